This design comes from an exercise in tuning for small area and few clock cycles on the open sky130 flow, not from production work. RTL that was checked went through simulation tests only; none was proved equivalent to the original. The runs stand in the order in which they began. Some may have run side by side, so a run need not build on the results above it, and the first need not be the original design. Not every run is shown, and edits may drop behaviour that the tests do not exercise. Only the layout flow was run in runs 2 to 8; the RTL was not checked for function there. Power and IR drop assume default switching activity.

**design/flow/run.sh**
```bash
#!/bin/bash
# synth_recipe.tcl (not shown) runs the flow's synth.tcl, then flattens the netlist and writes it again
# the make line also repeats each setting of config.mk as NAME=value (left out here)
make -C /OpenROAD-flow-scripts/flow DESIGN_CONFIG=/design/flow/config.mk WORK_HOME=/design/flow/orfs CLKGATE_MAP_FILE= SYNTH_SCRIPT=/design/flow/synth_recipe.tcl finish
```
**design/flow/config.mk**
```make
export PLATFORM = sky130hd
export DESIGN_NAME = krnl_vadd_rtl
export DESIGN_NICKNAME = krnl_vadd_rtl
export VERILOG_FILES = /design/flow/design.v
export SDC_FILE = /design/flow/constraint.sdc
export NUM_CORES = 4
export LEC_CHECK = 0
export CAP_MARGIN = 20
export CORE_MARGIN = 2
export CORE_UTILIZATION = 40
export PLACE_DENSITY = 0.6
export SLEW_MARGIN = 20
```
**design/flow/constraint.sdc**
```tcl
create_clock -name core_clock -period 8.0 [get_ports {ap_clk}]
set_input_delay 1.6000 -clock core_clock [delete_from_list [all_inputs] [get_ports {ap_clk}]]
set_output_delay 1.6000 -clock core_clock [all_outputs]
set_load 0.01 [all_outputs]
```
**design/flow/design.v**
```verilog
`default_nettype none
`timescale 1ns/1ps
module krnl_vadd_rtl_control_s_axi
#(parameter
    C_S_AXI_ADDR_WIDTH = 6,
    C_S_AXI_DATA_WIDTH = 32
)(
    input  wire                          ACLK,
    input  wire                          ARESET,
    input  wire [C_S_AXI_ADDR_WIDTH-1:0] AWADDR,
    input  wire                          AWVALID,
    output wire                          AWREADY,
    input  wire [C_S_AXI_DATA_WIDTH-1:0] WDATA,
    input  wire [C_S_AXI_DATA_WIDTH/8-1:0] WSTRB,
    input  wire                          WVALID,
    output wire                          WREADY,
    output wire [1:0]                    BRESP,
    output wire                          BVALID,
    input  wire                          BREADY,
    input  wire [C_S_AXI_ADDR_WIDTH-1:0] ARADDR,
    input  wire                          ARVALID,
    output wire                          ARREADY,
    output reg  [C_S_AXI_DATA_WIDTH-1:0] RDATA,
    output wire [1:0]                    RRESP,
    output wire                          RVALID,
    input  wire                          RREADY,
    output wire                          ap_start_pulse,
    input  wire                          ap_done,
    input  wire                          ap_idle,
    output wire [63:0]                   a,
    output wire [63:0]                   b,
    output wire [63:0]                   c,
    output wire [31:0]                   length_r
);
localparam
    ADDR_AP_CTRL         = 6'h00,
    ADDR_GIE             = 6'h04,
    ADDR_IER             = 6'h08,
    ADDR_ISR             = 6'h0c,
    ADDR_A_DATA_0        = 6'h10,
    ADDR_A_DATA_1        = 6'h14,
    ADDR_B_DATA_0        = 6'h1c,
    ADDR_B_DATA_1        = 6'h20,
    ADDR_C_DATA_0        = 6'h28,
    ADDR_C_DATA_1        = 6'h2c,
    ADDR_LENGTH_R_DATA_0 = 6'h34;
reg         bvalid;
reg         rvalid;
reg  [5:0]  raddr;
reg  [3:0]  st;             
reg         int_ap_start;
reg         int_ap_done;
reg         int_auto_restart;
reg         int_gie;
reg  [1:0]  int_ier;
reg  [1:0]  int_isr;
reg  [63:0] int_a;
reg  [63:0] int_b;
reg  [63:0] int_c;
reg  [31:0] int_length_r;
wire        wr    = AWVALID & WVALID & ~bvalid & ~ARESET;
wire        ar_hs = ARVALID & ~rvalid & ~ARESET;
wire [31:0] wdat  = WDATA & {32{~ARESET}};
wire        wr0   = wr & WSTRB[0];
assign AWREADY = wr;
assign WREADY  = wr;
assign BRESP   = 2'b00;
assign BVALID  = bvalid;
assign ARREADY = ~rvalid & ~ARESET;
assign RRESP   = 2'b00;
assign RVALID  = rvalid;
assign a        = int_a;
assign b        = int_b;
assign c        = int_c;
assign length_r = int_length_r;
assign ap_start_pulse = wr0 & (AWADDR == ADDR_AP_CTRL) & WDATA[0] & ~int_ap_start;
always @(posedge ACLK) begin
    if (ARESET)
        bvalid <= 1'b0;
    else if (wr)
        bvalid <= 1'b1;
    else if (BREADY)
        bvalid <= 1'b0;
end
always @(posedge ACLK) begin
    if (ARESET)
        rvalid <= 1'b0;
    else if (ar_hs)
        rvalid <= 1'b1;
    else if (RREADY)
        rvalid <= 1'b0;
end
always @(posedge ACLK) begin
    if (ar_hs) begin
        raddr <= ARADDR;
        st    <= {ap_done, ap_idle, int_ap_done, int_ap_start};
    end
end
always @(*) begin
    case (raddr)
        ADDR_AP_CTRL:         RDATA = {24'd0, int_auto_restart, 3'd0, st};
        ADDR_GIE:             RDATA = {31'd0, int_gie};
        ADDR_IER:             RDATA = {30'd0, int_ier};
        ADDR_ISR:             RDATA = {30'd0, int_isr};
        ADDR_A_DATA_0:        RDATA = int_a[31:0];
        ADDR_A_DATA_1:        RDATA = int_a[63:32];
        ADDR_B_DATA_0:        RDATA = int_b[31:0];
        ADDR_B_DATA_1:        RDATA = int_b[63:32];
        ADDR_C_DATA_0:        RDATA = int_c[31:0];
        ADDR_C_DATA_1:        RDATA = int_c[63:32];
        ADDR_LENGTH_R_DATA_0: RDATA = int_length_r;
        default:              RDATA = 32'd0;
    endcase
end
always @(posedge ACLK) begin
    if (ARESET)
        int_ap_start <= 1'b0;
    else if (ap_start_pulse)
        int_ap_start <= 1'b1;
    else if (ap_done)
        int_ap_start <= int_auto_restart;
end
always @(posedge ACLK) begin
    if (ARESET)
        int_ap_done <= 1'b0;
    else if (ap_done)
        int_ap_done <= 1'b1;
    else if (ar_hs && ARADDR == ADDR_AP_CTRL)
        int_ap_done <= 1'b0;
end
always @(posedge ACLK) begin
    if (ARESET)
        int_auto_restart <= 1'b0;
    else if (wr0 && AWADDR == ADDR_AP_CTRL)
        int_auto_restart <= WDATA[7];
end
always @(posedge ACLK) begin
    if (ARESET)
        int_gie <= 1'b0;
    else if (wr0 && AWADDR == ADDR_GIE)
        int_gie <= WDATA[0];
end
always @(posedge ACLK) begin
    if (ARESET)
        int_ier <= 2'b0;
    else if (wr0 && AWADDR == ADDR_IER)
        int_ier <= WDATA[1:0];
end
always @(posedge ACLK) begin
    if (ARESET)
        int_isr <= 2'b0;
    else if (ap_done)
        int_isr <= int_isr | int_ier;
    else if (wr0 && AWADDR == ADDR_ISR)
        int_isr <= int_isr ^ WDATA[1:0];
end
function automatic [3:0] be(input [5:0] addr);
    be = {4{ARESET}} | ({4{wr && AWADDR == addr}} & WSTRB);
endfunction
wire [3:0] be_a0 = be(ADDR_A_DATA_0);
wire [3:0] be_a1 = be(ADDR_A_DATA_1);
wire [3:0] be_b0 = be(ADDR_B_DATA_0);
wire [3:0] be_b1 = be(ADDR_B_DATA_1);
wire [3:0] be_c0 = be(ADDR_C_DATA_0);
wire [3:0] be_c1 = be(ADDR_C_DATA_1);
wire [3:0] be_l  = be(ADDR_LENGTH_R_DATA_0);
genvar k;
generate
for (k = 0; k < 4; k = k + 1) begin : g_byte
    always @(posedge ACLK) begin
        if (be_a0[k]) int_a[8*k +: 8]        <= wdat[8*k +: 8];
        if (be_a1[k]) int_a[32 + 8*k +: 8]   <= wdat[8*k +: 8];
        if (be_b0[k]) int_b[8*k +: 8]        <= wdat[8*k +: 8];
        if (be_b1[k]) int_b[32 + 8*k +: 8]   <= wdat[8*k +: 8];
        if (be_c0[k]) int_c[8*k +: 8]        <= wdat[8*k +: 8];
        if (be_c1[k]) int_c[32 + 8*k +: 8]   <= wdat[8*k +: 8];
        if (be_l[k])  int_length_r[8*k +: 8] <= wdat[8*k +: 8];
    end
end
endgenerate
endmodule
`default_nettype wire
`default_nettype none
`timescale 1 ns / 1 ps 
module krnl_vadd_rtl_int #( 
  parameter integer  C_S_AXI_CONTROL_DATA_WIDTH = 32,
  parameter integer  C_S_AXI_CONTROL_ADDR_WIDTH = 6,
  parameter integer  C_M_AXI_GMEM_ID_WIDTH = 1,
  parameter integer  C_M_AXI_GMEM_ADDR_WIDTH = 64,
  parameter integer  C_M_AXI_GMEM_DATA_WIDTH = 32
)
(
  input  wire  ap_clk,
  input  wire  ap_rst_n,
  output wire                                 m_axi_gmem_AWVALID,
  input  wire                                 m_axi_gmem_AWREADY,
  output wire [C_M_AXI_GMEM_ADDR_WIDTH-1:0]   m_axi_gmem_AWADDR,
  output wire [C_M_AXI_GMEM_ID_WIDTH - 1:0]   m_axi_gmem_AWID,
  output wire [7:0]                           m_axi_gmem_AWLEN,
  output wire [2:0]                           m_axi_gmem_AWSIZE,
  output wire [1:0]                           m_axi_gmem_AWBURST,
  output wire [1:0]                           m_axi_gmem_AWLOCK,
  output wire [3:0]                           m_axi_gmem_AWCACHE,
  output wire [2:0]                           m_axi_gmem_AWPROT,
  output wire [3:0]                           m_axi_gmem_AWQOS,
  output wire [3:0]                           m_axi_gmem_AWREGION,
  output wire                                 m_axi_gmem_WVALID,
  input  wire                                 m_axi_gmem_WREADY,
  output wire [C_M_AXI_GMEM_DATA_WIDTH-1:0]   m_axi_gmem_WDATA,
  output wire [C_M_AXI_GMEM_DATA_WIDTH/8-1:0] m_axi_gmem_WSTRB,
  output wire                                 m_axi_gmem_WLAST,
  output wire                                 m_axi_gmem_ARVALID,
  input  wire                                 m_axi_gmem_ARREADY,
  output wire [C_M_AXI_GMEM_ADDR_WIDTH-1:0]   m_axi_gmem_ARADDR,
  output wire [C_M_AXI_GMEM_ID_WIDTH-1:0]     m_axi_gmem_ARID,
  output wire [7:0]                           m_axi_gmem_ARLEN,
  output wire [2:0]                           m_axi_gmem_ARSIZE,
  output wire [1:0]                           m_axi_gmem_ARBURST,
  output wire [1:0]                           m_axi_gmem_ARLOCK,
  output wire [3:0]                           m_axi_gmem_ARCACHE,
  output wire [2:0]                           m_axi_gmem_ARPROT,
  output wire [3:0]                           m_axi_gmem_ARQOS,
  output wire [3:0]                           m_axi_gmem_ARREGION,
  input  wire                                 m_axi_gmem_RVALID,
  output wire                                 m_axi_gmem_RREADY,
  input  wire [C_M_AXI_GMEM_DATA_WIDTH - 1:0] m_axi_gmem_RDATA,
  input  wire                                 m_axi_gmem_RLAST,
  input  wire [C_M_AXI_GMEM_ID_WIDTH - 1:0]   m_axi_gmem_RID,
  input  wire [1:0]                           m_axi_gmem_RRESP,
  input  wire                                 m_axi_gmem_BVALID,
  output wire                                 m_axi_gmem_BREADY,
  input  wire [1:0]                           m_axi_gmem_BRESP,
  input  wire [C_M_AXI_GMEM_ID_WIDTH - 1:0]   m_axi_gmem_BID,
  input  wire                                    s_axi_control_AWVALID,
  output wire                                    s_axi_control_AWREADY,
  input  wire [C_S_AXI_CONTROL_ADDR_WIDTH-1:0]   s_axi_control_AWADDR,
  input  wire                                    s_axi_control_WVALID,
  output wire                                    s_axi_control_WREADY,
  input  wire [C_S_AXI_CONTROL_DATA_WIDTH-1:0]   s_axi_control_WDATA,
  input  wire [C_S_AXI_CONTROL_DATA_WIDTH/8-1:0] s_axi_control_WSTRB,
  input  wire                                    s_axi_control_ARVALID,
  output wire                                    s_axi_control_ARREADY,
  input  wire [C_S_AXI_CONTROL_ADDR_WIDTH-1:0]   s_axi_control_ARADDR,
  output wire                                    s_axi_control_RVALID,
  input  wire                                    s_axi_control_RREADY,
  output wire [C_S_AXI_CONTROL_DATA_WIDTH-1:0]   s_axi_control_RDATA,
  output wire [1:0]                              s_axi_control_RRESP,
  output wire                                    s_axi_control_BVALID,
  input  wire                                    s_axi_control_BREADY,
  output wire [1:0]                              s_axi_control_BRESP 
);
localparam integer LP_LOG_BURST = 1;
localparam integer LP_BURST     = 1 << LP_LOG_BURST;
localparam integer LP_BI_W      = (LP_LOG_BURST > 0) ? LP_LOG_BURST : 1;
logic        areset;
logic        ap_start_pulse;
logic        ap_done;
logic        running;
logic [63:0] a;
logic [63:0] b;
logic [63:0] c;
logic [31:0] length_r;
logic [15:0] lm1;
assign m_axi_gmem_AWID     = {C_M_AXI_GMEM_ID_WIDTH{1'b0}};
assign m_axi_gmem_AWSIZE   = 3'd2;
assign m_axi_gmem_AWBURST  = 2'b01;
assign m_axi_gmem_AWLOCK   = 2'b00;
assign m_axi_gmem_AWCACHE  = 4'b0011;
assign m_axi_gmem_AWPROT   = 3'b000;
assign m_axi_gmem_AWQOS    = 4'b0000;
assign m_axi_gmem_AWREGION = 4'b0000;
assign m_axi_gmem_ARID     = {C_M_AXI_GMEM_ID_WIDTH{1'b0}};
assign m_axi_gmem_ARSIZE   = 3'd2;
assign m_axi_gmem_ARBURST  = 2'b01;
assign m_axi_gmem_ARLOCK   = 2'b00;
assign m_axi_gmem_ARCACHE  = 4'b0011;
assign m_axi_gmem_ARPROT   = 3'b000;
assign m_axi_gmem_ARQOS    = 4'b0000;
assign m_axi_gmem_ARREGION = 4'b0000;
assign m_axi_gmem_WSTRB    = {C_M_AXI_GMEM_DATA_WIDTH/8{1'b1}};
assign m_axi_gmem_BREADY   = 1'b1;
always @(posedge ap_clk) begin
  areset <= ~ap_rst_n;
end
krnl_vadd_rtl_control_s_axi #(
  .C_S_AXI_ADDR_WIDTH( C_S_AXI_CONTROL_ADDR_WIDTH ),
  .C_S_AXI_DATA_WIDTH( C_S_AXI_CONTROL_DATA_WIDTH )
)
inst_krnl_vadd_control_s_axi (
  .ACLK           ( ap_clk                ),
  .ARESET         ( areset                ),
  .AWADDR         ( s_axi_control_AWADDR  ),
  .AWVALID        ( s_axi_control_AWVALID ),
  .AWREADY        ( s_axi_control_AWREADY ),
  .WDATA          ( s_axi_control_WDATA   ),
  .WSTRB          ( s_axi_control_WSTRB   ),
  .WVALID         ( s_axi_control_WVALID  ),
  .WREADY         ( s_axi_control_WREADY  ),
  .BRESP          ( s_axi_control_BRESP   ),
  .BVALID         ( s_axi_control_BVALID  ),
  .BREADY         ( s_axi_control_BREADY  ),
  .ARADDR         ( s_axi_control_ARADDR  ),
  .ARVALID        ( s_axi_control_ARVALID ),
  .ARREADY        ( s_axi_control_ARREADY ),
  .RDATA          ( s_axi_control_RDATA   ),
  .RRESP          ( s_axi_control_RRESP   ),
  .RVALID         ( s_axi_control_RVALID  ),
  .RREADY         ( s_axi_control_RREADY  ),
  .ap_start_pulse ( ap_start_pulse        ),
  .ap_done        ( ap_done               ),
  .ap_idle        ( ~running              ),
  .a              ( a                     ),
  .b              ( b                     ),
  .c              ( c                     ),
  .length_r       ( length_r              )
);
assign lm1 = length_r[15:0] - 1'b1;
always @(posedge ap_clk) begin
  if (areset)
    running <= 1'b0;
  else if (ap_start_pulse)
    running <= 1'b1;
  else if (ap_done)
    running <= 1'b0;
end
logic [15:0] ar_off;      
logic        ar_sel;      
logic        ar_done;
logic        ar_last;
logic        arxfer;
assign ar_last = (ar_off >> LP_LOG_BURST) == (lm1 >> LP_LOG_BURST);
assign m_axi_gmem_ARVALID = running & ~ar_done;
assign m_axi_gmem_ARADDR  = (ar_sel ? b : a) + {ar_off, 2'b00};
assign m_axi_gmem_ARLEN   = ar_last ? 8'(lm1 & (LP_BURST - 1)) : 8'(LP_BURST - 1);
assign arxfer = m_axi_gmem_ARVALID & m_axi_gmem_ARREADY;
always @(posedge ap_clk) begin
  if (ap_start_pulse) begin
    ar_off  <= 16'd0;
    ar_sel  <= 1'b0;
    ar_done <= 1'b0;
  end
  else if (arxfer) begin
    ar_sel <= ~ar_sel;
    if (ar_sel) begin
      ar_off  <= ar_off + LP_BURST;
      ar_done <= ar_last;
    end
  end
end
logic                               r_phase;    
logic [LP_BI_W-1:0]                 r_beat;
logic [C_M_AXI_GMEM_DATA_WIDTH-1:0] abuf [LP_BURST];
logic                               rxfer;
assign m_axi_gmem_RREADY = ~r_phase | m_axi_gmem_WREADY;
assign rxfer = m_axi_gmem_RVALID & m_axi_gmem_RREADY;
always @(posedge ap_clk) begin
  if (ap_start_pulse) begin
    r_phase <= 1'b0;
    r_beat  <= '0;
  end
  else if (rxfer) begin
    if (m_axi_gmem_RLAST) begin
      r_phase <= ~r_phase;
      r_beat  <= '0;
    end
    else begin
      r_beat  <= r_beat + 1'b1;
    end
  end
end
always @(posedge ap_clk) begin
  if (rxfer & ~r_phase) abuf[r_beat] <= m_axi_gmem_RDATA;
end
assign m_axi_gmem_WVALID = m_axi_gmem_RVALID & r_phase;
assign m_axi_gmem_WDATA  = abuf[r_beat] + m_axi_gmem_RDATA;
logic [15:0] w_cnt;
assign m_axi_gmem_WLAST = (&w_cnt[7:0]) | (w_cnt == lm1);
always @(posedge ap_clk) begin
  if (ap_start_pulse)
    w_cnt <= 16'd0;
  else if (m_axi_gmem_WVALID & m_axi_gmem_WREADY)
    w_cnt <= w_cnt + 1'b1;
end
logic [7:0] aw_idx;
logic       aw_done;
logic       aw_last;
assign aw_last = (aw_idx == lm1[15:8]);
assign m_axi_gmem_AWVALID = running & ~aw_done;
assign m_axi_gmem_AWADDR  = c + {aw_idx, 10'd0};
assign m_axi_gmem_AWLEN   = aw_last ? lm1[7:0] : 8'hff;
always @(posedge ap_clk) begin
  if (ap_start_pulse) begin
    aw_idx  <= 8'd0;
    aw_done <= 1'b0;
  end
  else if (m_axi_gmem_AWVALID & m_axi_gmem_AWREADY) begin
    aw_idx  <= aw_idx + 1'b1;
    aw_done <= aw_last;
  end
end
logic [7:0] b_cnt;
assign ap_done = running & m_axi_gmem_BVALID & (b_cnt == lm1[15:8]);
always @(posedge ap_clk) begin
  if (ap_start_pulse)
    b_cnt <= 8'd0;
  else if (m_axi_gmem_BVALID)
    b_cnt <= b_cnt + 1'b1;
end
endmodule
`default_nettype wire
`default_nettype none
`timescale 1 ns / 1 ps 
module krnl_vadd_rtl #( 
  parameter integer  C_S_AXI_CONTROL_DATA_WIDTH = 32,
  parameter integer  C_S_AXI_CONTROL_ADDR_WIDTH = 6,
  parameter integer  C_M_AXI_GMEM_ID_WIDTH = 1,
  parameter integer  C_M_AXI_GMEM_ADDR_WIDTH = 64,
  parameter integer  C_M_AXI_GMEM_DATA_WIDTH = 32
)
(
  input  wire  ap_clk,
  input  wire  ap_rst_n,
  output wire                                 m_axi_gmem_AWVALID,
  input  wire                                 m_axi_gmem_AWREADY,
  output wire [C_M_AXI_GMEM_ADDR_WIDTH-1:0]   m_axi_gmem_AWADDR,
  output wire [C_M_AXI_GMEM_ID_WIDTH - 1:0]   m_axi_gmem_AWID,
  output wire [7:0]                           m_axi_gmem_AWLEN,
  output wire [2:0]                           m_axi_gmem_AWSIZE,
  output wire [1:0]                           m_axi_gmem_AWBURST,
  output wire [1:0]                           m_axi_gmem_AWLOCK,
  output wire [3:0]                           m_axi_gmem_AWCACHE,
  output wire [2:0]                           m_axi_gmem_AWPROT,
  output wire [3:0]                           m_axi_gmem_AWQOS,
  output wire [3:0]                           m_axi_gmem_AWREGION,
  output wire                                 m_axi_gmem_WVALID,
  input  wire                                 m_axi_gmem_WREADY,
  output wire [C_M_AXI_GMEM_DATA_WIDTH-1:0]   m_axi_gmem_WDATA,
  output wire [C_M_AXI_GMEM_DATA_WIDTH/8-1:0] m_axi_gmem_WSTRB,
  output wire                                 m_axi_gmem_WLAST,
  output wire                                 m_axi_gmem_ARVALID,
  input  wire                                 m_axi_gmem_ARREADY,
  output wire [C_M_AXI_GMEM_ADDR_WIDTH-1:0]   m_axi_gmem_ARADDR,
  output wire [C_M_AXI_GMEM_ID_WIDTH-1:0]     m_axi_gmem_ARID,
  output wire [7:0]                           m_axi_gmem_ARLEN,
  output wire [2:0]                           m_axi_gmem_ARSIZE,
  output wire [1:0]                           m_axi_gmem_ARBURST,
  output wire [1:0]                           m_axi_gmem_ARLOCK,
  output wire [3:0]                           m_axi_gmem_ARCACHE,
  output wire [2:0]                           m_axi_gmem_ARPROT,
  output wire [3:0]                           m_axi_gmem_ARQOS,
  output wire [3:0]                           m_axi_gmem_ARREGION,
  input  wire                                 m_axi_gmem_RVALID,
  output wire                                 m_axi_gmem_RREADY,
  input  wire [C_M_AXI_GMEM_DATA_WIDTH - 1:0] m_axi_gmem_RDATA,
  input  wire                                 m_axi_gmem_RLAST,
  input  wire [C_M_AXI_GMEM_ID_WIDTH - 1:0]   m_axi_gmem_RID,
  input  wire [1:0]                           m_axi_gmem_RRESP,
  input  wire                                 m_axi_gmem_BVALID,
  output wire                                 m_axi_gmem_BREADY,
  input  wire [1:0]                           m_axi_gmem_BRESP,
  input  wire [C_M_AXI_GMEM_ID_WIDTH - 1:0]   m_axi_gmem_BID,
  input  wire                                    s_axi_control_AWVALID,
  output wire                                    s_axi_control_AWREADY,
  input  wire [C_S_AXI_CONTROL_ADDR_WIDTH-1:0]   s_axi_control_AWADDR,
  input  wire                                    s_axi_control_WVALID,
  output wire                                    s_axi_control_WREADY,
  input  wire [C_S_AXI_CONTROL_DATA_WIDTH-1:0]   s_axi_control_WDATA,
  input  wire [C_S_AXI_CONTROL_DATA_WIDTH/8-1:0] s_axi_control_WSTRB,
  input  wire                                    s_axi_control_ARVALID,
  output wire                                    s_axi_control_ARREADY,
  input  wire [C_S_AXI_CONTROL_ADDR_WIDTH-1:0]   s_axi_control_ARADDR,
  output wire                                    s_axi_control_RVALID,
  input  wire                                    s_axi_control_RREADY,
  output wire [C_S_AXI_CONTROL_DATA_WIDTH-1:0]   s_axi_control_RDATA,
  output wire [1:0]                              s_axi_control_RRESP,
  output wire                                    s_axi_control_BVALID,
  input  wire                                    s_axi_control_BREADY,
  output wire [1:0]                              s_axi_control_BRESP 
);
krnl_vadd_rtl_int #(
  .C_S_AXI_CONTROL_DATA_WIDTH  ( C_S_AXI_CONTROL_DATA_WIDTH ),
  .C_S_AXI_CONTROL_ADDR_WIDTH  ( C_S_AXI_CONTROL_ADDR_WIDTH ),
  .C_M_AXI_GMEM_ID_WIDTH       ( C_M_AXI_GMEM_ID_WIDTH ),
  .C_M_AXI_GMEM_ADDR_WIDTH     ( C_M_AXI_GMEM_ADDR_WIDTH ),
  .C_M_AXI_GMEM_DATA_WIDTH     ( C_M_AXI_GMEM_DATA_WIDTH )
)
inst_krnl_vadd_rtl_int (
  .ap_clk                 ( ap_clk ),
  .ap_rst_n               ( ap_rst_n ),
  .m_axi_gmem_AWVALID     ( m_axi_gmem_AWVALID ),
  .m_axi_gmem_AWREADY     ( m_axi_gmem_AWREADY ),
  .m_axi_gmem_AWADDR      ( m_axi_gmem_AWADDR ),
  .m_axi_gmem_AWID        ( m_axi_gmem_AWID ),
  .m_axi_gmem_AWLEN       ( m_axi_gmem_AWLEN ),
  .m_axi_gmem_AWSIZE      ( m_axi_gmem_AWSIZE ),
  .m_axi_gmem_AWBURST     ( m_axi_gmem_AWBURST ),
  .m_axi_gmem_AWLOCK      ( m_axi_gmem_AWLOCK ),
  .m_axi_gmem_AWCACHE     ( m_axi_gmem_AWCACHE ),
  .m_axi_gmem_AWPROT      ( m_axi_gmem_AWPROT ),
  .m_axi_gmem_AWQOS       ( m_axi_gmem_AWQOS ),
  .m_axi_gmem_AWREGION    ( m_axi_gmem_AWREGION ),
  .m_axi_gmem_WVALID      ( m_axi_gmem_WVALID ),
  .m_axi_gmem_WREADY      ( m_axi_gmem_WREADY ),
  .m_axi_gmem_WDATA       ( m_axi_gmem_WDATA ),
  .m_axi_gmem_WSTRB       ( m_axi_gmem_WSTRB ),
  .m_axi_gmem_WLAST       ( m_axi_gmem_WLAST ),
  .m_axi_gmem_ARVALID     ( m_axi_gmem_ARVALID ),
  .m_axi_gmem_ARREADY     ( m_axi_gmem_ARREADY ),
  .m_axi_gmem_ARADDR      ( m_axi_gmem_ARADDR ),
  .m_axi_gmem_ARID        ( m_axi_gmem_ARID ),
  .m_axi_gmem_ARLEN       ( m_axi_gmem_ARLEN ),
  .m_axi_gmem_ARSIZE      ( m_axi_gmem_ARSIZE ),
  .m_axi_gmem_ARBURST     ( m_axi_gmem_ARBURST ),
  .m_axi_gmem_ARLOCK      ( m_axi_gmem_ARLOCK ),
  .m_axi_gmem_ARCACHE     ( m_axi_gmem_ARCACHE ),
  .m_axi_gmem_ARPROT      ( m_axi_gmem_ARPROT ),
  .m_axi_gmem_ARQOS       ( m_axi_gmem_ARQOS ),
  .m_axi_gmem_ARREGION    ( m_axi_gmem_ARREGION ),
  .m_axi_gmem_RVALID      ( m_axi_gmem_RVALID ),
  .m_axi_gmem_RREADY      ( m_axi_gmem_RREADY ),
  .m_axi_gmem_RDATA       ( m_axi_gmem_RDATA ),
  .m_axi_gmem_RLAST       ( m_axi_gmem_RLAST ),
  .m_axi_gmem_RID         ( m_axi_gmem_RID ),
  .m_axi_gmem_RRESP       ( m_axi_gmem_RRESP ),
  .m_axi_gmem_BVALID      ( m_axi_gmem_BVALID ),
  .m_axi_gmem_BREADY      ( m_axi_gmem_BREADY ),
  .m_axi_gmem_BRESP       ( m_axi_gmem_BRESP ),
  .m_axi_gmem_BID         ( m_axi_gmem_BID ),
  .s_axi_control_AWVALID  ( s_axi_control_AWVALID ),
  .s_axi_control_AWREADY  ( s_axi_control_AWREADY ),
  .s_axi_control_AWADDR   ( s_axi_control_AWADDR ),
  .s_axi_control_WVALID   ( s_axi_control_WVALID ),
  .s_axi_control_WREADY   ( s_axi_control_WREADY ),
  .s_axi_control_WDATA    ( s_axi_control_WDATA ),
  .s_axi_control_WSTRB    ( s_axi_control_WSTRB ),
  .s_axi_control_ARVALID  ( s_axi_control_ARVALID ),
  .s_axi_control_ARREADY  ( s_axi_control_ARREADY ),
  .s_axi_control_ARADDR   ( s_axi_control_ARADDR ),
  .s_axi_control_RVALID   ( s_axi_control_RVALID ),
  .s_axi_control_RREADY   ( s_axi_control_RREADY ),
  .s_axi_control_RDATA    ( s_axi_control_RDATA ),
  .s_axi_control_RRESP    ( s_axi_control_RRESP ),
  .s_axi_control_BVALID   ( s_axi_control_BVALID ),
  .s_axi_control_BREADY   ( s_axi_control_BREADY ),
  .s_axi_control_BRESP    ( s_axi_control_BRESP )
);
endmodule
`default_nettype wire
```
==> metrics.yaml, run 1 <==
sta:
  finClkSkew_ns: 0.01316
  setup_viol: 0
  maxSlewHeadroom_pct: 24.87
  setup_tns_ns: 0
  drv_slew: 0
  rsz0062_at_grt: "false"
  finalCritPeriodShare_pct: 93.68
  clock.fmax_mhz: 133.4
  tightest_slew_ns: 1.118
  final_hold_viol_count: 0
  final.min_clock_period_ns: 7.494
global_routing:
  overflow: 0
  grt_start_max_net_pins: 75
  grt_pass1_vias: 15800
  grt_use_total_pct: 23.88
  antenna_found_initial: 3
  grt_pass1_wl_um: 97020
yosys:
  async_reset_ff_share_pct: 0
  avgSynthCellArea_um2: 10.89
  ys_warn_count: 2
  yosysTopAreaCell: "edfxtp_1"
  synth_edf_count: 298
  synth_cells: 1937
  synth.area.top_cells: "edfxtp_1, dfxtp_1, xnor2_1"
  synthFlopType: "edfxtp_1"
  synth_top_area_share_pct: 42.41
  synth_seq_cells: 363
  synth-seq-area-share_pct: 48.58
  synth_cell_type_count: 78
  syn_area_um2: 21100
die:
  start_util_pct: 40.31
  coreArea_um2: 52340
  die_y_um: 233.7
  fp.dieW_um: 233.7
  fp.dieArea_um2: 54600
  placementRows: 84
  num_io_pins: 372
place:
  place_hpwl_um: 50580
  gp_congestion: 0.9901
  port_buffers: 303
setup_path:
  cp-end-kind: "output port"
  slowest_stage: "or4b_2"
  cp.required_ns: 6.40
  crit_start: "inst_krnl_vadd_rtl_int.ar_sel"
  cp_cell_sequence: "buf_4 > mux2_2 > ha_1 > inv_1 > o21ai_0 > a21oi_1 > o31ai_2 > nand2_1 > or4b_2 > nand3_1 > clkdlybuf4s50_1"
  reg2regPathDepth: 9
  arrival_ns: 5.89
  cp_max_fo: 41
  crit_type: "register to output port"
  r2r_setup_slack_ns: 4.01
  slowest_delay_ns: 0.77
  cp-start-kind: "register"
finish:
  areaGrowthSynthToFinish_pct: 23.24
  drive_above_1_share_pct: 7.439
  antenna_cells: 0
  layout.cells.most_common: "clkdlybuf4s50_1"
  nets: 2372
  final_cell_mix: "clkdlybuf4s50_1, edfxtp_1, nor2_1, nand2_1, xnor2_1"
detailed_routing:
  num_vias: 16360
  dr.pass1.iters: 5
  drt-initial-drc-count: 1180
  totalWireLength_um: 67250
  ant_nets: 0
  via_per_inst: 5.577
  drc: 0
  wl_per_cell_um: 22.93
outcome:
  status: "no timing/DRC/antenna violations"
pwr:
  cellLeakagePower_nw: 9.725
  cellPowerDensity_nw_per_um2: 206.7
  p_switching_mw: 1.442
  ir_drop_uv: 165.2
  internal_power_mw: 3.931
  total_power_mw: 5.373
  p_clk_share_pct: 38.3
  switching_share_pct: 26.84
  combPwrFrac_pct: 19.0
  power_frac_seq_pct: 42.7
clock_tree:
  cts_tree: "yes"
  clkTransAtPathRegs_ns: 0.06
  cts_sinks: 363
  cts_setup_buffers: 0
  htreeDepth: 2
  clk_path_buf_depth: 3
  cts-root-buf: "clkbuf_16"
  clk-insertion-delay-late_ns: 0.57
  cts.repair.resized: 0
  hold_buffers: 0
  numCtsBuffers: 42
run:
  maxCapViolCount: 0
worst_hold_path:
  hold_class: "register to register"
  whs_path_depth: 0
power groups by stage:
stage               Sequential, mW  Combinational (mW)  Clock (mW)
finish                        2.29                1.02        2.06
global route                  2.31                1.10        2.17
CTS                           2.29                1.03        2.10
detailed placement            2.33                1.02           0
global placement              2.33                1.01           0
floorplan                     2.28               0.631           0
state kept, by name, summed over array words and instances, names as in the netlist, named ones only:
register and count:
inst_krnl_vadd_rtl_int.w_cnt 16, inst_krnl_vadd_rtl_int.ar_off 15, inst_krnl_vadd_rtl_int.aw_idx 8, inst_krnl_vadd_rtl_int.aw_done 1
inst_krnl_vadd_rtl_int.inst_krnl_vadd_control_s_axi.st 4, inst_krnl_vadd_rtl_int.inst_krnl_vadd_control_s_axi.rvalid 1, inst_krnl_vadd_rtl_int.running 1, inst_krnl_vadd_rtl_int.inst_krnl_vadd_control_s_axi.int_isr 2
inst_krnl_vadd_rtl_int.abuf 64, inst_krnl_vadd_rtl_int.ar_sel 1, inst_krnl_vadd_rtl_int.areset 1, inst_krnl_vadd_rtl_int.inst_krnl_vadd_control_s_axi.int_b 64
inst_krnl_vadd_rtl_int.inst_krnl_vadd_control_s_axi.bvalid 1, inst_krnl_vadd_rtl_int.inst_krnl_vadd_control_s_axi.int_ier 2, inst_krnl_vadd_rtl_int.r_phase 1, inst_krnl_vadd_rtl_int.ar_done 1
inst_krnl_vadd_rtl_int.b_cnt 8, inst_krnl_vadd_rtl_int.r_beat 1, inst_krnl_vadd_rtl_int.inst_krnl_vadd_control_s_axi.int_a 64, inst_krnl_vadd_rtl_int.inst_krnl_vadd_control_s_axi.int_gie 1
inst_krnl_vadd_rtl_int.inst_krnl_vadd_control_s_axi.raddr 6, inst_krnl_vadd_rtl_int.inst_krnl_vadd_control_s_axi.int_c 64
cells in the mapped netlist (all sizes together) (7+ instances only):
| cell type | instances |
|---|---|
| xnor3 | 7 |
| nor2 | 167 |
| nor4b | 15 |
| o21bai | 10 |
| and3 | 32 |
| a22oi | 27 |
| nor2b | 56 |
| a21oi | 72 |
| nor4 | 17 |
| nand3 | 73 |
| a31oi | 12 |
| edfxtp | 298 |
| nand2b | 11 |
| or3 | 17 |
| a21o | 58 |
| o21a | 8 |
| mux2i | 77 |
| dfxtp | 65 |
| nor3 | 59 |
| ha | 59 |
| xor2 | 105 |
| xnor2 | 118 |
| inv | 45 |
| a221oi | 35 |
| nand2 | 122 |
| mux2 | 51 |
| o21ai | 27 |
| clkbuf | 60 |
| buf | 92 |
| nand3b | 8 |
| a32oi | 11 |
| and4 | 9 |
| nand4 | 37 |
final cells by class:
class	instances	area, µm²
Clock inverter	22	277.8
Tap cell	688	860.8
Multi-Input combinational cell	1437	10060
Inverter	45	168.9
Sequential cell	363	10250
Fill cell	4715	26340
Timing Repair Buffer	322	3176
Clock buffer	56	1205
worst max-delay path: cells and delay by family, from the launching register on:
kind	cells	cell delay (ns)
AO/OA/AOI/OAI	3	1.20
AND/OR/NAND/NOR	3	1.53
buffers and inverters	3	1.07
adder cells (fa/ha/maj)	1	0.35
flip-flops	1	0.67
multiplexers	1	0.43
worst max-delay path by stage:
stage	depth (start not counted)	endpoint
detailed placement	13	m_axi_gmem_WDATA[22]
global placement	13	m_axi_gmem_WDATA[22]
floorplan	21	m_axi_gmem_ARADDR[61]
finish	11	m_axi_gmem_ARADDR[36]
global route	11	m_axi_gmem_ARADDR[36]
CTS	11	m_axi_gmem_ARADDR[46]
routing by layer:
layer  vias up  share of wire [%]  GRT usage [%]
li1       7557                  -              -
met1      8028                 41          30.96
met2       646                 48          40.12
met3       121                6.9          3.650
met4         4                3.6          9.078
met5         -              0.037              0
metrics by stage:
stage | area (µm²) | utilization (%) | hold WS, ns | cells | setup WS, ns
4_1_cts | 26000 | 49.68 | 0.4447 | 2933 | 0.5958
5_1_grt | 26000 | 49.68 | 0.4578 | 2933 | 0.3590
6_report | 26000 | 49.68 | 0.4451 | 2933 | 0.5055
3_3_place_gp | 24520 | 46.84 | 0.4224 | 2855 | 0.9503
3_5_place_dp | 24520 | 46.84 | 0.4340 | 2855 | 0.9067
2_1_floorplan | 21320 | - | 0.4079 | 1997 | 1.334
kinds of logic after synthesis:
| family | Yosys count | synth area share, % |
|---|---|---|
| xor gates and xnor gates | 231 | 10.15 |
| buffers and inverters | 197 | 4.982 |
| other | 2 | 0.03560 |
| adders and majority gates | 63 | 3.831 |
| AOI/OAI and AO/OA | 298 | 9.999 |
| DFF | 363 | 48.58 |
| and+or+nand+nor | 654 | 15.94 |
| muxes | 129 | 6.482 |
Testbench counts, summed over its fixed seeds: cycles 60,838.
==> run 2: changes to the inputs <==
--- a/design/flow/design.v
+++ b/design/flow/design.v
@@ -330,7 +330,11 @@
 logic        arxfer;
 assign ar_last = (ar_off >> LP_LOG_BURST) == (lm1 >> LP_LOG_BURST);
 assign m_axi_gmem_ARVALID = running & ~ar_done;
-assign m_axi_gmem_ARADDR  = (ar_sel ? b : a) + {ar_off, 2'b00};
+logic [63:0] ar_base;
+logic [18:0] ar_lo;
+assign ar_base = ar_sel ? b : a;
+assign ar_lo = {1'b0, ar_base[17:0]} + {1'b0, ar_off, 2'b00};
+assign m_axi_gmem_ARADDR  = {ar_base[63:18] + ar_lo[18], ar_lo[17:0]};
 assign m_axi_gmem_ARLEN   = ar_last ? 8'(lm1 & (LP_BURST - 1)) : 8'(LP_BURST - 1);
 assign arxfer = m_axi_gmem_ARVALID & m_axi_gmem_ARREADY;
 always @(posedge ap_clk) begin
@@ -351,7 +355,9 @@
 logic [LP_BI_W-1:0]                 r_beat;
 logic [C_M_AXI_GMEM_DATA_WIDTH-1:0] abuf [LP_BURST];
 logic                               rxfer;
-assign m_axi_gmem_RREADY = ~r_phase | m_axi_gmem_WREADY;
+logic                               w_valid;
+logic [C_M_AXI_GMEM_DATA_WIDTH-1:0] w_data;
+assign m_axi_gmem_RREADY = ~r_phase | ~w_valid | m_axi_gmem_WREADY;
 assign rxfer = m_axi_gmem_RVALID & m_axi_gmem_RREADY;
 always @(posedge ap_clk) begin
   if (ap_start_pulse) begin
@@ -371,8 +377,19 @@
 always @(posedge ap_clk) begin
   if (rxfer & ~r_phase) abuf[r_beat] <= m_axi_gmem_RDATA;
 end
-assign m_axi_gmem_WVALID = m_axi_gmem_RVALID & r_phase;
-assign m_axi_gmem_WDATA  = abuf[r_beat] + m_axi_gmem_RDATA;
+always @(posedge ap_clk) begin
+  if (areset)
+    w_valid <= 1'b0;
+  else if (rxfer & r_phase)
+    w_valid <= 1'b1;
+  else if (m_axi_gmem_WREADY)
+    w_valid <= 1'b0;
+end
+always @(posedge ap_clk) begin
+  if (rxfer & r_phase) w_data <= abuf[r_beat] + m_axi_gmem_RDATA;
+end
+assign m_axi_gmem_WVALID = w_valid;
+assign m_axi_gmem_WDATA  = w_data;
 logic [15:0] w_cnt;
 assign m_axi_gmem_WLAST = (&w_cnt[7:0]) | (w_cnt == lm1);
 always @(posedge ap_clk) begin
@@ -386,7 +403,9 @@
 logic       aw_last;
 assign aw_last = (aw_idx == lm1[15:8]);
 assign m_axi_gmem_AWVALID = running & ~aw_done;
-assign m_axi_gmem_AWADDR  = c + {aw_idx, 10'd0};
+logic [8:0] aw_mid;
+assign aw_mid = {1'b0, c[17:10]} + {1'b0, aw_idx};
+assign m_axi_gmem_AWADDR  = {c[63:18] + aw_mid[8], aw_mid[7:0], c[9:0]};
 assign m_axi_gmem_AWLEN   = aw_last ? lm1[7:0] : 8'hff;
 always @(posedge ap_clk) begin
   if (ap_start_pulse) begin
==> design/flow/flow/run.sh (new file) <==
#!/bin/bash
# Standard layout, with the smallest buffer on every input and output port
# instead of the default port buffer cell.
set -euo pipefail
export BUFFER_PORTS_ARGS="-buffer_cell sky130_fd_sc_hd__buf_1"
bash standard.sh BUFFER_PORTS_ARGS="$BUFFER_PORTS_ARGS" finish > standard_flow.log 2>&1
==> design/flow/standard.sh (new file) <==
#!/bin/bash
# synth_recipe.tcl (not shown) runs the flow's synth.tcl, then flattens the netlist and writes it again
# the make line also repeats each setting of config.mk as NAME=value (left out here)
make -C /OpenROAD-flow-scripts/flow DESIGN_CONFIG=/design/flow/config.mk WORK_HOME=/design/flow/orfs CLKGATE_MAP_FILE= SYNTH_SCRIPT=/design/flow/synth_recipe.tcl "${@:-finish}"
removed: design/flow/run.sh
==> metrics.yaml, run 2 <==
global_routing:
  overflow: 0  # unchanged
  antenna_found_initial: 8  # +5
  grt_pass1_vias: 15800  # -0.019%
  grt_start_max_net_pins: 76  # +1.3%
  grt_use_total_pct: 22.66  # -1.2 points
  grt_pass1_wl_um: 96120  # -0.92%
die:
  num_io_pins: 372  # unchanged
  fp.dieArea_um2: 55410  # +1.5%
  die_y_um: 235.4  # +0.74%
  placementRows: 84  # unchanged
  start_util_pct: 40.59  # +0.28 points
  fp.dieW_um: 235.4  # +0.74%
  coreArea_um2: 52760  # +0.80%
detailed_routing:
  num_vias: 16130  # -1.4%
  dr.pass1.iters: 6  # +1
  drc: 0  # unchanged
  via_per_inst: 5.638  # +1.1%
  totalWireLength_um: 64770  # -3.7%
  drt-initial-drc-count: 1419  # +20%
  ant_nets: 0  # unchanged
  wl_per_cell_um: 22.64  # -1.3%
setup_path:
  r2r_setup_slack_ns: 3.37  # -0.64 ns
  cp-end-kind: "output port"
  cp_max_fo: 16  # -61%
  arrival_ns: 6.10  # +0.21 ns
  r2r_end: "inst_krnl_vadd_rtl_int.w_data[30]"
  reg2regPathDepth: 13  # +4
  cp.required_ns: 6.40  # about the same
  cp-start-kind: "register"
  crit_type: "register to output port"
yosys:
  synth-seq-area-share_pct: 52.44  # +3.9 points
  synth_cells: 1847  # -4.6%
  synth_edf_count: 330  # +11%
  syn_area_um2: 21420  # +1.5%
  synth_cell_type_count: 73  # -6.4%
  synth_seq_cells: 396  # +9.1%
  avgSynthCellArea_um2: 11.60  # +6.5%
  synth_top_area_share_pct: 46.27  # +3.9 points
  synthFlopType: "edfxtp_1"
  yosysTopAreaCell: "edfxtp_1"
  synth.most_common_cell: "edfxtp_1"
  async_reset_ff_share_pct: 0  # unchanged
  ys_warn_count: 2  # unchanged
  synth.area.top_cells: "edfxtp_1, dfxtp_1, xnor2_1"
  synthTopCellsByCount: "edfxtp_1, nor2_1, xnor2_1"
clock_tree:
  numCtsBuffers: 45  # +7.1%
  clk_path_buf_depth: 3  # unchanged
  clk-insertion-delay-late_ns: 0.60  # +0.03 ns
  hold_buffers: 0  # unchanged
  cts_setup_buffers: 0  # unchanged
  htreeDepth: 2  # unchanged
  cts_tree: "yes"
  cts-root-buf: "clkbuf_16"
  clkTransAtPathRegs_ns: 0.06  # about the same
  cts_sinks: 396  # +9.1%
finish:
  drive_above_1_share_pct: 7.877  # +0.44 points
  multi_input_area_um2: 9545  # -5.1%
  n_fill_cell: 4911  # +4.2%
  areaGrowthSynthToFinish_pct: 14.04
  nets: 2301  # -3.0%
  regArea_um2: 11240  # +9.6%
  final_util_pct: 46.29  # -3.4 points
  layoutNonFillerInstCount: 2861  # -2.5%
  final_cell_mix: "edfxtp_1, buf_1, nor2_1, xnor2_1, nand2_1"
  layout.cells.most_common: "edfxtp_1"
sta:
  finClkSkew_ns: 0.03199  # +0.01883 ns
  setup_tns_ns: 0  # unchanged
  finalCritPeriodShare_pct: 96.19  # +2.5 points
  clock.fmax_mhz: 129.9  # -2.6%
  final.min_clock_period_ns: 7.695  # +0.2009 ns
  maxSlewHeadroom_pct: 27.99  # +3.1 points
  rsz0062_at_grt: "false"
  final_hold_viol_count: 0  # unchanged
  setup_viol: 0  # unchanged
  drv_slew: 0  # unchanged
  tightest_slew_ns: 1.075  # -0.04285 ns
worst_hold_path:
  hold_class: "register to register"
  whs_path_depth: 0  # unchanged
place:
  port_buffers: 303  # unchanged
  place_hpwl_um: 47850  # -5.4%
  gp_congestion: 0.9034  # -8.8%
  placed_cells: 2777  # -2.7%
pwr:
  cellPowerDensity_nw_per_um2: 215.0  # +4.0%
  ir_drop_uv: 160.2  # -3.0%
  total_power_mw: 5.250  # -2.3%
  cellLeakagePower_nw: 8.749  # -10%
run:
  maxCapViolCount: 0  # unchanged
outcome:
  status: "no timing/DRC/antenna violations"
[run 2: critical path, stage by stage, from the launching register on]
cell      delay (ns)
dfxtp_4         0.51
mux2_2          0.41
ha_1            0.28
a21o_1          0.10
a21o_1          0.14
a21oi_1         0.10
o21ai_1         0.31
a211oi_1        0.16
o41ai_1         0.57
a21oi_1         0.13
o21bai_1        0.33
ha_1            0.28
ha_1            0.20
inv_1           0.08
a211oi_2        0.31
and2_1          0.24
nand3_1         0.16
nor4_2          0.39
nand2_1         0.12
xor2_1          0.15
mux2i_1         0.33
buf_1           0.20
[run 2: cell type report]
cell class,count,area share (%)
sequential,396,46.00
timing repair buffer,322,5.241
antenna,2,0.02049
multi-input combinational,1342,39.08
inverter,29,0.4457
clock buffer,62,4.954
clock inverter,20,0.7275
tap,688,3.525
[run 2: kinds of logic (layout without fill, tap and decap cells)]
| kind of cell | count (synthesis) | count (layout) | share of synthesized area [%] |
|---|---|---|---|
| xor gates and xnor gates | 239 | 239 | 10.07 |
| DFF | 396 | 396 | 52.44 |
| buffers and inverters | 169 | 433 | 4.341 |
| muxes | 103 | 103 | 5.129 |
| AOI/OAI and AO/OA | 305 | 305 | 10.26 |
| adders and majority gates | 66 | 66 | 3.961 |
| and+or+nand+nor | 567 | 567 | 13.76 |
| other | 2 | 64 | 0.03507 |
[run 2: where the power goes]
group          switching (mW)  internal, mW  leakage [nW]  total, mW
clock network           0.871          1.10         0.676       1.97
logic                   0.442         0.288          4.25      0.730
registers               0.126          2.42          3.83       2.55
[run 2: per-stage QoR]
stage               hold WS (ns)  cell area (µm²)  setup WS (ns)
floorplan                 0.4086            21640         0.9068
global placement          0.4156            23000         0.6670
detailed placement        0.4256            23000         0.5656
CTS                       0.4353            24390        0.08784
global route              0.4522            24420        0.02484
finish                    0.4323            24420         0.3046
[run 2: how the worst max path moves through the flow]
stage | from | endpoint | slack [ns] | cells after the start
final | inst_krnl_vadd_rtl_int.ar_sel | m_axi_gmem_ARADDR[40] | 0.30 | 21
after global routing | inst_krnl_vadd_rtl_int.ar_sel | m_axi_gmem_ARADDR[40] | 0.02 | 21
after CTS | inst_krnl_vadd_rtl_int.ar_sel | m_axi_gmem_ARADDR[40] | 0.09 | 21
after detailed placement | inst_krnl_vadd_rtl_int.ar_sel | m_axi_gmem_ARADDR[40] | 0.57 | 21
after global placement | inst_krnl_vadd_rtl_int.ar_sel | m_axi_gmem_ARADDR[40] | 0.67 | 21
after floorplan | inst_krnl_vadd_rtl_int.ar_sel | m_axi_gmem_ARADDR[40] | 0.91 | 26
[run 2: what timing repair did]
action                     CTS  global route
setup endpoints to repair    6             7
gates cloned                 0             0
gates resized for setup      1             4
[run 2: routing by layer]
| layer | track usage [%] | up-vias | share of wire [%] |
|---|---|---|---|
| met2 | 36.52 | 675 | 46 |
| met5 | 0 | - | 0.11 |
| met4 | 7.180 | 10 | 2.8 |
| met1 | 30.48 | 8002 | 42 |
| li1 | - | 7332 | - |
| met3 | 4.937 | 111 | 8.7 |
==> run 3: changes to the inputs <==
--- a/design/flow/config.mk
+++ b/design/flow/config.mk
@@ -8,5 +8,7 @@
 export CAP_MARGIN = 20
 export CORE_MARGIN = 2
 export CORE_UTILIZATION = 40
+export CTS_BUF_LIST = sky130_fd_sc_hd__clkbuf_4 sky130_fd_sc_hd__clkbuf_8
+export CTS_CLUSTER_SIZE = 20
 export PLACE_DENSITY = 0.6
 export SLEW_MARGIN = 20
==> metrics.yaml, run 3 <==
outcome:
  status: "no timing/DRC/antenna violations"
setup_path:
  cp_max_fo: 16  # unchanged
  arrival_ns: 6.02  # -0.08 ns
  cp.required_ns: 6.40  # about the same
  cp-start-kind: "register"
  crit_type: "register to output port"
  cp-end-kind: "output port"
sta:
  clock.fmax_mhz: 131.2  # +0.94%
  tightest_slew_ns: 1.060  # -0.01542 ns
  final_hold_viol_count: 0  # unchanged
  final.min_clock_period_ns: 7.624  # -0.07163 ns
  finClkSkew_ns: 0.02577  # -0.006227 ns
  fin_ws_ns: 0.3762  # +0.07163 ns
  maxSlewHeadroom_pct: 29.02  # +1.0 points
  drv_slew: 0  # unchanged
  setup_tns_ns: 0  # unchanged
  finalCritPeriodShare_pct: 95.30  # -0.90 points
  rsz0062_at_grt: "false"
  setup_viol: 0  # unchanged
pwr:
  ir_drop_uv: 126.3  # -21%
  cellLeakagePower_nw: 8.804  # +0.62%
  cellPowerDensity_nw_per_um2: 210.8  # -1.9%
detailed_routing:
  dr.pass1.iters: 7  # +1
  via_per_inst: 5.554  # -1.5%
  ant_nets: 0  # unchanged
  wl_per_cell_um: 22.45  # -0.83%
  num_vias: 16120  # -0.074%
  totalWireLength_um: 65150  # +0.60%
  drt-initial-drc-count: 1438  # +1.3%
  drc: 0  # unchanged
place:
  placed_cell_area_um2: 23000  # unchanged
  gp_congestion: 0.9034  # unchanged
  place_hpwl_um: 47850  # unchanged
  port_buffers: 303  # unchanged
  pre_cts_ws_ns: 0.5656  # unchanged
finish:
  final_util_pct: 46.24  # -0.054 points
  nets: 2327  # +1.1%
  areaGrowthSynthToFinish_pct: 13.90
  finish.instance_area_um2: 24390  # -0.12%
  drive_above_1_share_pct: 10.04  # +2.2 points
  final_cell_mix: "edfxtp_1, buf_1, nor2_1, xnor2_1, nand2_1"
  layout.cells.most_common: "edfxtp_1"
yosys:
  synth_cells: 1847  # unchanged
  synth.area.top_cells: "edfxtp_1, dfxtp_1, xnor2_1"
  synth_edf_count: 330  # unchanged
  synthFlopType: "edfxtp_1"
  async_reset_ff_share_pct: 0  # unchanged
  yosysTopAreaCell: "edfxtp_1"
  synth_top_area_share_pct: 46.27  # unchanged
  synth-seq-area-share_pct: 52.44  # unchanged
  ys_warn_count: 2  # unchanged
  synth_cell_type_count: 73  # unchanged
  synth_seq_cells: 396  # unchanged
  syn_area_um2: 21420  # unchanged
  synthTopCellsByCount: "edfxtp_1, nor2_1, xnor2_1"
  avgSynthCellArea_um2: 11.60  # unchanged
  synth.most_common_cell: "edfxtp_1"
clock_tree:
  clk-insertion-delay-late_ns: 0.66  # +0.06 ns
  hold_buffers: 0  # unchanged
  clkTransAtPathRegs_ns: 0.06  # about the same
  cts-root-buf: "clkbuf_8"
  numCtsBuffers: 71  # +58%
  clk_path_buf_depth: 3  # unchanged
  htreeDepth: 3  # +1
  cts_tree: "yes"
  cts_sinks: 396  # unchanged
run:
  maxCapViolCount: 0  # unchanged
global_routing:
  grt_pass1_vias: 16080  # +1.8%
  antenna_found_initial: 9  # +1
  grt_pass1_wl_um: 96720  # +0.63%
  grt_start_max_net_pins: 76  # unchanged
  overflow: 0  # unchanged
  grt_use_total_pct: 22.87  # +0.20 points
die:
  die_y_um: 235.4  # unchanged
  fp.dieW_um: 235.4  # unchanged
  start_util_pct: 40.59  # unchanged
  coreArea_um2: 52760  # unchanged
  num_io_pins: 372  # unchanged
  placementRows: 84  # unchanged
  fp.dieArea_um2: 55410  # unchanged
worst_hold_path:
  hold_class: "register to register"
## run 3: cell count changes in the layout (fill, tap and decap cells not counted), sizes merged
cell	change
clkinv	+2
clkbuf	+33
inv	+5
diode	+1
## run 3: logic make-up after synthesis
kind of cell | after synthesis | share of synthesized area (%)
mux | 103 | 5.129
xor+xnor | 239 | 10.07
flops | 396 | 52.44
simple gates | 567 | 13.76
compound gates | 305 | 10.26
buf+inv | 169 | 4.341
other cells | 2 | 0.03507
fa+ha+maj | 66 | 3.961
## run 3: worst paths after layout
path	start	to	slack, ns	cells past startpoint
max	inst_krnl_vadd_rtl_int.ar_sel	m_axi_gmem_ARADDR[40]	0.38	21
min	register	register	0.44	0
min reg2reg	register	register	0.44	0
max reg2reg	register	inst_krnl_vadd_rtl_int.w_data[30]	3.43	13
## run 3: layout make-up
cell class	count	area, µm²
diodes	3	7.507
clock buffers	95	1176
clock inverters	27	172.7
fillers	4935	28370
inverters	29	108.9
multi-input cells	1342	9553
flip-flops and latches	396	11240
well taps	688	860.8
repair buffers	322	1280
## run 3: timing repair
item	in CTS	in global routing
cloned	0	0
buffers inserted	0	0
resized for setup	4	2
endpoints found under the setup margin	6	7
## run 3: metal layers
metal	routed length [µm]	track usage, %	up-vias
li1	-	-	7391
met4	1962	8.608	10
met3	5305	5.793	128
met1	27840	30.15	7914
met5	72	0	-
met2	29970	36.29	675
## run 3: through the flow
stage | power [mW] | cells | hold WS, ns
3_5_place_dp | 3.317 | 2777 | 0.4256
5_1_grt | 5.351 | 2902 | 0.4663
6_report | 5.142 | 2902 | 0.4393
3_3_place_gp | 3.297 | 2777 | 0.4156
2_1_floorplan | 3.085 | 1907 | 0.4086
4_1_cts | 5.185 | 2899 | 0.4418
## run 3: power by group
part	switching, mW	leakage (nW)	total (mW)	internal [mW]
logic	0.443	4.25	0.731	0.288
registers	0.126	3.83	2.55	2.42
clock network	0.868	0.724	1.86	0.993
## run 3: critical path, stage by stage (launching register included)
cell and delay (ns):
dfxtp_4 0.51, mux2_2 0.41, ha_1 0.28, a21o_1 0.10, a21o_1 0.14, a21oi_1 0.09
o21ai_1 0.32, a211oi_1 0.19, o41ai_2 0.44, a21oi_1 0.11, o21bai_1 0.32, ha_1 0.27
ha_1 0.20, inv_1 0.08, a211oi_2 0.31, and2_1 0.23, nand3_1 0.16, nor4_2 0.39
nand2_1 0.12, xor2_1 0.15, mux2i_1 0.32, buf_1 0.20
==> run 4: changes to the inputs <==
==> design/flow/config.mk (replaced) <==
export PLATFORM = sky130hd
export DESIGN_NAME = krnl_vadd_rtl
export DESIGN_NICKNAME = krnl_vadd_rtl
export VERILOG_FILES = /design/flow/design.v
export SDC_FILE = /design/flow/constraint.sdc
export NUM_CORES = 4
export LEC_CHECK = 0
export CAP_MARGIN = 20
export CORE_MARGIN = 2
export CORE_UTILIZATION = 60
export CTS_BUF_LIST = sky130_fd_sc_hd__clkbuf_2 sky130_fd_sc_hd__clkbuf_4
export CTS_CLUSTER_SIZE = 30
export PLACE_DENSITY = 0.75
export SLEW_MARGIN = 20
==> metrics.yaml, run 4 <==
detailed_routing:
  num_vias: 16550  # +2.7%
  ant_nets: 0  # unchanged
  dr.pass1.iters: 9  # +2
  drc: 0  # unchanged
  drt-initial-drc-count: 1755  # +22%
  wl_per_cell_um: 22.02  # -1.9%
  via_per_inst: 6.057  # +9.0%
  totalWireLength_um: 60150  # -7.7%
finish:
  layout.cells.most_common: "edfxtp_1"
  final_cell_mix: "edfxtp_1, buf_1, clkbuf_4, nor2_1, xnor2_1"
  n_fill_cell: 2690  # -45%
  nets: 2355  # +1.2%
  drive_above_1_share_pct: 11.78  # +1.7 points
  areaGrowthSynthToFinish_pct: 12.33
run:
  maxCapViolCount: 0  # unchanged
sta:
  drv_slew: 0  # unchanged
  final_hold_viol_count: 0  # unchanged
  maxSlewHeadroom_pct: 26.85  # -2.2 points
  finalCritPeriodShare_pct: 95.18  # -0.12 points
  tightest_slew_ns: 1.092  # +0.03235 ns
  setup_tns_ns: 0  # unchanged
  setup_viol: 0  # unchanged
  rsz0062_at_grt: "false"
  final.min_clock_period_ns: 7.614  # -0.009629 ns
  clock.fmax_mhz: 131.3  # +0.13%
  finClkSkew_ns: 0.06932  # +0.04355 ns
clock_tree:
  clk_path_buf_depth: 3  # unchanged
  clkTransAtPathRegs_ns: 0.07  # about the same
  numCtsBuffers: 100  # +41%
  clk-insertion-delay-late_ns: 0.81  # +0.15 ns
  cts_tree: "yes"
  cts_setup_buffers: 0  # unchanged
  cts-root-buf: "clkbuf_4"
  cts_sinks: 396  # unchanged
  hold_buffers: 0  # unchanged
  htreeDepth: 3  # unchanged
pwr:
  p_switching_mw: 1.405  # -2.2%
  cellLeakagePower_nw: 8.842  # +0.44%
  internal_power_mw: 3.613  # -2.5%
  combPwrFrac_pct: 14.5  # +0.3 points
  total_power_mw: 5.018  # -2.4%
  ir_drop_uv: 123.0  # -2.6%
  switching_share_pct: 28.01  # +0.066 points
  cellPowerDensity_nw_per_um2: 208.6  # -1.0%
  p_clk_share_pct: 34.9  # -1.3 points
  power_frac_seq_pct: 50.6  # +1.0 points
setup_path:
  cp_max_fo: 16  # unchanged
  cp.required_ns: 6.40  # about the same
  cp-end-kind: "output port"
  arrival_ns: 6.01  # about the same
  crit_type: "register to output port"
  cp-start-kind: "register"
worst_hold_path:
  hold_class: "register to register"
global_routing:
  overflow: 0  # unchanged
  grt_use_total_pct: 31.91  # +9.0 points
  grt_start_max_net_pins: 76  # unchanged
  grt_pass1_vias: 15630  # -2.8%
  antenna_found_initial: 5  # -4
  grt_pass1_wl_um: 88610  # -8.4%
yosys:
  synthFlopType: "edfxtp_1"
  synth_compound_area_share_pct: 10.26  # unchanged
  synth_top_family_by_area: "simple AND/OR/NAND/NOR gates"
  synth_top_area_share_pct: 46.27  # unchanged
  synth.area.top_cells: "edfxtp_1, dfxtp_1, xnor2_1"
  avgSynthCellArea_um2: 11.60  # unchanged
  synth_seq_cells: 396  # unchanged
  synth_cells: 1847  # unchanged
  async_reset_ff_share_pct: 0  # unchanged
  muxShareOfSynthArea_pct: 5.129  # unchanged
  synth-seq-area-share_pct: 52.44  # unchanged
  synth-simple-area-share_pct: 13.76  # unchanged
  synth.most_common_cell: "edfxtp_1"
  synth_edf_count: 330  # unchanged
  synth_xor_area_share_pct: 10.07  # unchanged
  syn_area_um2: 21420  # unchanged
  yosysTopAreaCell: "edfxtp_1"
  synth_cell_type_count: 73  # unchanged
  synthTopCellsByCount: "edfxtp_1, nor2_1, xnor2_1"
  synthAdderAreaFrac_pct: 3.961  # unchanged
  ys_warn_count: 2  # unchanged
die:
  fp.dieArea_um2: 37220  # -33%
  fp.dieW_um: 192.9  # -18%
  placementRows: 69  # -18%
  die_y_um: 192.9  # -18%
  start_util_pct: 60.51  # +20 points
  coreArea_um2: 35400  # -33%
  num_io_pins: 372  # unchanged
place:
  place_hpwl_um: 43480  # -9.1%
  port_buffers: 303  # unchanged
  gp_congestion: 0.9336  # +3.3%
outcome:
  status: "no timing/DRC/antenna violations"
## run 4: logic make-up (layout without fill, tap and decap cells)
group / count (synthesis) / count (layout)
AOI/OAI and AO/OA: 305 / 305
xor gates and xnor gates: 239 / 239
adders and majority gates: 66 / 66
buffers and inverters: 169 / 529
DFF: 396 / 396
muxes: 103 / 103
other: 2 / 66
and+or+nand+nor: 567 / 567
## run 4: path summary, 6_finish.rpt
| kind | from | to | slack [ns] | cells after the start |
|---|---|---|---|---|
| max | inst_krnl_vadd_rtl_int.ar_sel | m_axi_gmem_ARADDR[40] | 0.39 | 21 |
| min | inst_krnl_vadd_rtl_int.ar_done | inst_krnl_vadd_rtl_int.ar_done | 0.45 | 2 |
| max reg2reg | register | inst_krnl_vadd_rtl_int.w_data[30] | 3.82 | 13 |
| min reg2reg | inst_krnl_vadd_rtl_int.ar_done | inst_krnl_vadd_rtl_int.ar_done | 0.45 | 2 |
## run 4: layout make-up
cell class | instances | area (µm²) | share of cell area (%)
clock buffers | 139 | 1044 | 4.338
multi-input cells | 1342 | 9565 | 39.76
flip-flops and latches | 396 | 11240 | 46.71
repair buffers | 321 | 1272 | 5.289
well taps | 461 | 576.8 | 2.398
inverters | 29 | 108.9 | 0.4525
diodes | 4 | 10.01 | 0.04161
clock inverters | 40 | 244.0 | 1.014
## run 4: worst max-delay path: stages (launching register included)
cell      delay, ns
dfxtp_4        0.49
mux2_2         0.41
ha_1           0.28
a21o_1         0.10
a21o_1         0.14
a21oi_1        0.10
o21ai_1        0.27
a211oi_1       0.19
o41ai_2        0.46
a21oi_1        0.14
o21bai_2       0.24
ha_1           0.25
ha_1           0.20
inv_1          0.08
a211oi_2       0.30
and2_1         0.27
nand3_1        0.18
nor4_2         0.40
nand2_1        0.11
xor2_1         0.15
mux2i_1        0.28
buf_1          0.19
## run 4: routing by layer
metal  track usage, %  up-vias  share of wire [%]
li1                 -     7531                  -
met1            42.41     7919                 39
met2            50.22      955                 46
met3            7.041      142                 11
met4            15.03        0                4.1
met5                0        -                  0
## run 4: what timing repair did
action,4_1_cts,5_1_grt
gates cloned,0,0
endpoints found under the setup margin,3,17
gates resized for setup,4,5
## run 4: power groups by stage
stage	registers (mW)	logic (mW)	clock network [mW]
2_1_floorplan	2.56	0.524	0
3_3_place_gp	2.58	0.696	0
3_5_place_dp	2.58	0.716	0
4_1_cts	2.54	0.722	1.78
5_1_grt	2.56	0.800	1.88
6_report	2.54	0.726	1.75
## run 4: metrics by stage
| stage | setup WS, ns | utilization [%] | instances | hold slack [ns] | instance area, µm² |
|---|---|---|---|---|---|
| floorplan | 0.9068 | - | 1907 | 0.4086 | 21640 |
| global placement | 0.9061 | 64.17 | 2549 | 0.4200 | 22710 |
| detailed placement | 0.7407 | 64.19 | 2549 | 0.4332 | 22720 |
| CTS | 0.05116 | 67.89 | 2728 | 0.4423 | 24030 |
| global route | 0.05088 | 67.94 | 2729 | 0.4640 | 24050 |
| finish | 0.3858 | 67.96 | 2732 | 0.4461 | 24060 |
==> run 5: changes to the inputs <==
--- a/design/flow/config.mk
+++ b/design/flow/config.mk
@@ -8,7 +8,8 @@
 export CAP_MARGIN = 20
 export CORE_MARGIN = 2
 export CORE_UTILIZATION = 60
-export CTS_BUF_LIST = sky130_fd_sc_hd__clkbuf_2 sky130_fd_sc_hd__clkbuf_4
+export CTS_BUF_LIST = sky130_fd_sc_hd__clkbuf_16
+export CTS_CLUSTER_DIAMETER = 60
 export CTS_CLUSTER_SIZE = 30
 export PLACE_DENSITY = 0.75
 export SLEW_MARGIN = 20
==> metrics.yaml, run 5 <==
yosys:
  synth_top_family_by_area: "simple AND/OR/NAND/NOR gates"
  muxShareOfSynthArea_pct: 5.129  # unchanged
  synth_compound_area_share_pct: 10.26  # unchanged
  ys_warn_count: 2  # unchanged
  synth_seq_cells: 396  # unchanged
  yosysTopAreaCell: "edfxtp_1"
  synthAdderAreaFrac_pct: 3.961  # unchanged
  synth_cells: 1847  # unchanged
  syn_area_um2: 21420  # unchanged
  synth-simple-area-share_pct: 13.76  # unchanged
  synth.most_common_cell: "edfxtp_1"
  synth_top_area_share_pct: 46.27  # unchanged
  synthTopCellsByCount: "edfxtp_1, nor2_1, xnor2_1"
  avgSynthCellArea_um2: 11.60  # unchanged
  synth_cell_type_count: 73  # unchanged
  synthFlopType: "edfxtp_1"
  synth_xor_area_share_pct: 10.07  # unchanged
  synth_edf_count: 330  # unchanged
  async_reset_ff_share_pct: 0  # unchanged
  synth-seq-area-share_pct: 52.44  # unchanged
  synth.area.top_cells: "edfxtp_1, dfxtp_1, xnor2_1"
setup_path:
  crit_buf_inv: 2  # unchanged
  reg2regPathDepth: 13  # unchanged
  crit_type: "register to output port"
  slowest_delay_ns: 0.54  # +0.05 ns
  r2r_end: "inst_krnl_vadd_rtl_int.w_data[30]"
  cpLargestDelayFamily: "compound AO/OA/AOI/OAI gates"
  crit_start: "inst_krnl_vadd_rtl_int.ar_sel"
  arrival_ns: 5.89  # -0.12 ns
  slowest_stage: "or4_1"
  cp_common_cell: "ha_1"
  r2r_setup_slack_ns: 3.83  # about the same
  cp-start-kind: "register"
  cp-end-kind: "output port"
  cp.required_ns: 6.40  # about the same
  cp_max_fo: 16  # unchanged
  cp_cell_sequence: "mux2_2 > ha_1 > a21o_1 > a21o_1 > a21oi_1 > o21ai_1 > a211oi_1 > o41ai_2 > a21oi_1 > o21bai_1 > ha_1 > ha_1 > inv_1 > a211oi_1 > nand2_1 > or4_1 > nor2_1 > nand2_1 > xor2_1 > buf_1"
detailed_routing:
  num_vias: 16030  # -3.1%
  drc: 0  # unchanged
  wl_per_cell_um: 22.60  # +2.7%
  dr.pass1.iters: 6  # -3
  drt-initial-drc-count: 1802  # +2.7%
  ant_nets: 0  # unchanged
  totalWireLength_um: 59100  # -1.7%
  via_per_inst: 6.131  # +1.2%
finish:
  layout.cells.most_common: "edfxtp_1"
  areaGrowthSynthToFinish_pct: 11.43
  drive_above_1_share_pct: 7.725  # -4.1 points
  final_cell_mix: "edfxtp_1, buf_1, nor2_1, xnor2_1, nand2_1"
  nets: 2289  # -2.8%
die:
  placementRows: 69  # unchanged
  start_util_pct: 60.51  # unchanged
  num_io_pins: 372  # unchanged
  die_y_um: 192.9  # unchanged
  fp.dieArea_um2: 37220  # unchanged
  fp.dieW_um: 192.9  # unchanged
  coreArea_um2: 35400  # unchanged
sta:
  clock.fmax_mhz: 133.4  # +1.6%
  drv_slew: 0  # unchanged
  setup_tns_ns: 0  # unchanged
  finalCritPeriodShare_pct: 93.68  # -1.5 points
  tightest_slew_ns: 1.044  # -0.04835 ns
  maxSlewHeadroom_pct: 30.09  # +3.2 points
  final.min_clock_period_ns: 7.494  # -0.1199 ns
  finClkSkew_ns: 0.02102  # -0.04830 ns
  rsz0062_at_grt: "false"
  final_hold_viol_count: 0  # unchanged
  setup_viol: 0  # unchanged
place:
  place_hpwl_um: 43480  # unchanged
  port_buffers: 303  # unchanged
  gp_congestion: 0.9336  # unchanged
outcome:
  status: "no timing/DRC/antenna violations"
global_routing:
  antenna_found_initial: 4  # -1
  grt_use_total_pct: 31.14  # -0.77 points
  overflow: 0  # unchanged
  grt_start_max_net_pins: 76  # unchanged
  grt_pass1_wl_um: 87080  # -1.7%
  grt_pass1_vias: 15000  # -4.0%
clock_tree:
  clk_path_buf_depth: 3  # unchanged
  numCtsBuffers: 34  # -66%
  cts_sinks: 396  # unchanged
  cts.repair.resized: 0  # -4
  clk-insertion-delay-late_ns: 0.54  # -0.27 ns
  cts_setup_buffers: 0  # unchanged
  cts_tree: "yes"
  hold_buffers: 0  # unchanged
  clkTransAtPathRegs_ns: 0.07  # about the same
  htreeDepth: 2  # -1
  cts-root-buf: "clkbuf_16"
pwr:
  ir_drop_uv: 196.5  # +60%
  cellPowerDensity_nw_per_um2: 206.8  # -0.88%
  cellLeakagePower_nw: 8.597  # -2.8%
  total_power_mw: 4.934  # -1.7%
worst_hold_path:
  hold_class: "register to register"
  whs_path_depth: 0  # -2
run:
  maxCapViolCount: 0  # unchanged
-- run 5: final cells by class --
type	instances	area [µm²]
flip-flops and latches	396	11240
multi-input cells	1342	9552
diodes	5	12.51
clock buffers	35	875.8
well taps	461	576.8
repair buffers	321	1272
clock inverters	26	230.2
inverters	29	108.9
fillers	2655	11530
-- run 5: worst max path at each step --
stage | end | cells after the start
6_report | m_axi_gmem_ARADDR[52] | 20
5_1_grt | m_axi_gmem_ARADDR[52] | 20
4_1_cts | m_axi_gmem_ARADDR[32] | 21
3_5_place_dp | m_axi_gmem_ARADDR[40] | 21
3_3_place_gp | m_axi_gmem_ARADDR[40] | 21
2_1_floorplan | m_axi_gmem_ARADDR[40] | 26
-- run 5: power breakdown --
group | switching, mW | internal (mW)
Sequential | 0.119 | 2.42
Clock | 0.806 | 0.862
Combinational | 0.439 | 0.288
Total | 1.36 | 3.57
-- run 5: per-layer routing --
| layer | routed length, µm | track usage, % | up-vias | part of all wire (%) |
|---|---|---|---|---|
| li1 | - | - | 7334 | - |
| met1 | 24310 | 42.65 | 7739 | 41 |
| met2 | 27170 | 49.94 | 840 | 46 |
| met3 | 5352 | 5.593 | 118 | 9.1 |
| met4 | 2246 | 11.68 | 2 | 3.8 |
| met5 | 16 | 0 | - | 0.027 |
-- run 5: kinds of logic after synthesis --
logic type,Yosys count
multiplexers,103
adder cells (fa/ha/maj),66
AND/OR/NAND/NOR,567
buffers and inverters,169
flip-flops,396
AO/OA/AOI/OAI,305
other,2
XOR/XNOR,239
-- run 5: per-stage QoR --
stage	utilization [%]	area, µm²	hold WS [ns]	instances	setup slack, ns
2_1_floorplan	-	21640	0.4086	1907	0.9068
3_3_place_gp	64.17	22710	0.4200	2549	0.9061
3_5_place_dp	64.19	22720	0.4332	2549	0.7407
4_1_cts	67.31	23830	0.4427	2610	0.1803
5_1_grt	67.38	23850	0.4583	2610	0.1483
6_report	67.42	23860	0.4472	2615	0.5058
==> run 6: changes to the inputs <==
--- a/design/flow/config.mk
+++ b/design/flow/config.mk
@@ -9,7 +9,7 @@
 export CORE_MARGIN = 2
 export CORE_UTILIZATION = 60
 export CTS_BUF_LIST = sky130_fd_sc_hd__clkbuf_16
-export CTS_CLUSTER_DIAMETER = 60
+export CTS_CLUSTER_DIAMETER = 100
 export CTS_CLUSTER_SIZE = 30
 export PLACE_DENSITY = 0.75
 export SLEW_MARGIN = 20
==> metrics.yaml, run 6 <==
detailed_routing:
  top_layer: "met5"
  drt-initial-drc-count: 1565  # -13%
  totalWireLength_um: 58540  # -0.95%
  drc: 0  # unchanged
  wl_met1_um: 23770  # -2.2%
  dr.pass1.iters: 8  # +2
  wl_per_cell_um: 22.68  # +0.36%
  via_per_inst: 6.164  # +0.54%
  num_vias: 15910  # -0.77%
  route.met2.wl_um: 27170  # about the same
  met3_length_um: 5556  # +3.8%
  ant_nets: 0  # unchanged
clock_tree:
  clkTransAtPathRegs_ns: 0.11  # +0.04 ns
  cts_sinks: 396  # unchanged
  clk-insertion-delay-late_ns: 0.53  # about the same
  numCtsBuffers: 17  # -50%
  htreeDepth: 1  # -1
  cts_tree: "yes"
  clk_path_buf_depth: 3  # unchanged
  cts-root-buf: "clkbuf_16"
finish:
  layoutNonFillerInstCount: 2581  # -1.3%
  n_fill_cell: 2731  # +2.9%
  drive_above_1_share_pct: 6.094  # -1.6 points
  nets: 2272  # -0.74%
  layout.cells.most_common: "edfxtp_1"
  final_cell_mix: "edfxtp_1, buf_1, nor2_1, xnor2_1, nand2_1"
  areaGrowthSynthToFinish_pct: 8.512
setup_path:
  cp_max_fo: 16  # unchanged
  crit_type: "register to output port"
  cp-start-kind: "register"
  slowest_stage: "or4_1"
  slowest_delay_ns: 0.54  # about the same
  cpLargestDelayFamily: "compound AO/OA/AOI/OAI gates"
  cp_cell_sequence: "mux2_2 > ha_1 > a21o_1 > a21o_1 > a21oi_1 > o21ai_1 > a211oi_1 > o41ai_2 > a21oi_1 > o21bai_1 > ha_1 > ha_1 > inv_1 > a211oi_1 > nand2_1 > or4_1 > nor2_1 > nand2_1 > xor2_1 > buf_1"
  cp.required_ns: 6.40  # about the same
  arrival_ns: 5.94  # +0.05 ns
  crit_buf_inv: 2  # unchanged
  cp_common_cell: "ha_1"
  cp-end-kind: "output port"
die:
  num_io_pins: 372  # unchanged
  fp.dieArea_um2: 37220  # unchanged
  fp.dieW_um: 192.9  # unchanged
  coreArea_um2: 35400  # unchanged
  placementRows: 69  # unchanged
  start_util_pct: 60.51  # unchanged
  die_y_um: 192.9  # unchanged
yosys:
  ys_warn_count: 2  # unchanged
  synth_edf_count: 330  # unchanged
  synth-seq-area-share_pct: 52.44  # unchanged
  avgSynthCellArea_um2: 11.60  # unchanged
  synth_seq_cells: 396  # unchanged
  synthFlopType: "edfxtp_1"
  synthTopCellsByCount: "edfxtp_1, nor2_1, xnor2_1"
  synth_top_area_share_pct: 46.27  # unchanged
  yosysTopAreaCell: "edfxtp_1"
  async_reset_ff_share_pct: 0  # unchanged
  synth.most_common_cell: "edfxtp_1"
  synth_cells: 1847  # unchanged
  synth_cell_type_count: 73  # unchanged
  synth.area.top_cells: "edfxtp_1, dfxtp_1, xnor2_1"
  syn_area_um2: 21420  # unchanged
global_routing:
  antenna_found_initial: 4  # unchanged
  grt_start_max_net_pins: 76  # unchanged
  grt_use_total_pct: 30.61  # -0.53 points
  overflow: 0  # unchanged
  grt_pass1_vias: 14830  # -1.2%
  grt_pass1_wl_um: 85970  # -1.3%
sta:
  finClkSkew_ns: 0.01441  # -0.006610 ns
  setup_tns_ns: 0  # unchanged
  maxSlewHeadroom_pct: 27.48  # -2.6 points
  tightest_slew_ns: 1.083  # +0.03893 ns
  final.min_clock_period_ns: 7.536  # +0.04163 ns
  clock.fmax_mhz: 132.7  # -0.55%
  setup_viol: 0  # unchanged
  holdWs_ns: 0.4548  # +0.007599 ns
  finalCritPeriodShare_pct: 94.20  # +0.52 points
  final_hold_viol_count: 0  # unchanged
  rsz0062_at_grt: "false"
  drv_slew: 0  # unchanged
run:
  maxCapViolCount: 0  # unchanged
worst_hold_path:
  hold_class: "register to register"
pwr:
  ir_drop_uv: 150.2  # -24%
  cellPowerDensity_nw_per_um2: 184.7  # -11%
  cellLeakagePower_nw: 8.329  # -3.1%
place:
  place_hpwl_um: 43480  # unchanged
  placed_cells: 2549  # unchanged
  port_buffers: 303  # unchanged
  gp_congestion: 0.9336  # unchanged
outcome:
  status: "no timing/DRC/antenna violations"
[run 6: cell counts after synthesis]
No cell type changed its count.
[run 6: worst paths after layout]
path / cells after the start / start / to / slack [ns]
worst max register to register: 13 / register / inst_krnl_vadd_rtl_int.w_data[30] / 3.81
worst min-delay path: 2 / inst_krnl_vadd_rtl_int.ar_done / inst_krnl_vadd_rtl_int.ar_done / 0.45
worst min register to register: 2 / inst_krnl_vadd_rtl_int.ar_done / inst_krnl_vadd_rtl_int.ar_done / 0.45
worst max-delay path: 20 / inst_krnl_vadd_rtl_int.ar_sel / m_axi_gmem_ARADDR[52] / 0.46
[run 6: cell families after synthesis]
kind of cell / Yosys count / share of synthesized area [%]
flip-flops: 396 / 52.44
AND/OR/NAND/NOR: 567 / 13.76
adder cells (fa/ha/maj): 66 / 3.961
multiplexers: 103 / 5.129
AO/OA/AOI/OAI: 305 / 10.26
buffers and inverters: 169 / 4.341
XOR/XNOR: 239 / 10.07
other: 2 / 0.03507
[run 6: timing repair]
action,4_1_cts,5_1_grt
setup endpoints to repair,0,14
setup buffers,0,0
hold buffers,0,0
resized for setup,0,5
[run 6: area by class of cell]
type	count	area [µm²]	area share, %
repair buffers	321	1272	5.475
inverters	29	108.9	0.4684
multi-input cells	1342	9552	41.10
well taps	461	576.8	2.482
clock buffers	17	425.4	1.831
clock inverters	12	61.31	0.2638
diodes	3	7.507	0.03230
flip-flops and latches	396	11240	48.35
[run 6: stage by stage]
step           instance area, µm²  setup WS (ns)  utilization, %  power (mW)
2_1_floorplan               21640         0.9068               -       3.085
3_3_place_gp                22710         0.9061           64.17       3.271
3_5_place_dp                22720         0.7407           64.19       3.299
4_1_cts                     23210         0.1448           65.56       4.297
5_1_grt                     23230         0.1025           65.63       4.454
6_report                    23240         0.4641           65.66       4.293
[run 6: routing by layer]
layer  vias up  GRT usage (%)
met2       791          49.66
li1       7284              -
met5         -              0
met4         2          10.55
met1      7732          42.06
met3       101          5.140
[run 6: power by group]
group / internal (mW) / total (mW) / switching [mW] / leakage, nW
clock network: 0.400 / 1.03 / 0.630 / 0.265
registers: 2.42 / 2.54 / 0.119 / 3.83
logic: 0.288 / 0.725 / 0.437 / 4.24
[run 6: worst reg2reg max path, delay by kind of cell (launching register included)]
kind	cells	cell delay, ns
fa+ha+maj	2	0.56
flops	1	0.33
compound gates	7	2.13
buf+inv	2	0.47
simple gates	1	0.17
mux	1	0.29
==> run 7: changes to the inputs <==
--- a/design/flow/design.v
+++ b/design/flow/design.v
@@ -1,4 +1,47 @@
 `default_nettype none
+module krnl_vadd_rtl_adder #(
+  parameter integer W = 32
+)
+(
+  input  wire [W-1:0] a,
+  input  wire [W-1:0] b,
+  input  wire         cin,
+  output wire [W-1:0] s,
+  output wire         cout
+);
+logic [W-1:0] p;     
+logic [W-1:0] gp;    
+logic [W-1:0] pp;    
+always_comb begin
+  p  = a ^ b;
+  gp = a & b;
+  pp = p;
+  gp[0] = gp[0] | (p[0] & cin);
+  for (int d = 1; d < W; d = d * 2) begin
+    for (int i = 2 * d - 1; i < W; i = i + 2 * d) begin
+      gp[i] = gp[i] | (pp[i] & gp[i - d]);
+      pp[i] = pp[i] & pp[i - d];
+    end
+  end
+  for (int d = 1 << $clog2(W); d >= 1; d = d / 2) begin
+    for (int i = 3 * d - 1; i < W; i = i + 2 * d) begin
+      gp[i] = gp[i] | (pp[i] & gp[i - d]);
+      pp[i] = pp[i] & pp[i - d];
+    end
+  end
+end
+generate
+  if (W > 1) begin : g_wide
+    assign s = p ^ {gp[W-2:0], cin};
+  end
+  else begin : g_bit
+    assign s = p ^ cin;
+  end
+endgenerate
+assign cout = gp[W-1];
+endmodule
+`default_nettype wire
+`default_nettype none
 `timescale 1ns/1ps
 module krnl_vadd_rtl_control_s_axi
 #(parameter
@@ -25,8 +68,8 @@
     output wire                          RVALID,
     input  wire                          RREADY,
     output wire                          ap_start_pulse,
+    output wire                          ap_start,
     input  wire                          ap_done,
-    input  wire                          ap_idle,
     output wire [63:0]                   a,
     output wire [63:0]                   b,
     output wire [63:0]                   c,
@@ -46,8 +89,8 @@
     ADDR_LENGTH_R_DATA_0 = 6'h34;
 reg         bvalid;
 reg         rvalid;
-reg  [5:0]  raddr;
-reg  [3:0]  st;             
+reg  [3:0]  raddr;          
+reg  [1:0]  st;             
 reg         int_ap_start;
 reg         int_ap_done;
 reg         int_auto_restart;
@@ -69,6 +112,7 @@
 assign ARREADY = ~rvalid & ~ARESET;
 assign RRESP   = 2'b00;
 assign RVALID  = rvalid;
+assign ap_start = int_ap_start;
 assign a        = int_a;
 assign b        = int_b;
 assign c        = int_c;
@@ -92,24 +136,24 @@
 end
 always @(posedge ACLK) begin
     if (ar_hs) begin
-        raddr <= ARADDR;
-        st    <= {ap_done, ap_idle, int_ap_done, int_ap_start};
+        raddr <= (ARADDR[1:0] == 2'b00) ? ARADDR[5:2] : 4'h6;
+        st    <= {int_ap_done | ap_done, ap_done ? int_auto_restart : int_ap_start};
     end
 end
 always @(*) begin
     case (raddr)
-        ADDR_AP_CTRL:         RDATA = {24'd0, int_auto_restart, 3'd0, st};
-        ADDR_GIE:             RDATA = {31'd0, int_gie};
-        ADDR_IER:             RDATA = {30'd0, int_ier};
-        ADDR_ISR:             RDATA = {30'd0, int_isr};
-        ADDR_A_DATA_0:        RDATA = int_a[31:0];
-        ADDR_A_DATA_1:        RDATA = int_a[63:32];
-        ADDR_B_DATA_0:        RDATA = int_b[31:0];
-        ADDR_B_DATA_1:        RDATA = int_b[63:32];
-        ADDR_C_DATA_0:        RDATA = int_c[31:0];
-        ADDR_C_DATA_1:        RDATA = int_c[63:32];
-        ADDR_LENGTH_R_DATA_0: RDATA = int_length_r;
-        default:              RDATA = 32'd0;
+        ADDR_AP_CTRL[5:2]:         RDATA = {24'd0, int_auto_restart, 4'd0, ~st[0], st};
+        ADDR_GIE[5:2]:             RDATA = {31'd0, int_gie};
+        ADDR_IER[5:2]:             RDATA = {30'd0, int_ier};
+        ADDR_ISR[5:2]:             RDATA = {30'd0, int_isr};
+        ADDR_A_DATA_0[5:2]:        RDATA = int_a[31:0];
+        ADDR_A_DATA_1[5:2]:        RDATA = int_a[63:32];
+        ADDR_B_DATA_0[5:2]:        RDATA = int_b[31:0];
+        ADDR_B_DATA_1[5:2]:        RDATA = int_b[63:32];
+        ADDR_C_DATA_0[5:2]:        RDATA = int_c[31:0];
+        ADDR_C_DATA_1[5:2]:        RDATA = int_c[63:32];
+        ADDR_LENGTH_R_DATA_0[5:2]: RDATA = int_length_r;
+        default:                   RDATA = 32'd0;
     endcase
 end
 always @(posedge ACLK) begin
@@ -123,10 +167,10 @@
 always @(posedge ACLK) begin
     if (ARESET)
         int_ap_done <= 1'b0;
-    else if (ap_done)
-        int_ap_done <= 1'b1;
     else if (ar_hs && ARADDR == ADDR_AP_CTRL)
         int_ap_done <= 1'b0;
+    else if (ap_done)
+        int_ap_done <= 1'b1;
 end
 always @(posedge ACLK) begin
     if (ARESET)
@@ -254,6 +298,7 @@
 localparam integer LP_BI_W      = (LP_LOG_BURST > 0) ? LP_LOG_BURST : 1;
 logic        areset;
 logic        ap_start_pulse;
+logic        ap_start;
 logic        ap_done;
 logic        running;
 logic [63:0] a;
@@ -279,9 +324,7 @@
 assign m_axi_gmem_ARREGION = 4'b0000;
 assign m_axi_gmem_WSTRB    = {C_M_AXI_GMEM_DATA_WIDTH/8{1'b1}};
 assign m_axi_gmem_BREADY   = 1'b1;
-always @(posedge ap_clk) begin
-  areset <= ~ap_rst_n;
-end
+assign areset = ~ap_rst_n;
 krnl_vadd_rtl_control_s_axi #(
   .C_S_AXI_ADDR_WIDTH( C_S_AXI_CONTROL_ADDR_WIDTH ),
   .C_S_AXI_DATA_WIDTH( C_S_AXI_CONTROL_DATA_WIDTH )
@@ -307,46 +350,46 @@
   .RVALID         ( s_axi_control_RVALID  ),
   .RREADY         ( s_axi_control_RREADY  ),
   .ap_start_pulse ( ap_start_pulse        ),
+  .ap_start       ( ap_start              ),
   .ap_done        ( ap_done               ),
-  .ap_idle        ( ~running              ),
   .a              ( a                     ),
   .b              ( b                     ),
   .c              ( c                     ),
   .length_r       ( length_r              )
 );
 assign lm1 = length_r[15:0] - 1'b1;
-always @(posedge ap_clk) begin
-  if (areset)
-    running <= 1'b0;
-  else if (ap_start_pulse)
-    running <= 1'b1;
-  else if (ap_done)
-    running <= 1'b0;
-end
-logic [15:0] ar_off;      
+assign running = ap_start;
+logic [15:1] ar_off;      
 logic        ar_sel;      
 logic        ar_done;
 logic        ar_last;
 logic        arxfer;
-assign ar_last = (ar_off >> LP_LOG_BURST) == (lm1 >> LP_LOG_BURST);
+assign ar_last = (ar_off[15:1] == lm1[15:1]);
 assign m_axi_gmem_ARVALID = running & ~ar_done;
 logic [63:0] ar_base;
-logic [18:0] ar_lo;
+logic [17:3] ar_lo;
+logic        ar_lo_c;
+logic [63:18] ar_hi;
 assign ar_base = ar_sel ? b : a;
-assign ar_lo = {1'b0, ar_base[17:0]} + {1'b0, ar_off, 2'b00};
-assign m_axi_gmem_ARADDR  = {ar_base[63:18] + ar_lo[18], ar_lo[17:0]};
-assign m_axi_gmem_ARLEN   = ar_last ? 8'(lm1 & (LP_BURST - 1)) : 8'(LP_BURST - 1);
+krnl_vadd_rtl_adder #(.W(15)) inst_ar_lo_add (
+  .a(ar_base[17:3]), .b(ar_off), .cin(1'b0), .s(ar_lo), .cout(ar_lo_c)
+);
+krnl_vadd_rtl_adder #(.W(46)) inst_ar_hi_inc (
+  .a(ar_base[63:18]), .b(46'd0), .cin(ar_lo_c), .s(ar_hi), .cout()
+);
+assign m_axi_gmem_ARADDR  = {ar_hi, ar_lo, ar_base[2:0]};
+assign m_axi_gmem_ARLEN   = {7'd0, ~ar_last | lm1[0]};
 assign arxfer = m_axi_gmem_ARVALID & m_axi_gmem_ARREADY;
 always @(posedge ap_clk) begin
   if (ap_start_pulse) begin
-    ar_off  <= 16'd0;
+    ar_off  <= 15'd0;
     ar_sel  <= 1'b0;
     ar_done <= 1'b0;
   end
   else if (arxfer) begin
     ar_sel <= ~ar_sel;
     if (ar_sel) begin
-      ar_off  <= ar_off + LP_BURST;
+      ar_off  <= ar_off + 1'b1;
       ar_done <= ar_last;
     end
   end
@@ -385,8 +428,12 @@
   else if (m_axi_gmem_WREADY)
     w_valid <= 1'b0;
 end
+logic [C_M_AXI_GMEM_DATA_WIDTH-1:0] sum;
+krnl_vadd_rtl_adder #(.W(C_M_AXI_GMEM_DATA_WIDTH)) inst_adder (
+  .a(abuf[r_beat]), .b(m_axi_gmem_RDATA), .cin(1'b0), .s(sum), .cout()
+);
 always @(posedge ap_clk) begin
-  if (rxfer & r_phase) w_data <= abuf[r_beat] + m_axi_gmem_RDATA;
+  if (rxfer & r_phase) w_data <= sum;
 end
 assign m_axi_gmem_WVALID = w_valid;
 assign m_axi_gmem_WDATA  = w_data;
@@ -403,9 +450,16 @@
 logic       aw_last;
 assign aw_last = (aw_idx == lm1[15:8]);
 assign m_axi_gmem_AWVALID = running & ~aw_done;
-logic [8:0] aw_mid;
-assign aw_mid = {1'b0, c[17:10]} + {1'b0, aw_idx};
-assign m_axi_gmem_AWADDR  = {c[63:18] + aw_mid[8], aw_mid[7:0], c[9:0]};
+logic [17:10] aw_mid;
+logic         aw_mid_c;
+logic [63:18] aw_hi;
+krnl_vadd_rtl_adder #(.W(8)) inst_aw_mid_add (
+  .a(c[17:10]), .b(aw_idx), .cin(1'b0), .s(aw_mid), .cout(aw_mid_c)
+);
+krnl_vadd_rtl_adder #(.W(46)) inst_aw_hi_inc (
+  .a(c[63:18]), .b(46'd0), .cin(aw_mid_c), .s(aw_hi), .cout()
+);
+assign m_axi_gmem_AWADDR  = {aw_hi, aw_mid, c[9:0]};
 assign m_axi_gmem_AWLEN   = aw_last ? lm1[7:0] : 8'hff;
 always @(posedge ap_clk) begin
   if (ap_start_pulse) begin
==> design/flow/flow/run.sh (replaced) <==
#!/bin/bash
# Standard layout, with the smallest buffer on every input and output port
# instead of the default port buffer cell, and one tie cell per constant
# value instead of one per constant output.
set -euo pipefail
export BUFFER_PORTS_ARGS="-buffer_cell sky130_fd_sc_hd__buf_1"
export SKIP_REPAIR_TIE_FANOUT=1
bash standard.sh BUFFER_PORTS_ARGS="$BUFFER_PORTS_ARGS" SKIP_REPAIR_TIE_FANOUT=1 finish > standard_flow.log 2>&1
--- a/design/flow/config.mk
+++ b/design/flow/config.mk
@@ -10,6 +10,6 @@
 export CORE_UTILIZATION = 60
 export CTS_BUF_LIST = sky130_fd_sc_hd__clkbuf_16
 export CTS_CLUSTER_DIAMETER = 100
-export CTS_CLUSTER_SIZE = 30
+export CTS_CLUSTER_SIZE = 28
 export PLACE_DENSITY = 0.75
 export SLEW_MARGIN = 20
==> metrics.yaml, run 7 <==
sta:
  rsz0062_at_grt: "true"
  setup_tns_ns: 0  # unchanged
  finalCritPeriodShare_pct: 97.98  # +3.8 points
  tightest_slew_ns: 1.114  # +0.03071 ns
  finClkSkew_ns: 0.01983  # +0.005413 ns
  clock.fmax_mhz: 127.6  # -3.9%
  setup_viol: 0  # unchanged
  maxSlewHeadroom_pct: 25.07  # -2.4 points
  final.min_clock_period_ns: 7.838  # +0.3024 ns
  drv_slew: 0  # unchanged
  final_hold_viol_count: 0  # unchanged
yosys:
  synth.area.top_cells: "edfxtp_1, dfxtp_1, ha_1"
  syn_area_um2: 20780  # -3.0%
  synth_compound_area_share_pct: 7.918  # -2.3 points
  synth-simple-area-share_pct: 12.09  # -1.7 points
  synth_edf_count: 326  # -1.2%
  synth_seq_cells: 390  # -1.5%
  ys_warn_count: 6  # +4
  synth-seq-area-share_pct: 53.28  # +0.84 points
  synth_cells: 1680  # -9.0%
  synth_top_family_by_area: "simple AND/OR/NAND/NOR gates"
  synthAdderAreaFrac_pct: 8.840  # +4.9 points
  synth_xor_area_share_pct: 7.599  # -2.5 points
  synth_cell_type_count: 77  # +5.5%
  async_reset_ff_share_pct: 0  # unchanged
  synth_top_area_share_pct: 47.11  # +0.84 points
  yosysTopAreaCell: "edfxtp_1"
  synthFlopType: "edfxtp_1"
  avgSynthCellArea_um2: 12.37  # +6.7%
  synthTopCellsByCount: "edfxtp_1, nand2_1, ha_1"
  muxShareOfSynthArea_pct: 5.287  # +0.16 points
  synth.most_common_cell: "edfxtp_1"
setup_path:
  cp.required_ns: 6.40  # about the same
  r2r_end: "inst_krnl_vadd_rtl_int.w_data[30]"
  reg2regPathDepth: 13  # unchanged
  r2r_setup_slack_ns: 2.82  # -0.99 ns
  cp-start-kind: "register"
  arrival_ns: 6.24  # +0.30 ns
  cp-end-kind: "output port"
  crit_type: "register to output port"
  cp_max_fo: 26  # +10
die:
  placementRows: 68  # -1.4%
  coreArea_um2: 34290  # -3.1%
  die_y_um: 190.1  # -1.5%
  fp.dieArea_um2: 36140  # -2.9%
  start_util_pct: 60.60  # +0.095 points
  fp.dieW_um: 190.1  # -1.5%
  num_io_pins: 372  # unchanged
outcome:
  status: "no timing/DRC/antenna violations"
global_routing:
  grt_pass1_wl_um: 78670  # -8.5%
  antenna_found_initial: 3  # -1
  grt_pass1_vias: 14240  # -4.0%
  overflow: 0  # unchanged
  grt_use_total_pct: 28.52  # -2.1 points
  grt_start_max_net_pins: 64  # -16%
pwr:
  cellLeakagePower_nw: 8.355  # +0.32%
  total_power_mw: 4.403  # +2.6%
  cellPowerDensity_nw_per_um2: 195.3  # +5.7%
  ir_drop_uv: 247.8  # +65%
place:
  gp_congestion: 0.9037  # -3.2%
  port_buffers: 303  # unchanged
  placed_cell_area_um2: 21900  # -3.6%
  place_hpwl_um: 38690  # -11%
clock_tree:
  cts-root-buf: "clkbuf_16"
  numCtsBuffers: 18  # +1
  clk-insertion-delay-late_ns: 0.54  # about the same
  htreeDepth: 1  # unchanged
  cts_sinks: 390  # -1.5%
  clkTransAtPathRegs_ns: 0.11  # about the same
  clk_path_buf_depth: 3  # unchanged
  cts_tree: "yes"
finish:
  final_cell_mix: "edfxtp_1, buf_1, nand2_1, ha_1, nor2_1"
  nets: 2121  # -6.6%
  layout.cells.most_common: "edfxtp_1"
  drive_above_1_share_pct: 8.298  # +2.2 points
  areaGrowthSynthToFinish_pct: 8.484  # about the same
  n_fill_cell: 2650  # -3.0%
  final_util_pct: 65.74  # +0.087 points
  finish.instance_area_um2: 22540  # -3.0%
detailed_routing:
  totalWireLength_um: 52760  # -9.9%
  drt-initial-drc-count: 1393  # -11%
  ant_nets: 0  # unchanged
  dr.pass1.iters: 6  # -2
  via_per_inst: 6.143  # -0.34%
  drc: 0  # unchanged
  num_vias: 14500  # -8.9%
  wl_per_cell_um: 22.35  # -1.4%
run:
  maxCapViolCount: 0  # unchanged
worst_hold_path:
  whs_path_depth: 2  # unchanged
  hold_class: "register to register"
## run 7: cell count changes in the layout (fill, tap and decap cells not counted), sizes merged, moves of 25 or more
cell   before  now
a21oi      60   30
and2       10   50
conb       62    2
fa          3   28
ha         63  102
inv        39   70
nand3      89   48
nor2b      51   16
xnor2     123   66
xor2      113   86
## run 7: cells by family (layout without fill, tap and decap cells)
family          count (synthesis)  in the layout
other cells                     2              3
flops                         390            390
mux                           101            101
simple gates                  480            480
compound gates                220            220
buf+inv                       194            418
fa+ha+maj                     130            130
xor+xnor                      163            163
## run 7: worst max path at each step
stage / start / cells after the start / to
after floorplan: inst_krnl_vadd_rtl_int.ar_sel / 29 / m_axi_gmem_ARADDR[63]
after detailed placement: inst_krnl_vadd_rtl_int.ar_sel / 24 / m_axi_gmem_ARADDR[63]
after global routing: inst_krnl_vadd_rtl_int.ar_sel / 25 / m_axi_gmem_ARADDR[63]
after global placement: inst_krnl_vadd_rtl_int.ar_sel / 24 / m_axi_gmem_ARADDR[63]
final: inst_krnl_vadd_rtl_int.ar_sel / 24 / m_axi_gmem_ARADDR[43]
after CTS: inst_krnl_vadd_rtl_int.ar_sel / 24 / m_axi_gmem_ARADDR[63]
## run 7: repair_timing
action	4_1_cts	5_1_grt
hold buffers	0	0
cloned	0	1
pin swaps	1	1
gates resized for setup	5	5
buffers inserted	0	1
endpoints found under the setup margin	2	12
## run 7: layout make-up
| type | count | area (µm²) | area share [%] |
|---|---|---|---|
| Antenna cell | 1 | 2.502 | 0.01110 |
| Clock buffer | 19 | 475.5 | 2.109 |
| Clock inverter | 13 | 73.82 | 0.3275 |
| Inverter | 57 | 214.0 | 0.9492 |
| Multi-Input combinational cell | 1096 | 8760 | 38.86 |
| Sequential cell | 390 | 11080 | 49.13 |
| Tap cell | 455 | 569.3 | 2.526 |
| Timing Repair Buffer | 329 | 1371 | 6.084 |
## run 7: metal layers
layer | vias up | global-route usage, % | share of wire [%]
met5 | - | 0 | 0.044
met4 | 4 | 9.511 | 3.1
met3 | 98 | 4.483 | 9.7
met2 | 765 | 44.95 | 46
met1 | 7074 | 40.72 | 41
li1 | 6557 | - | -
## run 7: report_power, final
part	internal (mW)	switching, mW
registers	2.42	0.145
logic	0.306	0.453
clock network	0.447	0.636
total	3.17	1.23
## run 7: per-stage QoR
step	std cells	hold WS, ns	setup slack, ns
4_1_cts	2357	0.4783	0.05928
5_1_grt	2359	0.4976	-0.06454
3_3_place_gp	2325	0.4548	0.6426
2_1_floorplan	1680	0.4409	0.3114
3_5_place_dp	2325	0.4631	0.5894
6_report	2360	0.4827	0.1617
## run 7: worst max-delay path, stage by stage, from the launching register on
cell      delay [ns]
dfxtp_4         0.51
buf_16          0.24
mux2_2          0.39
fa_1            0.45
a21o_1          0.18
a21oi_2         0.21
o21bai_1        0.11
a31oi_1         0.31
o21ai_2         0.14
nor4_2          0.25
o41ai_1         0.15
buf_4           0.16
fa_1            0.39
ha_1            0.20
ha_1            0.22
inv_1           0.14
a221oi_4        0.06
and4b_2         0.27
nand4_1         0.19
or2_2           0.26
nor2b_1         0.08
and2_1          0.16
ha_1            0.19
xor2_1          0.25
buf_1           0.18
==> run 8: changes to the inputs <==
==> design/flow/flow/run.sh (replaced) <==
#!/bin/bash
# Standard layout, with the smallest buffer on every input and output port
# instead of the default port buffer cell.
set -euo pipefail
export BUFFER_PORTS_ARGS="-buffer_cell sky130_fd_sc_hd__buf_1"
bash standard.sh BUFFER_PORTS_ARGS="$BUFFER_PORTS_ARGS" finish > standard_flow.log 2>&1
==> metrics.yaml, run 8 <==
sta:
  holdWs_ns: 0.4947  # +0.01198 ns
  tightest_slew_ns: 1.233  # +0.1188 ns
  final_hold_viol_count: 0  # unchanged
  setup_viol: 0  # unchanged
  maxSlewHeadroom_pct: 17.07  # -8.0 points
  clock.fmax_mhz: 129.3  # +1.4%
  finalCritPeriodShare_pct: 96.67  # -1.3 points
  finClkSkew_ns: 0.01967  # -0.0001539 ns
  drv_slew: 0  # unchanged
  rsz0062_at_grt: "true"
  final.min_clock_period_ns: 7.734  # -0.1048 ns
finish:
  multi_input_area_um2: 8985  # +2.6%
  drive_above_1_share_pct: 7.998  # -0.30 points
  n_fill_cell: 2654  # +0.15%
  layoutNonFillerInstCount: 2418  # +2.5%
  nets: 2180  # +2.8%
  layout.cells.most_common: "edfxtp_1"
  antenna_cells: 0  # -1
  final_cell_mix: "edfxtp_1, buf_1, nand2_1, ha_1, nor2_1"
  final_util_pct: 66.25  # +0.51 points
  regArea_um2: 11070  # about the same
  finish.instance_area_um2: 22720  # +0.78%
  areaGrowthSynthToFinish_pct: 9.327
detailed_routing:
  via_per_inst: 6.018  # -2.0%
  drc: 0  # unchanged
  dr.pass1.iters: 6  # unchanged
  num_vias: 14550  # +0.37%
  ant_nets: 0  # unchanged
  totalWireLength_um: 52210  # -1.0%
  drt-initial-drc-count: 1418  # +1.8%
  wl_per_cell_um: 21.59  # -3.4%
place:
  place_hpwl_um: 38210  # -1.2%
  gp_congestion: 0.8920  # -1.3%
  port_buffers: 303  # unchanged
  placed_cell_area_um2: 22120  # +0.97%
  placed_cells: 2385  # +2.6%
yosys:
  synth_top_family_by_area: "simple AND/OR/NAND/NOR gates"
  synth_top_area_share_pct: 47.11  # unchanged
  synth.most_common_cell: "edfxtp_1"
  syn_area_um2: 20780  # unchanged
  synth.area.top_cells: "edfxtp_1, dfxtp_1, ha_1"
  yosysTopAreaCell: "edfxtp_1"
  synth_xor_area_share_pct: 7.599  # unchanged
  synth_cell_type_count: 77  # unchanged
  synth_cells: 1680  # unchanged
  synth_compound_area_share_pct: 7.918  # unchanged
  muxShareOfSynthArea_pct: 5.287  # unchanged
  synthFlopType: "edfxtp_1"
  synth_edf_count: 326  # unchanged
  synthAdderAreaFrac_pct: 8.840  # unchanged
  async_reset_ff_share_pct: 0  # unchanged
  synth_seq_cells: 390  # unchanged
  ys_warn_count: 6  # unchanged
  synth-seq-area-share_pct: 53.28  # unchanged
  avgSynthCellArea_um2: 12.37  # unchanged
  synthTopCellsByCount: "edfxtp_1, nand2_1, ha_1"
  synth-simple-area-share_pct: 12.09  # unchanged
die:
  num_io_pins: 372  # unchanged
  die_y_um: 190.1  # unchanged
  start_util_pct: 60.60  # unchanged
  placementRows: 68  # unchanged
  fp.dieArea_um2: 36140  # unchanged
  fp.dieW_um: 190.1  # unchanged
  coreArea_um2: 34290  # unchanged
pwr:
  total_power_mw: 4.403  # about the same
  ir_drop_uv: 156.4  # -37%
  cellPowerDensity_nw_per_um2: 193.8  # -0.77%
  cellLeakagePower_nw: 8.533  # +2.1%
worst_hold_path:
  hold_class: "register to register"
  whs_path_depth: 2  # unchanged
clock_tree:
  hold_buffers: 0  # unchanged
  clkTransAtPathRegs_ns: 0.12  # about the same
  htreeDepth: 1  # unchanged
  numCtsBuffers: 18  # unchanged
  cts-root-buf: "clkbuf_16"
  cts_sinks: 390  # unchanged
  clk-insertion-delay-late_ns: 0.54  # about the same
  cts_tree: "yes"
  clk_path_buf_depth: 3  # unchanged
setup_path:
  cp-start-kind: "register"
  arrival_ns: 6.13  # -0.11 ns
  cp_max_fo: 12  # -54%
  cp.required_ns: 6.40  # about the same
  reg2regPathDepth: 13  # unchanged
  crit_type: "register to output port"
  cp-end-kind: "output port"
global_routing:
  overflow: 0  # unchanged
  antenna_found_initial: 1  # -2
  grt_use_total_pct: 28.44  # -0.079 points
  grt_pass1_wl_um: 78680  # about the same
  grt_pass1_vias: 14140  # -0.70%
  grt_start_max_net_pins: 65  # +1.6%
run:
  maxCapViolCount: 0  # unchanged
outcome:
  status: "no timing/DRC/antenna violations"
run 8: cell types whose count changed in the layout (fill, tap and decap cells not counted), sizes merged:
cell    delta
conb      +60
diode      -1
clkbuf     -1
run 8: where the power goes:
group          internal (mW)  total [mW]  switching, mW
clock network          0.446        1.09          0.639
logic                  0.305       0.761          0.456
registers               2.42        2.56          0.141
total                   3.17        4.40           1.24
run 8: logic make-up (layout without fill, tap and decap cells):
group | after synthesis | count (layout)
buf+inv | 194 | 417
fa+ha+maj | 130 | 130
simple gates | 480 | 480
mux | 101 | 101
compound gates | 220 | 220
xor+xnor | 163 | 163
flops | 390 | 390
other cells | 2 | 62
run 8: area by class of cell:
type | instances | share of cell area (%)
clock buffers | 19 | 2.093
multi-input cells | 1156 | 39.55
inverters | 57 | 0.9418
repair buffers | 328 | 5.838
well taps | 455 | 2.506
flip-flops and latches | 390 | 48.75
clock inverters | 13 | 0.3195
run 8: worst max-delay path, cell delays in order (launching register included):
cell and delay (ns):
dfxtp_4 0.48, mux2_2 0.38, ha_1 0.22, fa_1 0.42
a21o_1 0.17, a21oi_1 0.28, o21bai_1 0.14, a31oi_2 0.27
o21ai_2 0.10, nor4_1 0.27, o41ai_1 0.15, buf_4 0.16
fa_1 0.40, ha_1 0.21, ha_1 0.22, inv_1 0.15
a221oi_4 0.07, and4b_2 0.28, nand4_1 0.18, or2_2 0.24
nor2b_1 0.08, and2_1 0.16, ha_1 0.18, xor2_1 0.21
buf_1 0.19
run 8: repair_timing:
| item | 4_1_cts | 5_1_grt |
|---|---|---|
| setup endpoints to repair | 2 | 6 |
| gates resized for setup | 2 | 7 |
| pin swaps | 0 | 5 |
| buffers inserted | 0 | 1 |
run 8: routing by layer:
| metal | GRT usage (%) | vias to the layer above | routed length, µm |
|---|---|---|---|
| li1 | - | 6605 | - |
| met2 | 44.40 | 775 | 23880 |
| met1 | 40.66 | 7069 | 21360 |
| met4 | 10.47 | 2 | 1879 |
| met3 | 4.280 | 100 | 5075 |
| met5 | 0 | - | 13 |
run 8: per-stage QoR:
step	setup slack, ns	TNS [ns]
finish	0.2665	0
CTS	0.04883	0
global placement	0.6406	0
floorplan	0.3114	0
global route	-0.09735	-0.1320
detailed placement	0.5061	0
run 8: final timing paths:
check	start	endpoint	slack [ns]
min	register	register	0.49
max reg2reg	register	inst_krnl_vadd_rtl_int.w_data[31]	2.61
min reg2reg	register	register	0.49
max	inst_krnl_vadd_rtl_int.ar_sel	m_axi_gmem_ARADDR[43]	0.27
==> run 9: changes to the inputs <==
--- a/design/flow/design.v
+++ b/design/flow/design.v
@@ -1,4 +1,52 @@
 `default_nettype none
+module krnl_vadd_rtl_incr #(
+  parameter integer W   = 16,
+  parameter bit     DEC = 1'b0
+)
+(
+  input  wire [W-1:0] a,
+  output wire [W-1:0] y
+);
+logic [W-1:0] c;     
+always_comb begin
+  c[0] = 1'b1;
+  for (int i = 1; i < W; i++) c[i] = c[i-1] & (a[i-1] ^ DEC);
+end
+assign y = a ^ c;
+endmodule
+`default_nettype wire
+`default_nettype none
+module krnl_vadd_rtl_incr_blk #(
+  parameter integer W = 46,
+  parameter integer B = 8
+)
+(
+  input  wire [W-1:0] a,
+  input  wire         cin,
+  output logic [W-1:0] y
+);
+localparam integer NB = (W + B - 1) / B;
+logic [NB:0]   bc;       
+logic [NB-1:0] ones;     
+logic          c;
+always_comb begin
+  for (int k = 0; k < NB; k++) begin
+    ones[k] = 1'b1;
+    for (int i = k * B; i < (k + 1) * B && i < W; i++) ones[k] = ones[k] & a[i];
+  end
+  bc[0] = cin;
+  for (int k = 0; k < NB; k++) bc[k+1] = bc[k] & ones[k];
+  for (int k = 0; k < NB; k++) begin
+    c = bc[k];
+    for (int i = k * B; i < (k + 1) * B && i < W; i++) begin
+      y[i] = a[i] ^ c;
+      c    = c & a[i];
+    end
+  end
+end
+endmodule
+`default_nettype wire
+`default_nettype none
 module krnl_vadd_rtl_adder #(
   parameter integer W = 32
 )
@@ -357,39 +405,44 @@
   .c              ( c                     ),
   .length_r       ( length_r              )
 );
-assign lm1 = length_r[15:0] - 1'b1;
+krnl_vadd_rtl_incr #(.W(16), .DEC(1'b1)) inst_lm1 (.a(length_r[15:0]), .y(lm1));
 assign running = ap_start;
 logic [15:1] ar_off;      
+logic [15:1] ar_off_inc;
 logic        ar_sel;      
 logic        ar_done;
 logic        ar_last;
 logic        arxfer;
 assign ar_last = (ar_off[15:1] == lm1[15:1]);
 assign m_axi_gmem_ARVALID = running & ~ar_done;
+logic        ar_sel_n;
 logic [63:0] ar_base;
 logic [17:3] ar_lo;
 logic        ar_lo_c;
 logic [63:18] ar_hi;
-assign ar_base = ar_sel ? b : a;
+assign ar_base = {ar_sel_n ? a[63:18] : b[63:18], ar_sel ? b[17:0] : a[17:0]};
 krnl_vadd_rtl_adder #(.W(15)) inst_ar_lo_add (
   .a(ar_base[17:3]), .b(ar_off), .cin(1'b0), .s(ar_lo), .cout(ar_lo_c)
 );
-krnl_vadd_rtl_adder #(.W(46)) inst_ar_hi_inc (
-  .a(ar_base[63:18]), .b(46'd0), .cin(ar_lo_c), .s(ar_hi), .cout()
+krnl_vadd_rtl_incr_blk #(.W(46), .B(8)) inst_ar_hi_inc (
+  .a(ar_base[63:18]), .cin(ar_lo_c), .y(ar_hi)
 );
 assign m_axi_gmem_ARADDR  = {ar_hi, ar_lo, ar_base[2:0]};
 assign m_axi_gmem_ARLEN   = {7'd0, ~ar_last | lm1[0]};
 assign arxfer = m_axi_gmem_ARVALID & m_axi_gmem_ARREADY;
+krnl_vadd_rtl_incr #(.W(15)) inst_ar_off_inc (.a(ar_off), .y(ar_off_inc));
 always @(posedge ap_clk) begin
   if (ap_start_pulse) begin
     ar_off  <= 15'd0;
-    ar_sel  <= 1'b0;
-    ar_done <= 1'b0;
+    ar_sel   <= 1'b0;
+    ar_sel_n <= 1'b1;
+    ar_done  <= 1'b0;
   end
   else if (arxfer) begin
-    ar_sel <= ~ar_sel;
+    ar_sel   <= ~ar_sel;
+    ar_sel_n <= ar_sel;
     if (ar_sel) begin
-      ar_off  <= ar_off + 1'b1;
+      ar_off  <= ar_off_inc;
       ar_done <= ar_last;
     end
   end
@@ -438,14 +491,18 @@
 assign m_axi_gmem_WVALID = w_valid;
 assign m_axi_gmem_WDATA  = w_data;
 logic [15:0] w_cnt;
+logic [15:0] w_cnt_inc;
+krnl_vadd_rtl_incr #(.W(16)) inst_w_cnt_inc (.a(w_cnt), .y(w_cnt_inc));
 assign m_axi_gmem_WLAST = (&w_cnt[7:0]) | (w_cnt == lm1);
 always @(posedge ap_clk) begin
   if (ap_start_pulse)
     w_cnt <= 16'd0;
   else if (m_axi_gmem_WVALID & m_axi_gmem_WREADY)
-    w_cnt <= w_cnt + 1'b1;
+    w_cnt <= w_cnt_inc;
 end
 logic [7:0] aw_idx;
+logic [7:0] aw_idx_inc;
+krnl_vadd_rtl_incr #(.W(8)) inst_aw_idx_inc (.a(aw_idx), .y(aw_idx_inc));
 logic       aw_done;
 logic       aw_last;
 assign aw_last = (aw_idx == lm1[15:8]);
@@ -456,8 +513,8 @@
 krnl_vadd_rtl_adder #(.W(8)) inst_aw_mid_add (
   .a(c[17:10]), .b(aw_idx), .cin(1'b0), .s(aw_mid), .cout(aw_mid_c)
 );
-krnl_vadd_rtl_adder #(.W(46)) inst_aw_hi_inc (
-  .a(c[63:18]), .b(46'd0), .cin(aw_mid_c), .s(aw_hi), .cout()
+krnl_vadd_rtl_incr_blk #(.W(46), .B(8)) inst_aw_hi_inc (
+  .a(c[63:18]), .cin(aw_mid_c), .y(aw_hi)
 );
 assign m_axi_gmem_AWADDR  = {aw_hi, aw_mid, c[9:0]};
 assign m_axi_gmem_AWLEN   = aw_last ? lm1[7:0] : 8'hff;
@@ -467,17 +524,19 @@
     aw_done <= 1'b0;
   end
   else if (m_axi_gmem_AWVALID & m_axi_gmem_AWREADY) begin
-    aw_idx  <= aw_idx + 1'b1;
+    aw_idx  <= aw_idx_inc;
     aw_done <= aw_last;
   end
 end
 logic [7:0] b_cnt;
+logic [7:0] b_cnt_inc;
+krnl_vadd_rtl_incr #(.W(8)) inst_b_cnt_inc (.a(b_cnt), .y(b_cnt_inc));
 assign ap_done = running & m_axi_gmem_BVALID & (b_cnt == lm1[15:8]);
 always @(posedge ap_clk) begin
   if (ap_start_pulse)
     b_cnt <= 8'd0;
   else if (m_axi_gmem_BVALID)
-    b_cnt <= b_cnt + 1'b1;
+    b_cnt <= b_cnt_inc;
 end
 endmodule
 `default_nettype wire
==> design/flow/flow/run.sh (replaced) <==
#!/bin/bash
# Standard layout, with the smallest buffer on every input and output port
# instead of the default port buffer cell, and one tie cell per constant
# value instead of one per constant output.
set -euo pipefail
export BUFFER_PORTS_ARGS="-buffer_cell sky130_fd_sc_hd__buf_1"
export SKIP_REPAIR_TIE_FANOUT=1
bash standard.sh BUFFER_PORTS_ARGS="$BUFFER_PORTS_ARGS" SKIP_REPAIR_TIE_FANOUT=1 finish > standard_flow.log 2>&1
==> metrics.yaml, run 9 <==
clock_tree:
  clkTransAtPathRegs_ns: 0.11  # about the same
  numCtsBuffers: 18  # unchanged
  clk-insertion-delay-late_ns: 0.53  # about the same
  clk_path_buf_depth: 3  # unchanged
  cts_setup_buffers: 0  # unchanged
  cts_tree: "yes"
  cts-root-buf: "clkbuf_16"
  htreeDepth: 1  # unchanged
  cts_sinks: 391  # +0.26%
finish:
  final_cell_mix: "edfxtp_1, buf_1, ha_1, nand2_1, mux2_2"
  finish.instance_area_um2: 22170  # -2.4%
  layout.cells.most_common: "edfxtp_1"
  final_util_pct: 65.95  # -0.31 points
  regArea_um2: 11090  # +0.16%
  drive_above_1_share_pct: 9.459  # +1.5 points
  nets: 2128  # -2.4%
  layoutNonFillerInstCount: 2281  # -5.7%
  areaGrowthSynthToFinish_pct: 7.820
  multi_input_area_um2: 8482  # -5.6%
  n_fill_cell: 2552  # -3.8%
run:
  maxCapViolCount: 0  # unchanged
outcome:
  status: "no timing/DRC/antenna violations"
yosys:
  ys_warn_count: 10  # +4
  synth_edf_count: 326  # unchanged
  avgSynthCellArea_um2: 12.77  # +3.3%
  synth_cell_type_count: 61  # -21%
  synth_top_area_share_pct: 47.61  # +0.50 points
  syn_area_um2: 20560  # -1.0%
  yosysTopAreaCell: "edfxtp_1"
  synth_seq_cells: 391  # +0.26%
  synth_cells: 1610  # -4.2%
  async_reset_ff_share_pct: 0  # unchanged
  synthTopCellsByCount: "edfxtp_1, ha_1, nand2_1"
  synth.most_common_cell: "edfxtp_1"
  synth-seq-area-share_pct: 53.94  # +0.66 points
  synth.area.top_cells: "edfxtp_1, ha_1, dfxtp_1"
  synthFlopType: "edfxtp_1"
setup_path:
  cp.required_ns: 6.40  # about the same
  crit_type: "register to output port"
  cpLargestDelayFamily: "adder cells"
  cp_cell_sequence: "buf_4 > mux2_2 > ha_1 > fa_1 > a21oi_1 > a2bb2oi_1 > a21oi_1 > and3_1 > a31oi_1 > a21oi_1 > fa_1 > nand3_1 > a211oi_2 > nand4_1 > a211oi_1 > ha_1 > ha_1 > ha_1 > ha_1 > ha_1 > ha_1 > ha_1 > xnor2_1 > buf_1"
  cp-end-kind: "output port"
  cp-start-kind: "register"
  crit_buf_inv: 2  # -1
  slowest_delay_ns: 0.50  # +0.02 ns
  slowest_stage: "fa_1"
  arrival_ns: 6.06  # -0.07 ns
  crit_start: "inst_krnl_vadd_rtl_int.ar_sel"
  cp_common_cell: "ha_1"
  cp_max_fo: 8  # -4
die:
  fp.dieW_um: 189.1  # -0.52%
  placementRows: 67  # -1.5%
  coreArea_um2: 33620  # -2.0%
  fp.dieArea_um2: 35760  # -1.0%
  start_util_pct: 61.16  # +0.56 points
  die_y_um: 189.1  # -0.52%
  num_io_pins: 372  # unchanged
detailed_routing:
  via_per_inst: 6.137  # +2.0%
  wl_per_cell_um: 23.19  # +7.4%
  drc: 0  # unchanged
  ant_nets: 0  # unchanged
  totalWireLength_um: 52910  # +1.3%
  drt-initial-drc-count: 1502  # +5.9%
  num_vias: 14000  # -3.8%
  dr.pass1.iters: 6  # unchanged
sta:
  final.min_clock_period_ns: 7.662  # -0.07119 ns
  finClkSkew_ns: 0.01092  # -0.008754 ns
  setup_viol: 0  # unchanged
  setup_tns_ns: 0  # unchanged
  clock.fmax_mhz: 130.5  # +0.93%
  maxSlewHeadroom_pct: 30.28  # +13 points
  tightest_slew_ns: 1.043  # -0.1891 ns
  finalCritPeriodShare_pct: 95.78  # -0.89 points
  drv_slew: 0  # unchanged
  final_hold_viol_count: 0  # unchanged
  rsz0062_at_grt: "false"
pwr:
  cellPowerDensity_nw_per_um2: 195.4  # +0.83%
  p_switching_mw: 1.193  # -3.5%
  combPwrFrac_pct: 16.7  # -0.6 points
  ir_drop_uv: 194.6  # +24%
  internal_power_mw: 3.139  # -0.88%
  p_clk_share_pct: 24.7  # about the same
  cellLeakagePower_nw: 8.452  # -0.95%
  switching_share_pct: 27.54  # -0.53 points
  power_frac_seq_pct: 58.6  # +0.5 points
worst_hold_path:
  hold_class: "register to register"
global_routing:
  antenna_found_initial: 2  # +1
  grt_pass1_vias: 13740  # -2.9%
  overflow: 0  # unchanged
  grt_start_max_net_pins: 65  # unchanged
  grt_pass1_wl_um: 79380  # +0.89%
  grt_use_total_pct: 29.19  # +0.74 points
place:
  placed_cell_area_um2: 21620  # -2.3%
  gp_congestion: 0.9162  # +2.7%
  placed_cells: 2247  # -5.8%
  port_buffers: 303  # unchanged
  place_hpwl_um: 38760  # +1.4%
[run 9: cell types whose count changed after synthesis, moves of 15 or more]
cell and delta:
a21oi_2 +30, a21o_1 -15, mux2i_1 -15, ha_1 +80
nor2_1 -53, nand2_1 +49, xnor2_1 -27, mux2_2 +15
xor2_1 -31
[run 9: layout make-up]
| cell class | count | area share (%) |
|---|---|---|
| timing repair buffer | 322 | 5.779 |
| sequential | 391 | 50.03 |
| clock buffer | 19 | 2.145 |
| multi-input combinational | 1031 | 38.26 |
| antenna | 4 | 0.04515 |
| inverter | 55 | 0.9313 |
| clock inverter | 11 | 0.2766 |
| tap | 448 | 2.528 |
[run 9: through the flow]
stage          total power, mW  hold slack [ns]  setup slack (ns)
3_3_place_gp             3.273           0.4455            0.9532
5_1_grt                  4.498           0.4885            0.1017
6_report                 4.332           0.4792            0.3377
3_5_place_dp             3.302           0.4629            0.8344
2_1_floorplan            3.054           0.4326             1.215
4_1_cts                  4.339           0.4782            0.2118
[run 9: logic make-up after synthesis]
group	synth area share, %
simple gates	9.670
flops	53.94
compound gates	8.160
fa+ha+maj	13.80
buf+inv	5.026
mux	5.361
xor+xnor	4.004
other cells	0.03653
[run 9: metal layers]
layer,wire length [µm],track usage (%),up-vias
li1,-,-,6320
met1,21120,40.57,6831
met2,24820,46.73,744
met3,5016,4.838,103
met4,1948,10.28,0
met5,0,0,-
[run 9: path summary, 6_finish.rpt]
check                          end  slack [ns]  depth (start not counted)
min                       register        0.48                          1
min reg2reg               register        0.48                          1
max reg2reg               register        2.56                         21
max          m_axi_gmem_ARADDR[57]        0.34                         24
[run 9: power by group through the flow]
stage               combinational [mW]  sequential (mW)  clock [mW]
finish                           0.723             2.54        1.07
detailed placement               0.720             2.58           0
global placement                 0.700             2.57           0
global route                     0.798             2.56        1.14
floorplan                        0.499             2.56           0
CTS                              0.726             2.54        1.08
[run 9: what timing repair did]
| action | CTS | global route |
|---|---|---|
| hold buffers | 0 | 0 |
| resized for setup | 0 | 1 |
| setup endpoints to repair | 0 | 3 |
Testbench counts for the RTL of run 9, summed over its fixed seeds: cycles 57,720.
==> run 10: changes to the inputs <==
==> design/flow/config.mk (replaced) <==
export PLATFORM = sky130hd
export DESIGN_NAME = krnl_vadd_rtl
export DESIGN_NICKNAME = krnl_vadd_rtl
export VERILOG_FILES = /design/flow/design.v
export SDC_FILE = /design/flow/constraint.sdc
export NUM_CORES = 4
export LEC_CHECK = 0
export CAP_MARGIN = 0
export CORE_MARGIN = 2
export CORE_UTILIZATION = 70
export CTS_BUF_LIST = sky130_fd_sc_hd__clkbuf_16
export CTS_CLUSTER_DIAMETER = 100
export CTS_CLUSTER_SIZE = 28
export PLACE_DENSITY = 0.85
export SLEW_MARGIN = 0
==> metrics.yaml, run 10 <==
detailed_routing:
  wl_per_cell_um: 23.81  # +2.6%
  totalWireLength_um: 52730  # -0.33%
  drt-initial-drc-count: 1960  # +30%
  drc: 0  # unchanged
  dr.pass1.iters: 9  # +3
  via_per_inst: 6.495  # +5.8%
  num_vias: 14390  # +2.8%
  ant_nets: 0  # unchanged
place:
  place_hpwl_um: 38330  # -1.1%
  port_buffers: 303  # unchanged
  gp_congestion: 0.9303  # +1.5%
setup_path:
  cp.required_ns: 6.40  # about the same
  cp_cell_sequence: "mux2_2 > ha_1 > fa_1 > a21oi_1 > a2bb2oi_1 > a21oi_1 > and3_1 > a31oi_1 > a21oi_1 > fa_1 > nand3_1 > a211oi_2 > nand4_1 > a211oi_1 > buf_4 > ha_1 > ha_1 > ha_1 > ha_1 > ha_1 > ha_1 > ha_1 > xnor2_1 > buf_1"
  crit_type: "register to output port"
  slowest_delay_ns: 0.51  # about the same
  cp-end-kind: "output port"
  cpLargestDelayFamily: "adder cells"
  crit_buf_inv: 2  # unchanged
  r2r_setup_slack_ns: 2.53  # -0.03 ns
  cp-start-kind: "register"
  arrival_ns: 6.05  # about the same
  cp_max_fo: 10  # +2
  cp_common_cell: "ha_1"
  slowest_stage: "fa_1"
clock_tree:
  cts_tree: "yes"
  clkTransAtPathRegs_ns: 0.11  # about the same
  clk-insertion-delay-late_ns: 0.53  # about the same
  hold_buffers: 0  # unchanged
  cts-root-buf: "clkbuf_16"
  clk_path_buf_depth: 3  # unchanged
  numCtsBuffers: 17  # -1
  cts.repair.resized: 1  # +1
  htreeDepth: 1  # unchanged
  cts_sinks: 391  # unchanged
  cts_setup_buffers: 0  # unchanged
pwr:
  cellPowerDensity_nw_per_um2: 194.4  # -0.54%
  cellLeakagePower_nw: 8.450  # about the same
  total_power_mw: 4.285  # -1.1%
  ir_drop_uv: 187.5  # -3.6%
finish:
  areaGrowthSynthToFinish_pct: 7.223
  final_util_pct: 76.60  # +11 points
  layout.cells.most_common: "edfxtp_1"
  nets: 2129  # +0.047%
  final_cell_mix: "edfxtp_1, buf_1, ha_1, nand2_1, mux2_2"
  drive_above_1_share_pct: 9.349  # -0.11 points
global_routing:
  grt_pass1_wl_um: 79670  # +0.37%
  grt_start_max_net_pins: 65  # unchanged
  overflow: 0  # unchanged
  antenna_found_initial: 2  # unchanged
  grt_use_total_pct: 34.01  # +4.8 points
  grt_pass1_vias: 14010  # +2.0%
sta:
  final_hold_viol_count: 0  # unchanged
  clock.fmax_mhz: 130.7  # +0.13%
  maxSlewHeadroom_pct: 28.26  # -2.0 points
  drv_slew: 0  # unchanged
  finClkSkew_ns: 0.01196  # +0.001038 ns
  finalCritPeriodShare_pct: 95.66  # -0.12 points
  setup_viol: 0  # unchanged
  rsz0062_at_grt: "false"
  setup_tns_ns: 0  # unchanged
  final.min_clock_period_ns: 7.653  # -0.009619 ns
  tightest_slew_ns: 1.074  # +0.03011 ns
yosys:
  synth_edf_count: 326  # unchanged
  ys_warn_count: 10  # unchanged
  synth_seq_cells: 391  # unchanged
  synth_top_area_share_pct: 47.61  # unchanged
  synthFlopType: "edfxtp_1"
  synth-seq-area-share_pct: 53.94  # unchanged
  syn_area_um2: 20560  # unchanged
  yosysTopAreaCell: "edfxtp_1"
  synthTopCellsByCount: "edfxtp_1, ha_1, nand2_1"
  synth.most_common_cell: "edfxtp_1"
  synth.area.top_cells: "edfxtp_1, ha_1, dfxtp_1"
  avgSynthCellArea_um2: 12.77  # unchanged
  synth_cells: 1610  # unchanged
  synth_cell_type_count: 61  # unchanged
  async_reset_ff_share_pct: 0  # unchanged
die:
  coreArea_um2: 28780  # -14%
  num_io_pins: 372  # unchanged
  start_util_pct: 71.44  # +10 points
  die_y_um: 175.4  # -7.3%
  placementRows: 62  # -7.5%
  fp.dieW_um: 175.4  # -7.3%
  fp.dieArea_um2: 30760  # -14%
run:
  maxCapViolCount: 0  # unchanged
worst_hold_path:
  hold_class: "register to register"
outcome:
  status: "no timing/DRC/antenna violations"
## run 10: cell count changes in the layout (fill, tap and decap cells not counted), sizes merged
| cell | delta |
|---|---|
| buf | +2 |
| bufinv | +1 |
| clkbuf | -2 |
| clkinv | -1 |
| diode | -2 |
## run 10: where the power goes
group          internal, mW  switching, mW  leakage [nW]
clock                 0.410          0.603         0.276
combinational         0.279          0.451          4.54
sequential             2.42          0.123          3.63
total                  3.11           1.18          8.45
## run 10: per-stage QoR
step	hold slack, ns	instance area (µm²)	std cells	worst slack, ns
after global routing	0.5087	22040	2214	0.04416
after global placement	0.4466	21550	2185	0.7708
after floorplan	0.4326	20560	1610	1.215
final	0.4774	22050	2215	0.3473
after CTS	0.4748	22040	2213	0.1667
after detailed placement	0.4569	21550	2185	0.5970
## run 10: logic make-up (layout without fill, tap and decap cells)
family	count (synthesis)	in the layout	synth area share, %
and+or+nand+nor	401	401	9.670
DFF	391	391	53.94
AOI/OAI and AO/OA	224	224	8.160
adders and majority gates	210	210	13.80
buffers and inverters	188	407	5.026
muxes	100	100	5.361
xor gates and xnor gates	94	94	4.004
other	2	4	0.03653
## run 10: final cells by class
type                       count  area (µm²)
inverter                      55       206.4
clock buffer                  17       425.4
multi-input combinational   1031        8482
timing repair buffer         324        1296
sequential                   391       11100
clock inverter                11       55.05
antenna                        2       5.005
fill                        1823        6734
tap                          384       480.5
## run 10: final timing paths
kind	startpoint	to	cells after the start
setup / recovery	inst_krnl_vadd_rtl_int.ar_sel	m_axi_gmem_ARADDR[57]	24
hold / removal	register	register	1
setup reg to reg	register	register	21
hold reg to reg	register	register	1
## run 10: per-layer routing
| metal | part of all wire (%) | GRT usage (%) | wire length [µm] | vias to the layer above |
|---|---|---|---|---|
| met5 | 0.025 | 0 | 13 | - |
| met1 | 37 | 45.91 | 19740 | 6988 |
| li1 | - | - | - | 6321 |
| met2 | 48 | 55.64 | 25210 | 930 |
| met3 | 11 | 6.169 | 5716 | 146 |
| met4 | 3.9 | 12.57 | 2055 | 2 |
==> run 11: changes to the inputs <==
--- a/design/flow/design.v
+++ b/design/flow/design.v
@@ -500,44 +500,39 @@
   else if (m_axi_gmem_WVALID & m_axi_gmem_WREADY)
     w_cnt <= w_cnt_inc;
 end
-logic [7:0] aw_idx;
-logic [7:0] aw_idx_inc;
-krnl_vadd_rtl_incr #(.W(8)) inst_aw_idx_inc (.a(aw_idx), .y(aw_idx_inc));
-logic       aw_done;
-logic       aw_last;
-assign aw_last = (aw_idx == lm1[15:8]);
-assign m_axi_gmem_AWVALID = running & ~aw_done;
+logic [7:0] b_cnt;
+logic [7:0] b_cnt_inc;
+logic       aw_sent;
+logic       b_last;
 logic [17:10] aw_mid;
 logic         aw_mid_c;
 logic [63:18] aw_hi;
+krnl_vadd_rtl_incr #(.W(8)) inst_b_cnt_inc (.a(b_cnt), .y(b_cnt_inc));
 krnl_vadd_rtl_adder #(.W(8)) inst_aw_mid_add (
-  .a(c[17:10]), .b(aw_idx), .cin(1'b0), .s(aw_mid), .cout(aw_mid_c)
+  .a(c[17:10]), .b(b_cnt), .cin(1'b0), .s(aw_mid), .cout(aw_mid_c)
 );
-krnl_vadd_rtl_incr_blk #(.W(46), .B(8)) inst_aw_hi_inc (
+krnl_vadd_rtl_incr_blk #(.W(46), .B(16)) inst_aw_hi_inc (
   .a(c[63:18]), .cin(aw_mid_c), .y(aw_hi)
 );
+assign b_last = (b_cnt == lm1[15:8]);
+assign m_axi_gmem_AWVALID = running & ~aw_sent;
 assign m_axi_gmem_AWADDR  = {aw_hi, aw_mid, c[9:0]};
-assign m_axi_gmem_AWLEN   = aw_last ? lm1[7:0] : 8'hff;
+assign m_axi_gmem_AWLEN   = b_last ? lm1[7:0] : 8'hff;
+assign ap_done = running & m_axi_gmem_BVALID & b_last;
 always @(posedge ap_clk) begin
   if (ap_start_pulse) begin
-    aw_idx  <= 8'd0;
-    aw_done <= 1'b0;
+    b_cnt   <= 8'd0;
+    aw_sent <= 1'b0;
   end
-  else if (m_axi_gmem_AWVALID & m_axi_gmem_AWREADY) begin
-    aw_idx  <= aw_idx_inc;
-    aw_done <= aw_last;
+  else begin
+    if (m_axi_gmem_AWVALID & m_axi_gmem_AWREADY)
+      aw_sent <= 1'b1;
+    else if (m_axi_gmem_BVALID & ~b_last)
+      aw_sent <= 1'b0;
+    if (m_axi_gmem_BVALID)
+      b_cnt <= b_cnt_inc;
   end
 end
-logic [7:0] b_cnt;
-logic [7:0] b_cnt_inc;
-krnl_vadd_rtl_incr #(.W(8)) inst_b_cnt_inc (.a(b_cnt), .y(b_cnt_inc));
-assign ap_done = running & m_axi_gmem_BVALID & (b_cnt == lm1[15:8]);
-always @(posedge ap_clk) begin
-  if (ap_start_pulse)
-    b_cnt <= 8'd0;
-  else if (m_axi_gmem_BVALID)
-    b_cnt <= b_cnt_inc;
-end
 endmodule
 `default_nettype wire
 `default_nettype none
==> design/flow/config.mk (replaced) <==
export PLATFORM = sky130hd
export DESIGN_NAME = krnl_vadd_rtl
export DESIGN_NICKNAME = krnl_vadd_rtl
export VERILOG_FILES = /design/flow/design.v
export SDC_FILE = /design/flow/constraint.sdc
export NUM_CORES = 4
export LEC_CHECK = 0
export CAP_MARGIN = 20
export CORE_MARGIN = 2
export CORE_UTILIZATION = 60
export CTS_BUF_LIST = sky130_fd_sc_hd__clkbuf_16
export CTS_CLUSTER_DIAMETER = 100
export CTS_CLUSTER_SIZE = 28
export PLACE_DENSITY = 0.75
export SLEW_MARGIN = 20
==> metrics.yaml, run 11 <==
setup_path:
  cp-start-kind: "register"
  reg2regPathDepth: 21  # unchanged
  crit_type: "register to output port"
  cp.required_ns: 6.40  # about the same
  cp_max_fo: 17  # +7
  cp-end-kind: "output port"
  r2r_setup_slack_ns: 2.41  # -0.12 ns
  arrival_ns: 6.04  # about the same
sta:
  clock.fmax_mhz: 131.0  # +0.22%
  finalCritPeriodShare_pct: 95.45  # -0.21 points
  setup_tns_ns: 0  # unchanged
  drv_slew: 0  # unchanged
  setup_viol: 0  # unchanged
  final_hold_viol_count: 0  # unchanged
  rsz0062_at_grt: "false"
  maxSlewHeadroom_pct: 39.97  # +12 points
  holdWs_ns: 0.4865  # +0.009140 ns
  finClkSkew_ns: 0.02001  # +0.008054 ns
  final.min_clock_period_ns: 7.636  # -0.01707 ns
  tightest_slew_ns: 0.8956  # -0.1779 ns
finish:
  layout.cells.most_common: "edfxtp_1"
  layoutNonFillerInstCount: 2210  # -0.23%
  nets: 2059  # -3.3%
  final_cell_mix: "edfxtp_1, buf_1, ha_1, nand2_1, mux2_2"
  areaGrowthSynthToFinish_pct: 7.830
  drive_above_1_share_pct: 7.993  # -1.4 points
detailed_routing:
  num_vias: 13320  # -7.4%
  wl_per_cell_um: 22.72  # -4.6%
  drc: 0  # unchanged
  dr.pass1.iters: 7  # -2
  ant_nets: 0  # unchanged
  drt-initial-drc-count: 1311  # -33%
  totalWireLength_um: 50210  # -4.8%
  via_per_inst: 6.029  # -7.2%
place:
  placed_cells: 2176  # -0.41%
  port_buffers: 303  # unchanged
  place_hpwl_um: 37390  # -2.5%
  gp_congestion: 0.9155  # -1.6%
global_routing:
  antenna_found_initial: 5  # +3
  grt_pass1_wl_um: 76250  # -4.3%
  grt_start_max_net_pins: 74  # +14%
  overflow: 0  # unchanged
  grt_pass1_vias: 13210  # -5.7%
  grt_use_total_pct: 28.30  # -5.7 points
pwr:
  cellPowerDensity_nw_per_um2: 200.8  # +3.3%
  p_switching_mw: 1.231  # +4.6%
  switching_share_pct: 28.45  # +0.98 points
  power_frac_seq_pct: 58.0  # -1.3 points
  cellLeakagePower_nw: 8.272  # -2.1%
  p_clk_share_pct: 22.9  # -0.7 points
  internal_power_mw: 3.097  # -0.35%
  ir_drop_uv: 227.7  # +21%
  combPwrFrac_pct: 19.1  # +2.0 points
yosys:
  synth_compound_area_share_pct: 7.354  # -0.81 points
  async_reset_ff_share_pct: 0  # unchanged
  synth_top_area_share_pct: 48.97  # +1.4 points
  synth.most_common_cell: "edfxtp_1"
  yosysTopAreaCell: "edfxtp_1"
  avgSynthCellArea_um2: 12.95  # +1.4%
  synth_xor_area_share_pct: 3.586  # -0.42 points
  synth_seq_cells: 383  # -2.0%
  synthAdderAreaFrac_pct: 14.01  # +0.21 points
  synth_cells: 1544  # -4.1%
  synth_top_family_by_area: "adder cells"
  synth-simple-area-share_pct: 9.414  # -0.26 points
  ys_warn_count: 11  # +1
  synthFlopType: "edfxtp_1"
  muxShareOfSynthArea_pct: 6.103  # +0.74 points
  synthTopCellsByCount: "edfxtp_1, ha_1, nand2_1"
  syn_area_um2: 19990  # -2.8%
  synth.area.top_cells: "edfxtp_1, ha_1, dfxtp_1"
  synth_cell_type_count: 58  # -4.9%
  synth_edf_count: 326  # unchanged
  synth-seq-area-share_pct: 54.68  # +0.74 points
die:
  start_util_pct: 61.13  # -10 points
  placementRows: 66  # +6.5%
  num_io_pins: 372  # unchanged
  coreArea_um2: 32700  # +14%
  die_y_um: 186.5  # +6.4%
  fp.dieW_um: 186.5  # +6.4%
  fp.dieArea_um2: 34790  # +13%
clock_tree:
  clk-insertion-delay-late_ns: 0.53  # about the same
  cts_sinks: 383  # -2.0%
  hold_buffers: 0  # unchanged
  cts_setup_buffers: 0  # unchanged
  clkTransAtPathRegs_ns: 0.12  # about the same
  cts_tree: "yes"
  cts.repair.resized: 0  # -1
  numCtsBuffers: 17  # unchanged
  htreeDepth: 1  # unchanged
  clk_path_buf_depth: 3  # unchanged
  cts-root-buf: "clkbuf_16"
worst_hold_path:
  whs_path_depth: 2  # +1
  hold_class: "register to register"
outcome:
  status: "no timing/DRC/antenna violations"
run:
  maxCapViolCount: 0  # unchanged
[run 11: metrics by stage]
| step | util (%) | worst slack (ns) | power [mW] | cell area (µm²) |
|---|---|---|---|---|
| after CTS | 65.89 | 0.3729 | 4.355 | 21550 |
| after global placement | 64.41 | 1.113 | 3.346 | 21060 |
| after global routing | 65.91 | 0.1169 | 4.533 | 21550 |
| after floorplan | - | 1.476 | 3.101 | 19990 |
| final | 65.92 | 0.3644 | 4.329 | 21560 |
| after detailed placement | 64.41 | 0.9523 | 3.374 | 21060 |
[run 11: power by group through the flow]
stage | combinational [mW] | clock (mW) | sequential (mW)
final | 0.827 | 0.993 | 2.51
after global placement | 0.803 | 0 | 2.54
after global routing | 0.925 | 1.08 | 2.53
after floorplan | 0.577 | 0 | 2.52
after CTS | 0.832 | 1.02 | 2.51
after detailed placement | 0.823 | 0 | 2.55
[run 11: cell families after synthesis]
family,Yosys count
xor gates and xnor gates,81
adders and majority gates,207
other,2
and+or+nand+nor,379
DFF,383
muxes,111
AOI/OAI and AO/OA,206
buffers and inverters,175
[run 11: area by class of cell]
| type | count | area, µm² |
|---|---|---|
| Sequential cell | 383 | 10930 |
| Fill cell | 2506 | 11150 |
| Clock buffer | 17 | 425.4 |
| Multi-Input combinational cell | 986 | 8134 |
| Clock inverter | 13 | 58.81 |
| Antenna cell | 4 | 10.01 |
| Inverter | 43 | 161.4 |
| Tap cell | 442 | 553.0 |
| Timing Repair Buffer | 322 | 1281 |
[run 11: layer usage]
metal	vias to the layer above	part of all wire, %	global-route usage (%)
met5	-	0.018	0
met3	92	10	6.413
met2	663	47	46.67
li1	6122	-	-
met4	2	3.7	10.20
met1	6445	39	37.03
[run 11: worst max-delay path by stage]
| stage | from | endpoint | slack, ns | cells after the start |
|---|---|---|---|---|
| 2_1_floorplan | inst_krnl_vadd_rtl_int.ar_sel | m_axi_gmem_ARADDR[57] | 1.48 | 25 |
| 3_3_place_gp | register | m_axi_gmem_AWADDR[49] | 1.11 | 26 |
| 3_5_place_dp | register | m_axi_gmem_AWADDR[49] | 0.95 | 26 |
| 4_1_cts | register | m_axi_gmem_AWADDR[49] | 0.37 | 26 |
| 5_1_grt | inst_krnl_vadd_rtl_int.ar_sel | m_axi_gmem_ARADDR[57] | 0.12 | 23 |
| 6_report | inst_krnl_vadd_rtl_int.ar_sel | m_axi_gmem_ARADDR[63] | 0.36 | 22 |
[run 11: worst max-delay path, cell delays in order, from the launching register on]
cell	delay, ns
dfxtp_1	0.44
buf_4	0.35
mux2_2	0.42
ha_1	0.28
nor2b_1	0.16
o31a_1	0.19
o21ai_0	0.16
a31oi_1	0.30
nand3_1	0.12
nand2_1	0.09
fa_1	0.30
nand3_1	0.13
a221oi_2	0.31
o21a_1	0.37
nor4b_2	0.49
and2_1	0.28
ha_1	0.19
ha_1	0.19
ha_1	0.15
ha_1	0.14
ha_1	0.15
xnor2_1	0.13
buf_1	0.17
Testbench counts for the RTL of run 11, summed over its fixed seeds: cycles 57,712.
==> run 12: changes to the inputs <==
--- a/design/flow/design.v
+++ b/design/flow/design.v
@@ -427,7 +427,7 @@
 krnl_vadd_rtl_incr_blk #(.W(46), .B(8)) inst_ar_hi_inc (
   .a(ar_base[63:18]), .cin(ar_lo_c), .y(ar_hi)
 );
-assign m_axi_gmem_ARADDR  = {ar_hi, ar_lo, ar_base[2:0]};
+assign m_axi_gmem_ARADDR  = {ar_hi, ar_lo, ar_base[2], 2'b00};
 assign m_axi_gmem_ARLEN   = {7'd0, ~ar_last | lm1[0]};
 assign arxfer = m_axi_gmem_ARVALID & m_axi_gmem_ARREADY;
 krnl_vadd_rtl_incr #(.W(15)) inst_ar_off_inc (.a(ar_off), .y(ar_off_inc));
@@ -516,7 +516,7 @@
 );
 assign b_last = (b_cnt == lm1[15:8]);
 assign m_axi_gmem_AWVALID = running & ~aw_sent;
-assign m_axi_gmem_AWADDR  = {aw_hi, aw_mid, c[9:0]};
+assign m_axi_gmem_AWADDR  = {aw_hi, aw_mid, c[9:2], 2'b00};
 assign m_axi_gmem_AWLEN   = b_last ? lm1[7:0] : 8'hff;
 assign ap_done = running & m_axi_gmem_BVALID & b_last;
 always @(posedge ap_clk) begin
==> metrics.yaml, run 12 <==
setup_path:
  cp-start-kind: "register"
  cpLargestDelayFamily: "adder cells"
  cp.required_ns: 6.40  # about the same
  slowest_delay_ns: 0.46  # -0.03 ns
  cp_cell_sequence: "buf_4 > mux2_2 > ha_1 > nor2b_1 > o31a_1 > o21ai_0 > a31oi_1 > nand3_1 > nand2_1 > fa_1 > nand3_1 > a221oi_1 > o21a_1 > nor4b_4 > ha_1 > ha_1 > ha_1 > ha_1 > ha_1 > ha_1 > ha_1 > xnor2_1 > buf_1"
  cp_common_cell: "ha_1"
  arrival_ns: 6.03  # about the same
  cp-end-kind: "output port"
  slowest_stage: "a221oi_1"
  reg2regPathDepth: 22  # +4.8%
  r2r_setup_slack_ns: 2.82  # +0.41 ns
  cp_max_fo: 15  # -2
  crit_type: "register to output port"
  crit_buf_inv: 2  # unchanged
global_routing:
  overflow: 0  # unchanged
  grt_pass1_vias: 13400  # +1.4%
  grt_pass1_wl_um: 77460  # +1.6%
  met2_usage_pct: 45.90  # -0.77 points
  antenna_found_initial: 3  # -2
  grt.busiest_layer: "met2"
  use_met3_pct: 7.166  # +0.75 points
  grt_start_max_net_pins: 74  # unchanged
  grt_use_total_pct: 28.72  # +0.41 points
  grt_util_met1_pct: 38.76  # +1.7 points
die:
  num_io_pins: 372  # unchanged
  coreArea_um2: 32700  # unchanged
  start_util_pct: 61.28  # +0.15 points
  die_y_um: 186.8  # +0.12%
  fp.dieArea_um2: 34880  # +0.25%
  fp.dieW_um: 186.8  # +0.12%
  placementRows: 66  # unchanged
finish:
  nets: 2063  # +0.19%
  layout.cells.most_common: "edfxtp_1"
  final_cell_mix: "edfxtp_1, buf_1, ha_1, nand2_1, mux2_2"
  areaGrowthSynthToFinish_pct: 7.873  # about the same
  drive_above_1_share_pct: 8.489  # +0.50 points
  n_fill_cell: 2513  # +0.28%
sta:
  finClkSkew_ns: 0.01306  # -0.006954 ns
  final.min_clock_period_ns: 7.625  # -0.01031 ns
  final_hold_viol_count: 0  # unchanged
  clock.fmax_mhz: 131.1  # +0.14%
  tightest_slew_ns: 1.041  # +0.1457 ns
  drv_slew: 0  # unchanged
  setup_tns_ns: 0  # unchanged
  rsz0062_at_grt: "false"
  maxSlewHeadroom_pct: 30.20  # -9.8 points
  holdWs_ns: 0.4906  # +0.004090 ns
  finalCritPeriodShare_pct: 95.32  # -0.13 points
  setup_viol: 0  # unchanged
run:
  maxCapViolCount: 0  # unchanged
yosys:
  synth_cells: 1552  # +0.52%
  yosysTopAreaCell: "edfxtp_1"
  synth_seq_cells: 383  # unchanged
  ys_warn_count: 11  # unchanged
  synth.most_common_cell: "edfxtp_1"
  syn_area_um2: 20040  # +0.25%
  synth_cell_type_count: 56  # -3.4%
  avgSynthCellArea_um2: 12.91  # -0.27%
  synthTopCellsByCount: "edfxtp_1, ha_1, nand2_1"
  synthFlopType: "edfxtp_1"
  synth-seq-area-share_pct: 54.54  # -0.14 points
  async_reset_ff_share_pct: 0  # unchanged
  synth_top_area_share_pct: 48.85  # -0.12 points
  synth.area.top_cells: "edfxtp_1, ha_1, dfxtp_1"
  synth_edf_count: 326  # unchanged
pwr:
  p_switching_mw: 1.241  # +0.82%
  switching_share_pct: 28.50  # +0.055 points
  cellLeakagePower_nw: 8.267  # about the same
  ir_drop_uv: 181.3  # -20%
  internal_power_mw: 3.114  # +0.55%
  cellPowerDensity_nw_per_um2: 201.5  # +0.34%
  power_frac_seq_pct: 57.6  # -0.4 points
  combPwrFrac_pct: 19.2  # about the same
  p_clk_share_pct: 23.2  # +0.3 points
detailed_routing:
  via_per_inst: 6.115  # +1.4%
  totalWireLength_um: 51010  # +1.6%
  drt-initial-drc-count: 1413  # +7.8%
  dr.pass1.iters: 8  # +1
  num_vias: 13540  # +1.6%
  wl_per_cell_um: 23.04  # +1.4%
  drc: 0  # unchanged
  ant_nets: 0  # unchanged
place:
  gp_congestion: 0.9311  # +1.7%
  place_hpwl_um: 37700  # +0.83%
  port_buffers: 299  # -1.3%
clock_tree:
  cts_tree: "yes"
  clk_path_buf_depth: 3  # unchanged
  htreeDepth: 1  # unchanged
  cts-root-buf: "clkbuf_16"
  hold_buffers: 0  # unchanged
  cts_setup_buffers: 0  # unchanged
  cts_sinks: 383  # unchanged
  clkTransAtPathRegs_ns: 0.11  # about the same
  numCtsBuffers: 17  # unchanged
  clk-insertion-delay-late_ns: 0.52  # about the same
  cts.repair.resized: 0  # unchanged
outcome:
  status: "no timing/DRC/antenna violations"
worst_hold_path:
  whs_path_depth: 2  # unchanged
  hold_end: "inst_krnl_vadd_rtl_int.ar_done"
  hold_class: "register to register"
  hp-start: "inst_krnl_vadd_rtl_int.ar_done"
[run 12: cell families (layout without fill, tap and decap cells)]
| family | count (synthesis) | after routing | synth area share (%) |
|---|---|---|---|
| other cells | 2 | 7 | 0.03747 |
| simple gates | 380 | 380 | 9.421 |
| xor+xnor | 81 | 81 | 3.540 |
| fa+ha+maj | 207 | 207 | 13.97 |
| compound gates | 221 | 221 | 7.929 |
| mux | 102 | 102 | 5.625 |
| flops | 383 | 383 | 54.54 |
| buf+inv | 176 | 391 | 4.932 |
[run 12: how the worst max path moves through the flow]
stage	to	cells after the start	slack (ns)	from
after detailed placement	m_axi_gmem_ARADDR[57]	23	0.88	inst_krnl_vadd_rtl_int.ar_sel
after global placement	m_axi_gmem_ARADDR[57]	23	1.02	inst_krnl_vadd_rtl_int.ar_sel
after global routing	m_axi_gmem_ARADDR[57]	23	0.08	inst_krnl_vadd_rtl_int.ar_sel
final	m_axi_gmem_ARADDR[57]	23	0.37	inst_krnl_vadd_rtl_int.ar_sel
after floorplan	m_axi_gmem_ARADDR[57]	25	1.53	inst_krnl_vadd_rtl_int.ar_sel
after CTS	m_axi_gmem_ARADDR[57]	23	0.24	inst_krnl_vadd_rtl_int.ar_sel
[run 12: layer usage]
layer / up-vias / part of all wire [%] / wire length, µm
li1: 6133 / - / -
met1: 6604 / 40 / 20420
met2: 714 / 46 / 23620
met3: 88 / 11 / 5401
met4: 0 / 3.1 / 1568
met5: - / 0 / 0
[run 12: stage by stage]
step	setup WS [ns]	cells	total power [mW]	utilization, %	instance area (µm²)
2_1_floorplan	1.531	1552	3.101	-	20040
3_3_place_gp	1.019	2180	3.347	64.49	21090
3_5_place_dp	0.8753	2180	3.383	64.49	21090
4_1_cts	0.2417	2209	4.370	66.00	21580
5_1_grt	0.08152	2211	4.550	66.09	21610
6_report	0.3747	2214	4.356	66.11	21620
[run 12: final cells by class]
type | count | area, µm² | share of cell area, %
inverters | 41 | 153.9 | 0.7119
clock inverters | 11 | 45.04 | 0.2084
clock buffers | 18 | 450.4 | 2.084
multi-input cells | 993 | 8183 | 37.85
diodes | 5 | 12.51 | 0.05788
repair buffers | 321 | 1289 | 5.961
well taps | 442 | 553.0 | 2.558
flip-flops and latches | 383 | 10930 | 50.57
[run 12: power by group through the flow]
| stage | clock [mW] | combinational [mW] | sequential (mW) |
|---|---|---|---|
| after global routing | 1.09 | 0.931 | 2.53 |
| after global placement | 0 | 0.803 | 2.54 |
| final | 1.01 | 0.836 | 2.51 |
| after floorplan | 0 | 0.578 | 2.52 |
| after CTS | 1.02 | 0.838 | 2.51 |
| after detailed placement | 0 | 0.830 | 2.55 |
[run 12: worst reg2reg max path: cells and delay by family (launching register included)]
| kind | cells | cell delay (ns) |
|---|---|---|
| fa+ha+maj | 14 | 2.77 |
| flops | 1 | 0.56 |
| xor+xnor | 2 | 0.53 |
| compound gates | 2 | 0.49 |
| simple gates | 2 | 0.37 |
| buf+inv | 2 | 0.34 |
Testbench counts for the RTL of run 12, summed over its fixed seeds: cycles 57,712.
==> run 13: changes to the inputs <==
--- a/design/flow/design.v
+++ b/design/flow/design.v
@@ -427,7 +427,7 @@
 krnl_vadd_rtl_incr_blk #(.W(46), .B(8)) inst_ar_hi_inc (
   .a(ar_base[63:18]), .cin(ar_lo_c), .y(ar_hi)
 );
-assign m_axi_gmem_ARADDR  = {ar_hi, ar_lo, ar_base[2], 2'b00};
+assign m_axi_gmem_ARADDR  = {ar_hi, ar_lo, ar_base[2:0]};
 assign m_axi_gmem_ARLEN   = {7'd0, ~ar_last | lm1[0]};
 assign arxfer = m_axi_gmem_ARVALID & m_axi_gmem_ARREADY;
 krnl_vadd_rtl_incr #(.W(15)) inst_ar_off_inc (.a(ar_off), .y(ar_off_inc));
@@ -516,7 +516,7 @@
 );
 assign b_last = (b_cnt == lm1[15:8]);
 assign m_axi_gmem_AWVALID = running & ~aw_sent;
-assign m_axi_gmem_AWADDR  = {aw_hi, aw_mid, c[9:2], 2'b00};
+assign m_axi_gmem_AWADDR  = {aw_hi, aw_mid, c[9:0]};
 assign m_axi_gmem_AWLEN   = b_last ? lm1[7:0] : 8'hff;
 assign ap_done = running & m_axi_gmem_BVALID & b_last;
 always @(posedge ap_clk) begin
--- a/design/flow/config.mk
+++ b/design/flow/config.mk
@@ -5,11 +5,11 @@
 export SDC_FILE = /design/flow/constraint.sdc
 export NUM_CORES = 4
 export LEC_CHECK = 0
-export CAP_MARGIN = 20
+export CAP_MARGIN = 0
 export CORE_MARGIN = 2
 export CORE_UTILIZATION = 60
 export CTS_BUF_LIST = sky130_fd_sc_hd__clkbuf_16
 export CTS_CLUSTER_DIAMETER = 100
 export CTS_CLUSTER_SIZE = 28
 export PLACE_DENSITY = 0.75
-export SLEW_MARGIN = 20
+export SLEW_MARGIN = 0
==> metrics.yaml, run 13 <==
outcome:
  status: "no timing/DRC/antenna violations"
setup_path:
  slowest_delay_ns: 0.49  # +0.03 ns
  cp-end-kind: "output port"
  crit_start: "inst_krnl_vadd_rtl_int.ar_sel"
  cp.required_ns: 6.40  # about the same
  cp-start-kind: "register"
  cp_cell_sequence: "buf_4 > mux2_2 > ha_1 > nor2b_1 > o31a_1 > o21ai_0 > a31oi_1 > nand3_1 > nand2_1 > fa_1 > nand3_1 > a221oi_2 > o21a_1 > nor4b_2 > and2_1 > ha_1 > ha_1 > ha_1 > ha_1 > ha_1 > xnor2_1 > buf_1"
  slowest_stage: "nor4b_2"
  cp_max_fo: 17  # +2
  cp_common_cell: "ha_1"
  crit_type: "register to output port"
  arrival_ns: 6.04  # about the same
finish:
  layout.cells.most_common: "edfxtp_1"
  final_cell_mix: "edfxtp_1, buf_1, ha_1, nand2_1, mux2_2"
  drive_above_1_share_pct: 7.993  # -0.50 points
  areaGrowthSynthToFinish_pct: 7.830  # about the same
  n_fill_cell: 2506  # -0.28%
  nets: 2059  # -0.19%
  final_util_pct: 65.92  # -0.19 points
yosys:
  synthFlopType: "edfxtp_1"
  async_reset_ff_share_pct: 0  # unchanged
  ys_warn_count: 11  # unchanged
  synth.most_common_cell: "edfxtp_1"
  syn_area_um2: 19990  # -0.25%
  synth_cells: 1544  # -0.52%
  avgSynthCellArea_um2: 12.95  # +0.27%
  synth_edf_count: 326  # unchanged
  synth.area.top_cells: "edfxtp_1, ha_1, dfxtp_1"
  yosysTopAreaCell: "edfxtp_1"
  synthTopCellsByCount: "edfxtp_1, ha_1, nand2_1"
  synth_cell_type_count: 58  # +3.6%
  synth_seq_cells: 383  # unchanged
  synth_top_area_share_pct: 48.97  # +0.12 points
  synth-seq-area-share_pct: 54.68  # +0.14 points
global_routing:
  grt_pass1_vias: 13210  # -1.4%
  antenna_found_initial: 5  # +2
  grt_use_total_pct: 28.30  # -0.41 points
  grt_start_max_net_pins: 74  # unchanged
  grt_pass1_wl_um: 76250  # -1.6%
  overflow: 0  # unchanged
die:
  num_io_pins: 372  # unchanged
  placementRows: 66  # unchanged
  coreArea_um2: 32700  # unchanged
  fp.dieW_um: 186.5  # -0.12%
  start_util_pct: 61.13  # -0.15 points
  die_y_um: 186.5  # -0.12%
  fp.dieArea_um2: 34790  # -0.25%
pwr:
  cellLeakagePower_nw: 8.272  # about the same
  ir_drop_uv: 227.7  # +26%
  cellPowerDensity_nw_per_um2: 200.8  # -0.34%
detailed_routing:
  ant_nets: 0  # unchanged
  via_per_inst: 6.029  # -1.4%
  wl_per_cell_um: 22.72  # -1.4%
  drt-initial-drc-count: 1311  # -7.2%
  totalWireLength_um: 50210  # -1.6%
  drc: 0  # unchanged
  dr.pass1.iters: 7  # -1
  num_vias: 13320  # -1.6%
place:
  port_buffers: 303  # +1.3%
  gp_congestion: 0.9155  # -1.7%
  place_hpwl_um: 37390  # -0.82%
  pre_cts_ws_ns: 0.9523  # +0.07704 ns
worst_hold_path:
  hold_class: "register to register"
clock_tree:
  htreeDepth: 1  # unchanged
  cts_tree: "yes"
  numCtsBuffers: 17  # unchanged
  cts_setup_buffers: 0  # unchanged
  cts-root-buf: "clkbuf_16"
  clk-insertion-delay-late_ns: 0.53  # about the same
  cts_sinks: 383  # unchanged
  clk_path_buf_depth: 3  # unchanged
  hold_buffers: 0  # unchanged
  clkTransAtPathRegs_ns: 0.12  # about the same
  cts.repair.resized: 0  # unchanged
sta:
  setup_tns_ns: 0  # unchanged
  final.min_clock_period_ns: 7.636  # +0.01031 ns
  tightest_slew_ns: 0.8956  # -0.1457 ns
  drv_slew: 0  # unchanged
  fin_ws_ns: 0.3644  # -0.01031 ns
  finalCritPeriodShare_pct: 95.45  # +0.13 points
  setup_viol: 0  # unchanged
  rsz0062_at_grt: "false"
  final_hold_viol_count: 0  # unchanged
  clock.fmax_mhz: 131.0  # -0.13%
  finClkSkew_ns: 0.02001  # +0.006954 ns
  maxSlewHeadroom_pct: 39.97  # +9.8 points
run:
  maxCapViolCount: 0  # unchanged
==> run 13: changes by cell type in the layout (fill, tap and decap cells not counted), moves of 5 or more <==
cell / previous run / this run
a21oi_1: 40 / 48
a21oi_2: 10 / 0
mux2i_1: 17 / 24
nand2_1: 150 / 145
o21ai_0: 31 / 24
==> run 13: logic make-up (layout without fill, tap and decap cells) <==
kind of cell	count (synthesis)	count (layout)	synth area share (%)
mux	111	111	6.103
fa+ha+maj	207	207	14.01
buf+inv	175	395	4.819
other cells	2	6	0.03757
compound gates	206	206	7.354
simple gates	379	379	9.414
flops	383	383	54.68
xor+xnor	81	81	3.586
==> run 13: per-stage QoR <==
stage / power [mW] / cell area (µm²) / instances / hold WS [ns]
floorplan: 3.101 / 19990 / 1544 / 0.4374
finish: 4.329 / 21560 / 2210 / 0.4865
global route: 4.533 / 21550 / 2209 / 0.5240
global placement: 3.346 / 21060 / 2176 / 0.4528
detailed placement: 3.374 / 21060 / 2176 / 0.4704
CTS: 4.355 / 21550 / 2206 / 0.4849
==> run 13: final cells by class <==
type                       instances  area [µm²]  area share, %
sequential                       383       10930          50.71
multi-input combinational        986        8134          37.74
timing repair buffer             322        1281          5.944
tap                              442       553.0          2.566
clock buffer                      17       425.4          1.974
inverter                          43       161.4         0.7488
clock inverter                    13       58.81         0.2728
antenna                            4       10.01        0.04644
==> run 13: worst paths after layout <==
path                                              end  slack (ns)  depth (start not counted)
worst max register to register               register        2.41                         21
worst min register to register               register        0.49                          2
worst min-delay path                         register        0.49                          2
worst max-delay path            m_axi_gmem_ARADDR[63]        0.36                         22
==> run 13: worst max-delay path: cells and delay by family, from the launching register on <==
family	cells	cell delay, ns
compound gates	5	1.33
xor+xnor	1	0.13
fa+ha+maj	7	1.40
buf+inv	2	0.52
flops	1	0.44
mux	1	0.42
simple gates	6	1.27
==> run 13: power by group <==
group	total (mW)	switching, mW	leakage [nW]	internal [mW]
combinational	0.827	0.509	4.43	0.318
sequential	2.51	0.128	3.57	2.38
clock	0.993	0.595	0.276	0.398
total	4.33	1.23	8.27	3.10
==> run 13: per-layer routing <==
| metal | wire [µm] | GRT usage (%) | vias up |
|---|---|---|---|
| met5 | 9 | 0 | - |
| met4 | 1855 | 10.20 | 2 |
| met3 | 5074 | 6.413 | 92 |
| met2 | 23700 | 46.67 | 663 |
| met1 | 19580 | 37.03 | 6445 |
| li1 | - | - | 6122 |
Testbench counts for the RTL of run 13, summed over its fixed seeds: cycles 57,712.
==> run 14: changes to the inputs <==
==> design/flow/config.mk (replaced) <==
export PLATFORM = sky130hd
export DESIGN_NAME = krnl_vadd_rtl
export DESIGN_NICKNAME = krnl_vadd_rtl
export VERILOG_FILES = /design/flow/design.v
export SDC_FILE = /design/flow/constraint.sdc
export NUM_CORES = 4
export LEC_CHECK = 0
export CAP_MARGIN = 20
export CORE_MARGIN = 2
export CORE_UTILIZATION = 60
export CTS_BUF_LIST = sky130_fd_sc_hd__clkbuf_16
export CTS_CLUSTER_DIAMETER = 100
export CTS_CLUSTER_SIZE = 30
export PLACE_DENSITY = 0.75
export SLEW_MARGIN = 20
==> metrics.yaml, run 14 <==
finish:
  layout.cells.most_common: "edfxtp_1"
  nets: 2058  # -0.049%
  drive_above_1_share_pct: 7.889  # -0.10 points
  n_fill_cell: 2528  # +0.88%
  areaGrowthSynthToFinish_pct: 7.711
  final_cell_mix: "edfxtp_1, buf_1, ha_1, nand2_1, mux2_2"
die:
  fp.dieArea_um2: 34790  # unchanged
  num_io_pins: 372  # unchanged
  placementRows: 66  # unchanged
  coreArea_um2: 32700  # unchanged
  die_y_um: 186.5  # unchanged
  start_util_pct: 61.13  # unchanged
  fp.dieW_um: 186.5  # unchanged
setup_path:
  cp-end-kind: "output port"
  cp-start-kind: "register"
  cp_cell_sequence: "buf_4 > mux2_2 > ha_1 > nor2b_1 > o31a_1 > o21ai_0 > a31oi_1 > nand3_1 > nand2_1 > fa_1 > nand3_1 > a221oi_2 > o21a_1 > nor4b_2 > and2_1 > ha_1 > ha_1 > ha_1 > ha_1 > ha_1 > xnor2_1 > buf_1"
  slowest_stage: "nor4b_2"
  crit_type: "register to output port"
  cp.required_ns: 6.40  # about the same
  cp_common_cell: "ha_1"
  r2r_setup_slack_ns: 2.40  # about the same
  slowest_delay_ns: 0.47  # -0.02 ns
  arrival_ns: 6.01  # -0.03 ns
  cp_max_fo: 17  # unchanged
detailed_routing:
  totalWireLength_um: 49980  # -0.47%
  dr.pass1.iters: 7  # unchanged
  ant_nets: 0  # unchanged
  drt-initial-drc-count: 1483  # +13%
  num_vias: 13390  # +0.47%
  drc: 0  # unchanged
  via_per_inst: 6.066  # +0.61%
  wl_per_cell_um: 22.64  # -0.33%
global_routing:
  grt_pass1_vias: 13160  # -0.43%
  grt_pass1_wl_um: 76000  # -0.32%
  grt_start_max_net_pins: 74  # unchanged
  grt_use_total_pct: 28.21  # -0.091 points
  antenna_found_initial: 5  # unchanged
  overflow: 0  # unchanged
yosys:
  syn_area_um2: 19990  # unchanged
  synth_cell_type_count: 58  # unchanged
  synth.most_common_cell: "edfxtp_1"
  synth_edf_count: 326  # unchanged
  async_reset_ff_share_pct: 0  # unchanged
  synthTopCellsByCount: "edfxtp_1, ha_1, nand2_1"
  avgSynthCellArea_um2: 12.95  # unchanged
  synth.area.top_cells: "edfxtp_1, ha_1, dfxtp_1"
  yosysTopAreaCell: "edfxtp_1"
  synth_top_area_share_pct: 48.97  # unchanged
  synth_seq_cells: 383  # unchanged
  ys_warn_count: 11  # unchanged
  synth-seq-area-share_pct: 54.68  # unchanged
  synth_cells: 1544  # unchanged
  synthFlopType: "edfxtp_1"
sta:
  setup_tns_ns: 0  # unchanged
  rsz0062_at_grt: "false"
  clock.fmax_mhz: 131.5  # +0.39%
  finClkSkew_ns: 0.01816  # -0.001850 ns
  drv_slew: 0  # unchanged
  tightest_slew_ns: 0.9010  # +0.005385 ns
  fin_ws_ns: 0.3944  # +0.03003 ns
  setup_viol: 0  # unchanged
  finalCritPeriodShare_pct: 95.07  # -0.38 points
  final_hold_viol_count: 0  # unchanged
  maxSlewHeadroom_pct: 39.94  # about the same
  final.min_clock_period_ns: 7.606  # -0.03003 ns
worst_hold_path:
  hold_class: "register to register"
clock_tree:
  htreeDepth: 1  # unchanged
  numCtsBuffers: 16  # -1
  cts.repair.resized: 0  # unchanged
  cts_setup_buffers: 0  # unchanged
  clk-insertion-delay-late_ns: 0.54  # about the same
  hold_buffers: 0  # unchanged
  cts_tree: "yes"
  clkTransAtPathRegs_ns: 0.12  # about the same
  clk_path_buf_depth: 3  # unchanged
  cts-root-buf: "clkbuf_16"
  cts_sinks: 383  # unchanged
pwr:
  combPwrFrac_pct: 19.1  # about the same
  power_frac_seq_pct: 58.2  # +0.2 points
  p_switching_mw: 1.236  # +0.37%
  switching_share_pct: 28.66  # +0.22 points
  p_clk_share_pct: 22.7  # -0.2 points
  cellPowerDensity_nw_per_um2: 200.3  # -0.28%
  cellLeakagePower_nw: 8.258  # -0.17%
  ir_drop_uv: 191.4  # -16%
  internal_power_mw: 3.076  # -0.69%
place:
  pre_cts_ws_ns: 0.9523  # unchanged
  place_hpwl_um: 37390  # unchanged
  gp_congestion: 0.9155  # unchanged
  port_buffers: 303  # unchanged
outcome:
  status: "no timing/DRC/antenna violations"
run:
  maxCapViolCount: 0  # unchanged
## run 14: changes by cell type in the layout (fill, tap and decap cells not counted), sizes merged
cell,delta
diode,-1
clkinv,+1
inv,-2
clkbuf,-1
## run 14: layer usage
layer / part of all wire [%] / up-vias / global-route usage [%]
li1: - / 6125 / -
met1: 39 / 6468 / 37.27
met2: 47 / 697 / 46.18
met3: 10 / 93 / 6.112
met4: 3.8 / 4 / 10.47
met5: 0.054 / - / 0
## run 14: critical path, delay by kind of cell (launching register included)
kind,cells,cell delay [ns]
buffers and inverters,2,0.53
and+or+nand+nor,6,1.25
AOI/OAI and AO/OA,5,1.31
adders and majority gates,7,1.40
DFF,1,0.44
muxes,1,0.42
xor gates and xnor gates,1,0.12
## run 14: logic make-up (layout without fill, tap and decap cells)
logic type / count (synthesis) / count (layout) / synth area share (%)
xor gates and xnor gates: 81 / 81 / 3.586
and+or+nand+nor: 379 / 379 / 9.414
DFF: 383 / 383 / 54.68
buffers and inverters: 175 / 393 / 4.819
AOI/OAI and AO/OA: 206 / 206 / 7.354
adders and majority gates: 207 / 207 / 14.01
other: 2 / 5 / 0.03757
muxes: 111 / 111 / 6.103
## run 14: area by class of cell
| class | count | area (µm²) | area share, % |
|---|---|---|---|
| Antenna cell | 3 | 7.507 | 0.03487 |
| Clock buffer | 16 | 400.4 | 1.859 |
| Clock inverter | 12 | 62.56 | 0.2905 |
| Inverter | 43 | 161.4 | 0.7496 |
| Multi-Input combinational cell | 986 | 8134 | 37.78 |
| Sequential cell | 383 | 10930 | 50.77 |
| Tap cell | 442 | 553.0 | 2.568 |
| Timing Repair Buffer | 322 | 1281 | 5.950 |
## run 14: path summary, 6_finish.rpt
kind	from	end	cells past startpoint
setup / recovery	inst_krnl_vadd_rtl_int.ar_sel	m_axi_gmem_ARADDR[63]	22
hold / removal	inst_krnl_vadd_rtl_int.aw_sent	inst_krnl_vadd_rtl_int.aw_sent	2
setup reg to reg	register	register	21
hold reg to reg	inst_krnl_vadd_rtl_int.aw_sent	inst_krnl_vadd_rtl_int.aw_sent	2
## run 14: power by group through the flow
| stage | Clock [mW] | Combinational, mW | Sequential (mW) |
|---|---|---|---|
| after floorplan | 0 | 0.577 | 2.52 |
| after global placement | 0 | 0.803 | 2.54 |
| after detailed placement | 0 | 0.823 | 2.55 |
| after CTS | 0.995 | 0.831 | 2.51 |
| after global routing | 1.06 | 0.925 | 2.53 |
| final | 0.978 | 0.825 | 2.51 |
## run 14: stage by stage
stage	hold slack, ns	cells	area, µm²	total power, mW	util [%]
global route	0.5257	2207	21530	4.511	65.84
floorplan	0.4374	1544	19990	3.101	-
finish	0.4861	2207	21530	4.312	65.84
detailed placement	0.4704	2176	21060	3.374	64.41
CTS	0.4851	2204	21520	4.332	65.82
global placement	0.4528	2176	21060	3.346	64.41

## what the ideal ports hide
The flow's constraints put no driver on any port. The routed layouts listed below were extracted and timed again, unchanged, in two steps. Step 1: set_driving_cell puts a clkbuf_16 on ap_clk and a buf_2 on each other input, an assumption about the parent block. Step 2 adds t to the input delays and takes it off the output delays; t is the mean of the earliest and latest rising clock arrival at the registers after step 1. Input paths then give back, and output paths get back, about the clock's delay inside the block. a / b / c = no drivers / after step 1 / after step 2; a / b = the first two.
| run | t (ns) | slack for setup (ns) | worst hold slack (ns) | worst register clock-pin slew, ns | worst slew at a driven data input, ns |
|---|---|---|---|---|---|
| run 1 | 0.626 | 0.506 / 0.446 / 0.926 | 0.445 / 0.445 / 0.445 | 0.06 / 0.06 | 0.11 |
| run 2 | 0.651 | 0.305 / 0.242 / 0.892 | 0.432 / 0.432 / 0.432 | 0.06 / 0.06 | 0.09 |
| run 3 | 0.709 | 0.376 / 0.312 / 1.021 | 0.439 / 0.439 / 0.439 | 0.07 / 0.07 | 0.09 |
| run 4 | 0.829 | 0.386 / 0.335 / 1.163 | 0.446 / 0.446 / 0.446 | 0.08 / 0.08 | 0.09 |
| run 5 | 0.583 | 0.506 / 0.447 / 1.030 | 0.447 / 0.447 / 0.447 | 0.08 / 0.08 | 0.09 |
| run 6 | 0.573 | 0.464 / 0.411 / 0.984 | 0.455 / 0.455 / 0.455 | 0.12 / 0.12 | 0.09 |
| run 7 | 0.576 | 0.162 / 0.110 / 0.686 | 0.483 / 0.483 / 0.483 | 0.11 / 0.11 | 0.08 |
| run 8 | 0.590 | 0.266 / 0.211 / 0.801 | 0.495 / 0.495 / 0.495 | 0.12 / 0.12 | 0.07 |
| run 9 | 0.577 | 0.338 / 0.281 / 0.858 | 0.479 / 0.479 / 0.479 | 0.11 / 0.11 | 0.09 |
| run 10 | 0.572 | 0.347 / 0.295 / 0.867 | 0.477 / 0.477 / 0.477 | 0.11 / 0.11 | 0.12 |
| run 11 | 0.569 | 0.364 / 0.315 / 0.884 | 0.487 / 0.487 / 0.487 | 0.12 / 0.12 | 0.08 |
| run 12 | 0.571 | 0.375 / 0.322 / 0.893 | 0.491 / 0.491 / 0.491 | 0.12 / 0.12 | 0.10 |
| run 13 | 0.569 | 0.364 / 0.315 / 0.884 | 0.487 / 0.487 / 0.487 | 0.12 / 0.12 | 0.08 |
| run 14 | 0.587 | 0.394 / 0.343 / 0.929 | 0.486 / 0.486 / 0.486 | 0.12 / 0.12 | 0.08 |
After both steps every run listed still meets setup and hold.
